This design comes from an exercise in tuning for small area and a short achievable clock period on the open sky130 flow, not from production work.
Where RTL was checked, it was by simulation tests only, not by an equivalence proof against the original.
The runs stand in the order in which they began. Some may have run side by side, so a run need not build on the results above it, and the first need not be the original design.
The series may have gaps, and a smaller design here may also do less where the tests do not look.
The RTL of runs 5 to 8 was laid out without a check of its function.

## design.v

```verilog
module check_node_comp (
   input wire [6:0] n1,
   input wire [1:0] n1_index,
   input wire [6:0] n2,
   input wire [1:0] n2_index,
   output reg [6:0] low,
   output reg [1:0] low_index,
   output reg [6:0] high,
   output reg [1:0] high_index
);
   always @(*) begin
      if (n1[5:0] < n2[5:0]) begin
         low = n1;
         low_index = n1_index;
         high = n2;
         high_index = n2_index;
      end
      else begin
         low = n2;
         low_index = n2_index;
         high = n1;
         high_index = n1_index;
      end
   end
endmodule
module check_node (
   input wire [5:0] beta1,   
   input wire [5:0] beta2,   
   input wire [5:0] beta3,   
   input wire [5:0] beta4,   
   output reg [5:0] alpha1,  
   output reg [5:0] alpha2,  
   output reg [5:0] alpha3,  
   output reg [5:0] alpha4   
);
   reg [6:0] beta1_sm;
   reg [6:0] beta2_sm;
   reg [6:0] beta3_sm;
   reg [6:0] beta4_sm;
   reg [6:0] alpha1_sm;
   reg [6:0] alpha2_sm;
   reg [6:0] alpha3_sm;
   reg [6:0] alpha4_sm;
   wire [6:0] comp_0_0_low;
   wire [1:0] comp_0_0_low_index;
   wire [6:0] comp_0_0_high;
   wire [1:0] comp_0_0_high_index;
   wire [6:0] comp_0_1_low;
   wire [1:0] comp_0_1_low_index;
   wire [6:0] comp_0_1_high;
   wire [1:0] comp_0_1_high_index;
   wire [6:0] comp_1_0_low;
   wire [1:0] comp_1_0_low_index;
   wire [6:0] comp_1_1_high;
   wire [1:0] comp_1_1_high_index;
   wire [6:0] min1;
   wire [1:0] min1_index;
   wire [6:0] min2;
   reg overall_sign;
   reg [3:0] signs;
   always @(*) begin
      if (beta1[5] == 1'b0)
         beta1_sm = {beta1[5], beta1};
      else
         beta1_sm = {1'b1, ~beta1[5:0] + 1};
      if (beta2[5] == 1'b0)
         beta2_sm = {beta2[5], beta2};
      else
         beta2_sm = {1'b1, ~beta2[5:0] + 1};
      if (beta3[5] == 1'b0)
         beta3_sm = {beta3[5], beta3};
      else
         beta3_sm = {1'b1, ~beta3[5:0] + 1};
      if (beta4[5] == 1'b0)
         beta4_sm = {beta4[5], beta4};
      else
         beta4_sm = {1'b1, ~beta4[5:0] + 1};
   end
   check_node_comp comp_0_0 (
      .n1 (beta1_sm),
      .n1_index (2'd0),
      .n2 (beta2_sm),
      .n2_index (2'd1),
      .low (comp_0_0_low),
      .low_index (comp_0_0_low_index),
      .high (comp_0_0_high),
      .high_index (comp_0_0_high_index)
   );
   check_node_comp comp_0_1 (
      .n1 (beta3_sm),
      .n1_index (2'd2),
      .n2 (beta4_sm),
      .n2_index (2'd3),
      .low (comp_0_1_low),
      .low_index (comp_0_1_low_index),
      .high (comp_0_1_high),
      .high_index (comp_0_1_high_index)
   );
   check_node_comp comp_1_0 (
      .n1 (comp_0_0_high),
      .n1_index (comp_0_0_high_index),
      .n2 (comp_0_1_high),
      .n2_index (comp_0_1_high_index),
      .low (comp_1_0_low),
      .low_index (comp_1_0_low_index),
      .high (),
      .high_index ()
   );
   check_node_comp comp_1_1 (
      .n1 (comp_0_0_low),
      .n1_index (comp_0_0_low_index),
      .n2 (comp_0_1_low),
      .n2_index (comp_0_1_low_index),
      .low (min1),
      .low_index (min1_index),
      .high (comp_1_1_high),
      .high_index (comp_1_1_high_index)
   );
   check_node_comp comp_2_0 (
      .n1 (comp_1_0_low),
      .n1_index (comp_1_0_low_index),
      .n2 (comp_1_1_high),
      .n2_index (comp_1_1_high_index),
      .low (min2)
   );
   always @(*) begin
      overall_sign = beta1[5] ^ beta2[5] ^ beta3[5] ^ beta4[5];
      signs[0] = overall_sign ^ beta1[5];
      signs[1] = overall_sign ^ beta2[5];
      signs[2] = overall_sign ^ beta3[5];
      signs[3] = overall_sign ^ beta4[5];
   end
   always @(*) begin
      if (min1_index != 0)
         alpha1_sm = {signs[0], min1[5:0]};
      else
         alpha1_sm = {signs[0], min2[5:0]};
      if (min1_index != 1)
         alpha2_sm = {signs[1], min1[5:0]};
      else
         alpha2_sm = {signs[1], min2[5:0]};
      if (min1_index != 2)
         alpha3_sm = {signs[2], min1[5:0]};
      else
         alpha3_sm = {signs[2], min2[5:0]};
      if (min1_index != 3)
         alpha4_sm = {signs[3], min1[5:0]};
      else
         alpha4_sm = {signs[3], min2[5:0]};
   end
   always @(*) begin
      if (alpha1_sm[6] == 1'b0)
         alpha1 = alpha1_sm;
      else
         alpha1 = ~alpha1_sm + 1;
      if (alpha2_sm[6] == 1'b0)
         alpha2 = alpha2_sm;
      else
         alpha2 = ~alpha2_sm + 1;
      if (alpha3_sm[6] == 1'b0)
         alpha3 = alpha3_sm;
      else
         alpha3 = ~alpha3_sm + 1;
      if (alpha4_sm[6] == 1'b0)
         alpha4 = alpha4_sm;
      else
         alpha4 = ~alpha4_sm + 1;
   end
endmodule
module variable_node (
   input wire [5:0] lambda,  
   input wire [5:0] alpha1,  
   input wire [5:0] alpha2,  
   output reg [5:0] beta1,   
   output reg [5:0] beta2,   
   output reg [7:0] z        
);
   reg [6:0] sum_alpha;  
   reg [8:0] beta1_int;  
   reg [8:0] beta2_int;  
   always @(*) begin
      sum_alpha = {alpha1[5], alpha1} + {alpha2[5], alpha2};
      z = {sum_alpha[6], sum_alpha} + {{2{lambda[5]}}, lambda};
      beta1_int = {z[7], z} - {{3{alpha1[5]}}, alpha1};
      beta2_int = {z[7], z} - {{3{alpha2[5]}}, alpha2};
      if ($signed(beta1_int) > $signed(8'b00011111))
         beta1 = 6'b011111;
      else if ($signed(beta1_int) < $signed(8'b11100000))
         beta1 = 6'b100000;
      else
         beta1 = beta1_int[5:0];
      if ($signed(beta2_int) > $signed(8'b00011111))
         beta2 = 6'b011111;
      else if ($signed(beta2_int) < $signed(8'b11100000))
         beta2 = 6'b100000;
      else
         beta2 = beta2_int[5:0];
   end
endmodule
module code_estimator #(
   parameter BPS = 12,
   parameter Z_IBITS = 4,
   parameter Z_FBITS = 4,
   parameter Z_NBITS = Z_IBITS + Z_FBITS
)(
   input wire [(BPS*Z_NBITS)-1:0] z,
   output reg [BPS-1:0] v_hat
);
   integer i;
   always @(*) begin
      for (i = 0; i < BPS; i = i+1) begin
         v_hat[i] = z[(Z_NBITS * (i+1)) - 1];
      end
   end
endmodule
module syndrome_check (
   input wire [11:0] v_hat,
   output reg [5:0] syndrome,
   output reg done
);
   reg [0:11] v_hat_rev;
   always @(*) begin
      v_hat_rev = v_hat;
      syndrome[0] = v_hat_rev[2] ^ v_hat_rev[3] ^ v_hat_rev[7] ^ v_hat_rev[9];
      syndrome[1] = v_hat_rev[0] ^ v_hat_rev[4] ^ v_hat_rev[8] ^ v_hat_rev[10];
      syndrome[2] = v_hat_rev[1] ^ v_hat_rev[5] ^ v_hat_rev[6] ^ v_hat_rev[10];
      syndrome[3] = v_hat_rev[2] ^ v_hat_rev[4] ^ v_hat_rev[6] ^ v_hat_rev[11];
      syndrome[4] = v_hat_rev[0] ^ v_hat_rev[5] ^ v_hat_rev[7] ^ v_hat_rev[11];
      syndrome[5] = v_hat_rev[1] ^ v_hat_rev[3] ^ v_hat_rev[8] ^ v_hat_rev[9];
      done = ~|syndrome;
   end
endmodule
module ldpc_decoder #(
   parameter BPS = 12,
   parameter LAMBDA_IBITS = 3,
   parameter LAMBDA_FBITS = 3,
   parameter LAMBDA_NBITS = LAMBDA_IBITS + LAMBDA_FBITS
)(
   input wire clk,
   input wire lambda_valid,
   input wire [(BPS*LAMBDA_NBITS)-1:0] lambda,
   output wire [BPS-1:0] v_hat,
   output wire done
);
   localparam Z_NBITS = 8;
   reg [(BPS*LAMBDA_NBITS)-1:0] lambda_F;
   wire [5:0] c1_alpha1;
   wire [5:0] c1_alpha2;
   wire [5:0] c1_alpha3;
   wire [5:0] c1_alpha4;
   wire [5:0] c2_alpha1;
   wire [5:0] c2_alpha2;
   wire [5:0] c2_alpha3;
   wire [5:0] c2_alpha4;
   wire [5:0] c3_alpha1;
   wire [5:0] c3_alpha2;
   wire [5:0] c3_alpha3;
   wire [5:0] c3_alpha4;
   wire [5:0] c4_alpha1;
   wire [5:0] c4_alpha2;
   wire [5:0] c4_alpha3;
   wire [5:0] c4_alpha4;
   wire [5:0] c5_alpha1;
   wire [5:0] c5_alpha2;
   wire [5:0] c5_alpha3;
   wire [5:0] c5_alpha4;
   wire [5:0] c6_alpha1;
   wire [5:0] c6_alpha2;
   wire [5:0] c6_alpha3;
   wire [5:0] c6_alpha4;
   wire [5:0] v1_beta1;
   wire [5:0] v1_beta2;
   wire [5:0] v2_beta1;
   wire [5:0] v2_beta2;
   wire [5:0] v3_beta1;
   wire [5:0] v3_beta2;
   wire [5:0] v4_beta1;
   wire [5:0] v4_beta2;
   wire [5:0] v5_beta1;
   wire [5:0] v5_beta2;
   wire [5:0] v6_beta1;
   wire [5:0] v6_beta2;
   wire [5:0] v7_beta1;
   wire [5:0] v7_beta2;
   wire [5:0] v8_beta1;
   wire [5:0] v8_beta2;
   wire [5:0] v9_beta1;
   wire [5:0] v9_beta2;
   wire [5:0] v10_beta1;
   wire [5:0] v10_beta2;
   wire [5:0] v11_beta1;
   wire [5:0] v11_beta2;
   wire [5:0] v12_beta1;
   wire [5:0] v12_beta2;
   reg [5:0] v1_beta1_F;
   reg [5:0] v1_beta2_F;
   reg [5:0] v2_beta1_F;
   reg [5:0] v2_beta2_F;
   reg [5:0] v3_beta1_F;
   reg [5:0] v3_beta2_F;
   reg [5:0] v4_beta1_F;
   reg [5:0] v4_beta2_F;
   reg [5:0] v5_beta1_F;
   reg [5:0] v5_beta2_F;
   reg [5:0] v6_beta1_F;
   reg [5:0] v6_beta2_F;
   reg [5:0] v7_beta1_F;
   reg [5:0] v7_beta2_F;
   reg [5:0] v8_beta1_F;
   reg [5:0] v8_beta2_F;
   reg [5:0] v9_beta1_F;
   reg [5:0] v9_beta2_F;
   reg [5:0] v10_beta1_F;
   reg [5:0] v10_beta2_F;
   reg [5:0] v11_beta1_F;
   reg [5:0] v11_beta2_F;
   reg [5:0] v12_beta1_F;
   reg [5:0] v12_beta2_F;
   wire [(BPS*Z_NBITS)-1:0] z;
   wire [5:0] syndrome;
   always @(posedge clk) begin
      if (lambda_valid == 1'b1) begin
         lambda_F <= lambda;
         v1_beta1_F <= lambda[(LAMBDA_NBITS*12)-1:(LAMBDA_NBITS*11)];
         v1_beta2_F <= lambda[(LAMBDA_NBITS*12)-1:(LAMBDA_NBITS*11)];
         v2_beta1_F <= lambda[(LAMBDA_NBITS*11)-1:(LAMBDA_NBITS*10)];
         v2_beta2_F <= lambda[(LAMBDA_NBITS*11)-1:(LAMBDA_NBITS*10)];
         v3_beta1_F <= lambda[(LAMBDA_NBITS*10)-1:(LAMBDA_NBITS*9)];
         v3_beta2_F <= lambda[(LAMBDA_NBITS*10)-1:(LAMBDA_NBITS*9)];
         v4_beta1_F <= lambda[(LAMBDA_NBITS*9)-1:(LAMBDA_NBITS*8)];
         v4_beta2_F <= lambda[(LAMBDA_NBITS*9)-1:(LAMBDA_NBITS*8)];
         v5_beta1_F <= lambda[(LAMBDA_NBITS*8)-1:(LAMBDA_NBITS*7)];
         v5_beta2_F <= lambda[(LAMBDA_NBITS*8)-1:(LAMBDA_NBITS*7)];
         v6_beta1_F <= lambda[(LAMBDA_NBITS*7)-1:(LAMBDA_NBITS*6)];
         v6_beta2_F <= lambda[(LAMBDA_NBITS*7)-1:(LAMBDA_NBITS*6)];
         v7_beta1_F <= lambda[(LAMBDA_NBITS*6)-1:(LAMBDA_NBITS*5)];
         v7_beta2_F <= lambda[(LAMBDA_NBITS*6)-1:(LAMBDA_NBITS*5)];
         v8_beta1_F <= lambda[(LAMBDA_NBITS*5)-1:(LAMBDA_NBITS*4)];
         v8_beta2_F <= lambda[(LAMBDA_NBITS*5)-1:(LAMBDA_NBITS*4)];
         v9_beta1_F <= lambda[(LAMBDA_NBITS*4)-1:(LAMBDA_NBITS*3)];
         v9_beta2_F <= lambda[(LAMBDA_NBITS*4)-1:(LAMBDA_NBITS*3)];
         v10_beta1_F <= lambda[(LAMBDA_NBITS*3)-1:(LAMBDA_NBITS*2)];
         v10_beta2_F <= lambda[(LAMBDA_NBITS*3)-1:(LAMBDA_NBITS*2)];
         v11_beta1_F <= lambda[(LAMBDA_NBITS*2)-1:(LAMBDA_NBITS*1)];
         v11_beta2_F <= lambda[(LAMBDA_NBITS*2)-1:(LAMBDA_NBITS*1)];
         v12_beta1_F <= lambda[(LAMBDA_NBITS*1)-1:(LAMBDA_NBITS*0)];
         v12_beta2_F <= lambda[(LAMBDA_NBITS*1)-1:(LAMBDA_NBITS*0)];
      end
      else begin
         v1_beta1_F <= v1_beta1;
         v1_beta2_F <= v1_beta2;
         v2_beta1_F <= v2_beta1;
         v2_beta2_F <= v2_beta2;
         v3_beta1_F <= v3_beta1;
         v3_beta2_F <= v3_beta2;
         v4_beta1_F <= v4_beta1;
         v4_beta2_F <= v4_beta2;
         v5_beta1_F <= v5_beta1;
         v5_beta2_F <= v5_beta2;
         v6_beta1_F <= v6_beta1;
         v6_beta2_F <= v6_beta2;
         v7_beta1_F <= v7_beta1;
         v7_beta2_F <= v7_beta2;
         v8_beta1_F <= v8_beta1;
         v8_beta2_F <= v8_beta2;
         v9_beta1_F <= v9_beta1;
         v9_beta2_F <= v9_beta2;
         v10_beta1_F <= v10_beta1;
         v10_beta2_F <= v10_beta2;
         v11_beta1_F <= v11_beta1;
         v11_beta2_F <= v11_beta2;
         v12_beta1_F <= v12_beta1;
         v12_beta2_F <= v12_beta2;
      end
   end
   variable_node v12 (
      .lambda (lambda_F[(LAMBDA_NBITS*1)-1:(LAMBDA_NBITS*0)]),
      .alpha1 (c4_alpha4),
      .alpha2 (c5_alpha4),
      .beta1  (v12_beta1),
      .beta2  (v12_beta2),
      .z      (z[(Z_NBITS*1)-1:(Z_NBITS*0)])
   );
   variable_node v11 (
      .lambda (lambda_F[(LAMBDA_NBITS*2)-1:(LAMBDA_NBITS*1)]),
      .alpha1 (c2_alpha4),
      .alpha2 (c3_alpha4),
      .beta1  (v11_beta1),
      .beta2  (v11_beta2),
      .z      (z[(Z_NBITS*2)-1:(Z_NBITS*1)])
   );
   variable_node v10 (
      .lambda (lambda_F[(LAMBDA_NBITS*3)-1:(LAMBDA_NBITS*2)]),
      .alpha1 (c1_alpha4),
      .alpha2 (c6_alpha4),
      .beta1  (v10_beta1),
      .beta2  (v10_beta2),
      .z      (z[(Z_NBITS*3)-1:(Z_NBITS*2)])
   );
   variable_node v9 (
      .lambda (lambda_F[(LAMBDA_NBITS*4)-1:(LAMBDA_NBITS*3)]),
      .alpha1 (c2_alpha3),
      .alpha2 (c6_alpha3),
      .beta1  (v9_beta1),
      .beta2  (v9_beta2),
      .z      (z[(Z_NBITS*4)-1:(Z_NBITS*3)])
   );
   variable_node v8 (
      .lambda (lambda_F[(LAMBDA_NBITS*5)-1:(LAMBDA_NBITS*4)]),
      .alpha1 (c1_alpha3),
      .alpha2 (c5_alpha3),
      .beta1  (v8_beta1),
      .beta2  (v8_beta2),
      .z      (z[(Z_NBITS*5)-1:(Z_NBITS*4)])
   );
   variable_node v7 (
      .lambda (lambda_F[(LAMBDA_NBITS*6)-1:(LAMBDA_NBITS*5)]),
      .alpha1 (c3_alpha3),
      .alpha2 (c4_alpha3),
      .beta1  (v7_beta1),
      .beta2  (v7_beta2),
      .z      (z[(Z_NBITS*6)-1:(Z_NBITS*5)])
   );
   variable_node v6 (
      .lambda (lambda_F[(LAMBDA_NBITS*7)-1:(LAMBDA_NBITS*6)]),
      .alpha1 (c3_alpha2),
      .alpha2 (c5_alpha2),
      .beta1  (v6_beta1),
      .beta2  (v6_beta2),
      .z      (z[(Z_NBITS*7)-1:(Z_NBITS*6)])
   );
   variable_node v5 (
      .lambda (lambda_F[(LAMBDA_NBITS*8)-1:(LAMBDA_NBITS*7)]),
      .alpha1 (c2_alpha2),
      .alpha2 (c4_alpha2),
      .beta1  (v5_beta1),
      .beta2  (v5_beta2),
      .z      (z[(Z_NBITS*8)-1:(Z_NBITS*7)])
   );
   variable_node v4 (
      .lambda (lambda_F[(LAMBDA_NBITS*9)-1:(LAMBDA_NBITS*8)]),
      .alpha1 (c1_alpha2),
      .alpha2 (c6_alpha2),
      .beta1  (v4_beta1),
      .beta2  (v4_beta2),
      .z      (z[(Z_NBITS*9)-1:(Z_NBITS*8)])
   );
   variable_node v3 (
      .lambda (lambda_F[(LAMBDA_NBITS*10)-1:(LAMBDA_NBITS*9)]),
      .alpha1 (c1_alpha1),
      .alpha2 (c4_alpha1),
      .beta1  (v3_beta1),
      .beta2  (v3_beta2),
      .z      (z[(Z_NBITS*10)-1:(Z_NBITS*9)])
   );
   variable_node v2 (
      .lambda (lambda_F[(LAMBDA_NBITS*11)-1:(LAMBDA_NBITS*10)]),
      .alpha1 (c3_alpha1),
      .alpha2 (c6_alpha1),
      .beta1  (v2_beta1),
      .beta2  (v2_beta2),
      .z      (z[(Z_NBITS*11)-1:(Z_NBITS*10)])
   );
   variable_node v1 (
      .lambda (lambda_F[(LAMBDA_NBITS*12)-1:(LAMBDA_NBITS*11)]),
      .alpha1 (c2_alpha1),
      .alpha2 (c5_alpha1),
      .beta1  (v1_beta1),
      .beta2  (v1_beta2),
      .z      (z[(Z_NBITS*12)-1:(Z_NBITS*11)])
   );
   check_node c6 (
      .beta1  (v2_beta2_F),
      .beta2  (v4_beta2_F),
      .beta3  (v9_beta2_F),
      .beta4  (v10_beta2_F),
      .alpha1 (c6_alpha1),
      .alpha2 (c6_alpha2),
      .alpha3 (c6_alpha3),
      .alpha4 (c6_alpha4)
   );
   check_node c5 (
      .beta1  (v1_beta2_F),
      .beta2  (v6_beta2_F),
      .beta3  (v8_beta2_F),
      .beta4  (v12_beta2_F),
      .alpha1 (c5_alpha1),
      .alpha2 (c5_alpha2),
      .alpha3 (c5_alpha3),
      .alpha4 (c5_alpha4)
   );
   check_node c4 (
      .beta1  (v3_beta2_F),
      .beta2  (v5_beta2_F),
      .beta3  (v7_beta2_F),
      .beta4  (v12_beta1_F),
      .alpha1 (c4_alpha1),
      .alpha2 (c4_alpha2),
      .alpha3 (c4_alpha3),
      .alpha4 (c4_alpha4)
   );
   check_node c3 (
      .beta1  (v2_beta1_F),
      .beta2  (v6_beta1_F),
      .beta3  (v7_beta1_F),
      .beta4  (v11_beta2_F),
      .alpha1 (c3_alpha1),
      .alpha2 (c3_alpha2),
      .alpha3 (c3_alpha3),
      .alpha4 (c3_alpha4)
   );
   check_node c2 (
      .beta1  (v1_beta1_F),
      .beta2  (v5_beta1_F),
      .beta3  (v9_beta1_F),
      .beta4  (v11_beta1_F),
      .alpha1 (c2_alpha1),
      .alpha2 (c2_alpha2),
      .alpha3 (c2_alpha3),
      .alpha4 (c2_alpha4)
   );
   check_node c1 (
      .beta1  (v3_beta1_F),
      .beta2  (v4_beta1_F),
      .beta3  (v8_beta1_F),
      .beta4  (v10_beta1_F),
      .alpha1 (c1_alpha1),
      .alpha2 (c1_alpha2),
      .alpha3 (c1_alpha3),
      .alpha4 (c1_alpha4)
   );
   code_estimator e (
      .z (z),
      .v_hat (v_hat)
   );
   syndrome_check s (
      .v_hat (v_hat),
      .syndrome (syndrome),
      .done (done)
   );
endmodule
```

## run.sh

```bash
#!/bin/bash
# synth_recipe.tcl (not shown) runs the flow's synth.tcl, then flattens the netlist and writes it again
# the make line also repeats each setting of config.mk as NAME=value (left out here)
make -C /OpenROAD-flow-scripts/flow DESIGN_CONFIG=/design/flow/config.mk WORK_HOME=/design/flow/orfs CLKGATE_MAP_FILE= SYNTH_SCRIPT=/design/flow/synth_recipe.tcl finish
```

## config.mk

```make
export PLATFORM = sky130hd
export DESIGN_NAME = ldpc_decoder
export DESIGN_NICKNAME = ldpc_decoder
export VERILOG_FILES = /design/flow/design.v
export SDC_FILE = /design/flow/constraint.sdc
export NUM_CORES = 4
export LEC_CHECK = 0
export CAP_MARGIN = 20
export CORE_MARGIN = 2
export CORE_UTILIZATION = 40
export SLEW_MARGIN = 20
```

## constraint.sdc

```tcl
create_clock -name core_clock -period 13.0 [get_ports {clk}]
set_input_delay 2.6000 -clock core_clock [delete_from_list [all_inputs] [get_ports {clk}]]
set_output_delay 2.6000 -clock core_clock [all_outputs]
set_load 0.01 [all_outputs]
```

==> impl_metrics.csv, run 1 <==
group,metric,value,unit
synth,synth_xor_area_share,11.2,%
finish,regArea,5060,um^2
timing,worst_slack,486,ps
finish,fin_util,48.3,%
synth,synthFlopType,"dfxtp_1",
worst_setup_path,critical_path_required,10400,ps
timing,hold_viol,0,
outcome,status,"complete, no violations",
grt,antenna_found_initial,6,
finish,layout_commonest_cell,"ha_1",
synth,synth_top_family_by_area,"compound AO/OA/AOI/OAI gates",
floorplanning,ioPinCount,87,
grt,grt_pass1_wl,165,mm
grt,grt_pass1_vias,30500,
routing,via_per_inst,5.52,
finish,area_delta_synth_final,19.3,%
worst_setup_path,critical_path.slowest_cell,"or4_1",
synth,yosys_register_bits,216,
finish,largest_register_ffs,72,
worst_setup_path,start_kind,"register",
place,routabilityCongestion,0.954,
grt,grt-ovfl-total,0,
clocking,cts_root_buf,"clkbuf_16",
timing,slew_violations,0,
timing,slew_headroom,41.9,%
finish,multi_input_area,28700,um^2
synth,synthTopCellsByArea,"ha_1 (17%), dfxtp_1 (8.4%), edfxtp_1 (6.3%)",
place,dp_hpwl,86.7,mm
routing,final_antenna_net_count,0,
timing,setup_tns,0,ps
grt,grt_max_degree,74,
timing,fin_crit_sh,96.3,%
worst_setup_path,worstPathMaxFanout,7,
floorplanning,die_y,298,um
flow_run,max-cap-violations,0,
synth,yosys.area_share.simple,14.1,%
worst_setup_path,worst_ep_arrival_time,9910,ps
synth,synthAdderAreaFrac,23.4,%
synth,yosysWarnings,6,
timing,fin_crit,12510,ps
synth,synthMuxAreaShare,4.75,%
worst_setup_path,critical_path.max_stage_delay,540,ps
routing,routedWlPerCell,18.4,um
worst_setup_path,crit_path_end_kind,"output pin",
routing,route.detailed.drc,0,
place,port-buffer-count,86,
floorplanning,core.rowCount,107,
clocking,cts_tree,"done",
min_path,hp-class,"register to register",
synth,synthCells,4227,
floorplanning,coreArea,85300,um^2
synth,synth_nets,4875,
clocking,ctsLongestPathBuffers,3,
synth,synth_compound_area_share,25.8,%
worst_setup_path,cpMostUsedCell,"inv_1",
floorplanning,die_area,88600,um^2
place,place_ws,-240,ps
synth,async_reset_ff_share,0,%
synth,synth_seq_area_share,14.6,%
routing,via_count,31700,
synth,yosysUniqueCellTypes,108,
clocking,clock-sinks,216,
routing,wl,105,mm
timing,fmax,79.9,MHz
finish,drive_gt1_share,15.5,%
finish,fillers,8310,
floorplanning,fp.dieW,298,um
synth,syn-cell-area,34500,um^2
clocking,cts_max_level,1,
routing,drtIter0Drc,2204,
finish,largest-register,"lambda_F",
grt,grt_usage,23.0,%
routing,dr.pass1.iters,6,
finish,layout_common_cells,"ha_1 (457), inv_1 (451), buf_4 (309)",
synth,synth_top_area_share,16.9,%
floorplanning,initial_core_util,40.5,%
timing,finalSetupViolCount,0,
clocking,clkSlewWorstSetupHoldPaths,60,ps
clocking,clk_latency,600,ps
worst_setup_path,crit_type,"register to output pin",
clocking,cts_made_buffers,29,
finish,fin_nets,5218,
worst_setup_path,r2r_slack,2850,ps
timing,tightest_slew,872,ps
synth,synth_edf_count,72,
timing,clock_skew,22.7,ps
synth,synth_top_area_cell,"ha_1",
synth,avgSynthCellArea,8.16,um^2
## layer usage
| metal | part of all wire (%) | global-route usage (%) |
|---|---|---|
| met5 | 0.012 | 0 |
| met4 | 3.2 | 6.99 |
| met3 | 4.4 | 2.12 |
| met2 | 46 | 38.3 |
| met1 | 46 | 31.5 |
## kinds of logic after synthesis
kind of cell    count (synthesis)
fa+ha+maj                     582
flops                         216
mux                           160
simple gates                 1007
xor+xnor                      442
compound gates               1268
buf+inv                       552
## layout make-up
class | instances | share of cell area [%]
timing repair buffer | 409 | 8.19
clock inverter | 9 | 0.128
inverter | 455 | 4.15
clock buffer | 44 | 2.15
tap | 1144 | 3.48
multi-input combinational | 3459 | 69.6
antenna | 2 | 0.0122
sequential | 216 | 12.3
## timing repair
action / CTS / global route
setup buffers: 39 / 56
pin swaps: 24 / 74
setup endpoints to repair: 3 / 11
hold buffers: 0 / 0
gates resized for setup: 136 / 204
cloned: 0 / 1
## final timing paths
| kind | start | end | depth (start not counted) |
|---|---|---|---|
| worst max-delay path | v7_beta2_F[2]$_DFF_P_ | done | 42 |
| worst min register to register | lambda_F[12]$_DFFE_PP_ | v10_beta1_F[0]$_DFF_P_ | 3 |
| worst min-delay path | lambda_F[12]$_DFFE_PP_ | v10_beta1_F[0]$_DFF_P_ | 3 |
| worst max register to register | v2_beta2_F[3]$_DFF_P_ | v10_beta2_F[4]$_DFF_P_ | 41 |
## Yosys cell counts, types with 23 or more instances
cell type / count
o31ai_1: 52
o21ai_0: 210
xor2_1: 243
a221o_1: 78
a21oi_1: 275
fa_1: 108
o211ai_1: 25
a22o_1: 51
nand2b_1: 99
nor3_1: 53
inv_1: 454
o21a_1: 28
a211oi_1: 27
dfxtp_1: 144
mux2i_1: 134
a21o_1: 203
clkbuf_1: 81
nand3_1: 50
ha_1: 466
nor2b_1: 78
xnor2_1: 199
mux2_2: 23
o21bai_1: 29
a31oi_1: 76
nand2_1: 272
edfxtp_1: 72
nor2_1: 307
## critical path, delay by kind of cell, from the launching register on
family / cells / cell delay, ps
and+or+nand+nor: 7 / 1960
muxes: 1 / 260
buffers and inverters: 9 / 1000
AOI/OAI and AO/OA: 16 / 3150
adders and majority gates: 7 / 2250
xor gates and xnor gates: 2 / 250
DFF: 1 / 440
## metrics by stage
step,cells,hold slack [ps],instance area [um^2]
2_1_floorplan,4227,735,34500
3_3_place_gp,5587,780,38100
3_5_place_dp,5587,781,38100
4_1_cts,5679,817,39800
5_1_grt,5737,869,41200
6_report,5738,801,41200
Power of run 1 is not shown: default switching activity piles up to over one toggle a cycle in this logic, so the estimate is an artifact.
==> run 2, diff against run 1 <==
==> design.v (replaced) <==
module ldpc_expand (
   input wire [5:0] k1,
   input wire [5:0] k2,
   input wire [1:0] idx,
   input wire [3:0] sgn,
   output wire [6:0] x0, x1, x2, x3,
   output wire c0, c1, c2, c3
);
   wire [5:0] s0 = (idx == 2'd0) ? k2 : k1;
   wire [5:0] s1 = (idx == 2'd1) ? k2 : k1;
   wire [5:0] s2 = (idx == 2'd2) ? k2 : k1;
   wire [5:0] s3 = (idx == 2'd3) ? k2 : k1;
   assign x0 = {2'b11, s0[5:1]} ^ {7{~sgn[0]}};
   assign x1 = {2'b11, s1[5:1]} ^ {7{~sgn[1]}};
   assign x2 = {2'b11, s2[5:1]} ^ {7{~sgn[2]}};
   assign x3 = {2'b11, s3[5:1]} ^ {7{~sgn[3]}};
   assign c0 = s0[0] ^ ~sgn[0];
   assign c1 = s1[0] ^ ~sgn[1];
   assign c2 = s2[0] ^ ~sgn[2];
   assign c3 = s3[0] ^ ~sgn[3];
endmodule
module ldpc_cnode (
   input wire [5:0] k0,
   input wire [5:0] k1_in,
   input wire [5:0] k2_in,
   input wire [5:0] k3,
   output reg [5:0] k1,
   output reg [5:0] k2,
   output reg [1:0] idx,
   output wire [3:0] sgn
);
   wire [5:0] m0 = k0;
   wire [5:0] m1 = k1_in;
   wire [5:0] m2 = k2_in;
   wire [5:0] m3 = k3;
   wire all = m0[0] ^ m1[0] ^ m2[0] ^ m3[0];
   assign sgn = ~{all ^ m3[0], all ^ m2[0], all ^ m1[0], all ^ m0[0]};
   function ge;
      input [5:0] a, b;
      integer i; reg c;
      begin
         c = 1'b1;
         for (i = 0; i < 6; i = i + 1)
            c = (a[i] & ~b[i]) | (a[i] & c) | (~b[i] & c);
         ge = c;
      end
   endfunction
   wire g01 = ge(m0, m1);
   wire g02 = ge(m0, m2);
   wire g03 = ge(m0, m3);
   wire g12 = ge(m1, m2);
   wire g13 = ge(m1, m3);
   wire g23 = ge(m2, m3);
   wire w0 = g01 & g02 & g03;
   wire w1 = ~g01 & g12 & g13;
   wire w2 = ~g02 & ~g12 & g23;
   wire w3 = ~w0 & ~w1 & ~w2;
   always @(*) begin
      idx = {w2 | w3, w1 | w3};
      k1 = ({6{w0}} & m0) | ({6{w1}} & m1) | ({6{w2}} & m2) | ({6{w3}} & m3);
      case (1'b1)
         w0: k2 = (g12 & g13) ? m1 : (g23 ? m2 : m3);
         w1: k2 = (g02 & g03) ? m0 : (g23 ? m2 : m3);
         w2: k2 = (g01 & g03) ? m0 : (g13 ? m1 : m3);
         default: k2 = (g01 & g02) ? m0 : (g12 ? m1 : m2);
      endcase
   end
endmodule
module ldpc_vnode (
   input wire lambda_valid,
   input wire [5:0] lambda_in,
   input wire [5:0] lambda,
   input wire [6:0] x1,
   input wire c1,
   input wire [6:0] x2,
   input wire c2,
   output wire [5:0] key1,
   output wire [5:0] key2,
   output wire v_hat
);
   function [7:0] radd;   
      input [6:0] a, b; input ci;
      integer i; reg c;
      begin
         c = ci;
         for (i = 0; i < 7; i = i + 1) begin
            radd[i] = a[i] ^ b[i] ^ c;
            c = (a[i] & b[i]) | (a[i] & c) | (b[i] & c);
         end
         radd[7] = c;
      end
   endfunction
   wire [6:0] l7 = {lambda[5], lambda};
   wire [7:0] r1 = radd(l7, x2, c2);
   wire [7:0] r2 = radd(l7, x1, c1);
   wire [6:0] t1 = r1[6:0];
   wire [6:0] t2 = r2[6:0];
   wire [7:0] l8 = {l7[6], l7};
   wire [7:0] a8 = {x1[6], x1};
   wire [7:0] b8 = {x2[6], x2};
   wire [7:0] cs = l8 ^ a8 ^ b8;
   wire [7:0] cc = (l8 & a8) | (l8 & b8) | (a8 & b8);
   wire [7:0] z = cs + {cc[6:0], c1} + c2;
   wire zs = z[7];
   wire [5:0] kt1 = {{5{t1[6] == t1[5]}} & (t1[4:0] ^ {5{~t1[6]}}), ~t1[6]};
   wire [5:0] kt2 = {{5{t2[6] == t2[5]}} & (t2[4:0] ^ {5{~t2[6]}}), ~t2[6]};
   wire [5:0] kl = {lambda_in[4:0] ^ {5{~lambda_in[5]}}, ~lambda_in[5]};
   assign key1 = lambda_valid ? kl : kt1;
   assign key2 = lambda_valid ? kl : kt2;
   assign v_hat = zs;
endmodule
module syndrome_check (
   input wire [11:0] v_hat,
   output wire done
);
   wire [1:12] v = v_hat;
   wire [5:0] syndrome = {v[2] ^ v[4] ^ v[9] ^ v[10],
                          v[1] ^ v[6] ^ v[8] ^ v[12],
                          v[3] ^ v[5] ^ v[7] ^ v[12],
                          v[2] ^ v[6] ^ v[7] ^ v[11],
                          v[1] ^ v[5] ^ v[9] ^ v[11],
                          v[3] ^ v[4] ^ v[8] ^ v[10]};
   assign done = ~|syndrome;
endmodule
module ldpc_decoder #(
   parameter BPS = 12,
   parameter LAMBDA_IBITS = 3,
   parameter LAMBDA_FBITS = 3,
   parameter LAMBDA_NBITS = LAMBDA_IBITS + LAMBDA_FBITS
)(
   input wire clk,
   input wire lambda_valid,
   input wire [(BPS*LAMBDA_NBITS)-1:0] lambda,
   output wire [BPS-1:0] v_hat,
   output wire done
);
   reg [71:0] lambda_F;
   reg [5:0] c1_k1_F, c1_k2_F;
   reg [1:0] c1_idx_F;
   reg [3:0] c1_sgn_F;
   reg [5:0] c2_k1_F, c2_k2_F;
   reg [1:0] c2_idx_F;
   reg [3:0] c2_sgn_F;
   reg [5:0] c3_k1_F, c3_k2_F;
   reg [1:0] c3_idx_F;
   reg [3:0] c3_sgn_F;
   reg [5:0] c4_k1_F, c4_k2_F;
   reg [1:0] c4_idx_F;
   reg [3:0] c4_sgn_F;
   reg [5:0] c5_k1_F, c5_k2_F;
   reg [1:0] c5_idx_F;
   reg [3:0] c5_sgn_F;
   reg [5:0] c6_k1_F, c6_k2_F;
   reg [1:0] c6_idx_F;
   reg [3:0] c6_sgn_F;
   wire [5:0] c1_k1, c1_k2;
   wire [1:0] c1_idx;
   wire [3:0] c1_sgn;
   wire [6:0] c1_x0, c1_x1, c1_x2, c1_x3;
   wire c1_c0, c1_c1, c1_c2, c1_c3;
   wire [5:0] c1_b0, c1_b1, c1_b2, c1_b3;
   wire [5:0] c2_k1, c2_k2;
   wire [1:0] c2_idx;
   wire [3:0] c2_sgn;
   wire [6:0] c2_x0, c2_x1, c2_x2, c2_x3;
   wire c2_c0, c2_c1, c2_c2, c2_c3;
   wire [5:0] c2_b0, c2_b1, c2_b2, c2_b3;
   wire [5:0] c3_k1, c3_k2;
   wire [1:0] c3_idx;
   wire [3:0] c3_sgn;
   wire [6:0] c3_x0, c3_x1, c3_x2, c3_x3;
   wire c3_c0, c3_c1, c3_c2, c3_c3;
   wire [5:0] c3_b0, c3_b1, c3_b2, c3_b3;
   wire [5:0] c4_k1, c4_k2;
   wire [1:0] c4_idx;
   wire [3:0] c4_sgn;
   wire [6:0] c4_x0, c4_x1, c4_x2, c4_x3;
   wire c4_c0, c4_c1, c4_c2, c4_c3;
   wire [5:0] c4_b0, c4_b1, c4_b2, c4_b3;
   wire [5:0] c5_k1, c5_k2;
   wire [1:0] c5_idx;
   wire [3:0] c5_sgn;
   wire [6:0] c5_x0, c5_x1, c5_x2, c5_x3;
   wire c5_c0, c5_c1, c5_c2, c5_c3;
   wire [5:0] c5_b0, c5_b1, c5_b2, c5_b3;
   wire [5:0] c6_k1, c6_k2;
   wire [1:0] c6_idx;
   wire [3:0] c6_sgn;
   wire [6:0] c6_x0, c6_x1, c6_x2, c6_x3;
   wire c6_c0, c6_c1, c6_c2, c6_c3;
   wire [5:0] c6_b0, c6_b1, c6_b2, c6_b3;
   always @(posedge clk) begin
      if (lambda_valid) lambda_F <= lambda;
      c1_k1_F <= c1_k1;
      c1_k2_F <= c1_k2;
      c1_idx_F <= c1_idx;
      c1_sgn_F <= c1_sgn;
      c2_k1_F <= c2_k1;
      c2_k2_F <= c2_k2;
      c2_idx_F <= c2_idx;
      c2_sgn_F <= c2_sgn;
      c3_k1_F <= c3_k1;
      c3_k2_F <= c3_k2;
      c3_idx_F <= c3_idx;
      c3_sgn_F <= c3_sgn;
      c4_k1_F <= c4_k1;
      c4_k2_F <= c4_k2;
      c4_idx_F <= c4_idx;
      c4_sgn_F <= c4_sgn;
      c5_k1_F <= c5_k1;
      c5_k2_F <= c5_k2;
      c5_idx_F <= c5_idx;
      c5_sgn_F <= c5_sgn;
      c6_k1_F <= c6_k1;
      c6_k2_F <= c6_k2;
      c6_idx_F <= c6_idx;
      c6_sgn_F <= c6_sgn;
   end
   ldpc_expand x1 (.k1(c1_k1_F), .k2(c1_k2_F), .idx(c1_idx_F), .sgn(c1_sgn_F),
      .x0(c1_x0), .x1(c1_x1), .x2(c1_x2), .x3(c1_x3), .c0(c1_c0), .c1(c1_c1), .c2(c1_c2), .c3(c1_c3));
   ldpc_expand x2 (.k1(c2_k1_F), .k2(c2_k2_F), .idx(c2_idx_F), .sgn(c2_sgn_F),
      .x0(c2_x0), .x1(c2_x1), .x2(c2_x2), .x3(c2_x3), .c0(c2_c0), .c1(c2_c1), .c2(c2_c2), .c3(c2_c3));
   ldpc_expand x3 (.k1(c3_k1_F), .k2(c3_k2_F), .idx(c3_idx_F), .sgn(c3_sgn_F),
      .x0(c3_x0), .x1(c3_x1), .x2(c3_x2), .x3(c3_x3), .c0(c3_c0), .c1(c3_c1), .c2(c3_c2), .c3(c3_c3));
   ldpc_expand x4 (.k1(c4_k1_F), .k2(c4_k2_F), .idx(c4_idx_F), .sgn(c4_sgn_F),
      .x0(c4_x0), .x1(c4_x1), .x2(c4_x2), .x3(c4_x3), .c0(c4_c0), .c1(c4_c1), .c2(c4_c2), .c3(c4_c3));
   ldpc_expand x5 (.k1(c5_k1_F), .k2(c5_k2_F), .idx(c5_idx_F), .sgn(c5_sgn_F),
      .x0(c5_x0), .x1(c5_x1), .x2(c5_x2), .x3(c5_x3), .c0(c5_c0), .c1(c5_c1), .c2(c5_c2), .c3(c5_c3));
   ldpc_expand x6 (.k1(c6_k1_F), .k2(c6_k2_F), .idx(c6_idx_F), .sgn(c6_sgn_F),
      .x0(c6_x0), .x1(c6_x1), .x2(c6_x2), .x3(c6_x3), .c0(c6_c0), .c1(c6_c1), .c2(c6_c2), .c3(c6_c3));
   ldpc_vnode v1 (.lambda_valid(lambda_valid), .lambda_in(lambda[71:66]), .lambda(lambda_F[71:66]),
      .x1(c2_x0), .c1(c2_c0), .x2(c5_x0), .c2(c5_c0), .key1(c2_b0), .key2(c5_b0), .v_hat(v_hat[11]));
   ldpc_vnode v2 (.lambda_valid(lambda_valid), .lambda_in(lambda[65:60]), .lambda(lambda_F[65:60]),
      .x1(c3_x0), .c1(c3_c0), .x2(c6_x0), .c2(c6_c0), .key1(c3_b0), .key2(c6_b0), .v_hat(v_hat[10]));
   ldpc_vnode v3 (.lambda_valid(lambda_valid), .lambda_in(lambda[59:54]), .lambda(lambda_F[59:54]),
      .x1(c1_x0), .c1(c1_c0), .x2(c4_x0), .c2(c4_c0), .key1(c1_b0), .key2(c4_b0), .v_hat(v_hat[9]));
   ldpc_vnode v4 (.lambda_valid(lambda_valid), .lambda_in(lambda[53:48]), .lambda(lambda_F[53:48]),
      .x1(c1_x1), .c1(c1_c1), .x2(c6_x1), .c2(c6_c1), .key1(c1_b1), .key2(c6_b1), .v_hat(v_hat[8]));
   ldpc_vnode v5 (.lambda_valid(lambda_valid), .lambda_in(lambda[47:42]), .lambda(lambda_F[47:42]),
      .x1(c2_x1), .c1(c2_c1), .x2(c4_x1), .c2(c4_c1), .key1(c2_b1), .key2(c4_b1), .v_hat(v_hat[7]));
   ldpc_vnode v6 (.lambda_valid(lambda_valid), .lambda_in(lambda[41:36]), .lambda(lambda_F[41:36]),
      .x1(c3_x1), .c1(c3_c1), .x2(c5_x1), .c2(c5_c1), .key1(c3_b1), .key2(c5_b1), .v_hat(v_hat[6]));
   ldpc_vnode v7 (.lambda_valid(lambda_valid), .lambda_in(lambda[35:30]), .lambda(lambda_F[35:30]),
      .x1(c3_x2), .c1(c3_c2), .x2(c4_x2), .c2(c4_c2), .key1(c3_b2), .key2(c4_b2), .v_hat(v_hat[5]));
   ldpc_vnode v8 (.lambda_valid(lambda_valid), .lambda_in(lambda[29:24]), .lambda(lambda_F[29:24]),
      .x1(c1_x2), .c1(c1_c2), .x2(c5_x2), .c2(c5_c2), .key1(c1_b2), .key2(c5_b2), .v_hat(v_hat[4]));
   ldpc_vnode v9 (.lambda_valid(lambda_valid), .lambda_in(lambda[23:18]), .lambda(lambda_F[23:18]),
      .x1(c2_x2), .c1(c2_c2), .x2(c6_x2), .c2(c6_c2), .key1(c2_b2), .key2(c6_b2), .v_hat(v_hat[3]));
   ldpc_vnode v10 (.lambda_valid(lambda_valid), .lambda_in(lambda[17:12]), .lambda(lambda_F[17:12]),
      .x1(c1_x3), .c1(c1_c3), .x2(c6_x3), .c2(c6_c3), .key1(c1_b3), .key2(c6_b3), .v_hat(v_hat[2]));
   ldpc_vnode v11 (.lambda_valid(lambda_valid), .lambda_in(lambda[11:6]), .lambda(lambda_F[11:6]),
      .x1(c2_x3), .c1(c2_c3), .x2(c3_x3), .c2(c3_c3), .key1(c2_b3), .key2(c3_b3), .v_hat(v_hat[1]));
   ldpc_vnode v12 (.lambda_valid(lambda_valid), .lambda_in(lambda[5:0]), .lambda(lambda_F[5:0]),
      .x1(c4_x3), .c1(c4_c3), .x2(c5_x3), .c2(c5_c3), .key1(c4_b3), .key2(c5_b3), .v_hat(v_hat[0]));
   ldpc_cnode k1 (.k0(c1_b0), .k1_in(c1_b1), .k2_in(c1_b2), .k3(c1_b3),
      .k1(c1_k1), .k2(c1_k2), .idx(c1_idx), .sgn(c1_sgn));
   ldpc_cnode k2 (.k0(c2_b0), .k1_in(c2_b1), .k2_in(c2_b2), .k3(c2_b3),
      .k1(c2_k1), .k2(c2_k2), .idx(c2_idx), .sgn(c2_sgn));
   ldpc_cnode k3 (.k0(c3_b0), .k1_in(c3_b1), .k2_in(c3_b2), .k3(c3_b3),
      .k1(c3_k1), .k2(c3_k2), .idx(c3_idx), .sgn(c3_sgn));
   ldpc_cnode k4 (.k0(c4_b0), .k1_in(c4_b1), .k2_in(c4_b2), .k3(c4_b3),
      .k1(c4_k1), .k2(c4_k2), .idx(c4_idx), .sgn(c4_sgn));
   ldpc_cnode k5 (.k0(c5_b0), .k1_in(c5_b1), .k2_in(c5_b2), .k3(c5_b3),
      .k1(c5_k1), .k2(c5_k2), .idx(c5_idx), .sgn(c5_sgn));
   ldpc_cnode k6 (.k0(c6_b0), .k1_in(c6_b1), .k2_in(c6_b2), .k3(c6_b3),
      .k1(c6_k1), .k2(c6_k2), .idx(c6_idx), .sgn(c6_sgn));
   syndrome_check s (.v_hat(v_hat), .done(done));
endmodule
==> run 2 against run 1 <==
Compared with the run above: critical endpoint unchanged; critical path type unchanged; setup slack better by 3700 ps; via count down 21%; still clean; register-to-register slack better by 2100 ps; critical path depth down 28.
==> impl_metrics.csv, run 2 <==
group,metric,value,unit
clocking,cts-resized-gates,0,
floorplanning,die_area,68900,um^2
clocking,ctsLongestPathBuffers,2,
timing,hold_viol,0,
worst_setup_path,path_cells,"nor2b_1 > mux2i_1 > xnor2_1 > fa_1 > ha_1 > a31o_2 > a221o_1 > a31oi_1 > xnor2_1 > or4bb_1 > nand4_1 > mux2i_1 > a21oi_1 > clkdlybuf4s50_1",
outcome,status,"complete, no violations",
worst_setup_path,critical_path.max_stage_delay,670,ps
timing,rsz0062_at_grt,"no",
clocking,clkSlewWorstSetupHoldPaths,80,ps
grt,grt-ovfl-total,0,
worst_setup_path,crit_path_end_kind,"output pin",
worst_setup_path,worst_ep_arrival_time,6170,ps
synth,synth_edf_count,72,
routing,drtIter0Drc,2928,
timing,fin_crit,8770,ps
clocking,clock-sinks,180,
synth,synth_seq_area_share,16.2,%
routing,route.detailed.drc,0,
clocking,cts_setup_buffers,0,
floorplanning,ioPinCount,87,
finish,largest-register,"lambda_F",
finish,layout_commonest_cell,"nand2_1",
grt,grt_pass1_vias,24300,
worst_setup_path,r2r_slack,4900,ps
floorplanning,coreArea,66000,um^2
synth,yosys_register_bits,180,
worst_setup_path,start_kind,"register",
worst_setup_path,critical_path_required,10400,ps
worst_setup_path,crit_type,"register to output pin",
min_path,hp-class,"register to register",
routing,wl,99.5,mm
synth,synth_most_common_cell,"nand2_1",
synth,netlist_top_cells_count,"nand2_1 (266), nor2_1 (214), fa_1 (210), mux2i_1 (199), xnor2_1 (150)",
synth,synth_top_area_cell,"fa_1",
synth,synthFlopType,"dfxtp_1",
synth,synthTopCellsByArea,"fa_1 (16%), dfxtp_1 (8.1%), edfxtp_1 (8.1%)",
synth,yosysUniqueCellTypes,118,
routing,final_antenna_net_count,0,
synth,avgSynthCellArea,8.82,um^2
synth,synth_nets,3404,
timing,setup_tns,0,ps
floorplanning,die_y,263,um
clocking,cts_made_buffers,17,
timing,fmax,114,MHz
grt,grt_usage,28.3,%
finish,area_delta_synth_final,7.04,%
grt,grt_pass1_wl,150,mm
synth,synth_top_area_share,15.7,%
place,routabilityCongestion,1.02,
synth,yosysWarnings,3,
clocking,cts_root_buf,"clkbuf_16",
grt,grt_max_degree,126,
routing,via_per_inst,6.41,
finish,drive_gt1_share,6.54,%
finish,largest_register_ffs,72,
timing,slew_headroom,27.2,%
worst_setup_path,cp_top_family,"compound AO/OA/AOI/OAI gates",
routing,routedWlPerCell,25.6,um
synth,synthCells,3032,
grt,antenna_found_initial,0,
synth,async_reset_ff_share,0,%
timing,fin_crit_sh,67.4,%
clocking,clk_latency,510,ps
routing,via_count,24900,
finish,layout_common_cells,"nand2_1 (266), nor2_1 (214), fa_1 (210)",
place,dp_hpwl,79.3,mm
floorplanning,fp.dieW,263,um
timing,finalSetupViolCount,0,
timing,slew_violations,0,
worst_setup_path,worstPathMaxFanout,8,
synth,syn-cell-area,26700,um^2
routing,dr.pass1.iters,8,
clocking,cts_max_level,4,
flow_run,max-cap-violations,0,
floorplanning,core.rowCount,94,
clocking,cts_hold_buf,0,
worst_setup_path,worst-path-buf-inv,1,
finish,fin_nets,3386,
clocking,cts_tree,"done",
floorplanning,initial_core_util,40.5,%
timing,clock_skew,15.7,ps
timing,tightest_slew,1080,ps
worst_setup_path,critical_path.slowest_cell,"clkdlybuf4s50_1",
finish,diodes,0,
finish,fillers,6445,
place,port-buffer-count,86,
[run 2: cell types whose count changed after synthesis, sizes merged, moves of 54 or more]
| cell | before | now |
|---|---|---|
| a21o | 203 | 19 |
| a21oi | 278 | 110 |
| a221o | 78 | 16 |
| a222oi | 1 | 55 |
| a31oi | 78 | 22 |
| buf | 15 | 83 |
| fa | 108 | 210 |
| ha | 466 | 88 |
| inv | 455 | 119 |
| mux2i | 136 | 200 |
| nor2 | 309 | 224 |
| xor2 | 243 | 93 |
[run 2: area by class of cell]
| cell class | count | area, um^2 | area share, % |
|---|---|---|---|
| Sequential cell | 180 | 4320 | 15.1 |
| Timing Repair Buffer | 115 | 1090 | 3.82 |
| Inverter | 119 | 447 | 1.56 |
| Clock inverter | 12 | 155 | 0.542 |
| Clock buffer | 20 | 447 | 1.56 |
| Multi-Input combinational cell | 2581 | 21100 | 73.6 |
| Tap cell | 864 | 1080 | 3.78 |
[run 2: worst paths after layout]
path	from	endpoint	cells after the start
max	c5_idx_F[0]$_DFF_P_	done	14
min	lambda_F[29]$_DFFE_PP_	c1_sgn_F[0]$_DFF_P_	3
max reg2reg	c6_idx_F[0]$_DFF_P_	c1_k1_F[1]$_DFF_P_	21
min reg2reg	lambda_F[29]$_DFFE_PP_	c1_sgn_F[0]$_DFF_P_	3
[run 2: logic make-up (layout without fill, tap and decap cells)]
family | after synthesis | after routing | synth area share [%]
simple gates | 907 | 907 | 17.0
compound gates | 866 | 866 | 23.7
fa+ha+maj | 337 | 337 | 21.3
buf+inv | 271 | 266 | 5.05
xor+xnor | 246 | 246 | 8.21
mux | 225 | 225 | 8.57
flops | 180 | 180 | 16.2
[run 2: worst register-to-register path: stages, from the launching register on]
cell and delay (ps):
dfxtp_1 400, nor2b_1 530, mux2i_1 300, xnor2_1 120, fa_1 420, fa_1 400, fa_1 390, fa_1 380
fa_1 390, fa_1 550, or2_2 330, a221oi_1 660, maj3_1 280, a2111oi_0 90, a2111o_1 400, o21ai_1 350
nand2b_1 450, nor2b_1 790, or2_2 320, inv_2 70, o21ai_1 250, o21ai_1 120
[run 2: per-stage QoR]
stage	instance area, um^2	cells	util, %	setup slack [ps]	hold slack [ps]
finish	28600	3891	43.4	4230	1120
detailed placement	28000	3858	42.5	4800	1110
global route	28600	3891	43.4	4010	1210
global placement	28000	3858	42.5	4870	1090
floorplan	26700	3032	-	6360	884
CTS	28600	3890	43.4	4230	1130
[run 2: routing by layer]
layer  up-vias  global-route usage, %  routed length, um
met5         -                      0                  0
met4         0                   14.0               5200
met3       261                   4.87               7640
met2      1291                   45.0              45100
met1     12200                   37.2              41600
li1      11200                      -                  -
Power of run 2 is left out for the same reason.
==> run 3, diff against run 2 <==
--- a/config.mk
+++ b/config.mk
@@ -8,4 +8,5 @@
 export CAP_MARGIN = 20
 export CORE_MARGIN = 2
 export CORE_UTILIZATION = 40
+export SETUP_SLACK_MARGIN = 3
 export SLEW_MARGIN = 20
==> run 3 against run 2 <==
Compared with the run above: count of clock-buffer cells in the layout unchanged; sequential share of layout area unchanged; fmax unchanged; setup slack unchanged; critical path depth unchanged; cell area unchanged; wire length unchanged; area after synthesis unchanged; non-clock buffer count unchanged; core utilization unchanged; largest cell class unchanged.
==> impl_metrics.csv, run 3 <==
group,metric,value,unit
outcome,status,"complete, no violations",
clocking,clk_latency,510,ps
floorplanning,core.rowCount,94,
synth,async_reset_ff_share,0,%
timing,tightest_slew,1080,ps
timing,slew_headroom,27.2,%
routing,routedWlPerCell,25.6,um
timing,fmax,114,MHz
worst_setup_path,worstReg2RegStart,"c6_idx_F[0]$_DFF_P_",
timing,slew_violations,0,
finish,area_delta_synth_final,7.04,%
finish,largest_register_ffs,72,
worst_setup_path,critical_path_required,10400,ps
clocking,clkSlewWorstSetupHoldPaths,80,ps
synth,yosysUniqueCellTypes,118,
finish,largest-register,"lambda_F",
synth,synth_edf_count,72,
routing,drtIter0Drc,2928,
worst_setup_path,reg2reg_depth,21,
timing,fin_crit_sh,67.4,%
floorplanning,die_y,263,um
synth,synthCells,3032,
timing,clock_skew,15.7,ps
synth,netlist_top_cells_count,"nand2_1 (266), nor2_1 (214), fa_1 (210), mux2i_1 (199), xnor2_1 (150)",
clocking,clock-sinks,180,
grt,grt_pass1_vias,24300,
synth,yosysWarnings,3,
worst_setup_path,r2r_slack,4900,ps
floorplanning,initial_core_util,40.5,%
timing,rsz0062_at_grt,"no",
min_path,whs_endpoint,"c1_sgn_F[0]$_DFF_P_",
min_path,hp-start,"lambda_F[29]$_DFFE_PP_",
grt,antenna_found_initial,0,
worst_setup_path,crit_type,"register to output pin",
place,dp_hpwl,79.3,mm
timing,setup_tns,0,ps
worst_setup_path,worstPathMaxFanout,8,
clocking,cts_root_buf,"clkbuf_16",
finish,diodes,0,
synth,synth_top_area_share,15.7,%
finish,fillers,6445,
min_path,holdPathStages,3,
clocking,cts_made_buffers,17,
worst_setup_path,start_kind,"register",
floorplanning,die_area,68900,um^2
synth,syn-cell-area,26700,um^2
timing,finalSetupViolCount,0,
synth,avgSynthCellArea,8.82,um^2
worst_setup_path,crit_path_end_kind,"output pin",
worst_setup_path,timing.rr.end,"c1_k1_F[1]$_DFF_P_",
synth,synthFlopType,"dfxtp_1",
clocking,cts_hold_buf,0,
clocking,cts_max_level,4,
synth,synth_nets,3404,
grt,grt_max_degree,126,
min_path,hp-class,"register to register",
place,routabilityCongestion,1.02,
clocking,cts-resized-gates,0,
timing,fin_crit,8770,ps
routing,via_count,24900,
timing,hold_viol,0,
routing,wl,99.5,mm
grt,grt_usage,28.3,%
routing,dr.pass1.iters,8,
floorplanning,coreArea,66000,um^2
synth,synthTopCellsByArea,"fa_1 (16%), dfxtp_1 (8.1%), edfxtp_1 (8.1%)",
place,port-buffer-count,86,
finish,layout_commonest_cell,"nand2_1",
synth,synth_most_common_cell,"nand2_1",
synth,yosys_register_bits,180,
finish,fin_nets,3386,
floorplanning,ioPinCount,87,
finish,drive_gt1_share,6.54,%
synth,synth_top_area_cell,"fa_1",
routing,route.detailed.drc,0,
finish,layout_common_cells,"nand2_1 (266), nor2_1 (214), fa_1 (210)",
grt,grt_pass1_wl,150,mm
clocking,cts_setup_buffers,0,
clocking,ctsLongestPathBuffers,2,
floorplanning,fp.dieW,263,um
worst_setup_path,worst_ep_arrival_time,6170,ps
grt,grt-ovfl-total,0,
routing,via_per_inst,6.41,
routing,final_antenna_net_count,0,
synth,synth_seq_area_share,16.2,%
flow_run,max-cap-violations,0,
clocking,cts_tree,"done",
## run 3: cell counts in the layout (fill, tap and decap cells not counted)
Identical to the previous run, type by type.
## run 3: per-stage QoR
| step | std cells | hold slack (ps) | utilization [%] | area (um^2) | setup WS, ps |
|---|---|---|---|---|---|
| after floorplan | 3032 | 884 | - | 26700 | 6360 |
| after global placement | 3858 | 1090 | 42.5 | 28000 | 4870 |
| after detailed placement | 3858 | 1110 | 42.5 | 28000 | 4800 |
| after CTS | 3890 | 1130 | 43.4 | 28600 | 4230 |
| after global routing | 3891 | 1210 | 43.4 | 28600 | 4010 |
| final | 3891 | 1120 | 43.4 | 28600 | 4230 |
## run 3: routing by layer
metal  global-route usage, %  wire (um)
met1                    37.2      41600
met2                    45.0      45100
met3                    4.87       7640
met4                    14.0       5200
met5                       0          0
## run 3: critical path: stages, from the launching register on
cell and delay [ps]:
dfxtp_1 450, nor2b_1 580, mux2i_1 200, xnor2_1 370
fa_1 490, ha_1 290, a31o_2 240, a221o_1 350
a31oi_1 510, xnor2_1 310, or4bb_1 570, nand4_1 110
mux2i_1 90, a21oi_1 440, clkdlybuf4s50_1 670
## run 3: final cells by class
type | count | area [um^2] | area share (%)
multi-input cells | 2581 | 21100 | 73.6
flip-flops and latches | 180 | 4320 | 15.1
well taps | 864 | 1080 | 3.78
clock buffers | 20 | 447 | 1.56
repair buffers | 115 | 1090 | 3.82
inverters | 119 | 447 | 1.56
clock inverters | 12 | 155 | 0.542
## run 3: worst max path at each step
stage,startpoint,endpoint,slack (ps)
6_report,c5_idx_F[0]$_DFF_P_,done,4230
3_3_place_gp,c5_idx_F[0]$_DFF_P_,done,4870
3_5_place_dp,c5_idx_F[0]$_DFF_P_,done,4800
5_1_grt,c5_idx_F[0]$_DFF_P_,done,4010
2_1_floorplan,c4_idx_F[1]$_DFF_P_,c2_k2_F[2]$_DFF_P_,6360
4_1_cts,c5_idx_F[0]$_DFF_P_,done,4230
## run 3: cells by family after synthesis
group / Yosys count / synth area share, %
AND/OR/NAND/NOR: 907 / 17.0
multiplexers: 225 / 8.57
AO/OA/AOI/OAI: 866 / 23.7
adder cells (fa/ha/maj): 337 / 21.3
flip-flops: 180 / 16.2
buffers and inverters: 271 / 5.05
XOR/XNOR: 246 / 8.21
Power of run 3 is left out for the same reason.
==> run 4, diff against run 3 <==
--- a/config.mk
+++ b/config.mk
@@ -8,5 +8,5 @@
 export CAP_MARGIN = 20
 export CORE_MARGIN = 2
 export CORE_UTILIZATION = 40
-export SETUP_SLACK_MARGIN = 3
+export SETUP_SLACK_MARGIN = 5
 export SLEW_MARGIN = 20
==> run 4 against run 3 <==
Compared with the run above: clock skew is essentially flat; non-clock buffer count grew 14; synthesized cell count is the same; flip-flop and latch count is the same; cell count grew 0.36%; setup slack gained 1000 ps; fmax grew 13%; largest cell class unchanged.
==> impl_metrics.csv, run 4 <==
group,metric,value,unit
worst_setup_path,critical_path_required,13360,ps
grt,grt_pass1_wl,151,mm
synth,netlist_top_cells_count,"nand2_1 (266), nor2_1 (214), fa_1 (210), mux2i_1 (199), xnor2_1 (150)",
routing,via_per_inst,6.40,
synth,async_reset_ff_share,0,%
synth,synth_seq_area_share,16.2,%
finish,diodes,0,
timing,rsz0062_at_grt,"no",
floorplanning,die_area,68900,um^2
routing,dr.pass1.iters,9,
clocking,cts_hold_buf,0,
finish,layout_commonest_cell,"nand2_1",
timing,finalSetupViolCount,0,
timing,fin_crit_sh,59.4,%
place,routabilityCongestion,1.02,
timing,slew_violations,0,
timing,clock_skew,15.7,ps
synth,synth_most_common_cell,"nand2_1",
clocking,clkSlewWorstSetupHoldPaths,80,ps
grt,grt-ovfl-total,0,
worst_setup_path,crit_type,"register to register",
synth,synthTopCellsByArea,"fa_1 (16%), dfxtp_1 (8.1%), edfxtp_1 (8.1%)",
routing,via_count,25000,
clocking,ctsLongestPathBuffers,2,
place,placed_cell_area,28000,um^2
timing,fin_hold_ws,1130,ps
worst_setup_path,cpMostUsedCell,"fa_1",
worst_setup_path,worst_ep_arrival_time,8080,ps
synth,synth_edf_count,72,
flow_run,max-cap-violations,0,
floorplanning,core.rowCount,94,
worst_setup_path,cp_top_family,"simple AND/OR/NAND/NOR gates",
worst_setup_path,critical_path.slowest_cell,"nor2_2",
finish,fin_nets,3400,
worst_setup_path,worst-path-buf-inv,2,
clocking,cts_root_buf,"clkbuf_16",
finish,fin_area,29000,um^2
synth,syn-cell-area,26700,um^2
synth,synthCells,3032,
clocking,clk_latency,510,ps
place,dp_hpwl,79.3,mm
timing,fmax,129,MHz
floorplanning,coreArea,66000,um^2
synth,synthFlopType,"dfxtp_1",
synth,synth_nets,3404,
finish,drive_gt1_share,8.78,%
worst_setup_path,critical_path.max_stage_delay,650,ps
synth,yosysUniqueCellTypes,118,
min_path,hp-class,"register to register",
routing,wl,99.8,mm
timing,slew_headroom,27.0,%
worst_setup_path,path_cells,"nor2_2 > mux2i_1 > xnor2_1 > inv_1 > fa_1 > inv_1 > fa_1 > fa_1 > fa_1 > fa_1 > fa_1 > nor2b_1 > a211o_1 > and2_0 > o21ai_0 > o21ai_1 > nand2_1 > nor2_2 > a21oi_4 > nand2_2 > o221ai_1",
finish,area_delta_synth_final,8.59,%
finish,largest_register_ffs,72,
timing,fin_crit,7720,ps
floorplanning,die_y,263,um
clocking,cts_made_buffers,17,
synth,synth_top_area_share,15.7,%
timing,tightest_slew,1080,ps
grt,grt_pass1_vias,24400,
routing,drtIter0Drc,2962,
synth,synth_top_area_cell,"fa_1",
routing,route.detailed.drc,0,
clocking,cts_max_level,4,
worst_setup_path,start_kind,"register",
grt,antenna_found_initial,0,
floorplanning,ioPinCount,87,
worst_setup_path,reg2reg_depth,21,
floorplanning,initial_core_util,40.5,%
synth,avgSynthCellArea,8.82,um^2
grt,grt_usage,28.3,%
finish,layout_common_cells,"nand2_1 (262), fa_1 (210), nor2_1 (207)",
floorplanning,fp.dieW,263,um
worst_setup_path,crit_path_end_kind,"register",
routing,final_antenna_net_count,0,
clocking,clock-sinks,180,
timing,hold_viol,0,
outcome,status,"complete, no violations",
timing,setup_tns,0,ps
grt,grt_max_degree,126,
finish,fillers,6410,
synth,yosysWarnings,3,
synth,yosys_register_bits,180,
routing,routedWlPerCell,25.6,um
min_path,holdPathStages,3,
worst_setup_path,cp.depth,21,
finish,largest-register,"lambda_F",
worst_setup_path,worstPathMaxFanout,11,
clocking,cts_tree,"done",
place,port-buffer-count,86,
## run 4: cells by family after synthesis
kind of cell	synth area share (%)
flops	16.2
mux	8.57
fa+ha+maj	21.3
compound gates	23.7
buf+inv	5.05
simple gates	17.0
xor+xnor	8.21
## run 4: layout make-up
| type | instances | area [um^2] | share of cell area (%) |
|---|---|---|---|
| Clock buffer | 20 | 447 | 1.54 |
| Clock inverter | 12 | 155 | 0.534 |
| Inverter | 119 | 447 | 1.54 |
| Multi-Input combinational cell | 2581 | 21400 | 73.6 |
| Sequential cell | 180 | 4330 | 14.9 |
| Tap cell | 864 | 1080 | 3.72 |
| Timing Repair Buffer | 129 | 1200 | 4.14 |
## run 4: tightest hold or removal path, cell delays in order (launching register included)
cell and delay, ps:
edfxtp_1 480, fa_1 270, mux2_2 250, xnor2_1 80
## run 4: timing repair
item | in CTS | in global routing
hold endpoints to repair | 0 | 0
setup buffers | 3 | 11
endpoints found under the setup margin | 1 | 28
gates resized for setup | 38 | 34
pin swaps | 2 | 3
## run 4: metrics by stage
step,utilization [%],cells,setup WS [ps]
after floorplan,-,3032,6360
after global placement,42.5,3858,4870
after detailed placement,42.5,3858,4800
after CTS,43.7,3893,5000
after global routing,44.0,3905,5080
final,44.0,3905,5280
## run 4: final timing paths
check	from	end	slack [ps]
worst max-delay path	c2_idx_F[1]$_DFF_P_	c5_k1_F[5]$_DFF_P_	5280
worst min-delay path	lambda_F[29]$_DFFE_PP_	c1_sgn_F[0]$_DFF_P_	1130
worst max register to register	c2_idx_F[1]$_DFF_P_	c5_k1_F[5]$_DFF_P_	5280
worst min register to register	lambda_F[29]$_DFFE_PP_	c1_sgn_F[0]$_DFF_P_	1130
## run 4: metal layers
metal / vias up / global-route usage (%) / wire, um
li1: 11200 / - / -
met1: 12200 / 37.3 / 41300
met2: 1356 / 45.2 / 45500
met3: 255 / 4.65 / 8020
met4: 0 / 13.8 / 4980
met5: - / 0 / 0
Power of run 4 is left out for the same reason.
==> run 5, diff against run 4 <==
==> design.v (replaced) <==
module ldpc_cnode (
   input wire [5:0] k0,
   input wire [5:0] k1,
   input wire [5:0] k2,
   input wire [5:0] k3,
   output wire [6:0] m0,
   output wire [6:0] m1,
   output wire [6:0] m2,
   output wire [6:0] m3
);
   function ge;
      input [5:0] a, b;
      reg [5:0] g, l;
      reg g10, l10, g32, l32, g54, l54, g30, l30;
      begin
         g = a & ~b;
         l = ~a & b;
         g10 = g[1] | (~l[1] & g[0]);  l10 = l[1] | (~g[1] & l[0]);
         g32 = g[3] | (~l[3] & g[2]);  l32 = l[3] | (~g[3] & l[2]);
         g54 = g[5] | (~l[5] & g[4]);  l54 = l[5] | (~g[5] & l[4]);
         g30 = g32 | (~l32 & g10);     l30 = l32 | (~g32 & l10);
         ge = g54 | (~l54 & ~l30);
      end
   endfunction
   function [6:0] msg;
      input [5:0] k;
      input s;
      msg = {s, k[5:1] ^ {5{~s}}, k[0] ^ ~s};
   endfunction
   wire g01 = ge(k0, k1);
   wire g02 = ge(k0, k2);
   wire g03 = ge(k0, k3);
   wire g12 = ge(k1, k2);
   wire g13 = ge(k1, k3);
   wire g23 = ge(k2, k3);
   wire s0 = ~(k1[0] ^ k2[0] ^ k3[0]);
   wire s1 = ~(k0[0] ^ k2[0] ^ k3[0]);
   wire s2 = ~(k0[0] ^ k1[0] ^ k3[0]);
   wire s3 = ~(k0[0] ^ k1[0] ^ k2[0]);
   wire [5:0] o0 = ({6{g12 & g13}} & k1) | ({6{~g12 & g23}} & k2) | ({6{~g13 & ~g23}} & k3);
   wire [5:0] o1 = ({6{g02 & g03}} & k0) | ({6{~g02 & g23}} & k2) | ({6{~g03 & ~g23}} & k3);
   wire [5:0] o2 = ({6{g01 & g03}} & k0) | ({6{~g01 & g13}} & k1) | ({6{~g03 & ~g13}} & k3);
   wire [5:0] o3 = ({6{g01 & g02}} & k0) | ({6{~g01 & g12}} & k1) | ({6{~g02 & ~g12}} & k2);
   assign m0 = msg(o0, s0);
   assign m1 = msg(o1, s1);
   assign m2 = msg(o2, s2);
   assign m3 = msg(o3, s3);
endmodule
module ldpc_vnode (
   input wire lambda_valid,
   input wire [5:0] lambda_in,
   input wire [5:0] lambda,
   input wire [6:0] m1,    
   input wire [6:0] m2,
   output wire [5:0] key1,
   output wire [5:0] key2,
   output wire v_hat
);
   function [7:0] radd;
      input [6:0] a, b; input ci;
      integer i; reg c;
      begin
         c = ci;
         for (i = 0; i < 7; i = i + 1) begin
            radd[i] = a[i] ^ b[i] ^ c;
            c = (a[i] & b[i]) | (a[i] & c) | (b[i] & c);
         end
         radd[7] = c;
      end
   endfunction
   wire [6:0] l7 = {lambda[5], lambda};
   wire [6:0] x1 = {m1[6], m1[6:1]};
   wire [6:0] x2 = {m2[6], m2[6:1]};
   wire c1 = m1[0];
   wire c2 = m2[0];
   wire [7:0] r1 = radd(l7, x2, c2);
   wire [7:0] r2 = radd(l7, x1, c1);
   wire [6:0] t1 = r1[6:0];
   wire [6:0] t2 = r2[6:0];
   wire [7:0] l8 = {l7[6], l7};
   wire [7:0] a8 = {x1[6], x1};
   wire [7:0] b8 = {x2[6], x2};
   wire [7:0] cs = l8 ^ a8 ^ b8;
   wire [7:0] cc = (l8 & a8) | (l8 & b8) | (a8 & b8);
   wire [7:0] z = cs + {cc[6:0], c1} + c2;
   wire [5:0] kt1 = {{5{t1[6] == t1[5]}} & (t1[4:0] ^ {5{~t1[6]}}), ~t1[6]};
   wire [5:0] kt2 = {{5{t2[6] == t2[5]}} & (t2[4:0] ^ {5{~t2[6]}}), ~t2[6]};
   wire [5:0] kl = {lambda_in[4:0] ^ {5{~lambda_in[5]}}, ~lambda_in[5]};
   assign key1 = lambda_valid ? kl : kt1;
   assign key2 = lambda_valid ? kl : kt2;
   assign v_hat = z[7];
endmodule
module syndrome_check (
   input wire [11:0] v_hat,
   output wire done
);
   wire [1:12] v = v_hat;
   wire [5:0] syndrome = {v[2] ^ v[4] ^ v[9] ^ v[10],
                          v[1] ^ v[6] ^ v[8] ^ v[12],
                          v[3] ^ v[5] ^ v[7] ^ v[12],
                          v[2] ^ v[6] ^ v[7] ^ v[11],
                          v[1] ^ v[5] ^ v[9] ^ v[11],
                          v[3] ^ v[4] ^ v[8] ^ v[10]};
   assign done = ~|syndrome;
endmodule
module ldpc_decoder #(
   parameter BPS = 12,
   parameter LAMBDA_IBITS = 3,
   parameter LAMBDA_FBITS = 3,
   parameter LAMBDA_NBITS = LAMBDA_IBITS + LAMBDA_FBITS
)(
   input wire clk,
   input wire lambda_valid,
   input wire [(BPS*LAMBDA_NBITS)-1:0] lambda,
   output wire [BPS-1:0] v_hat,
   output wire done
);
   reg [71:0] lambda_F;
   reg [6:0] c1_m0_F, c1_m1_F, c1_m2_F, c1_m3_F;
   reg [6:0] c2_m0_F, c2_m1_F, c2_m2_F, c2_m3_F;
   reg [6:0] c3_m0_F, c3_m1_F, c3_m2_F, c3_m3_F;
   reg [6:0] c4_m0_F, c4_m1_F, c4_m2_F, c4_m3_F;
   reg [6:0] c5_m0_F, c5_m1_F, c5_m2_F, c5_m3_F;
   reg [6:0] c6_m0_F, c6_m1_F, c6_m2_F, c6_m3_F;
   wire [6:0] c1_m0, c1_m1, c1_m2, c1_m3;
   wire [5:0] c1_k0, c1_k1, c1_k2, c1_k3;
   wire [6:0] c2_m0, c2_m1, c2_m2, c2_m3;
   wire [5:0] c2_k0, c2_k1, c2_k2, c2_k3;
   wire [6:0] c3_m0, c3_m1, c3_m2, c3_m3;
   wire [5:0] c3_k0, c3_k1, c3_k2, c3_k3;
   wire [6:0] c4_m0, c4_m1, c4_m2, c4_m3;
   wire [5:0] c4_k0, c4_k1, c4_k2, c4_k3;
   wire [6:0] c5_m0, c5_m1, c5_m2, c5_m3;
   wire [5:0] c5_k0, c5_k1, c5_k2, c5_k3;
   wire [6:0] c6_m0, c6_m1, c6_m2, c6_m3;
   wire [5:0] c6_k0, c6_k1, c6_k2, c6_k3;
   always @(posedge clk) begin
      if (lambda_valid) lambda_F <= lambda;
      c1_m0_F <= c1_m0;
      c1_m1_F <= c1_m1;
      c1_m2_F <= c1_m2;
      c1_m3_F <= c1_m3;
      c2_m0_F <= c2_m0;
      c2_m1_F <= c2_m1;
      c2_m2_F <= c2_m2;
      c2_m3_F <= c2_m3;
      c3_m0_F <= c3_m0;
      c3_m1_F <= c3_m1;
      c3_m2_F <= c3_m2;
      c3_m3_F <= c3_m3;
      c4_m0_F <= c4_m0;
      c4_m1_F <= c4_m1;
      c4_m2_F <= c4_m2;
      c4_m3_F <= c4_m3;
      c5_m0_F <= c5_m0;
      c5_m1_F <= c5_m1;
      c5_m2_F <= c5_m2;
      c5_m3_F <= c5_m3;
      c6_m0_F <= c6_m0;
      c6_m1_F <= c6_m1;
      c6_m2_F <= c6_m2;
      c6_m3_F <= c6_m3;
   end
   ldpc_vnode v1 (.lambda_valid(lambda_valid), .lambda_in(lambda[71:66]), .lambda(lambda_F[71:66]),
      .m1(c2_m0_F), .m2(c5_m0_F), .key1(c2_k0), .key2(c5_k0), .v_hat(v_hat[11]));
   ldpc_vnode v2 (.lambda_valid(lambda_valid), .lambda_in(lambda[65:60]), .lambda(lambda_F[65:60]),
      .m1(c3_m0_F), .m2(c6_m0_F), .key1(c3_k0), .key2(c6_k0), .v_hat(v_hat[10]));
   ldpc_vnode v3 (.lambda_valid(lambda_valid), .lambda_in(lambda[59:54]), .lambda(lambda_F[59:54]),
      .m1(c1_m0_F), .m2(c4_m0_F), .key1(c1_k0), .key2(c4_k0), .v_hat(v_hat[9]));
   ldpc_vnode v4 (.lambda_valid(lambda_valid), .lambda_in(lambda[53:48]), .lambda(lambda_F[53:48]),
      .m1(c1_m1_F), .m2(c6_m1_F), .key1(c1_k1), .key2(c6_k1), .v_hat(v_hat[8]));
   ldpc_vnode v5 (.lambda_valid(lambda_valid), .lambda_in(lambda[47:42]), .lambda(lambda_F[47:42]),
      .m1(c2_m1_F), .m2(c4_m1_F), .key1(c2_k1), .key2(c4_k1), .v_hat(v_hat[7]));
   ldpc_vnode v6 (.lambda_valid(lambda_valid), .lambda_in(lambda[41:36]), .lambda(lambda_F[41:36]),
      .m1(c3_m1_F), .m2(c5_m1_F), .key1(c3_k1), .key2(c5_k1), .v_hat(v_hat[6]));
   ldpc_vnode v7 (.lambda_valid(lambda_valid), .lambda_in(lambda[35:30]), .lambda(lambda_F[35:30]),
      .m1(c3_m2_F), .m2(c4_m2_F), .key1(c3_k2), .key2(c4_k2), .v_hat(v_hat[5]));
   ldpc_vnode v8 (.lambda_valid(lambda_valid), .lambda_in(lambda[29:24]), .lambda(lambda_F[29:24]),
      .m1(c1_m2_F), .m2(c5_m2_F), .key1(c1_k2), .key2(c5_k2), .v_hat(v_hat[4]));
   ldpc_vnode v9 (.lambda_valid(lambda_valid), .lambda_in(lambda[23:18]), .lambda(lambda_F[23:18]),
      .m1(c2_m2_F), .m2(c6_m2_F), .key1(c2_k2), .key2(c6_k2), .v_hat(v_hat[3]));
   ldpc_vnode v10 (.lambda_valid(lambda_valid), .lambda_in(lambda[17:12]), .lambda(lambda_F[17:12]),
      .m1(c1_m3_F), .m2(c6_m3_F), .key1(c1_k3), .key2(c6_k3), .v_hat(v_hat[2]));
   ldpc_vnode v11 (.lambda_valid(lambda_valid), .lambda_in(lambda[11:6]), .lambda(lambda_F[11:6]),
      .m1(c2_m3_F), .m2(c3_m3_F), .key1(c2_k3), .key2(c3_k3), .v_hat(v_hat[1]));
   ldpc_vnode v12 (.lambda_valid(lambda_valid), .lambda_in(lambda[5:0]), .lambda(lambda_F[5:0]),
      .m1(c4_m3_F), .m2(c5_m3_F), .key1(c4_k3), .key2(c5_k3), .v_hat(v_hat[0]));
   ldpc_cnode k1 (.k0(c1_k0), .k1(c1_k1), .k2(c1_k2), .k3(c1_k3),
      .m0(c1_m0), .m1(c1_m1), .m2(c1_m2), .m3(c1_m3));
   ldpc_cnode k2 (.k0(c2_k0), .k1(c2_k1), .k2(c2_k2), .k3(c2_k3),
      .m0(c2_m0), .m1(c2_m1), .m2(c2_m2), .m3(c2_m3));
   ldpc_cnode k3 (.k0(c3_k0), .k1(c3_k1), .k2(c3_k2), .k3(c3_k3),
      .m0(c3_m0), .m1(c3_m1), .m2(c3_m2), .m3(c3_m3));
   ldpc_cnode k4 (.k0(c4_k0), .k1(c4_k1), .k2(c4_k2), .k3(c4_k3),
      .m0(c4_m0), .m1(c4_m1), .m2(c4_m2), .m3(c4_m3));
   ldpc_cnode k5 (.k0(c5_k0), .k1(c5_k1), .k2(c5_k2), .k3(c5_k3),
      .m0(c5_m0), .m1(c5_m1), .m2(c5_m2), .m3(c5_m3));
   ldpc_cnode k6 (.k0(c6_k0), .k1(c6_k1), .k2(c6_k2), .k3(c6_k3),
      .m0(c6_m0), .m1(c6_m1), .m2(c6_m2), .m3(c6_m3));
   syndrome_check s (.v_hat(v_hat), .done(done));
endmodule
==> flow/run.sh (new file) <==
#!/bin/bash
set -o pipefail
bash standard.sh "BUFFER_PORTS_ARGS=-buffer_cell sky130_fd_sc_hd__buf_2" SETUP_SLACK_MARGIN=7.5 finish 2>&1 | tee standard.log
==> standard.sh (new file) <==
#!/bin/bash
# synth_recipe.tcl (not shown) runs the flow's synth.tcl, then flattens the netlist and writes it again
# the make line also repeats each setting of config.mk as NAME=value (left out here)
make -C /OpenROAD-flow-scripts/flow DESIGN_CONFIG=/design/flow/config.mk WORK_HOME=/design/flow/orfs CLKGATE_MAP_FILE= SYNTH_SCRIPT=/design/flow/synth_recipe.tcl "${@:-finish}"
--- a/config.mk
+++ b/config.mk
@@ -8,5 +8,4 @@
 export CAP_MARGIN = 20
 export CORE_MARGIN = 2
 export CORE_UTILIZATION = 40
-export SETUP_SLACK_MARGIN = 5
 export SLEW_MARGIN = 20
removed: run.sh
==> run 5 against run 4 <==
Compared with the run above: synthesized cell count decreased by 6.8%; setup slack improved by 1400 ps; critical path depth is 7 lower; flip-flop and latch count is 60 higher; non-clock buffer count is 196 higher; die area down 5.6%; core utilization is 6.1 points higher.
==> impl_metrics.csv, run 5 <==
group,metric,value,unit
outcome,status,"complete, no violations",
place,routabilityCongestion,0.977,
flow_run,max-cap-violations,0,
finish,layout_common_cells,"inv_1 (277), buf_4 (209), nand2_1 (185)",
timing,finalSetupViolCount,0,
finish,layout_commonest_cell,"inv_1",
finish,area_delta_synth_final,24.8,%
worst_setup_path,critical_path.slowest_cell,"fa_1",
routing,dr.pass1.iters,10,
timing,fmax,158,MHz
synth,synth_seq_area_share,21.9,%
finish,fillers,5785,
worst_setup_path,critical_path.max_stage_delay,470,ps
grt,grt_max_degree,85,
floorplanning,die_area,65000,um^2
routing,via_count,23400,
finish,fin_util,50.1,%
timing,rsz0062_at_grt,"yes",
grt,grt_pass1_wl,133,mm
grt,grt_pass1_vias,21900,
routing,wl,93.0,mm
synth,synth_edf_count,72,
timing,clock_skew,28.9,ps
finish,fin_nets,3457,
clocking,cts_made_buffers,34,
clocking,cts_max_level,2,
place,dp_hpwl,70.0,mm
synth,yosysUniqueCellTypes,85,
worst_setup_path,worstPathMaxFanout,3,
worst_setup_path,start_kind,"register",
synth,async_reset_ff_share,0,%
worst_setup_path,path_cells,"fa_1 > ha_1 > a21o_1 > a21o_1 > a21oi_1 > nor2b_1 > o31ai_4 > buf_12 > xnor2_1 > xnor2_1 > buf_4 > nor3b_2 > o221a_4 > buf_6",
routing,route.detailed.drc,0,
worst_setup_path,reg2reg_depth,20,
timing,tightest_slew,1100,ps
synth,synth_most_common_cell,"inv_1",
clocking,clock-sinks,240,
timing,slew_violations,0,
clocking,ctsLongestPathBuffers,3,
synth,synthCells,2827,
clocking,cts_root_buf,"clkbuf_16",
synth,syn-cell-area,25200,um^2
clocking,clkSlewWorstSetupHoldPaths,70,ps
floorplanning,fp.dieW,255,um
timing,hold_viol,0,
synth,avgSynthCellArea,8.92,um^2
floorplanning,core.rowCount,92,
min_path,holdPathStages,5,
finish,diodes,0,
grt,grt-ovfl-total,0,
worst_setup_path,crit_path_end_kind,"output pin",
worst_setup_path,worstReg2RegStart,"lambda_F[42]$_DFFE_PP_",
min_path,whs_endpoint,"c2_m3_F[0]$_DFF_P_",
grt,antenna_found_initial,1,
timing,fin_crit,6340,ps
timing,slew_headroom,26.4,%
worst_setup_path,r2r_slack,7490,ps
worst_setup_path,worst_ep_arrival_time,3740,ps
worst_setup_path,timing.rr.end,"c4_m3_F[4]$_DFF_P_",
finish,largest_register_ffs,72,
min_path,hp-start,"c6_m2_F[6]$_DFF_P_",
clocking,clk_latency,580,ps
finish,drive_gt1_share,26.6,%
routing,via_per_inst,5.93,
place,port-buffer-count,86,
floorplanning,die_y,255,um
synth,netlist_top_cells_count,"inv_1 (293), fa_1 (216), nand2_1 (198), nor2_1 (186), dfxtp_1 (168)",
clocking,cts_tree,"done",
min_path,hp-class,"register to register",
synth,synthTopCellsByArea,"fa_1 (17%), dfxtp_1 (13%), edfxtp_1 (8.6%)",
synth,synth_top_area_cell,"fa_1",
floorplanning,coreArea,62700,um^2
synth,yosys_register_bits,240,
routing,final_antenna_net_count,0,
synth,synth_top_area_share,17.2,%
timing,fin_crit_sh,48.7,%
timing,setup_tns,0,ps
floorplanning,ioPinCount,87,
floorplanning,initial_core_util,40.2,%
synth,synthFlopType,"dfxtp_1",
synth,synth_nets,3219,
routing,routedWlPerCell,23.6,um
synth,yosysWarnings,3,
worst_setup_path,critical_path_required,10400,ps
grt,grt_usage,27.2,%
routing,drtIter0Drc,2451,
worst_setup_path,crit_type,"register to output pin",
finish,largest-register,"lambda_F",
[run 5: changes by cell type in the layout (fill, tap and decap cells not counted), moves of 43 or more]
cell	previous run	this run
inv_1	97	277
buf_4	41	209
mux2i_1	191	35
clkdlybuf4s50_1	84	0
buf_2	1	78
nand2_1	262	185
o21ai_0	142	65
xnor2_1	145	75
xor2_1	88	151
dfxtp_1	106	160
fa_2	0	49
fa_1	210	167
[run 5: area by class of cell]
| type | count | area, um^2 | share of cell area, % |
|---|---|---|---|
| Clock buffer | 48 | 1040 | 3.30 |
| Clock inverter | 14 | 201 | 0.640 |
| Tap cell | 846 | 1060 | 3.37 |
| Timing Repair Buffer | 325 | 2520 | 8.00 |
| Multi-Input combinational cell | 2171 | 20000 | 63.6 |
| Inverter | 293 | 1100 | 3.51 |
| Sequential cell | 240 | 5540 | 17.6 |
[run 5: routing by layer]
metal	track usage, %	part of all wire [%]
met5	0	0
met4	10.3	4.2
met3	3.91	7.3
met2	45.0	47
met1	36.1	41
[run 5: worst max path at each step]
stage / startpoint / end / slack [ps]
2_1_floorplan: lambda_valid / c6_m0_F[2]$_DFF_P_ / 7150
3_3_place_gp: lambda_valid / c6_m1_F[5]$_DFF_P_ / 6000
3_5_place_dp: lambda_valid / c3_m3_F[1]$_DFF_P_ / 6000
4_1_cts: lambda_F[24]$_DFFE_PP_ / done / 6590
5_1_grt: lambda_F[42]$_DFFE_PP_ / done / 6560
6_report: lambda_F[42]$_DFFE_PP_ / done / 6660
[run 5: worst max-delay path, delay by kind of cell (launching register included)]
family	cells	cell delay, ps
DFF	1	420
AOI/OAI and AO/OA	5	930
and+or+nand+nor	2	300
adders and majority gates	2	780
xor gates and xnor gates	2	310
buffers and inverters	3	440
[run 5: what timing repair did]
item | 4_1_cts | 5_1_grt
setup endpoints to repair | 160 | 153
cloned | 0 | 5
setup buffers | 67 | 122
gates resized for setup | 136 | 318
hold buffers | 0 | 0
pin swaps | 62 | 162
[run 5: stage by stage]
step                hold WS, ps  setup WS, ps  instance area (um^2)  std cells
finish                     1150          6660                 31500       3937
global route               1220          6560                 31500       3937
CTS                        1210          6590                 29100       3810
detailed placement         1160          6000                 26800       3681
global placement           1140          6000                 26800       3681
floorplan                   955          7150                 25700       2827
[run 5: kinds of logic (layout without fill, tap and decap cells)]
family	count (synthesis)	after routing	synth area share, %
buffers and inverters	416	680	7.03
AOI/OAI and AO/OA	763	763	22.0
xor gates and xnor gates	239	239	8.30
adders and majority gates	359	359	23.8
DFF	240	240	21.9
muxes	45	45	1.80
and+or+nand+nor	765	765	15.1
Power of run 5 is left out for the same reason.
==> run 6, diff against run 5 <==
==> flow/run.sh (replaced) <==
#!/bin/bash
set -o pipefail
bash standard.sh "BUFFER_PORTS_ARGS=-buffer_cell sky130_fd_sc_hd__buf_2" SETUP_SLACK_MARGIN=6 finish 2>&1 | tee standard.log
==> run 6 against run 5 <==
Compared with the run above: die area is the same; critical path depth shrank 1; via count down 5.6%; non-clock buffer count is 183 lower; wire length is 4.8% lower; largest cell class unchanged; clock skew decreased by 3.0 ps; sequential share of layout area up 2.4 points; global-route usage hardly changed; count of clock-buffer cells in the layout increased by 1; critical endpoint unchanged; core utilization fell by 6.1 points.
==> impl_metrics.csv, run 6 <==
group,metric,value,unit
outcome,status,"complete, no violations",
synth,yosysWarnings,3,
grt,grt_usage,27.2,%
clocking,cts_tree,"done",
routing,final_antenna_net_count,0,
finish,largest-register,"lambda_F",
timing,rsz0062_at_grt,"no",
timing,finalSetupViolCount,0,
timing,slew_violations,0,
routing,wl,88.6,mm
clocking,clkSlewWorstSetupHoldPaths,60,ps
routing,via_count,22100,
clocking,clock-sinks,240,
floorplanning,initial_core_util,40.2,%
finish,diodes,0,
synth,synth_top_area_cell,"fa_1",
grt,grt_pass1_vias,21900,
routing,route.detailed.drc,0,
finish,area_delta_synth_final,9.49,%
finish,largest_register_ffs,72,
synth,syn-cell-area,25200,um^2
synth,synth_nets,3219,
synth,yosys_register_bits,240,
synth,synthFlopType,"dfxtp_1",
synth,synth_edf_count,72,
grt,grt_max_degree,184,
grt,antenna_found_initial,1,
timing,fin_crit_sh,52.9,%
routing,drtIter0Drc,2263,
timing,slew_headroom,19.8,%
synth,avgSynthCellArea,8.92,um^2
clocking,clk_latency,560,ps
synth,yosysUniqueCellTypes,85,
finish,layout_common_cells,"inv_1 (293), fa_1 (216), nand2_1 (198)",
routing,via_per_inst,5.88,
synth,synthCells,2827,
synth,synth_top_area_share,17.2,%
finish,regArea,5530,um^2
synth,synth_most_common_cell,"inv_1",
finish,drive_gt1_share,8.80,%
worst_setup_path,crit_type,"register to output pin",
timing,fin_crit,6880,ps
clocking,cts_root_buf,"clkbuf_16",
floorplanning,core.rowCount,92,
place,port-buffer-count,86,
finish,layout_commonest_cell,"inv_1",
routing,routedWlPerCell,23.6,um
worst_setup_path,worst_ep_arrival_time,4280,ps
timing,clock_skew,26.0,ps
clocking,ctsLongestPathBuffers,3,
timing,setup_tns,0,ps
timing,tightest_slew,1200,ps
place,dp_hpwl,70.5,mm
worst_setup_path,worstPathMaxFanout,3,
synth,async_reset_ff_share,0,%
grt,grt_pass1_wl,134,mm
flow_run,max-cap-violations,0,
finish,fillers,6138,
floorplanning,die_area,65000,um^2
timing,hold_viol,0,
clocking,cts_max_level,2,
grt,grt-ovfl-total,0,
synth,synthTopCellsByArea,"fa_1 (17%), dfxtp_1 (13%), edfxtp_1 (8.6%)",
clocking,cts_made_buffers,34,
routing,dr.pass1.iters,7,
worst_setup_path,critical_path_required,10400,ps
floorplanning,fp.dieW,255,um
floorplanning,die_y,255,um
synth,netlist_top_cells_count,"inv_1 (293), fa_1 (216), nand2_1 (198), nor2_1 (186), dfxtp_1 (168)",
floorplanning,coreArea,62700,um^2
finish,multi_input_area,17900,um^2
worst_setup_path,start_kind,"register",
floorplanning,ioPinCount,87,
worst_setup_path,crit_path_end_kind,"output pin",
place,routabilityCongestion,0.984,
finish,fin_nets,3274,
min_path,hp-class,"register to register",
timing,fmax,145,MHz
synth,synth_seq_area_share,21.9,%
clocking,cts_hold_buf,0,
## run 6: cell count changes in the layout (fill, tap and decap cells not counted), moves of 21 or more
cell,before,now
a21oi_1,79,105
a21oi_2,25,2
a221oi_1,15,38
a221oi_2,21,0
buf_4,209,50
buf_6,25,1
fa_1,167,216
fa_2,49,0
nor2_1,165,186
o21ai_0,65,103
o21ai_2,21,0
## run 6: repair_timing
item,4_1_cts,5_1_grt
endpoints found under the setup margin,1,5
gates resized for setup,3,2
setup buffers,1,0
pin swaps,1,0
## run 6: cell type report
class                   instances  area share, %
clock inverters                13          0.344
multi-input cells            2171           65.0
repair buffers                142           3.14
well taps                     846           3.83
inverters                     293           3.98
clock buffers                  49           3.70
flip-flops and latches        240           20.0
## run 6: routing by layer
metal | part of all wire [%] | track usage, % | up-vias
met3 | 6.0 | 3.59 | 195
met2 | 46 | 44.4 | 875
met1 | 43 | 36.2 | 10900
met4 | 4.8 | 12.0 | 0
met5 | 0 | 0 | -
li1 | - | - | 10100
## run 6: metrics by stage
stage / utilization (%) / hold slack [ps] / std cells / cell area (um^2) / worst slack (ps)
2_1_floorplan: - / 959 / 2827 / 25200 / 6660
3_3_place_gp: 42.1 / 1240 / 3687 / 26400 / 5840
3_5_place_dp: 42.2 / 1230 / 3691 / 26500 / 5710
4_1_cts: 44.0 / 1250 / 3754 / 27600 / 6060
5_1_grt: 44.0 / 1350 / 3754 / 27600 / 6020
6_report: 44.0 / 1240 / 3754 / 27600 / 6120
## run 6: path summary, 6_finish.rpt
check                               from            endpoint  slack [ps]  depth (start not counted)
setup / recovery  lambda_F[24]$_DFFE_PP_                done        6120                         13
hold / removal        c3_m1_F[0]$_DFF_P_  c5_m0_F[1]$_DFF_P_        1240                          6
setup reg to reg      c2_m1_F[0]$_DFF_P_  c4_m3_F[4]$_DFF_P_        6740                         18
hold reg to reg       c3_m1_F[0]$_DFF_P_  c5_m0_F[1]$_DFF_P_        1240                          6
## run 6: cells by family (layout without fill, tap and decap cells)
group	after synthesis	in the layout	synth area share, %
AND/OR/NAND/NOR	765	765	15.1
AO/OA/AOI/OAI	763	763	22.0
buffers and inverters	416	497	7.03
adder cells (fa/ha/maj)	359	359	23.8
flip-flops	240	240	21.9
XOR/XNOR	239	239	8.30
multiplexers	45	45	1.80
## run 6: critical path: stages, from the launching register on
cell,delay (ps)
edfxtp_1,480
fa_1,510
ha_1,300
a21o_1,160
a21o_1,170
a21o_1,170
a21o_1,170
a21o_1,210
a31oi_4,350
xnor2_1,140
or2_2,330
mux2i_2,240
o221a_2,320
buf_2,160
Power of run 6 is left out for the same reason.
==> run 7, diff against run 6 <==
--- a/design.v
+++ b/design.v
@@ -77,18 +77,42 @@
    wire [7:0] r2 = radd(l7, x1, c1);
    wire [6:0] t1 = r1[6:0];
    wire [6:0] t2 = r2[6:0];
+   wire zs;
+   ldpc_zsign zsign (.l7(l7), .x1(x1), .c1(c1), .x2(x2), .c2(c2), .zs(zs));
+   wire [5:0] kt1 = {{5{t1[6] == t1[5]}} & (t1[4:0] ^ {5{~t1[6]}}), ~t1[6]};
+   wire [5:0] kt2 = {{5{t2[6] == t2[5]}} & (t2[4:0] ^ {5{~t2[6]}}), ~t2[6]};
+   wire [5:0] kl = {lambda_in[4:0] ^ {5{~lambda_in[5]}}, ~lambda_in[5]};
+   assign key1 = lambda_valid ? kl : kt1;
+   assign key2 = lambda_valid ? kl : kt2;
+   assign v_hat = zs;
+endmodule
+module ldpc_zsign (
+   input wire [6:0] l7,
+   input wire [6:0] x1,
+   input wire c1,
+   input wire [6:0] x2,
+   input wire c2,
+   output wire zs
+);
    wire [7:0] l8 = {l7[6], l7};
    wire [7:0] a8 = {x1[6], x1};
    wire [7:0] b8 = {x2[6], x2};
    wire [7:0] cs = l8 ^ a8 ^ b8;
    wire [7:0] cc = (l8 & a8) | (l8 & b8) | (a8 & b8);
-   wire [7:0] z = cs + {cc[6:0], c1} + c2;
-   wire [5:0] kt1 = {{5{t1[6] == t1[5]}} & (t1[4:0] ^ {5{~t1[6]}}), ~t1[6]};
-   wire [5:0] kt2 = {{5{t2[6] == t2[5]}} & (t2[4:0] ^ {5{~t2[6]}}), ~t2[6]};
-   wire [5:0] kl = {lambda_in[4:0] ^ {5{~lambda_in[5]}}, ~lambda_in[5]};
-   assign key1 = lambda_valid ? kl : kt1;
-   assign key2 = lambda_valid ? kl : kt2;
-   assign v_hat = z[7];
+   wire [7:0] ea = cs;
+   wire [7:0] eb = {cc[6:0], c1};
+   wire [7:0] g = ea & eb;
+   wire [7:0] p = ea ^ eb;
+   wire [7:0] gg = {g[6:0], c2};
+   wire [7:0] pp = {p[6:0], 1'b0};
+   wire g10 = gg[1] | (pp[1] & gg[0]);
+   wire g32 = gg[3] | (pp[3] & gg[2]);  wire p32 = pp[3] & pp[2];
+   wire g54 = gg[5] | (pp[5] & gg[4]);  wire p54 = pp[5] & pp[4];
+   wire g76 = gg[7] | (pp[7] & gg[6]);  wire p76 = pp[7] & pp[6];
+   wire g30 = g32 | (p32 & g10);
+   wire g74 = g76 | (p76 & g54);        wire p74 = p76 & p54;
+   wire c7 = g74 | (p74 & g30);
+   assign zs = p[7] ^ c7;
 endmodule
 module syndrome_check (
    input wire [11:0] v_hat,
==> flow/run.sh (replaced) <==
#!/bin/bash
set -o pipefail
bash standard.sh "BUFFER_PORTS_ARGS=-buffer_cell sky130_fd_sc_hd__buf_2" SETUP_SLACK_MARGIN=6.5 finish 2>&1 | tee standard.log
--- a/config.mk
+++ b/config.mk
@@ -9,3 +9,5 @@
 export CORE_MARGIN = 2
 export CORE_UTILIZATION = 40
 export SLEW_MARGIN = 20
+export SYNTH_HIERARCHICAL = 1
+export SYNTH_MINIMUM_KEEP_SIZE = 0
==> run 7 against run 6 <==
Compared with the run above: flip-flop and latch count unchanged; first-iteration DRC count up 18%; via count up 4.6%; critical endpoint is now c6_m2_F[5]$_DFF_P_; largest cell class unchanged.
==> impl_metrics.csv, run 7 <==
group,metric,value,unit
synth,netlist_top_cells_count,"inv_1 (492), fa_1 (228), xor2_1 (226), dfxtp_1 (168), a222oi_1 (162)",
min_path,holdPathStages,6,
finish,multi_input_area,19000,um^2
finish,fillers,6713,
clocking,clock-sinks,240,
finish,largest_register_ffs,72,
routing,via_per_inst,5.74,
finish,largest-register,"lambda_F",
grt,grt_pass1_vias,21900,
routing,wl,79.9,mm
grt,grt_usage,22.2,%
floorplanning,coreArea,68200,um^2
grt,grt_pass1_wl,124,mm
grt,antenna_found_initial,4,
clocking,cts_made_buffers,31,
timing,hold_viol,0,
routing,via_count,23100,
clocking,cts_root_buf,"clkbuf_16",
finish,regArea,5530,um^2
finish,diodes,0,
worst_setup_path,worstPathMaxFanout,148,
floorplanning,ioPinCount,87,
flow_run,max-cap-violations,0,
synth,avgSynthCellArea,9.00,um^2
clocking,cts_tree,"done",
timing,fin_crit,6340,ps
synth,synthTopCellsByArea,"fa_1 (17%), dfxtp_1 (12%), edfxtp_1 (7.9%)",
routing,final_antenna_net_count,0,
worst_setup_path,r2r_slack,6770,ps
place,dp_hpwl,61.2,mm
min_path,whs_endpoint,"c4_m1_F[1]$_DFF_P_",
worst_setup_path,crit_path_end_kind,"register",
synth,synthFlopType,"dfxtp_1",
synth,synthCells,3049,
floorplanning,die_area,70700,um^2
finish,area_delta_synth_final,9.76,%
min_path,hp-class,"register to register",
synth,yosysUniqueCellTypes,66,
finish,layout_common_cells,"inv_1 (492), fa_1 (228), xor2_1 (226)",
timing,tightest_slew,1170,ps
synth,yosysWarnings,9,
clocking,cts_hold_buf,0,
synth,synth_top_area_cell,"fa_1",
synth,synth_seq_area_share,20.1,%
synth,syn-cell-area,27400,um^2
clocking,cts_max_level,1,
worst_setup_path,timing.rr.end,"c1_m3_F[0]$_DFF_P_",
worst_setup_path,crit_type,"input pin to register",
routing,routedWlPerCell,19.9,um
synth,async_reset_ff_share,0,%
finish,fin_nets,3517,
floorplanning,initial_core_util,40.2,%
timing,finalSetupViolCount,0,
synth,synth_nets,3453,
synth,synth_edf_count,72,
synth,synth_top_area_share,16.6,%
finish,layout_commonest_cell,"inv_1",
place,port-buffer-count,86,
worst_setup_path,worst_ep_arrival_time,6850,ps
min_path,hp-start,"c1_m0_F[1]$_DFF_P_",
floorplanning,core.rowCount,96,
routing,drtIter0Drc,2673,
synth,synth_most_common_cell,"inv_1",
clocking,clkSlewWorstSetupHoldPaths,60,ps
floorplanning,fp.dieW,266,um
grt,grt-ovfl-total,0,
floorplanning,die_y,266,um
place,routabilityCongestion,0.944,
finish,drive_gt1_share,15.1,%
timing,fin_crit_sh,48.8,%
outcome,status,"complete, no violations",
routing,dr.pass1.iters,9,
timing,fmax,158,MHz
timing,setup_tns,0,ps
routing,route.detailed.drc,0,
timing,rsz0062_at_grt,"no",
clocking,ctsLongestPathBuffers,3,
timing,slew_violations,0,
worst_setup_path,critical_path_required,13510,ps
synth,yosys_register_bits,240,
timing,slew_headroom,21.9,%
worst_setup_path,start_kind,"input pin",
worst_setup_path,worstReg2RegStart,"lambda_F[24]$_DFFE_PP_",
timing,clock_skew,25.7,ps
worst_setup_path,reg2reg_depth,16,
grt,grt_max_degree,149,
clocking,clk_latency,600,ps
run 7: cell families after synthesis:
| kind of cell | after synthesis | share of synthesized area (%) |
|---|---|---|
| AND/OR/NAND/NOR | 752 | 15.2 |
| buffers and inverters | 708 | 11.6 |
| AO/OA/AOI/OAI | 690 | 20.6 |
| adder cells (fa/ha/maj) | 378 | 23.1 |
| XOR/XNOR | 263 | 8.42 |
| flip-flops | 240 | 20.1 |
| multiplexers | 18 | 0.930 |
run 7: worst max path at each step:
| stage | start | to | slack (ps) | cells after the start |
|---|---|---|---|---|
| after floorplan | lambda_F[11]$_DFFE_PP_ | done | 7680 | 12 |
| after global placement | lambda_valid | c2_m2_F[1]$_DFF_P_ | 5690 | 11 |
| after detailed placement | lambda_valid | c4_m3_F[0]$_DFF_P_ | 5800 | 12 |
| after CTS | lambda_F[6]$_DFFE_PP_ | done | 6440 | 11 |
| after global routing | c2_m2_F[6]$_DFF_P_ | done | 6460 | 13 |
| final | lambda_valid | c6_m2_F[5]$_DFF_P_ | 6660 | 12 |
run 7: Yosys stat by module (local to each module, per instance):
| module | flip-flops and latches | cells inside | copies in the design |
|---|---|---|---|
| syndrome_check | 0 | 19 | 1 |
| ldpc_zsign | 0 | 44 | 12 |
| ldpc_decoder | 240 | 240 | 1 |
| ldpc_vnode | 0 | 75 | 12 |
| ldpc_cnode | 0 | 227 | 6 |
run 7: layout make-up:
class                      count  share of cell area, %
multi-input combinational   2101                   63.1
sequential                   240                   18.4
inverter                     510                   6.36
timing repair buffer         229                   5.08
tap                          882                   3.66
clock buffer                  43                   2.96
clock inverter                14                  0.411
run 7: critical path: stages:
cell and delay [ps]:
buf_8 420, buf_12 510, and2b_2 340, a21oi_1 560, ha_1 250, inv_1 40, maj3_1 380, o2111ai_1 320
and2_1 370, nor2_1 160, a222oi_1 480, xor2_1 210
run 7: repair_timing:
action	4_1_cts	5_1_grt
pin swaps	0	17
buffers inserted	0	26
endpoints found under the setup margin	2	40
gates resized for setup	8	40
run 7: routing by layer:
metal	up-vias	share of wire, %	GRT usage (%)
met5	-	0.058	0
met4	8	2.7	6.15
met3	140	9.1	4.68
met2	1010	45	35.0
met1	11100	43	30.7
li1	10800	-	-
run 7: stage by stage:
step | std cells | util (%) | hold WS (ps) | area, um^2 | setup slack, ps
floorplan | 3049 | - | 1130 | 27400 | 7680
global placement | 3935 | 41.9 | 1340 | 28600 | 5690
detailed placement | 3936 | 41.9 | 1340 | 28600 | 5800
CTS | 3993 | 43.5 | 1340 | 29700 | 6440
global route | 4019 | 44.1 | 1420 | 30100 | 6460
finish | 4019 | 44.1 | 1330 | 30100 | 6660
Power of run 7 is left out for the same reason.
==> run 8, diff against run 7 <==
==> flow/run.sh (replaced) <==
#!/bin/bash
set -o pipefail
bash standard.sh "BUFFER_PORTS_ARGS=-buffer_cell sky130_fd_sc_hd__buf_2" SETUP_SLACK_MARGIN=7.2 finish 2>&1 | tee standard.log
==> run 8 against run 7 <==
Compared with the run above: register-to-register slack better by 610 ps; still clean on timing, DRC and antenna; first-iteration DRC count rose by 9.6%; global-route usage rose by 0.46 points; clock skew is 2.5 ps higher; largest cell class unchanged; critical endpoint is now done.
==> impl_metrics.csv, run 8 <==
group,metric,value,unit
outcome,status,"complete, no violations",
synth,async_reset_ff_share,0,%
routing,wl,83.0,mm
synth,netlist_top_cells_count,"inv_1 (492), fa_1 (228), xor2_1 (226), dfxtp_1 (168), a222oi_1 (162)",
synth,yosys_register_bits,240,
timing,hold_viol,0,
floorplanning,coreArea,68200,um^2
floorplanning,fp.dieW,266,um
routing,drt-met1-wl,35.5,mm
routing,dr.max_layer_used,"met5",
worst_setup_path,reg2reg_depth,18,
routing,route.met2.wl,37.5,mm
grt,grt_pass1_vias,22500,
synth,yosysWarnings,9,
grt,grt-ovfl-total,0,
min_path,whs_endpoint,"c4_m3_F[0]$_DFF_P_",
routing,via_per_inst,5.76,
finish,fin_util,46.9,%
floorplanning,die_y,266,um
min_path,holdPathStages,5,
worst_setup_path,crit_type,"register to output pin",
clocking,clkSlewWorstSetupHoldPaths,60,ps
clocking,cts_hold_buf,0,
worst_setup_path,crit_path_end_kind,"output pin",
timing,fin_crit_sh,47.8,%
synth,yosysUniqueCellTypes,66,
worst_setup_path,worstPathMaxFanout,3,
timing,finalSetupViolCount,0,
timing,rsz0062_at_grt,"yes",
synth,synth_most_common_cell,"inv_1",
finish,drive_gt1_share,22.2,%
synth,synthCells,3049,
finish,largest_register_ffs,72,
place,dp_cells,3936,
floorplanning,core.rowCount,96,
floorplanning,ioPinCount,87,
synth,synth_top_area_share,16.6,%
synth,synthFlopType,"dfxtp_1",
routing,dr.pass1.iters,13,
timing,slew_headroom,37.9,%
grt,grt_max_degree,106,
finish,layout_common_cells,"inv_1 (480), buf_4 (238), xor2_1 (223)",
timing,clock_skew,28.2,ps
flow_run,max-cap-violations,0,
worst_setup_path,critical_path_required,10400,ps
routing,routedWlPerCell,20.1,um
routing,drtIter0Drc,2929,
timing,worst_slack,6790,ps
place,port-buffer-count,86,
routing,via_count,23800,
floorplanning,initial_core_util,40.2,%
clocking,clock-sinks,240,
worst_setup_path,r2r_slack,7380,ps
finish,diodes,0,
timing,tightest_slew,929,ps
worst_setup_path,worstReg2RegStart,"c4_m0_F[0]$_DFF_P_",
clocking,cts_tree,"done",
place,dp_hpwl,61.2,mm
clocking,ctsLongestPathBuffers,3,
min_path,hp-class,"register to register",
min_path,hp-start,"c3_m2_F[6]$_DFF_P_",
place,routabilityCongestion,0.944,
finish,largest-register,"lambda_F",
worst_setup_path,worst_ep_arrival_time,3610,ps
floorplanning,die_area,70700,um^2
routing,dr_wl_met3,7.02,mm
finish,finalNonFillerCells,4132,
clocking,cts_max_level,1,
worst_setup_path,start_kind,"register",
grt,grt_pass1_wl,127,mm
place,place_ws,5800,ps
finish,fin_nets,3630,
timing,setup_tns,0,ps
timing,fmax,161,MHz
timing,slew_violations,0,
synth,synth_edf_count,72,
grt,grt_usage,22.6,%
clocking,cts_made_buffers,31,
clocking,cts_root_buf,"clkbuf_16",
timing,fin_crit,6210,ps
worst_setup_path,timing.rr.end,"c1_m3_F[4]$_DFF_P_",
routing,route.detailed.drc,0,
synth,syn-cell-area,27400,um^2
synth,synth_top_area_cell,"fa_1",
grt,antenna_found_initial,4,
routing,final_antenna_net_count,0,
synth,synth_seq_area_share,20.1,%
synth,avgSynthCellArea,9.00,um^2
finish,layout_commonest_cell,"inv_1",
clocking,clk_latency,600,ps
finish,area_delta_synth_final,16.5,%
synth,synth_nets,3453,
synth,synthTopCellsByArea,"fa_1 (17%), dfxtp_1 (12%), edfxtp_1 (7.9%)",
run 8: cells by family after synthesis:
| kind of cell | synth area share [%] |
|---|---|
| xor+xnor | 8.42 |
| simple gates | 15.2 |
| buf+inv | 11.6 |
| flops | 20.1 |
| mux | 0.930 |
| fa+ha+maj | 23.1 |
| compound gates | 20.6 |
run 8: critical path: stages, from the launching register on:
cell,delay (ps)
edfxtp_1,370
inv_1,80
fa_1,540
inv_1,40
ha_1,260
nand2_1,40
o21ai_1,310
a221oi_4,130
xnor2_2,350
xnor2_2,180
xnor2_1,150
nand4_1,170
nor3_4,230
buf_2,180
run 8: modules after synthesis (local to each module, per instance):
module,times used,flip-flops and latches
syndrome_check,1,0
ldpc_cnode,6,0
ldpc_zsign,12,0
ldpc_vnode,12,0
ldpc_decoder,1,240
run 8: worst max-delay path by stage:
stage | cells after the start | from | to | slack [ps]
detailed placement | 12 | lambda_valid | c4_m3_F[0]$_DFF_P_ | 5800
finish | 13 | lambda_F[37]$_DFFE_PP_ | done | 6790
global route | 11 | lambda_F[36]$_DFFE_PP_ | done | 6650
CTS | 12 | lambda_F[0]$_DFFE_PP_ | done | 6740
floorplan | 12 | lambda_F[11]$_DFFE_PP_ | done | 7680
global placement | 11 | lambda_valid | c2_m2_F[1]$_DFF_P_ | 5690
run 8: repair_timing:
action                     in CTS  in global routing
pin swaps                      45                 73
buffers inserted               48                 88
gates cloned                    1                  2
setup endpoints to repair     152                139
resized for setup             110                140
run 8: routing by layer:
layer,vias up,global-route usage [%]
met5,-,0
met4,8,6.91
met3,197,4.85
met2,1052,35.9
met1,11500,30.8
li1,11000,-
run 8: layout make-up:
class	instances	area [um^2]
clock buffer	43	892
tap	882	1100
timing repair buffer	340	2500
multi-input combinational	2103	19900
clock inverter	14	124
fill	6552	36300
inverter	510	1920
sequential	240	5570
run 8: metrics by stage:
| stage | cell area, um^2 | hold slack (ps) |
|---|---|---|
| floorplan | 27400 | 1130 |
| global placement | 28600 | 1340 |
| detailed placement | 28600 | 1340 |
| CTS | 30600 | 1290 |
| global route | 32000 | 1310 |
| finish | 32000 | 1260 |
Power of run 8 is left out for the same reason.
==> run 9, diff against run 8 <==
==> design.v (replaced) <==
module ldpc_zsign (
   input wire [6:0] l7,
   input wire [6:0] x1,
   input wire c1,
   input wire [6:0] x2,
   input wire c2,
   output wire zs
);
   wire [7:0] l8 = {l7[6], l7};
   wire [7:0] a8 = {x1[6], x1};
   wire [7:0] b8 = {x2[6], x2};
   wire [7:0] cs = l8 ^ a8 ^ b8;
   wire [7:0] cc = (l8 & a8) | (l8 & b8) | (a8 & b8);
   wire [7:0] ea = cs;
   wire [7:0] eb = {cc[6:0], c1};
   wire [7:0] g = ea & eb;
   wire [7:0] p = ea ^ eb;
   wire [7:0] gg = {g[6:0], c2};
   wire [7:0] pp = {p[6:0], 1'b0};
   wire g10 = gg[1] | (pp[1] & gg[0]);
   wire g32 = gg[3] | (pp[3] & gg[2]);  wire p32 = pp[3] & pp[2];
   wire g54 = gg[5] | (pp[5] & gg[4]);  wire p54 = pp[5] & pp[4];
   wire g76 = gg[7] | (pp[7] & gg[6]);  wire p76 = pp[7] & pp[6];
   wire g30 = g32 | (p32 & g10);
   wire g74 = g76 | (p76 & g54);        wire p74 = p76 & p54;
   wire c7 = g74 | (p74 & g30);
   assign zs = p[7] ^ c7;
endmodule
module syndrome_check (
   input wire [11:0] v_hat,
   output wire done
);
   wire [1:12] v = v_hat;
   wire [5:0] syndrome = {v[2] ^ v[4] ^ v[9] ^ v[10],
                          v[1] ^ v[6] ^ v[8] ^ v[12],
                          v[3] ^ v[5] ^ v[7] ^ v[12],
                          v[2] ^ v[6] ^ v[7] ^ v[11],
                          v[1] ^ v[5] ^ v[9] ^ v[11],
                          v[3] ^ v[4] ^ v[8] ^ v[10]};
   assign done = ~|syndrome;
endmodule
module ldpc_decoder #(
   parameter BPS = 12,
   parameter LAMBDA_IBITS = 3,
   parameter LAMBDA_FBITS = 3,
   parameter LAMBDA_NBITS = LAMBDA_IBITS + LAMBDA_FBITS
)(
   input wire clk,
   input wire lambda_valid,
   input wire [(BPS*LAMBDA_NBITS)-1:0] lambda,
   output wire [BPS-1:0] v_hat,
   output wire done
);
   function [5:0] vn_key;
      input [5:0] lambda;
      input [6:0] m;
      reg [6:0] a, b, t;
      reg c;
      integer i;
      begin
         a = {lambda[5], lambda};
         b = {m[6], m[6:1]};
         c = m[0];
         for (i = 0; i < 7; i = i + 1) begin
            t[i] = a[i] ^ b[i] ^ c;
            c = (a[i] & b[i]) | (a[i] & c) | (b[i] & c);
         end
         vn_key = {{5{t[6] == t[5]}} & (t[4:0] ^ {5{~t[6]}}), ~t[6]};
      end
   endfunction
   function [5:0] ch_key;
      input [5:0] lambda;
      ch_key = {lambda[4:0] ^ {5{~lambda[5]}}, ~lambda[5]};
   endfunction
   function ge;
      input [5:0] a, b;
      reg [5:0] g, l;
      reg g10, l10, g32, l32, g54, l54, g30, l30;
      begin
         g = a & ~b;
         l = ~a & b;
         g10 = g[1] | (~l[1] & g[0]);  l10 = l[1] | (~g[1] & l[0]);
         g32 = g[3] | (~l[3] & g[2]);  l32 = l[3] | (~g[3] & l[2]);
         g54 = g[5] | (~l[5] & g[4]);  l54 = l[5] | (~g[5] & l[4]);
         g30 = g32 | (~l32 & g10);     l30 = l32 | (~g32 & l10);
         ge = g54 | (~l54 & ~l30);
      end
   endfunction
   function [27:0] cn;
      input [5:0] k0, k1, k2, k3;
      reg g01, g02, g03, g12, g13, g23;
      reg s0, s1, s2, s3;
      reg [5:0] o0, o1, o2, o3;
      begin
         g01 = ge(k0, k1);
         g02 = ge(k0, k2);
         g03 = ge(k0, k3);
         g12 = ge(k1, k2);
         g13 = ge(k1, k3);
         g23 = ge(k2, k3);
         s0 = ~(k1[0] ^ k2[0] ^ k3[0]);
         s1 = ~(k0[0] ^ k2[0] ^ k3[0]);
         s2 = ~(k0[0] ^ k1[0] ^ k3[0]);
         s3 = ~(k0[0] ^ k1[0] ^ k2[0]);
         o0 = ({6{g12 & g13}} & k1) | ({6{~g12 & g23}} & k2) | ({6{~g13 & ~g23}} & k3);
         o1 = ({6{g02 & g03}} & k0) | ({6{~g02 & g23}} & k2) | ({6{~g03 & ~g23}} & k3);
         o2 = ({6{g01 & g03}} & k0) | ({6{~g01 & g13}} & k1) | ({6{~g03 & ~g13}} & k3);
         o3 = ({6{g01 & g02}} & k0) | ({6{~g01 & g12}} & k1) | ({6{~g02 & ~g12}} & k2);
         cn = {s3, o3[5:1] ^ {5{~s3}}, o3[0] ^ ~s3,
               s2, o2[5:1] ^ {5{~s2}}, o2[0] ^ ~s2,
               s1, o1[5:1] ^ {5{~s1}}, o1[0] ^ ~s1,
               s0, o0[5:1] ^ {5{~s0}}, o0[0] ^ ~s0};
      end
   endfunction
   reg [71:0] lambda_F;
   reg [6:0] c1_m0_F, c1_m1_F, c1_m2_F, c1_m3_F;
   reg [6:0] c2_m0_F, c2_m1_F, c2_m2_F, c2_m3_F;
   reg [6:0] c3_m0_F, c3_m1_F, c3_m2_F, c3_m3_F;
   reg [6:0] c4_m0_F, c4_m1_F, c4_m2_F, c4_m3_F;
   reg [6:0] c5_m0_F, c5_m1_F, c5_m2_F, c5_m3_F;
   reg [6:0] c6_m0_F, c6_m1_F, c6_m2_F, c6_m3_F;
   wire [5:0] c1_k0, c1_k1, c1_k2, c1_k3;
   wire [5:0] c2_k0, c2_k1, c2_k2, c2_k3;
   wire [5:0] c3_k0, c3_k1, c3_k2, c3_k3;
   wire [5:0] c4_k0, c4_k1, c4_k2, c4_k3;
   wire [5:0] c5_k0, c5_k1, c5_k2, c5_k3;
   wire [5:0] c6_k0, c6_k1, c6_k2, c6_k3;
   wire [5:0] v1_kl = ch_key(lambda[71:66]);
   assign c2_k0 = lambda_valid ? v1_kl : vn_key(lambda_F[71:66], c5_m0_F);
   assign c5_k0 = lambda_valid ? v1_kl : vn_key(lambda_F[71:66], c2_m0_F);
   wire [5:0] v2_kl = ch_key(lambda[65:60]);
   assign c3_k0 = lambda_valid ? v2_kl : vn_key(lambda_F[65:60], c6_m0_F);
   assign c6_k0 = lambda_valid ? v2_kl : vn_key(lambda_F[65:60], c3_m0_F);
   wire [5:0] v3_kl = ch_key(lambda[59:54]);
   assign c1_k0 = lambda_valid ? v3_kl : vn_key(lambda_F[59:54], c4_m0_F);
   assign c4_k0 = lambda_valid ? v3_kl : vn_key(lambda_F[59:54], c1_m0_F);
   wire [5:0] v4_kl = ch_key(lambda[53:48]);
   assign c1_k1 = lambda_valid ? v4_kl : vn_key(lambda_F[53:48], c6_m1_F);
   assign c6_k1 = lambda_valid ? v4_kl : vn_key(lambda_F[53:48], c1_m1_F);
   wire [5:0] v5_kl = ch_key(lambda[47:42]);
   assign c2_k1 = lambda_valid ? v5_kl : vn_key(lambda_F[47:42], c4_m1_F);
   assign c4_k1 = lambda_valid ? v5_kl : vn_key(lambda_F[47:42], c2_m1_F);
   wire [5:0] v6_kl = ch_key(lambda[41:36]);
   assign c3_k1 = lambda_valid ? v6_kl : vn_key(lambda_F[41:36], c5_m1_F);
   assign c5_k1 = lambda_valid ? v6_kl : vn_key(lambda_F[41:36], c3_m1_F);
   wire [5:0] v7_kl = ch_key(lambda[35:30]);
   assign c3_k2 = lambda_valid ? v7_kl : vn_key(lambda_F[35:30], c4_m2_F);
   assign c4_k2 = lambda_valid ? v7_kl : vn_key(lambda_F[35:30], c3_m2_F);
   wire [5:0] v8_kl = ch_key(lambda[29:24]);
   assign c1_k2 = lambda_valid ? v8_kl : vn_key(lambda_F[29:24], c5_m2_F);
   assign c5_k2 = lambda_valid ? v8_kl : vn_key(lambda_F[29:24], c1_m2_F);
   wire [5:0] v9_kl = ch_key(lambda[23:18]);
   assign c2_k2 = lambda_valid ? v9_kl : vn_key(lambda_F[23:18], c6_m2_F);
   assign c6_k2 = lambda_valid ? v9_kl : vn_key(lambda_F[23:18], c2_m2_F);
   wire [5:0] v10_kl = ch_key(lambda[17:12]);
   assign c1_k3 = lambda_valid ? v10_kl : vn_key(lambda_F[17:12], c6_m3_F);
   assign c6_k3 = lambda_valid ? v10_kl : vn_key(lambda_F[17:12], c1_m3_F);
   wire [5:0] v11_kl = ch_key(lambda[11:6]);
   assign c2_k3 = lambda_valid ? v11_kl : vn_key(lambda_F[11:6], c3_m3_F);
   assign c3_k3 = lambda_valid ? v11_kl : vn_key(lambda_F[11:6], c2_m3_F);
   wire [5:0] v12_kl = ch_key(lambda[5:0]);
   assign c4_k3 = lambda_valid ? v12_kl : vn_key(lambda_F[5:0], c5_m3_F);
   assign c5_k3 = lambda_valid ? v12_kl : vn_key(lambda_F[5:0], c4_m3_F);
   wire [27:0] c1_m = cn(c1_k0, c1_k1, c1_k2, c1_k3);
   wire [27:0] c2_m = cn(c2_k0, c2_k1, c2_k2, c2_k3);
   wire [27:0] c3_m = cn(c3_k0, c3_k1, c3_k2, c3_k3);
   wire [27:0] c4_m = cn(c4_k0, c4_k1, c4_k2, c4_k3);
   wire [27:0] c5_m = cn(c5_k0, c5_k1, c5_k2, c5_k3);
   wire [27:0] c6_m = cn(c6_k0, c6_k1, c6_k2, c6_k3);
   always @(posedge clk) begin
      if (lambda_valid) lambda_F <= lambda;
      c1_m0_F <= c1_m[6:0];
      c1_m1_F <= c1_m[13:7];
      c1_m2_F <= c1_m[20:14];
      c1_m3_F <= c1_m[27:21];
      c2_m0_F <= c2_m[6:0];
      c2_m1_F <= c2_m[13:7];
      c2_m2_F <= c2_m[20:14];
      c2_m3_F <= c2_m[27:21];
      c3_m0_F <= c3_m[6:0];
      c3_m1_F <= c3_m[13:7];
      c3_m2_F <= c3_m[20:14];
      c3_m3_F <= c3_m[27:21];
      c4_m0_F <= c4_m[6:0];
      c4_m1_F <= c4_m[13:7];
      c4_m2_F <= c4_m[20:14];
      c4_m3_F <= c4_m[27:21];
      c5_m0_F <= c5_m[6:0];
      c5_m1_F <= c5_m[13:7];
      c5_m2_F <= c5_m[20:14];
      c5_m3_F <= c5_m[27:21];
      c6_m0_F <= c6_m[6:0];
      c6_m1_F <= c6_m[13:7];
      c6_m2_F <= c6_m[20:14];
      c6_m3_F <= c6_m[27:21];
   end
   ldpc_zsign z1 (.l7({lambda_F[71], lambda_F[71:66]}), .x1({c2_m0_F[6], c2_m0_F[6:1]}), .c1(c2_m0_F[0]),
      .x2({c5_m0_F[6], c5_m0_F[6:1]}), .c2(c5_m0_F[0]), .zs(v_hat[11]));
   ldpc_zsign z2 (.l7({lambda_F[65], lambda_F[65:60]}), .x1({c3_m0_F[6], c3_m0_F[6:1]}), .c1(c3_m0_F[0]),
      .x2({c6_m0_F[6], c6_m0_F[6:1]}), .c2(c6_m0_F[0]), .zs(v_hat[10]));
   ldpc_zsign z3 (.l7({lambda_F[59], lambda_F[59:54]}), .x1({c1_m0_F[6], c1_m0_F[6:1]}), .c1(c1_m0_F[0]),
      .x2({c4_m0_F[6], c4_m0_F[6:1]}), .c2(c4_m0_F[0]), .zs(v_hat[9]));
   ldpc_zsign z4 (.l7({lambda_F[53], lambda_F[53:48]}), .x1({c1_m1_F[6], c1_m1_F[6:1]}), .c1(c1_m1_F[0]),
      .x2({c6_m1_F[6], c6_m1_F[6:1]}), .c2(c6_m1_F[0]), .zs(v_hat[8]));
   ldpc_zsign z5 (.l7({lambda_F[47], lambda_F[47:42]}), .x1({c2_m1_F[6], c2_m1_F[6:1]}), .c1(c2_m1_F[0]),
      .x2({c4_m1_F[6], c4_m1_F[6:1]}), .c2(c4_m1_F[0]), .zs(v_hat[7]));
   ldpc_zsign z6 (.l7({lambda_F[41], lambda_F[41:36]}), .x1({c3_m1_F[6], c3_m1_F[6:1]}), .c1(c3_m1_F[0]),
      .x2({c5_m1_F[6], c5_m1_F[6:1]}), .c2(c5_m1_F[0]), .zs(v_hat[6]));
   ldpc_zsign z7 (.l7({lambda_F[35], lambda_F[35:30]}), .x1({c3_m2_F[6], c3_m2_F[6:1]}), .c1(c3_m2_F[0]),
      .x2({c4_m2_F[6], c4_m2_F[6:1]}), .c2(c4_m2_F[0]), .zs(v_hat[5]));
   ldpc_zsign z8 (.l7({lambda_F[29], lambda_F[29:24]}), .x1({c1_m2_F[6], c1_m2_F[6:1]}), .c1(c1_m2_F[0]),
      .x2({c5_m2_F[6], c5_m2_F[6:1]}), .c2(c5_m2_F[0]), .zs(v_hat[4]));
   ldpc_zsign z9 (.l7({lambda_F[23], lambda_F[23:18]}), .x1({c2_m2_F[6], c2_m2_F[6:1]}), .c1(c2_m2_F[0]),
      .x2({c6_m2_F[6], c6_m2_F[6:1]}), .c2(c6_m2_F[0]), .zs(v_hat[3]));
   ldpc_zsign z10 (.l7({lambda_F[17], lambda_F[17:12]}), .x1({c1_m3_F[6], c1_m3_F[6:1]}), .c1(c1_m3_F[0]),
      .x2({c6_m3_F[6], c6_m3_F[6:1]}), .c2(c6_m3_F[0]), .zs(v_hat[2]));
   ldpc_zsign z11 (.l7({lambda_F[11], lambda_F[11:6]}), .x1({c2_m3_F[6], c2_m3_F[6:1]}), .c1(c2_m3_F[0]),
      .x2({c3_m3_F[6], c3_m3_F[6:1]}), .c2(c3_m3_F[0]), .zs(v_hat[1]));
   ldpc_zsign z12 (.l7({lambda_F[5], lambda_F[5:0]}), .x1({c4_m3_F[6], c4_m3_F[6:1]}), .c1(c4_m3_F[0]),
      .x2({c5_m3_F[6], c5_m3_F[6:1]}), .c2(c5_m3_F[0]), .zs(v_hat[0]));
   syndrome_check s (.v_hat(v_hat), .done(done));
endmodule
==> flow/run.sh (replaced) <==
#!/bin/bash
# The standard layout (standard.sh, unchanged synthesis), with two
# settings changed:
#  - port buffers use a plain buffer cell (sky130_fd_sc_hd__buf_2);
#  - timing repair aims for a setup slack of MARGIN ns, i.e. a period shorter
#    than the design's; the constraints themselves are not changed.
# Each make run's full output goes to a log of its own in this folder.
set -o pipefail
MARGIN=6.7
bash standard.sh "BUFFER_PORTS_ARGS=-buffer_cell sky130_fd_sc_hd__buf_2" SETUP_SLACK_MARGIN=$MARGIN finish > standard.log 2>&1
--- a/config.mk
+++ b/config.mk
@@ -8,6 +8,8 @@
 export CAP_MARGIN = 20
 export CORE_MARGIN = 2
 export CORE_UTILIZATION = 40
+export CTS_CLUSTER_DIAMETER = 120
+export CTS_CLUSTER_SIZE = 20
 export SLEW_MARGIN = 20
 export SYNTH_HIERARCHICAL = 1
 export SYNTH_MINIMUM_KEEP_SIZE = 0
==> run 9 against run 8 <==
Compared with the run above: cell count is 3.2% lower; fmax is 1.3% lower; die area is 3.5% lower; sequential share of layout area is 1.6 points higher.
==> impl_metrics.csv, run 9 <==
group,metric,value,unit
timing,fin_crit,6290,ps
synth,synthCells,3050,
timing,fin_crit_sh,48.4,%
timing,rsz0062_at_grt,"yes",
routing,routedWlPerCell,21.1,um
routing,dr.pass1.iters,9,
floorplanning,die_y,261,um
finish,area_delta_synth_final,9.77,%
worst_setup_path,start_kind,"register",
worst_setup_path,cpMostUsedCell,"inv_1",
worst_setup_path,worst_ep_arrival_time,3690,ps
finish,drive_gt1_share,10.8,%
synth,synth_top_area_share,17.3,%
place,routabilityCongestion,0.969,
floorplanning,die_area,68200,um^2
finish,largest_register_ffs,72,
clocking,cts_max_level,1,
timing,setup_tns,0,ps
grt,grt-ovfl-total,0,
worst_setup_path,crit_type,"register to output pin",
timing,tightest_slew,1080,ps
grt,antenna_found_initial,2,
floorplanning,core.rowCount,94,
flow_run,max-cap-violations,0,
finish,layout_commonest_cell,"inv_1",
worst_setup_path,worst-path-buf-inv,3,
routing,via_per_inst,5.77,
grt,grt_pass1_vias,21400,
clocking,ctsLongestPathBuffers,3,
synth,async_reset_ff_share,0,%
worst_setup_path,worstPathMaxFanout,3,
worst_setup_path,critical_path.max_stage_delay,570,ps
timing,worst_slack,6710,ps
timing,clock_skew,26.5,ps
timing,slew_headroom,27.4,%
routing,via_count,23100,
routing,wl,84.3,mm
synth,yosys_register_bits,240,
finish,finalNonFillerCells,3999,
clocking,clock-sinks,240,
finish,diodes,0,
worst_setup_path,critical_path_required,10400,ps
floorplanning,coreArea,65600,um^2
timing,finalSetupViolCount,0,
grt,top_usage_layer,"met2",
synth,yosysUniqueCellTypes,102,
clocking,cts_made_buffers,16,
synth,synth_seq_area_share,20.9,%
outcome,status,"complete, no violations",
worst_setup_path,critical_path.slowest_cell,"fa_1",
clocking,cts_root_buf,"clkbuf_16",
synth,yosysWarnings,7,
clocking,cts_tree,"done",
place,dp_hpwl,66.0,mm
synth,avgSynthCellArea,8.68,um^2
timing,slew_violations,0,
synth,netlist_top_cells_count,"inv_1 (507), fa_1 (228), nand2_1 (227), dfxtp_1 (168), xor2_1 (166)",
synth,synth_edf_count,72,
worst_setup_path,crit_path_end_kind,"output pin",
synth,synthTopCellsByArea,"fa_1 (17%), dfxtp_1 (13%), edfxtp_1 (8.2%)",
routing,route.detailed.drc,0,
grt,grt_util_met2,38.9,%
synth,synth_top_area_cell,"fa_1",
worst_setup_path,path_cells,"inv_1 > fa_1 > inv_1 > ha_1 > and4_1 > a221oi_4 > xnor2_4 > xnor2_2 > xnor2_1 > nand4_1 > nor3_4 > buf_2",
synth,synthFlopType,"dfxtp_1",
floorplanning,ioPinCount,87,
synth,syn-cell-area,26500,um^2
grt,grt_max_degree,164,
grt,grt_use_met3,2.40,%
grt,grt_usage,23.9,%
min_path,hp-class,"register to register",
clocking,clkSlewWorstSetupHoldPaths,90,ps
timing,fmax,159,MHz
finish,layout_common_cells,"inv_1 (503), fa_1 (228), nand2_1 (226)",
timing,hold_viol,0,
finish,largest-register,"lambda_F",
place,port-buffer-count,86,
floorplanning,fp.dieW,261,um
grt,met1_usage,34.3,%
floorplanning,initial_core_util,40.3,%
place,dp_cells,3923,
grt,grt_pass1_wl,127,mm
worst_setup_path,cp_top_family,"adder cells",
place,place_ws,5750,ps
finish,fin_nets,3529,
synth,synth_nets,3454,
synth,synth_most_common_cell,"inv_1",
routing,final_antenna_net_count,0,
timing,fin_hold_ws,1230,ps
routing,drtIter0Drc,2693,
clocking,clk_latency,540,ps
[run 9: cell count changes after synthesis, moves of 35 or more]
cell	delta
nand3_1	+40
a222oi_1	-141
and2b_2	-36
o22ai_1	+87
a221oi_1	-56
or2b_1	-35
xor2_1	-60
nand2_1	+107
xnor2_1	+66
nor3_1	-38
o221ai_1	+35
[run 9: worst min-delay path: cells and delay by family, from the launching register on]
kind,cells,cell delay [ps]
AOI/OAI and AO/OA,3,390
DFF,1,380
adders and majority gates,1,200
and+or+nand+nor,1,120
xor gates and xnor gates,1,80
[run 9: cells by family after synthesis]
group | Yosys count | synth area share [%]
buffers and inverters | 607 | 9.15
AND/OR/NAND/NOR | 734 | 14.0
adder cells (fa/ha/maj) | 359 | 23.2
multiplexers | 29 | 1.12
AO/OA/AOI/OAI | 812 | 22.7
flip-flops | 240 | 20.9
XOR/XNOR | 269 | 8.93
[run 9: final timing paths]
kind,start,depth (start not counted),end,slack [ps]
worst max-delay path,lambda_F[29]$_DFFE_PP_,12,done,6710
worst min register to register,c1_m3_F[1]$_DFF_P_,6,c6_m1_F[1]$_DFF_P_,1230
worst max register to register,lambda_F[6]$_DFFE_PP_,19,c3_m0_F[1]$_DFF_P_,7020
worst min-delay path,c1_m3_F[1]$_DFF_P_,6,c6_m1_F[1]$_DFF_P_,1230
[run 9: cell type report]
cell class	count	area, um^2
inverters	507	1900
well taps	864	1080
repair buffers	157	1050
flip-flops and latches	240	5540
multi-input cells	2203	19000
fillers	6586	36600
clock buffers	27	494
clock inverters	1	16.3
[run 9: timing repair]
item | in CTS | in global routing
hold endpoints to repair | 0 | 0
gates cloned | 0 | 1
setup buffers | 4 | 42
gates resized for setup | 16 | 69
endpoints found under the setup margin | 82 | 120
hold buffers | 0 | 0
pin swaps | 3 | 40
[run 9: metal layers]
metal | part of all wire [%] | up-vias
met2 | 46 | 1024
met4 | 2.6 | 0
met1 | 44 | 11200
li1 | - | 10700
met5 | 0 | -
met3 | 7.2 | 141
[run 9: per-module statistics from Yosys, one instance, submodules excluded]
module          copies in the design  flip-flops and latches
ldpc_decoder                       1                     240
ldpc_zsign                        12                       0
syndrome_check                     1                       0
[run 9: stage by stage]
| step | area (um^2) | utilization, % |
|---|---|---|
| 2_1_floorplan | 26500 | - |
| 3_3_place_gp | 27600 | 42.1 |
| 3_5_place_dp | 27600 | 42.1 |
| 4_1_cts | 28300 | 43.1 |
| 5_1_grt | 29000 | 44.3 |
| 6_report | 29000 | 44.3 |
Power of run 9 is left out for the same reason.
==> run 10, diff against run 9 <==
--- a/design.v
+++ b/design.v
@@ -58,11 +58,11 @@
       reg c;
       integer i;
       begin
-         a = {lambda[5], lambda};
-         b = {m[6], m[6:1]};
-         c = m[0];
+         a = ~{lambda[5], lambda};
+         b = ~{m[6], m[6:1]};
+         c = ~m[0];
          for (i = 0; i < 7; i = i + 1) begin
-            t[i] = a[i] ^ b[i] ^ c;
+            t[i] = ~(a[i] ^ b[i] ^ c);
             c = (a[i] & b[i]) | (a[i] & c) | (b[i] & c);
          end
          vn_key = {{5{t[6] == t[5]}} & (t[4:0] ^ {5{~t[6]}}), ~t[6]};
==> run 10 against run 9 <==
Compared with the run above: clock skew up 3.2 ps; area after synthesis shrank 3.4%; flip-flop and latch count stayed put; highest routed layer unchanged; synthesized cell count down 7.3%; die area decreased by 3.3%; setup slack better by 47 ps; still clean on timing, DRC and antenna; cell count shrank 5.1%; fmax is 0.75% higher; sequential share of layout area is 0.38 points higher; critical path depth grew 2; via count decreased by 2.5%.
==> impl_metrics.csv, run 10 <==
group,metric,value,unit
outcome,status,"complete, no violations",
synth,synth_top_area_share,17.9,%
synth,synth_nets,3231,
synth,yosys.area_share.simple,13.9,%
synth,netlist_top_cells_count,"inv_1 (299), fa_1 (228), nand2_1 (226), dfxtp_1 (168), nor2_1 (168)",
grt,grt_pass1_wl,132,mm
worst_setup_path,crit_type,"register to output pin",
grt,grt_max_degree,83,
timing,rsz0062_at_grt,"yes",
routing,via_per_inst,5.93,
finish,largest_register_ffs,72,
timing,setup_tns,0,ps
min_path,hp-class,"register to register",
finish,layout_common_cells,"inv_1 (293), fa_1 (222), nand2_1 (221)",
worst_setup_path,critical_path.max_stage_delay,550,ps
timing,finalSetupViolCount,0,
synth,synthTopCellsByArea,"fa_1 (18%), dfxtp_1 (13%), edfxtp_1 (8.5%)",
timing,slew_headroom,28.2,%
worst_setup_path,worstPathMaxFanout,3,
worst_setup_path,path_cells,"inv_1 > fa_1 > inv_2 > ha_4 > a21oi_2 > nand2_1 > a221oi_2 > xnor2_2 > xnor2_2 > buf_6 > xnor2_1 > nand4_1 > nor3_4 > buf_2",
clocking,cts_max_level,1,
routing,drtIter0Drc,2135,
grt,grt_usage,25.7,%
grt,met1_usage,35.7,%
finish,area_delta_synth_final,11.7,%
clocking,cts_made_buffers,16,
synth,async_reset_ff_share,0,%
routing,wl,86.8,mm
place,routabilityCongestion,0.970,
routing,via_count,22500,
routing,dr.pass1.iters,8,
synth,synthAdderAreaFrac,24.4,%
synth,synthMuxAreaShare,1.85,%
synth,yosys_register_bits,240,
grt,top_usage_layer,"met2",
synth,yosysWarnings,7,
synth,synth_edf_count,72,
timing,clock_skew,29.7,ps
finish,largest-register,"lambda_F",
synth,synth_compound_area_share,22.4,%
floorplanning,ioPinCount,87,
worst_setup_path,crit_path_end_kind,"output pin",
synth,synthFlopType,"dfxtp_1",
clocking,cts_root_buf,"clkbuf_16",
flow_run,max-cap-violations,0,
worst_setup_path,critical_path_required,10400,ps
floorplanning,core.rowCount,92,
floorplanning,fp.dieW,257,um
synth,syn-cell-area,25600,um^2
grt,grt_pass1_vias,22200,
clocking,ctsLongestPathBuffers,3,
synth,synthCells,2827,
floorplanning,coreArea,63100,um^2
clocking,clkSlewWorstSetupHoldPaths,110,ps
timing,fin_crit,6250,ps
timing,tightest_slew,1070,ps
place,port-buffer-count,86,
finish,fillers,6205,
synth,yosysUniqueCellTypes,88,
synth,synth_seq_area_share,21.6,%
worst_setup_path,worst_ep_arrival_time,3650,ps
grt,grt_use_met3,3.74,%
synth,synth_top_family_by_area,"adder cells",
floorplanning,die_y,257,um
grt,grt-ovfl-total,0,
timing,slew_violations,0,
floorplanning,initial_core_util,40.5,%
worst_setup_path,cpMostUsedCell,"xnor2_2",
floorplanning,die_area,65900,um^2
synth,avgSynthCellArea,9.04,um^2
synth,synth_xor_area_share,9.14,%
finish,fin_nets,3341,
synth,synth_most_common_cell,"inv_1",
clocking,cts_tree,"done",
timing,fin_crit_sh,48.1,%
routing,routedWlPerCell,22.9,um
clocking,clk_latency,550,ps
worst_setup_path,critical_path.slowest_cell,"fa_1",
routing,final_antenna_net_count,0,
clocking,cts_hold_buf,0,
routing,route.detailed.drc,0,
finish,layout_commonest_cell,"inv_1",
timing,hold_viol,0,
place,dp_hpwl,68.0,mm
grt,grt_util_met2,41.8,%
synth,synth_top_area_cell,"fa_1",
worst_setup_path,start_kind,"register",
finish,drive_gt1_share,14.2,%
clocking,clock-sinks,240,
grt,antenna_found_initial,2,
timing,fmax,160,MHz
-- run 10: changes by cell type after synthesis, moves of 11 or more --
cell and delta:
xor2_1 -14, clkbuf_1 +18, o22ai_1 -44, a21oi_1 -19
mux2i_1 +20, nand3_1 -24, a31oi_1 +12, nor2_1 +32
inv_1 -208, a222oi_1 +15, xnor2_1 +11, and2_1 +11
-- run 10: path summary, 6_finish.rpt --
check	startpoint	endpoint	slack (ps)	depth (start not counted)
setup / recovery	c6_m3_F[6]$_DFF_P_	done	6750	14
hold / removal	c6_m2_F[4]$_DFF_P_	c2_m1_F[4]$_DFF_P_	1250	5
setup reg to reg	lambda_F[18]$_DFFE_PP_	c6_m1_F[0]$_DFF_P_	6870	17
hold reg to reg	c6_m2_F[4]$_DFF_P_	c2_m1_F[4]$_DFF_P_	1250	5
-- run 10: area by class of cell --
class                      instances  area, um^2  area share [%]
multi-input combinational       2173       18900            66.1
sequential                       240        5550            19.4
timing repair buffer             207        1460            5.11
inverter                         299        1120            3.94
tap                              846        1060            3.71
clock buffer                      25         465            1.63
clock inverter                     3        22.5          0.0789
antenna                            1        2.50         0.00876
-- run 10: cells by family after synthesis --
family	Yosys count
multiplexers	47
XOR/XNOR	266
flip-flops	240
buffers and inverters	414
AND/OR/NAND/NOR	723
AO/OA/AOI/OAI	767
adder cells (fa/ha/maj)	370
-- run 10: worst max-delay path, delay by kind of cell, from the launching register on --
family	cells	cell delay (ps)
adder cells (fa/ha/maj)	2	760
AO/OA/AOI/OAI	2	500
AND/OR/NAND/NOR	3	500
buffers and inverters	4	480
XOR/XNOR	3	470
flip-flops	1	410
-- run 10: layer usage --
metal | up-vias | part of all wire [%]
li1 | 10300 | -
met1 | 11100 | 44
met2 | 953 | 46
met3 | 142 | 7.6
met4 | 0 | 2.9
met5 | - | 0
-- run 10: stage by stage --
step / hold WS, ps / cell area (um^2) / setup slack [ps] / cells / util [%]
after floorplan: 867 / 25600 / 6720 / 2827 / -
after global placement: 1190 / 26700 / 5600 / 3676 / 42.4
after detailed placement: 1210 / 26700 / 5480 / 3678 / 42.4
after CTS: 1250 / 28000 / 6670 / 3764 / 44.4
after global routing: 1310 / 28600 / 6590 / 3794 / 45.3
final: 1250 / 28600 / 6750 / 3794 / 45.3
-- run 10: timing repair --
item / CTS / global route
setup endpoints to repair: 92 / 116
cloned: 0 / 1
setup buffers: 58 / 28
pin swaps: 34 / 25
gates resized for setup: 69 / 83
-- run 10: modules after synthesis (local to each module, per instance) --
module          cells  copies in the design  flops+latches  area, um^2
ldpc_decoder     2280                     1            240       20900
ldpc_zsign         44                    12              0         377
syndrome_check     19                     1              0         173
Power of run 10 is left out for the same reason.
==> run 11, diff against run 10 <==
==> flow/run.sh (replaced) <==
#!/bin/bash
# The standard layout (standard.sh, unchanged synthesis), with these
# settings changed:
#  - port buffers use a plain buffer cell (sky130_fd_sc_hd__buf_2);
#  - timing repair aims for a setup slack of MARGIN_PLACE ns up to clock tree
#    synthesis and MARGIN_ROUTE ns after global routing, i.e. a period shorter
#    than the design's; the constraints themselves are not changed.
# Each make run's full output goes to a log of its own in this folder.
set -o pipefail
MARGIN_PLACE=7
MARGIN_ROUTE=6.7
BUF="BUFFER_PORTS_ARGS=-buffer_cell sky130_fd_sc_hd__buf_2"
bash standard.sh "$BUF" SETUP_SLACK_MARGIN=$MARGIN_PLACE cts > standard_cts.log 2>&1 || exit 1
bash standard.sh "$BUF" SETUP_SLACK_MARGIN=$MARGIN_ROUTE finish > standard_finish.log 2>&1
--- a/config.mk
+++ b/config.mk
@@ -7,9 +7,10 @@
 export LEC_CHECK = 0
 export CAP_MARGIN = 20
 export CORE_MARGIN = 2
-export CORE_UTILIZATION = 40
+export CORE_UTILIZATION = 60
 export CTS_CLUSTER_DIAMETER = 120
 export CTS_CLUSTER_SIZE = 20
+export PLACE_DENSITY = 0.75
 export SLEW_MARGIN = 20
 export SYNTH_HIERARCHICAL = 1
 export SYNTH_MINIMUM_KEEP_SIZE = 0
==> run 11 against run 10 <==
Compared with the run above: still clean; synthesized cell count is the same; fmax grew 0.64%; count of clock-buffer cells in the layout is the same; critical endpoint unchanged; die area shrank 33%; flip-flop and latch count is the same; core utilization grew 22 points; global-route usage grew 12 points; wire length shrank 4.6%; critical path depth shrank 1; cell count shrank 8.0%; largest cell class unchanged.
==> impl_metrics.csv, run 11 <==
group,metric,value,unit
timing,finalSetupViolCount,0,
synth,synthCells,2827,
routing,drtIter0Drc,2537,
grt,grt-ovfl-total,0,
finish,largest_register_ffs,72,
finish,drive_gt1_share,14.6,%
routing,dr.pass1.iters,8,
flow_run,max-cap-violations,0,
finish,largest-register,"lambda_F",
floorplanning,fp.dieW,210,um
timing,rsz0062_at_grt,"yes",
worst_setup_path,worstPathMaxFanout,3,
synth,synth_seq_area_share,21.6,%
timing,fin_crit,6210,ps
synth,yosysWarnings,7,
synth,syn-cell-area,25600,um^2
synth,synthTopCellsByArea,"fa_1 (18%), dfxtp_1 (13%), edfxtp_1 (8.5%)",
routing,via_per_inst,6.54,
synth,synth_edf_count,72,
grt,grt_max_degree,114,
clocking,ctsLongestPathBuffers,3,
grt,grt_util_met2,60.6,%
clocking,cts_tree,"done",
floorplanning,ioPinCount,87,
routing,routedWlPerCell,23.7,um
synth,synth_top_area_share,17.9,%
worst_setup_path,worst_ep_arrival_time,3610,ps
floorplanning,coreArea,42000,um^2
synth,synth_most_common_cell,"inv_1",
clocking,cts_made_buffers,15,
worst_setup_path,critical_path_required,10400,ps
finish,finalNonFillerCells,3490,
grt,met1_usage,49.9,%
finish,area_delta_synth_final,10.0,%
min_path,hp-class,"register to register",
clocking,cts_root_buf,"clkbuf_16",
timing,setup_tns,0,ps
grt,grt_pass1_wl,129,mm
timing,clock_skew,13.8,ps
floorplanning,die_area,44300,um^2
synth,async_reset_ff_share,0,%
synth,netlist_top_cells_count,"inv_1 (299), fa_1 (228), nand2_1 (226), dfxtp_1 (168), nor2_1 (168)",
synth,yosysUniqueCellTypes,88,
clocking,clk_latency,530,ps
floorplanning,die_y,210,um
clocking,clkSlewWorstSetupHoldPaths,100,ps
clocking,cts_max_level,1,
synth,avgSynthCellArea,9.04,um^2
worst_setup_path,crit_type,"register to output pin",
clocking,clock-sinks,240,
timing,hold_viol,0,
finish,layout_commonest_cell,"inv_1",
finish,fin_nets,3345,
place,routabilityCongestion,1.03,
place,dp_cells,3364,
place,dp_hpwl,63.8,mm
timing,fmax,161,MHz
synth,yosys_register_bits,240,
timing,slew_violations,0,
routing,via_count,22800,
routing,final_antenna_net_count,0,
routing,wl,82.9,mm
synth,synth_top_area_cell,"fa_1",
grt,grt_usage,37.4,%
timing,fin_crit_sh,47.8,%
synth,synthFlopType,"dfxtp_1",
grt,top_usage_layer,"met2",
timing,tightest_slew,1080,ps
outcome,status,"complete, no violations",
finish,fillers,3357,
floorplanning,core.rowCount,75,
grt,grt_pass1_vias,22500,
synth,synth_nets,3231,
worst_setup_path,start_kind,"register",
grt,antenna_found_initial,2,
place,port-buffer-count,86,
worst_setup_path,crit_path_end_kind,"output pin",
grt,grt_use_met3,5.21,%
finish,layout_common_cells,"inv_1 (287), nand2_1 (224), fa_1 (224)",
timing,slew_headroom,27.0,%
routing,route.detailed.drc,0,
floorplanning,initial_core_util,60.8,%
run 11: cell counts after synthesis:
No cell type changed its count.
run 11: cell families (layout without fill, tap and decap cells):
kind of cell	Yosys count	count (layout)	share of synthesized area, %
buf+inv	414	536	6.67
flops	240	240	21.6
xor+xnor	266	266	9.14
fa+ha+maj	370	370	24.4
simple gates	723	723	13.9
compound gates	767	767	22.4
other cells	0	2	0
mux	47	47	1.85
run 11: what timing repair did:
item | 4_1_cts | 5_1_grt
hold buffers | 0 | 0
setup buffers | 88 | 11
pin swaps | 61 | 11
gates resized for setup | 133 | 15
setup endpoints to repair | 127 | 13
run 11: Yosys stat by module, one instance, submodules excluded:
module          area [um^2]  cells  flip-flops and latches  times used
ldpc_zsign              377     44                       0          12
ldpc_decoder          20900   2280                     240           1
syndrome_check          173     19                       0           1
run 11: cell type report:
type | count | area [um^2] | share of cell area (%)
sequential | 240 | 5570 | 19.8
multi-input combinational | 2173 | 18900 | 67.2
timing repair buffer | 212 | 1450 | 5.16
inverter | 299 | 1120 | 4.00
antenna | 2 | 5.00 | 0.0178
tap | 539 | 674 | 2.40
clock buffer | 25 | 413 | 1.47
run 11: metrics by stage:
step	util, %	hold slack (ps)	cell area [um^2]	setup slack [ps]
final	66.9	1230	28100	6790
after detailed placement	62.6	1200	26300	5970
after floorplan	-	867	25600	6920
after CTS	66.5	1210	28000	6810
after global placement	62.6	1180	26300	6050
after global routing	66.9	1260	28100	6660
run 11: worst paths after layout:
path / slack (ps) / cells after the start / from / endpoint
worst min register to register: 1230 / 6 / c5_m2_F[2]$_DFF_P_ / c1_m3_F[2]$_DFF_P_
worst min-delay path: 1230 / 6 / c5_m2_F[2]$_DFF_P_ / c1_m3_F[2]$_DFF_P_
worst max register to register: 6880 / 17 / lambda_F[12]$_DFFE_PP_ / c6_m1_F[4]$_DFF_P_
worst max-delay path: 6790 / 13 / c2_m2_F[4]$_DFF_P_ / done
run 11: worst max-delay path, cell delays in order (launching register included):
cell and delay, ps:
dfxtp_1 420, inv_1 80, fa_1 500, inv_1 40
ha_1 260, and4_1 210, a221oi_4 350, xnor2_4 170
buf_12 160, buf_6 110, xor2_2 190, xnor2_2 110
nor3_4 290, buf_2 180
run 11: metal layers:
metal	vias to the layer above	part of all wire [%]
met5	-	0
met4	0	5.4
met3	280	8.1
met2	1129	46
met1	11100	41
li1	10300	-
Power of run 11 is left out for the same reason.
==> run 12, diff against run 11 <==
--- a/design.v
+++ b/design.v
@@ -6,13 +6,13 @@
    input wire c2,
    output wire zs
 );
-   wire [7:0] l8 = {l7[6], l7};
-   wire [7:0] a8 = {x1[6], x1};
-   wire [7:0] b8 = {x2[6], x2};
-   wire [7:0] cs = l8 ^ a8 ^ b8;
-   wire [7:0] cc = (l8 & a8) | (l8 & b8) | (a8 & b8);
-   wire [7:0] ea = cs;
-   wire [7:0] eb = {cc[6:0], c1};
+   wire [5:0] l = l7[5:0];
+   wire [5:0] a = x1[5:0];
+   wire [5:0] b = x2[5:0];
+   wire [5:0] cs = l ^ a ^ b;
+   wire [5:0] cc = (l & a) | (l & b) | (a & b);
+   wire [7:0] ea = {{2{cs[5]}}, cs};
+   wire [7:0] eb = {cc[5], cc, c1};
    wire [7:0] g = ea & eb;
    wire [7:0] p = ea ^ eb;
    wire [7:0] gg = {g[6:0], c2};
==> run 12 against run 11 <==
Compared with the run above: clock skew rose by 5.8 ps; register-to-register slack barely moved; count of clock-buffer cells in the layout did not move; global-route usage fell by 0.27 points; non-clock buffer count fell by 61; cell count fell by 5.5%; core utilization fell by 1.9 points; critical path depth rose by 1; fmax rose by 1.4%; area after synthesis fell by 3.2%; first-iteration DRC count rose by 12%; critical path type is now input pin to register.
==> impl_metrics.csv, run 12 <==
group,metric,value,unit
clocking,cts_tree,"done",
finish,largest-register,"lambda_F",
timing,fmax,163,MHz
timing,tightest_slew,1180,ps
routing,dr.pass1.iters,8,
timing,fin_crit,6120,ps
worst_setup_path,critical_path.slowest_cell,"mux2i_2",
worst_setup_path,critical_path_required,13470,ps
worst_setup_path,crit_path_end_kind,"register",
worst_setup_path,reg2reg_depth,16,
timing,hold_viol,0,
min_path,hp-start,"c3_m2_F[6]$_DFF_P_",
synth,netlist_top_cells_count,"nand2_1 (238), fa_1 (216), inv_1 (209), dfxtp_1 (168), nor2_1 (142)",
routing,drt-met1-wl,32.2,mm
synth,synthTopCellsByArea,"fa_1 (17%), dfxtp_1 (14%), edfxtp_1 (8.7%)",
routing,route.detailed.drc,0,
grt,antenna_found_initial,5,
synth,syn-cell-area,24800,um^2
worst_setup_path,startpoint,"lambda_valid",
floorplanning,core.rowCount,74,
routing,route.met2.wl,37.9,mm
finish,layout_commonest_cell,"nand2_1",
clocking,clkSlewWorstSetupHoldPaths,90,ps
timing,rsz0062_at_grt,"no",
min_path,holdPathStages,5,
worst_setup_path,worstPathMaxFanout,90,
synth,yosysUniqueCellTypes,95,
finish,layout_common_cells,"nand2_1 (237), fa_1 (213), inv_1 (209)",
clocking,cts_root_buf,"clkbuf_16",
worst_setup_path,path_cells,"buf_12 > buf_12 > buf_6 > mux2i_2 > inv_1 > ha_1 > maj3_1 > a32o_1 > a221oi_1 > a221oi_2 > and2_0 > a22oi_1 > mux2i_1 > xor2_1",
place,port-buffer-count,86,
timing,setup_tns,0,ps
grt,grt_pass1_wl,125,mm
min_path,hp-class,"register to register",
clocking,cts_max_level,1,
routing,final_antenna_net_count,0,
floorplanning,fp.dieW,207,um
clocking,cts_made_buffers,16,
routing,drtIter0Drc,2836,
timing,fin_crit_sh,47.1,%
synth,yosysWarnings,7,
timing,clock_skew,19.6,ps
timing,finalSetupViolCount,0,
worst_setup_path,timing.rr.end,"c3_m0_F[0]$_DFF_P_",
routing,via_count,22300,
clocking,clk_latency,530,ps
clocking,cts_hold_buf,0,
floorplanning,coreArea,40700,um^2
grt,grt_max_degree,94,
finish,largest_register_ffs,72,
routing,wl,81.4,mm
synth,async_reset_ff_share,0,%
clocking,clock-sinks,240,
synth,avgSynthCellArea,9.21,um^2
worst_setup_path,r2r_slack,6890,ps
synth,synth_top_area_share,17.5,%
grt,grt_pass1_vias,22100,
grt,grt-ovfl-total,0,
routing,dr_wl_met3,7.39,mm
floorplanning,die_y,207,um
synth,synth_nets,3078,
synth,synthFlopType,"dfxtp_1",
worst_setup_path,start_kind,"input pin",
synth,synth_most_common_cell,"nand2_1",
clocking,ctsLongestPathBuffers,3,
place,routabilityCongestion,1.06,
worst_setup_path,cpMostUsedCell,"buf_12",
synth,synth_edf_count,72,
finish,area_delta_synth_final,7.02,%
floorplanning,initial_core_util,60.8,%
worst_setup_path,crit_type,"input pin to register",
floorplanning,ioPinCount,87,
finish,fin_nets,3146,
floorplanning,die_area,42900,um^2
worst_setup_path,critical_path.max_stage_delay,460,ps
synth,synth_top_area_cell,"fa_1",
finish,drive_gt1_share,10.9,%
place,dp_hpwl,64.5,mm
routing,dr.max_layer_used,"met5",
flow_run,max-cap-violations,0,
outcome,status,"complete, no violations",
synth,synthCells,2686,
synth,yosys_register_bits,240,
synth,synth_seq_area_share,22.3,%
timing,slew_violations,0,
timing,slew_headroom,20.4,%
worst_setup_path,worstReg2RegStart,"lambda_F[36]$_DFFE_PP_",
worst_setup_path,worst_ep_arrival_time,6590,ps
routing,routedWlPerCell,24.7,um
grt,grt_usage,37.1,%
min_path,whs_endpoint,"c4_m3_F[0]$_DFF_P_",
routing,via_per_inst,6.75,
run 12: cell types whose count changed after synthesis, sizes merged, moves of 10 or more:
| cell | change |
|---|---|
| xor2 | -29 |
| nor2 | -26 |
| o221ai | +33 |
| or2b | +10 |
| o211ai | +15 |
| fa | -12 |
| nand2 | +12 |
| and2 | -17 |
| nor3 | +11 |
| inv | -85 |
| a222oi | -14 |
| mux2i | -11 |
| a22oi | +23 |
| a31oi | -16 |
run 12: per-module statistics from Yosys (local to each module, per instance):
module          flops+latches  cells inside  times used  cell area, um^2
ldpc_decoder              240          2259           1            20800
ldpc_zsign                  0            34          12              317
syndrome_check              0            19           1              173
run 12: layout make-up:
cell class	instances	area [um^2]
inverter	215	807
multi-input combinational	2130	18000
tap	532	666
clock buffer	25	455
fill	3379	14200
clock inverter	3	23.8
sequential	240	5530
antenna	1	2.50
timing repair buffer	151	998
run 12: per-stage QoR:
| step | hold WS [ps] | area [um^2] | worst slack [ps] | std cells | util (%) |
|---|---|---|---|---|---|
| finish | 1210 | 26500 | 6880 | 3297 | 65.0 |
| global placement | 1170 | 25500 | 5820 | 3223 | 62.5 |
| floorplan | 980 | 24800 | 6940 | 2686 | - |
| CTS | 1180 | 26400 | 6960 | 3287 | 64.8 |
| global route | 1290 | 26500 | 6710 | 3296 | 65.0 |
| detailed placement | 1140 | 25500 | 5750 | 3224 | 62.5 |
run 12: cells by family (layout without fill, tap and decap cells):
logic type,after synthesis,count (layout),synth area share [%]
other,0,1,0
multiplexers,38,38,1.56
AND/OR/NAND/NOR,721,721,14.6
AO/OA/AOI/OAI,778,778,23.4
adder cells (fa/ha/maj),349,349,23.9
flip-flops,240,240,22.3
XOR/XNOR,244,244,8.66
buffers and inverters,316,394,5.51
run 12: repair_timing:
action / 4_1_cts / 5_1_grt
gates cloned: 0 / 0
resized for setup: 27 / 6
endpoints found under the setup margin: 116 / 17
buffers inserted: 35 / 9
pin swaps: 22 / 4
run 12: per-layer routing:
| layer | vias to the layer above | GRT usage (%) |
|---|---|---|
| li1 | 9868 | - |
| met3 | 274 | 5.23 |
| met2 | 1265 | 60.6 |
| met5 | - | 0 |
| met4 | 6 | 15.7 |
| met1 | 10800 | 49.7 |
run 12: worst max path at each step:
stage | endpoint | cells after the start
final | c3_m2_F[0]$_DFF_P_ | 14
after global routing | c1_m1_F[0]$_DFF_P_ | 15
after CTS | c3_m0_F[0]$_DFF_P_ | 16
after detailed placement | c3_m0_F[0]$_DFF_P_ | 13
after global placement | c3_m1_F[0]$_DFF_P_ | 13
after floorplan | c4_m3_F[0]$_DFF_P_ | 21
run 12: critical path, delay by kind of cell:
family | cells | cell delay [ps]
AOI/OAI and AO/OA | 4 | 970
xor gates and xnor gates | 1 | 150
adders and majority gates | 2 | 580
buffers and inverters | 4 | 1160
muxes | 2 | 700
and+or+nand+nor | 1 | 310
Power of run 12 is left out for the same reason.
==> run 13, diff against run 12 <==
--- a/design.v
+++ b/design.v
@@ -74,16 +74,13 @@
    endfunction
    function ge;
       input [5:0] a, b;
-      reg [5:0] g, l;
-      reg g10, l10, g32, l32, g54, l54, g30, l30;
+      integer i;
+      reg c;
       begin
-         g = a & ~b;
-         l = ~a & b;
-         g10 = g[1] | (~l[1] & g[0]);  l10 = l[1] | (~g[1] & l[0]);
-         g32 = g[3] | (~l[3] & g[2]);  l32 = l[3] | (~g[3] & l[2]);
-         g54 = g[5] | (~l[5] & g[4]);  l54 = l[5] | (~g[5] & l[4]);
-         g30 = g32 | (~l32 & g10);     l30 = l32 | (~g32 & l10);
-         ge = g54 | (~l54 & ~l30);
+         c = 1'b1;
+         for (i = 0; i < 6; i = i + 1)
+            c = (a[i] & ~b[i]) | (a[i] & c) | (~b[i] & c);
+         ge = c;
       end
    endfunction
    function [27:0] cn;
==> run 13 against run 12 <==
Compared with the run above: cell count is 3.0% higher; clock skew rose by 9.0 ps; flip-flop and latch count stayed put; highest routed layer is now met4; die area increased by 1.8%; critical path type is now register to register; first-iteration DRC count is essentially flat; sequential share of layout area down 0.30 points; cell area grew 1.5%; critical path depth increased by 3; worst hold slack worse by 160 ps; setup slack lost 11 ps; global-route usage rose by 1.3 points.
==> impl_metrics.csv, run 13 <==
group,metric,value,unit
floorplanning,fp.dieW,209,um
synth,synthCells,2787,
timing,rsz0062_at_grt,"yes",
routing,routedWlPerCell,24.8,um
routing,wl,84.2,mm
worst_setup_path,start_kind,"register",
finish,largest_register_ffs,72,
grt,grt-ovfl-total,0,
timing,slew_violations,0,
routing,final_antenna_net_count,0,
floorplanning,die_y,209,um
synth,yosysUniqueCellTypes,98,
place,port-buffer-count,86,
flow_run,max-cap-violations,0,
synth,synthFlopType,"dfxtp_1",
routing,route.detailed.drc,0,
floorplanning,coreArea,41800,um^2
clocking,cts_hold_buf,0,
clocking,clock-sinks,240,
synth,async_reset_ff_share,0,%
clocking,cts_max_level,1,
worst_setup_path,critical_path_required,13410,ps
timing,fin_hold_ws,1050,ps
clocking,cts_root_buf,"clkbuf_16",
floorplanning,die_area,43700,um^2
finish,drive_gt1_share,11.0,%
finish,fin_nets,3217,
synth,syn-cell-area,25200,um^2
grt,grt_pass1_vias,22500,
finish,fin_util,64.4,%
routing,via_per_inst,6.77,
timing,tightest_slew,1070,ps
timing,setup_tns,0,ps
timing,clock_skew,28.6,ps
clocking,cts_tree,"done",
timing,fin_crit_sh,47.2,%
synth,synth_top_area_cell,"fa_1",
worst_setup_path,critical_path.slowest_cell,"fa_1",
synth,synth_nets,3161,
worst_setup_path,crit_type,"register to register",
grt,grt_max_degree,125,
place,routabilityCongestion,1.01,
timing,slew_headroom,28.2,%
synth,synth_most_common_cell,"fa_1",
synth,netlist_top_cells_count,"fa_1 (216), inv_1 (213), nand2_1 (200), nor2_1 (188), dfxtp_1 (168)",
worst_setup_path,crit_path_end_kind,"register",
grt,grt_pass1_wl,130,mm
timing,fin_crit,6130,ps
place,dp_hpwl,66.3,mm
worst_setup_path,critical_path.max_stage_delay,620,ps
floorplanning,initial_core_util,60.4,%
finish,layout_common_cells,"inv_1 (213), fa_1 (213), nand2_1 (200)",
timing,fmax,163,MHz
floorplanning,core.rowCount,75,
grt,antenna_found_initial,5,
synth,synth_top_area_share,17.1,%
finish,area_delta_synth_final,6.58,%
clocking,cts_made_buffers,15,
floorplanning,ioPinCount,87,
timing,hold_viol,0,
clocking,clkSlewWorstSetupHoldPaths,90,ps
routing,via_count,23000,
synth,avgSynthCellArea,9.05,um^2
synth,yosys_register_bits,240,
outcome,status,"complete, no violations",
worst_setup_path,path_cells,"buf_4 > fa_1 > fa_1 > fa_1 > fa_1 > fa_1 > fa_1 > nor2b_1 > a211o_1 > nand2_1 > o21ai_0 > a221oi_1 > a211o_1 > or2_2 > o22ai_1 > a31oi_1 > xor2_1",
synth,synth_seq_area_share,21.9,%
synth,synth_edf_count,72,
worst_setup_path,worstPathMaxFanout,10,
timing,finalSetupViolCount,0,
worst_setup_path,cpMostUsedCell,"fa_1",
clocking,ctsLongestPathBuffers,3,
routing,drtIter0Drc,2837,
grt,grt_usage,38.4,%
worst_setup_path,worst_ep_arrival_time,6550,ps
synth,synthTopCellsByArea,"fa_1 (17%), dfxtp_1 (13%), edfxtp_1 (8.6%)",
synth,yosysWarnings,7,
finish,largest-register,"lambda_F",
clocking,clk_latency,550,ps
min_path,hp-class,"register to register",
routing,dr.pass1.iters,9,
## run 13: Yosys stat by module (local to each module, per instance)
module,cell area [um^2],flip-flops and latches,times used
ldpc_zsign,317,0,12
syndrome_check,173,0,1
ldpc_decoder,21200,240,1
## run 13: what timing repair did
item / in CTS / in global routing
endpoints found under the setup margin: 126 / 37
resized for setup: 39 / 11
setup buffers: 36 / 2
pin swaps: 23 / 3
## run 13: layout make-up
type,instances,area (um^2)
Fill cell,3566,14900
Tap cell,539,674
Clock buffer,25,413
Antenna cell,5,12.5
Clock inverter,1,8.76
Timing Repair Buffer,154,983
Multi-Input combinational cell,2218,18500
Sequential cell,240,5530
Inverter,214,803
## run 13: metrics by stage
step,instances,instance area [um^2],setup slack [ps]
floorplan,2787,25200,7260
global placement,3327,25900,5890
detailed placement,3327,25900,5640
CTS,3389,26800,6990
global route,3396,26900,6660
finish,3396,26900,6870
## run 13: worst paths after layout
check / start / to / slack, ps / cells past startpoint
setup / recovery: lambda_F[42]$_DFFE_PP_ / c4_m0_F[2]$_DFF_P_ / 6870 / 17
hold / removal: c6_m0_F[6]$_DFF_P_ / c3_m1_F[0]$_DFF_P_ / 1050 / 5
setup reg to reg: lambda_F[42]$_DFFE_PP_ / c4_m0_F[2]$_DFF_P_ / 6870 / 17
hold reg to reg: c6_m0_F[6]$_DFF_P_ / c3_m1_F[0]$_DFF_P_ / 1050 / 5
## run 13: kinds of logic after synthesis
logic type	Yosys count	share of synthesized area (%)
muxes	10	0.397
DFF	240	21.9
adders and majority gates	330	22.5
and+or+nand+nor	836	17.1
AOI/OAI and AO/OA	807	24.2
buffers and inverters	329	5.64
xor gates and xnor gates	235	8.19
## run 13: routing by layer
layer	GRT usage, %	vias up	part of all wire [%]
met1	52.8	11200	41
met4	15.8	0	4.6
met3	6.16	247	9.4
met2	60.6	1347	45
li1	-	10200	-
met5	0	-	0
## run 13: worst max-delay path, delay by kind of cell, from the launching register on
family / cells / cell delay [ps]
adders and majority gates: 6 / 2620
AOI/OAI and AO/OA: 6 / 1370
and+or+nand+nor: 3 / 1070
DFF: 1 / 460
xor gates and xnor gates: 1 / 290
buffers and inverters: 1 / 180
Power of run 13 is left out for the same reason.

[afterwards: timing with drivers on the ports]
In the flow no input, the clock included, has a driving cell. The finished layouts below were timed again as built, in two steps. Step 1 (the two cells are an assumption about what drives the block):
set clk [get_ports {clk}]
set_driving_cell -lib_cell sky130_fd_sc_hd__clkbuf_16 $clk
set_driving_cell -lib_cell sky130_fd_sc_hd__buf_2 [delete_from_list [all_inputs] $clk]
Step 2, shift: input delay + t, output delay - t, t = (earliest + latest rising clock arrival at the registers) / 2. This alone moves slack from input paths to output paths. Three values: ideal, step 1, step 2; two values: the first two.
run	shift t [ns]	setup WS [ns]	slew at the worst register clock pin (ns)	worst data-port slew with drivers (ns)
run 1	0.655	0.486 / 0.417 / 1.072	0.06 / 0.06	0.09
run 2	0.562	4.235 / 4.169 / 4.731	0.08 / 0.08	0.05
run 3	0.562	4.235 / 4.169 / 4.731	0.08 / 0.08	0.05
run 4	0.563	5.276 / 5.276 / 5.032	0.08 / 0.08	0.05
run 5	0.629	6.664 / 6.600 / 6.804	0.07 / 0.07	0.18
run 6	0.609	6.119 / 6.059 / 5.793	0.07 / 0.07	0.06
run 7	0.648	6.658 / 6.627 / 6.019	0.06 / 0.06	0.11
run 8	0.646	6.788 / 6.731 / 6.690	0.06 / 0.06	0.11
run 9	0.591	6.705 / 6.646 / 6.158	0.10 / 0.10	0.06
run 10	0.598	6.752 / 6.689 / 6.314	0.11 / 0.11	0.06
run 11	0.583	6.791 / 6.729 / 6.273	0.10 / 0.10	0.08
run 12	0.581	6.877 / 6.864 / 6.283	0.10 / 0.10	0.10
run 13	0.593	6.866 / 6.866 / 6.284	0.10 / 0.10	0.08
After both steps every run listed still meets setup and hold. The setup slack of run 7, which loses most, moves by -0.031 ns with the drivers and by -0.639 ns with both steps.
